Source: an optimization exercise on an open RTL-to-GDS flow (aim: small area). Production flows keep margins and buffers that such runs may drop.
Where RTL was checked, it was by simulation tests only, not by an equivalence proof against the original.
Order is by start time. A run may have started before the one above it ended, and the first run may already hold edits.
Not every run is shown, and edits may drop behaviour that the tests do not exercise.
No functional check of the RTL was part of runs 1, 2, 5 to 11, 14, 22, 27, 28, 31 and 32.
No driver is modelled on the clock port, so clocking that relies on it looks cheaper here than on a real chip.
Power and IR drop assume default switching activity.

**flow/run.sh**
```bash
#!/bin/bash
# synth_recipe.tcl (not shown) runs the flow's synth.tcl, then flattens the netlist and writes it again
# the make line also repeats each setting of config.mk as NAME=value (left out here)
make -C /OpenROAD-flow-scripts/flow DESIGN_CONFIG=/design/flow/config.mk WORK_HOME=/design/flow/orfs CLKGATE_MAP_FILE= SYNTH_SCRIPT=/design/flow/synth_recipe.tcl finish
```
**flow/config.mk**
```make
export PLATFORM = sky130hd
export DESIGN_NAME = calculator
export DESIGN_NICKNAME = calculator
export VERILOG_FILES = /design/flow/design.v
export SDC_FILE = /design/flow/constraint.sdc
export NUM_CORES = 4
export LEC_CHECK = 0
export CAP_MARGIN = 20
export CORE_MARGIN = 2
export CORE_UTILIZATION = 40
export SLEW_MARGIN = 20
```
**flow/constraint.sdc**
```tcl
create_clock -name core_clock -period 15.0 [get_ports {clk}]
set_input_delay 3.0000 -clock core_clock [delete_from_list [all_inputs] [get_ports {clk}]]
set_output_delay 3.0000 -clock core_clock [all_outputs]
set_load 0.01 [all_outputs]
```
**flow/design.v**
```verilog
module ALU (
    input  wire [7:0] a,
    input  wire [7:0] b,
    input  wire [2:0] op,
    output wire [7:0] result
);
    wire is_mul = (op == 3'd3);
    wire is_dv  = op[2] & (op[0] ^ op[1]);    
    wire is_div = (op == 3'd5);
    wire is_as  = ~is_mul & ~is_dv;           
    wire inv    = is_dv | (op == 3'd4);       
    wire [7:0] bx = b ^ {8{inv}};
    wire [8:0] nz;
    assign nz[8] = 1'b1;
    genvar w, j;
    generate
        for (w = 7; w >= 1; w = w - 1) begin : g_nz
            assign nz[w] = nz[w + 1] & ~b[w];
        end
    endgenerate
    wire [7:0] rr [0:8];
    assign rr[8] = 8'd0;
    wire [7:0] q;
    generate
        for (w = 1; w <= 8; w = w + 1) begin : g_st
            wire [w-1:0] t;
            wire [w-1:0] s;
            wire [w:0]   c;
            wire         sel;
            assign t[0] = a[8 - w] & ~is_mul;
            if (w > 1) begin : g_t
                assign t[w-1:1] = rr[9 - w][w-2:0];
            end
            assign c[0] = inv;
            for (j = 0; j < w; j = j + 1) begin : g_b
                assign s[j]   = t[j] ^ bx[j] ^ c[j];
                assign c[j+1] = (t[j] & bx[j]) | (t[j] & c[j]) | (bx[j] & c[j]);
            end
            assign q[8 - w] = c[w] & nz[w];
            if (w == 8) begin : g_last
                assign sel = is_mul ? a[0] : is_dv ? q[0] : 1'b1;
            end else begin : g_mid
                assign sel = is_mul ? a[8 - w] : (is_dv & q[8 - w]);
            end
            assign rr[8 - w][w-1:0] = sel ? s : t;
            if (w < 8) begin : g_pad
                assign rr[8 - w][7:w] = {(8 - w){1'b0}};
            end
        end
    endgenerate
    assign result = is_div ? q : rr[0];
endmodule
module queue_with_controller (
    input  wire       clk,
    input  wire       rst,
    input  wire       shift,
    input  wire [7:0] back,
    input  wire       inc,
    input  wire       dec,
    input  wire       set_err,
    output wire [7:0] a,
    output wire [7:0] b,
    output wire [7:0] tail,
    output reg  [2:0] n,
    output reg        err
);
    reg [7:0] r0, r1, r2, r3, r4;
    always @(posedge clk) begin
        if (shift) begin
            r0 <= back;
            r1 <= r0;
            r2 <= r1;
            r3 <= r2;
            r4 <= r3;
        end
    end
    always @(posedge clk or posedge rst) begin
        if (rst) begin
            n   <= 3'd0;
            err <= 1'b0;
        end else begin
            if (inc)
                n <= n + 3'd1;
            else if (dec)
                n <= n - 3'd1;
            if (set_err)
                err <= 1'b1;
        end
    end
    reg [7:0] ra, rb;
    always @* begin
        case (n)
            3'd2:    begin ra = r1; rb = r0; end
            3'd3:    begin ra = r2; rb = r1; end
            3'd4:    begin ra = r3; rb = r2; end
            default: begin ra = r4; rb = r3; end
        endcase
    end
    assign a = ra;
    assign b = rb;
    assign tail = r0;
endmodule
module calculator(
    input wire clk,
    input wire rst,
    input wire[7:0] in,
    input wire[2:0] op,
    input wire apply,
    output wire[7:0] tail,
    output wire empty,
    output wire valid
);
    wire [7:0] a, b, result;
    wire [2:0] n;
    wire err;
    wire go     = apply & ~err;
    wire is_push = (op == 3'd0);
    wire is_pop  = (op == 3'd1);
    wire is_arith = (op != 3'd0) & (op != 3'd1) & (op != 3'd7);
    wire by_div  = op[2] & (op[0] ^ op[1]);
    wire full    = (n == 3'd5);
    wire none    = (n == 3'd0);
    wire two     = n[2] | n[1];            
    wire bzero   = (b == 8'd0);
    wire ok_push  = is_push & ~full;
    wire ok_pop   = is_pop & ~none;
    wire ok_arith = is_arith & two & ~(by_div & bzero);
    wire shift   = go & (ok_push | ok_arith);
    wire inc     = go & ok_push;
    wire dec     = go & (ok_pop | ok_arith);
    wire set_err = go & ~(ok_push | ok_pop | ok_arith);
    queue_with_controller queue (
        .clk(clk), .rst(rst),
        .shift(shift), .back(is_push ? in : result),
        .inc(inc), .dec(dec), .set_err(set_err),
        .a(a), .b(b), .tail(tail), .n(n), .err(err)
    );
    ALU alu (.a(a), .b(b), .op(op), .result(result));
    assign empty = none;
    assign valid = ~err;
endmodule
```
==> impl_metrics.csv, run 1 <==
group,metric,value,unit
status,status,"finished with violations",
status,violatedChecks,"negative setup slack",
placed_design,dp_hpwl,9790,um
critical_path,critPathLaunch,"op[1]",
drt,viasPerCell,5.53,
critical_path,critPathKind,"in -> reg",
timing,holdWs,495,ps
synthesis,synth_fp_nets,445,
critical_path,cp.required,15040,ps
placed_design,pre_cts_ws,-3680,ps
floorplan,io_pins,24,
synthesis,synth_edf_count,40,
timing,worst_pin_slew,1040,ps
critical_path,crit_arrival,17780,ps
floorplan,coreArea,9640,sq um
floorplan,dieArea,10600,sq um
timing,final_hold_viol_count,0,
synthesis,yosysUniqueCellTypes,65,
critical_path,worstPathMaxFanout,6,
timing,finalCriticalPeriod,17740,ps
grt,grt_usage,25.4,%
synthesis,async_reset_ff_share,9.09,%
drt,wl_per_cell,18.4,um
synthesis,synth_warnings,2,
floorplan,start_util,40.8,%
synthesis,synth_mux_area_share,9.00,%
critical_path,endpoint_kind,"flip-flop",
layout,utilization,62.6,%
synthesis,yosys.area_share.adder,15.5,%
critical_path,timing.rr.start,"queue.n[2]$_DFFE_PP0P_",
synthesis,ys_ff_latch,44,
synthesis,synth_top_family_by_area,"compound AO/OA/AOI/OAI gates",
synthesis,synthSimpleGateAreaFrac,14.8,%
job,maxCapViolCount,0,
placed_design,place.gp.congestion,0.961,
grt,grt_max_degree,41,
grt,grt_antenna_before_repair,0,
grt,overflow,0,
grt,grt_pass1_vias,3872,
cts,cts_max_path_buffers,2,
synthesis,yosys-top-cells-area,"edfxtp_1 (31%), fa_1 (14%), mux2i_1 (5.1%)",
drt,ant_nets,0,
timing,timing.setup.tns,-21260,ps
synthesis,synth_compound_area_share,20.4,%
critical_path,cp_common_cell,"fa_2",
floorplan,die_y,103,um
layout,nets,614,
synthesis,synth_top_flop_cell,"edfxtp_1",
power,vdd_ir_drop_max,0.0000435,V
layout,fill_cells,812,
critical_path,crit_slowest_cell,"fa_2",
cts,cts_sinks,44,
cts,cts_tree,"built",
timing,setup_viol,8,
power,powerDensity,57.7,nW/um^2
timing,skew,12.4,ps
synthesis,synth_top_area_share,30.5,%
synthesis,synth_xor_area_share,3.12,%
synthesis,yosys.area.top_type,"edfxtp_1",
timing,fmax,56.4,MHz
timing,rsz0062_at_grt,"yes",
timing,slew_headroom,29.7,%
cts,cts_root_buffer,"clkbuf_8",
timing,slew_violations,0,
placed_design,io_buffers,23,
drt,dr.pass1.iters,5,
drt,drc,0,
timing,timing.final.ws_setup,-2740,ps
synthesis,syn_avg_cell_area,9.86,sq um
cts,hold_buffers,0,
synthesis,seq_area_frac_synth,33.1,%
min_path,holdCritPathClass,"reg -> reg",
min_path,hp-start,"queue.r2[6]$_DFFE_PP_",
critical_path,max_stage_delay,410,ps
cts,numCtsBuffers,5,
layout,area_growth,53.4,%
drt,wl,12900,um
cts,clock_latency,310,ps
layout,antenna_cells,0,
critical_path,worst_setup_path_start_kind,"input port",
synthesis,syn_area,3940,sq um
floorplan,dieWidth,103,um
floorplan,rows,36,
cts,clk_pin_slew,100,ps
layout,final_layout_size_suffix_gt1_share,45.5,%
cts,cts_max_level,2,
timing,fin_crit_sh,118,%
grt,grt_pass1_wl,20300,um
synthesis,synthCells,399,
drt,vias,3880,
power,leakagePower,2.35,nW
drt,drtIter0Drc,265,
[sequential cells by signal, summed over array words and instances (netlist names)]
name and count:
queue.err 1, queue.r4 8, queue.r2 8, queue.n 3
queue.r0 8, queue.r1 8, queue.r3 8
[report_power, final]
group	leakage, nW	switching, mW	internal (mW)	total [mW]
Clock	0.0583	0.0453	0.0502	0.0955
Sequential	0.405	0	0.134	0.134
Combinational	1.89	0.0604	0.0590	0.119
[cell type report]
cell class	instances	area (sq um)	area share [%]
multi-input combinational	316	2870	47.6
timing repair buffer	182	1490	24.7
sequential	44	1300	21.5
tap	133	166	2.76
inverter	19	88.8	1.47
clock buffer	5	68.8	1.14
clock inverter	3	47.5	0.787
[cells in the mapped netlist, types with 3 or more instances]
master and instances:
a211oi_1 5, a21oi_1 19, a2bb2oi_1 3, a31oi_1 8, and2_1 6, buf_2 4, clkbuf_1 12, dfrtp_1 4
edfxtp_1 40, fa_1 28, ha_1 4, inv_1 19, mux2_2 8, mux2i_1 20, nand2_1 46, nand2b_1 10
nand3_1 6, nor2_1 33, nor2b_1 4, nor3_1 9, nor3b_1 3, o211a_1 4, o211ai_1 10, o21a_1 3
o21ai_0 21, o21ai_1 3, o21bai_1 3, o22ai_1 3, o31ai_1 3, or3_1 3, xnor2_1 7, xor2_1 7
[cells in the final DEF, fill, tap and decap left out, types with 3 or more instances in the layout]
cell type        Yosys  final
o21ai_0             21     17
o211ai_1            10     10
a21oi_1             19     17
clkdlybuf4s50_1      0     20
nor2_4               0      4
clkbuf_8             0      5
o21a_1               3      3
and2_1               6      5
buf_4                1    148
edfxtp_1            40     40
mux2i_1             20     20
nand2_1             46     43
fa_2                 0     27
nor2b_1              4      4
inv_2                0      4
a2bb2oi_1            3      3
o21ai_1              3      4
dfrtp_1              4      4
xnor2_1              7      5
or3_1                3      3
mux2_4               2      3
buf_6                1     10
nor3_1               9      8
o211a_1              4      4
inv_1               19     13
nand2b_1            10      9
a31oi_1              8      6
nor3b_1              3      3
xor2_1               7      6
nor2_1              33     27
mux2_2               8      7
nand3_1              6      6
[metal layers]
metal | global-route usage, % | vias up | part of all wire, %
li1 | - | 1812 | -
met5 | 0 | - | 0
met1 | 35.3 | 1913 | 44
met4 | 8.20 | 0 | 2.6
met2 | 41.5 | 132 | 49
met3 | 3.16 | 23 | 4.4
[cells by family (layout without fill, tap and decap cells)]
| kind of cell | Yosys count | after routing |
|---|---|---|
| simple gates | 126 | 126 |
| compound gates | 112 | 112 |
| flops | 44 | 44 |
| buf+inv | 39 | 209 |
| fa+ha+maj | 32 | 32 |
| mux | 32 | 32 |
| xor+xnor | 14 | 14 |
[worst max-delay path: cells and delay by family]
kind,cells,cell delay [ps]
compound gates,16,2870
xor+xnor,2,260
buf+inv,7,640
simple gates,8,830
mux,1,190
fa+ha+maj,29,9990
[what timing repair did]
| action | in CTS | in global routing |
|---|---|---|
| pin swaps | 23 | 8 |
| hold endpoints to repair | 0 | 0 |
| setup buffers | 24 | 8 |
| setup endpoints to repair | 8 | 8 |
| gates resized for setup | 49 | 12 |
[metrics by stage]
step                cells  total power, mW  area [sq um]
global placement      663            0.233          5460
CTS                   693            0.343          5890
floorplan             399            0.196          4200
detailed placement    663            0.236          5460
global route          702            0.366          6040
finish                702            0.348          6040
[path summary, 6_finish.rpt]
kind	to	slack, ps	depth (start not counted)
setup reg to reg	queue.r0[1]$_DFFE_PP_	-1150	61
hold reg to reg	queue.r3[6]$_DFFE_PP_	500	0
hold / removal	queue.r3[6]$_DFFE_PP_	500	0
setup / recovery	queue.r0[1]$_DFFE_PP_	-2740	63
min in group asynchronous	queue.n[0]$_DFFE_PP0P_	2870	2
max in group asynchronous	queue.n[1]$_DFFE_PP0P_	11980	2
==> run 2, diff against run 1 <==
--- a/flow/design.v
+++ b/flow/design.v
@@ -1,4 +1,6 @@
-module ALU (
+module ALU #(
+    parameter [8:0] FAST = 9'b000000000    
+) (
     input  wire [7:0] a,
     input  wire [7:0] b,
     input  wire [2:0] op,
@@ -7,7 +9,6 @@
     wire is_mul = (op == 3'd3);
     wire is_dv  = op[2] & (op[0] ^ op[1]);    
     wire is_div = (op == 3'd5);
-    wire is_as  = ~is_mul & ~is_dv;           
     wire inv    = is_dv | (op == 3'd4);       
     wire [7:0] bx = b ^ {8{inv}};
     wire [8:0] nz;
@@ -18,36 +19,59 @@
             assign nz[w] = nz[w + 1] & ~b[w];
         end
     endgenerate
+    wire [7:0] q;
     wire [7:0] rr [0:8];
     assign rr[8] = 8'd0;
-    wire [7:0] q;
+    wire [2:0] r5;    
     generate
         for (w = 1; w <= 8; w = w + 1) begin : g_st
             wire [w-1:0] t;
-            wire [w-1:0] s;
-            wire [w:0]   c;
-            wire         sel;
-            assign t[0] = a[8 - w] & ~is_mul;
-            if (w > 1) begin : g_t
+            wire [w:0]   d;
+            wire [w-1:0] y;
+            wire         cin;
+            if (w == 4) begin : g_t4
+                assign t[3:1] = r5;
+            end else if (w > 1) begin : g_t
                 assign t[w-1:1] = rr[9 - w][w-2:0];
             end
-            assign c[0] = inv;
-            for (j = 0; j < w; j = j + 1) begin : g_b
-                assign s[j]   = t[j] ^ bx[j] ^ c[j];
-                assign c[j+1] = (t[j] & bx[j]) | (t[j] & c[j]) | (bx[j] & c[j]);
+            if (w <= 3) begin : g_ytop
+                assign t[0] = a[8 - w];
+                assign y = ~b[w-1:0];
+                assign cin = 1'b1;
+            end else begin : g_y
+                assign t[0] = a[8 - w] & ~is_mul;
+                assign y = bx[w-1:0];
+                assign cin = inv;
             end
-            assign q[8 - w] = c[w] & nz[w];
-            if (w == 8) begin : g_last
-                assign sel = is_mul ? a[0] : is_dv ? q[0] : 1'b1;
-            end else begin : g_mid
-                assign sel = is_mul ? a[8 - w] : (is_dv & q[8 - w]);
+            if (FAST[w]) begin : g_fast
+                assign d = {1'b0, t} + {1'b0, y} + {{w{1'b0}}, cin};
+            end else begin : g_rip
+                wire [w:0] c;
+                assign c[0] = cin;
+                for (j = 0; j < w; j = j + 1) begin : g_b
+                    assign d[j]   = t[j] ^ y[j] ^ c[j];
+                    assign c[j+1] = (t[j] & y[j]) | (t[j] & c[j]) | (y[j] & c[j]);
+                end
+                assign d[w] = c[w];
             end
-            assign rr[8 - w][w-1:0] = sel ? s : t;
+            wire ge = nz[w] & d[w];
+            assign q[8 - w] = ge;
+            wire sel;
+            if (w <= 3) begin : g_stop
+                assign sel = ge;
+            end else if (w == 8) begin : g_slast
+                assign sel = is_mul ? a[0] : is_dv ? ge : 1'b1;
+            end else begin : g_smid
+                assign sel = is_mul ? a[8 - w] : (is_dv & ge);
+            end
+            assign rr[8 - w][w-1:0] = sel ? d[w-1:0] : t;
             if (w < 8) begin : g_pad
                 assign rr[8 - w][7:w] = {(8 - w){1'b0}};
             end
         end
     endgenerate
+    wire [2:0] m5 = a[7:5] * b[2:0];
+    assign r5 = is_mul ? m5 : is_dv ? rr[5][2:0] : a[7:5];
     assign result = is_div ? q : rr[0];
 endmodule
 module queue_with_controller (
--- a/flow/config.mk
+++ b/flow/config.mk
@@ -5,6 +5,7 @@
 export SDC_FILE = /design/flow/constraint.sdc
 export NUM_CORES = 4
 export LEC_CHECK = 0
+export ABC_AREA = 1
 export CAP_MARGIN = 20
 export CORE_MARGIN = 2
 export CORE_UTILIZATION = 40
==> run 2 against run 1 <==
Compared with the run above:
- the layout still fails its checks (negative setup slack)
- largest power group is now combinational cells
- total power rose by 56%
- sequential cell count unchanged
- critical endpoint unchanged
- largest cell class unchanged
- combinational power rose to 2.7 times the previous value
- highest routed layer unchanged
- final cell count is 10% higher
- fmax increased by 15%
- critical path depth fell by 4
- synthesized cell count up 14%
- design area increased by 2.1%
- count of clock-buffer cells in the layout increased by 1
==> impl_metrics.csv, run 2 <==
group,metric,value,unit
synthesis,yosys-top-cells-area,"edfxtp_1 (30%), fa_1 (12%), nand2_1 (7.6%)",
timing,skew,6.34,ps
cts,clock_latency,290,ps
critical_path,crit_arrival,15530,ps
grt,grt_antenna_before_repair,0,
placed_design,pre_cts_ws,-1150,ps
floorplan,coreArea,9820,sq um
cts,cts_root_buffer,"clkbuf_8",
floorplan,die_y,105,um
synthesis,synth_warnings,2,
cts,cts_tree,"built",
drt,drtIter0Drc,195,
critical_path,cp_common_cell,"fa_2",
layout,utilization,62.8,%
grt,overflow,0,
critical_path,critPathLaunch,"op[1]",
synthesis,synthCells,455,
layout,final_layout_size_suffix_gt1_share,52.0,%
timing,slew_headroom,60.9,%
placed_design,dp_hpwl,8820,um
timing,fin_crit_sh,103,%
critical_path,critPathKind,"in -> reg",
status,violatedChecks,"negative setup slack",
timing,worst_pin_slew,580,ps
timing,finalCriticalPeriod,15480,ps
grt,grt_usage,22.9,%
critical_path,r2r_cells,82,
status,status,"finished with violations",
synthesis,post-synth-top-count-cell,"nand2_1",
layout,fill_cells,827,
drt,ant_nets,0,
floorplan,start_util,41.4,%
layout,nets,691,
timing,final_hold_viol_count,0,
synthesis,synth_top_flop_cell,"edfxtp_1",
min_path,holdPathEnd,"queue.r2[1]$_DFFE_PP_",
grt,grt_pass1_vias,4051,
floorplan,dieArea,11000,sq um
placed_design,place.gp.congestion,0.864,
layout,antenna_cells,0,
layout,final_cell_mix,"buf_4 (157), nand2_1 (73), inv_1 (40), edfxtp_1 (40), inv_2 (25)",
cts,cts_sinks,44,
synthesis,synth_edf_count,40,
critical_path,cp.required,15060,ps
power,powerDensity,88.2,nW/um^2
layout,area_growth,51.7,%
drt,viasPerCell,5.14,
cts,numCtsBuffers,5,
critical_path,worst_setup_path_start_kind,"input port",
layout,layout_commonest_cell,"buf_4",
drt,wl_per_cell,16.3,um
drt,drc,0,
drt,vias,3972,
min_path,holdCritPathClass,"reg -> reg",
synthesis,syn_area,4070,sq um
cts,clk_pin_slew,80,ps
timing,slew_violations,0,
critical_path,timing.rr.start,"queue.n[0]$_DFFE_PP0P_",
synthesis,synth_fp_nets,507,
drt,dr.pass1.iters,5,
min_path,hp-start,"queue.r1[1]$_DFFE_PP_",
power,p_total,0.544,mW
synthesis,yosysUniqueCellTypes,52,
placed_design,io_buffers,23,
synthesis,synth_top_area_share,29.5,%
synthesis,seq_area_frac_synth,32.0,%
floorplan,rows,36,
min_path,min_delay_path_depth,0,
critical_path,endpoint_kind,"flip-flop",
critical_path,worstPathMaxFanout,6,
drt,wl,12600,um
critical_path,max_stage_delay,400,ps
timing,timing.final.ws_setup,-477,ps
synthesis,syn_avg_cell_area,8.94,sq um
timing,setup_viol,8,
critical_path,crit_slowest_cell,"fa_2",
synthesis,ys_ff_latch,44,
power,leakagePower,2.74,nW
grt,grt_max_degree,37,
critical_path,reg2reg_slack,-330,ps
floorplan,io_pins,24,
cts,cts_max_level,2,
floorplan,dieWidth,105,um
synthesis,yosys.area.top_type,"edfxtp_1",
synthesis,synth_common_cells,"nand2_1 (82), inv_1 (56), edfxtp_1 (40), nor2_1 (30), fa_1 (25)",
synthesis,async_reset_ff_share,9.09,%
cts,cts_max_path_buffers,2,
job,maxCapViolCount,0,
critical_path,rr_endpoint,"queue.r0[1]$_DFFE_PP_",
timing,rsz0062_at_grt,"yes",
timing,fmax,64.6,MHz
power,vdd_ir_drop_max,0.0000618,V
grt,grt_pass1_wl,19900,um
-- run 2: cell types whose count changed after synthesis, moves of 15 or more --
cell / before / now
inv_1: 19 / 56
nand2_1: 46 / 82
mux2i_1: 20 / 1
nand3_1: 6 / 23
nand2_2: 0 / 15
-- run 2: through the flow --
step	area, sq um	TNS, ps	cells	hold slack (ps)
after global routing	6170	-7620	773	479
after global placement	5170	-7230	685	437
final	6170	-3290	773	458
after detailed placement	5170	-8760	685	439
after CTS	5700	-3480	742	459
after floorplan	4230	-16.4	455	426
-- run 2: where the power goes --
part	total [mW]	internal (mW)	switching, mW
clock network	0.0898	0.0495	0.0403
logic	0.316	0.154	0.162
registers	0.138	0.137	0.00155
-- run 2: worst max path at each step --
stage	to	slack, ps	cells after the start
global placement	queue.r0[2]$_DFFE_PP_	-960	59
detailed placement	queue.r0[2]$_DFFE_PP_	-1150	61
floorplan	queue.r0[1]$_DFFE_PP_	-20	57
CTS	queue.r0[4]$_DFFE_PP_	-480	59
finish	queue.r0[1]$_DFFE_PP_	-480	59
global route	queue.r0[0]$_DFFE_PP_	-1030	84
-- run 2: what timing repair did --
| action | 4_1_cts | 5_1_grt |
|---|---|---|
| resized for setup | 31 | 56 |
| endpoints found under the hold margin | 0 | 0 |
| endpoints found under the setup margin | 8 | 8 |
| pin swaps | 25 | 39 |
| setup buffers | 49 | 32 |
| hold buffers | 0 | 0 |
-- run 2: area by class of cell --
type	instances	area (sq um)	area share [%]
multi-input cells	334	2830	45.8
clock buffers	6	72.6	1.18
repair buffers	186	1490	24.2
flip-flops and latches	44	1310	21.2
clock inverters	2	35.0	0.568
well taps	133	166	2.70
inverters	68	270	4.38
-- run 2: worst max-delay path, delay by kind of cell --
family / cells / cell delay, ps
AOI/OAI and AO/OA: 13 / 1830
xor gates and xnor gates: 2 / 440
adders and majority gates: 25 / 8430
buffers and inverters: 11 / 860
and+or+nand+nor: 8 / 940
-- run 2: cells by family (layout without fill, tap and decap cells) --
kind of cell    count (synthesis)  in the layout  synth area share [%]
xor+xnor                       18             18                  4.34
simple gates                  196            196                  25.2
mux                             2              2                 0.523
flops                          44             44                  32.0
fa+ha+maj                      38             38                  16.3
buf+inv                        77            262                  8.25
compound gates                 80             80                  13.4
-- run 2: routing by layer --
layer  global-route usage [%]  part of all wire (%)
met3                     5.12                   5.4
met4                     8.38                   3.3
met1                     30.0                    42
met2                     37.0                    49
met5                        0                     0
==> run 3, diff against run 2 <==
--- a/flow/design.v
+++ b/flow/design.v
@@ -1,5 +1,5 @@
 module ALU #(
-    parameter [8:0] FAST = 9'b000000000    
+    parameter [8:0] FAST = 9'b110000000    
 ) (
     input  wire [7:0] a,
     input  wire [7:0] b,
==> run 3 against run 2 <==
Compared with the run above:
- the run now finishes clean
- critical path depth is 3 higher
- via count is 11% lower
- die area up 3.3%
- count of clock-buffer cells in the layout unchanged
- largest cell class unchanged
- area after synthesis grew 3.5%
- clock skew decreased by 1.1 ps
- critical endpoint is now queue.r0[3]$_DFFE_PP_
- first-iteration DRC count up 4.1%
- largest power group unchanged
- sequential share of layout area increased by 5.1 points
- non-clock buffer count fell by 125
- total power down 6.2%
- final cell count down 9.1%
==> impl_metrics.csv, run 3 <==
group,metric,value,unit
critical_path,crit_slowest_cell,"clkdlybuf4s50_1",
timing,slew_violations,0,
layout,layout_commonest_cell,"nand2_1",
floorplan,start_util,40.9,%
timing,setup_viol,0,
drt,viasPerCell,5.03,
layout,final_layout_size_suffix_gt1_share,20.3,%
floorplan,rows,37,
layout,antenna_cells,0,
placed_design,io_buffers,23,
timing,finalCriticalPeriod,14100,ps
power,vdd_ir_drop_max,0.0000732,V
drt,wl,11100,um
cts,clk_pin_slew,80,ps
critical_path,max_stage_delay,510,ps
synthesis,yosysUniqueCellTypes,54,
drt,drtIter0Drc,203,
power,p_int,0.300,mW
drt,dr.pass1.iters,4,
layout,final_cell_mix,"nand2_1 (107), inv_1 (60), edfxtp_1 (40), nor2_1 (38), buf_4 (37)",
timing,timing.final.ws_setup,903,ps
power,leakagePower,2.18,nW
cts,cts_sinks,44,
power,combPwrFrac,57.3,%
grt,grt_pass1_wl,18100,um
grt,grt_usage,20.1,%
grt,grt_max_degree,41,
placed_design,dp_hpwl,8890,um
cts,cts_tree,"built",
synthesis,async_reset_ff_share,9.09,%
min_path,min_delay_path_depth,0,
synthesis,yosys.area_share.adder,14.7,%
cts,numCtsBuffers,5,
floorplan,coreArea,10300,sq um
timing,skew,5.22,ps
synthesis,synth_top_family_by_area,"simple AND/OR/NAND/NOR gates",
placed_design,dpl.cell_count,692,
cts,cts_max_level,2,
power,switching_share,41.1,%
synthesis,seq_area_frac_synth,30.9,%
min_path,holdCritPathClass,"reg -> reg",
grt,overflow,0,
floorplan,dieArea,11400,sq um
drt,ant_nets,0,
timing,final_hold_viol_count,0,
synthesis,synth_compound_area_share,15.3,%
timing,fin_crit_sh,94.0,%
cts,cts_root_buffer,"clkbuf_8",
critical_path,cp_common_cell,"fa_1",
timing,slew_headroom,52.4,%
critical_path,rr_endpoint,"queue.r0[3]$_DFFE_PP_",
drt,drc,0,
grt,grt_antenna_before_repair,0,
critical_path,worstPathMaxFanout,11,
layout,fill_cells,1054,
synthesis,synth_warnings,2,
synthesis,synth_top_flop_cell,"edfxtp_1",
critical_path,endpoint_kind,"flip-flop",
critical_path,timing.rr.start,"queue.n[0]$_DFFE_PP0P_",
grt,grt_pass1_vias,3577,
power,switching_power,0.210,mW
drt,wl_per_cell,15.7,um
synthesis,syn_avg_cell_area,8.32,sq um
synthesis,synth_edf_count,40,
critical_path,critPathKind,"in -> reg",
layout,regArea,1310,sq um
floorplan,io_pins,24,
critical_path,reg2reg_slack,1150,ps
status,status,"no timing/DRC/antenna violations",
floorplan,dieWidth,107,um
placed_design,place.gp.congestion,0.938,
min_path,hp-start,"queue.r2[0]$_DFFE_PP_",
floorplan,die_y,107,um
cts,cts_max_path_buffers,2,
power,powerDensity,103,nW/um^2
layout,area_growth,17.9,%
timing,fmax,70.9,MHz
layout,fin_cells,703,
critical_path,crit_arrival,14120,ps
cts,clock_latency,300,ps
layout,multiInputGateArea,2590,sq um
synthesis,post-synth-top-count-cell,"nand2_1",
layout,nets,620,
power,clockPowerShare,15.4,%
synthesis,syn_area,4210,sq um
synthesis,synth_top_area_share,28.5,%
timing,worst_pin_slew,711,ps
critical_path,worst_setup_path_start_kind,"input port",
job,maxCapViolCount,0,
drt,vias,3535,
synthesis,synth_common_cells,"nand2_1 (108), inv_1 (61), edfxtp_1 (40), nor2_1 (38), nand3_1 (28)",
synthesis,synth_xor_area_share,4.55,%
synthesis,synthCells,506,
min_path,holdPathEnd,"queue.r3[0]$_DFFE_PP_",
synthesis,yosys-top-cells-area,"edfxtp_1 (29%), nand2_1 (9.6%), fa_1 (7.6%)",
synthesis,synth_fp_nets,560,
critical_path,r2r_cells,82,
synthesis,ys_ff_latch,44,
synthesis,synth_mux_area_share,0.506,%
power,seqPwrFrac,27.3,%
critical_path,cp.required,15030,ps
synthesis,synthSimpleGateAreaFrac,25.6,%
synthesis,yosys.area.top_type,"edfxtp_1",
placed_design,pre_cts_ws,502,ps
-- run 3: how the worst max path moves through the flow --
| stage | startpoint | endpoint | cells past startpoint |
|---|---|---|---|
| floorplan | op[1] | queue.r0[0]$_DFFE_PP_ | 58 |
| CTS | queue.n[1]$_DFFE_PP0P_ | queue.r0[0]$_DFFE_PP_ | 79 |
| detailed placement | op[0] | queue.r0[0]$_DFFE_PP_ | 59 |
| finish | op[0] | queue.r0[3]$_DFFE_PP_ | 62 |
| global route | op[0] | queue.r0[3]$_DFFE_PP_ | 62 |
| global placement | op[0] | queue.r0[5]$_DFFE_PP_ | 61 |
-- run 3: power by group through the flow --
stage | clock network, mW | logic, mW | registers, mW
2_1_floorplan | 0 | 0.197 | 0.140
3_3_place_gp | 0 | 0.282 | 0.142
3_5_place_dp | 0 | 0.287 | 0.142
4_1_cts | 0.0798 | 0.290 | 0.139
5_1_grt | 0.0848 | 0.329 | 0.140
6_report | 0.0783 | 0.292 | 0.139
-- run 3: critical path, delay by kind of cell --
family                     cells  cell delay (ps)
AOI/OAI and AO/OA             16             2060
xor gates and xnor gates       1              180
adders and majority gates     14             5380
buffers and inverters         11             1470
and+or+nand+nor               20             1990
-- run 3: logic make-up (layout without fill, tap and decap cells) --
family | after synthesis | in the layout
xor+xnor | 21 | 21
simple gates | 222 | 222
flops | 44 | 44
buf+inv | 81 | 142
compound gates | 96 | 96
fa+ha+maj | 40 | 40
mux | 2 | 2
-- run 3: routing by layer --
| layer | up-vias | wire length (um) | track usage, % | share of wire (%) |
|---|---|---|---|---|
| li1 | 1809 | - | - | - |
| met1 | 1643 | 5200 | 28.9 | 47 |
| met2 | 77 | 5310 | 33.4 | 48 |
| met3 | 6 | 475 | 2.45 | 4.3 |
| met4 | 0 | 87 | 2.69 | 0.79 |
| met5 | - | 0 | 0 | 0 |
-- run 3: stage by stage --
stage          hold slack (ps)  utilization, %  TNS (ps)  power [mW]  cell area [sq um]
2_1_floorplan              426               -         0       0.337               4210
3_3_place_gp               433            46.8         0       0.424               4810
3_5_place_dp               438            46.8         0       0.429               4810
4_1_cts                    459            47.7         0       0.509               4910
5_1_grt                    468            48.3     -11.3       0.554               4960
6_report                   458            48.3         0       0.510               4960
-- run 3: area by class of cell --
cell class / instances / share of cell area (%)
clock buffer: 6 / 1.66
multi-input combinational: 381 / 52.1
tap: 136 / 3.43
sequential: 44 / 26.3
clock inverter: 2 / 0.202
inverter: 73 / 5.62
timing repair buffer: 61 / 10.6
-- run 3: timing repair --
action                     CTS  global route
buffers inserted             0             3
setup endpoints to repair    0             8
resized for setup            0            10
hold buffers                 0             0
==> run 4, diff against run 3 <==
--- a/flow/config.mk
+++ b/flow/config.mk
@@ -8,5 +8,6 @@
 export ABC_AREA = 1
 export CAP_MARGIN = 20
 export CORE_MARGIN = 2
-export CORE_UTILIZATION = 40
+export CORE_UTILIZATION = 70
+export GPL_TIMING_DRIVEN = 0
 export SLEW_MARGIN = 20
==> run 4 against run 3 <==
Compared with the run above:
- still clean on timing, DRC and antenna
- register-to-register slack lost 450 ps
- synthesized cell count is the same
- first-iteration DRC count rose by 140%
- fmax fell by 3.5%
- clock power decreased by 6.6%
- largest power group unchanged
==> impl_metrics.csv, run 4 <==
group,metric,value,unit
placed_design,place.gp.congestion,0.898,
cts,cts_max_path_buffers,2,
drt,wl,11300,um
power,switching_share,42.9,%
drt,wl_per_cell,17.9,um
critical_path,rr_endpoint,"queue.r0[4]$_DFFE_PP_",
timing,slew_violations,0,
power,vdd_ir_drop_max,0.0000969,V
power,leakagePower,2.13,nW
layout,final_layout_size_suffix_gt1_share,20.8,%
cts,cts_max_level,2,
critical_path,crit_arrival,14720,ps
synthesis,seq_area_frac_synth,30.9,%
grt,grt_pass1_vias,3625,
synthesis,synth_top_area_share,28.5,%
critical_path,cp.required,15120,ps
cts,cts_tree,"built",
cts,numCtsBuffers,5,
cts,cts_sinks,44,
synthesis,syn_avg_cell_area,8.32,sq um
synthesis,post-synth-top-count-cell,"nand2_1",
drt,viasPerCell,6.24,
timing,fmax,68.5,MHz
layout,design_area,4920,sq um
cts,clk_pin_slew,80,ps
power,clockPowerShare,14.6,%
min_path,holdCritPathClass,"reg -> reg",
power,switching_power,0.215,mW
grt,grt_usage,33.9,%
timing,fin_crit_sh,97.3,%
layout,final_cell_mix,"nand2_1 (103), inv_1 (59), edfxtp_1 (40), nor2_1 (35), nand3_1 (27)",
synthesis,synth_common_cells,"nand2_1 (108), inv_1 (61), edfxtp_1 (40), nor2_1 (38), nand3_1 (28)",
timing,setup_viol,0,
synthesis,synth_fp_nets,560,
floorplan,dieWidth,81.5,um
synthesis,yosys-top-cells-area,"edfxtp_1 (29%), nand2_1 (9.6%), fa_1 (7.6%)",
synthesis,syn_area,4210,sq um
critical_path,cp_common_cell,"fa_1",
critical_path,timing.rr.start,"queue.n[1]$_DFFE_PP0P_",
critical_path,r2r_cells,82,
timing,finalCriticalPeriod,14600,ps
synthesis,synth_warnings,2,
critical_path,crit_slowest_cell,"clkdlybuf4s50_1",
critical_path,critPathKind,"in -> reg",
critical_path,worstPathMaxFanout,10,
placed_design,io_buffers,23,
floorplan,start_util,71.9,%
layout,antenna_cells,0,
synthesis,synthCells,506,
floorplan,die_y,81.5,um
grt,overflow,0,
min_path,min_delay_path_depth,0,
placed_design,dp_hpwl,8400,um
cts,cts_root_buffer,"clkbuf_8",
critical_path,reg2reg_slack,700,ps
power,seqPwrFrac,27.4,%
timing,slew_headroom,53.6,%
grt,grt_pass1_wl,17100,um
layout,area_growth,16.9,%
critical_path,max_stage_delay,520,ps
drt,dr.pass1.iters,6,
job,maxCapViolCount,0,
synthesis,synth_top_flop_cell,"edfxtp_1",
timing,holdWs,475,ps
power,p_int,0.285,mW
status,status,"no timing/DRC/antenna violations",
grt,grt_antenna_before_repair,0,
floorplan,rows,28,
drt,ant_nets,0,
grt,grt_max_degree,14,
layout,layout_commonest_cell,"nand2_1",
floorplan,io_pins,24,
critical_path,endpoint_kind,"flip-flop",
synthesis,ys_ff_latch,44,
layout,fill_cells,357,
cts,clock_latency,300,ps
timing,final_hold_viol_count,0,
min_path,holdPathEnd,"queue.r3[0]$_DFFE_PP_",
power,combPwrFrac,57.9,%
timing,worst_pin_slew,694,ps
floorplan,dieArea,6650,sq um
power,powerDensity,102,nW/um^2
synthesis,yosys.area.top_type,"edfxtp_1",
drt,drtIter0Drc,495,
timing,skew,11.6,ps
critical_path,worst_setup_path_start_kind,"input port",
synthesis,async_reset_ff_share,9.09,%
placed_design,place_area,4570,sq um
synthesis,synth_edf_count,40,
synthesis,yosysUniqueCellTypes,54,
min_path,hp-start,"queue.r2[0]$_DFFE_PP_",
floorplan,coreArea,5850,sq um
drt,drc,0,
layout,nets,606,
drt,vias,3920,
## run 4: cell counts after synthesis
No cell type changed its count.
## run 4: repair_timing
item	in CTS	in global routing
endpoints found under the setup margin	8	8
gates resized for setup	10	31
hold buffers	0	0
setup buffers	1	11
pin swaps	1	10
## run 4: per-stage QoR
step | setup WS, ps | instances | utilization, % | TNS, ps | power, mW
after floorplan | 1350 | 506 | - | 0 | 0.337
after global placement | -560 | 604 | 77.5 | -3630 | 0.384
after detailed placement | -802 | 608 | 78.1 | -5600 | 0.394
after CTS | 42.4 | 617 | 80.3 | 0 | 0.469
after global routing | -108 | 628 | 84.1 | -127 | 0.534
final | 398 | 628 | 84.1 | 0 | 0.500
## run 4: metal layers
| metal | GRT usage, % | part of all wire (%) |
|---|---|---|
| met4 | 11.7 | 2.4 |
| met1 | 46.3 | 41 |
| met5 | 0 | 0 |
| met2 | 53.9 | 47 |
| met3 | 6.70 | 9.3 |
## run 4: cell families after synthesis
kind of cell	synth area share (%)
mux	0.505
compound gates	15.3
flops	30.9
fa+ha+maj	14.7
buf+inv	8.38
simple gates	25.6
xor+xnor	4.55
## run 4: how the worst max path moves through the flow
| stage | from | to | slack, ps | cells past startpoint |
|---|---|---|---|---|
| 5_1_grt | op[0] | queue.r0[4]$_DFFE_PP_ | -110 | 61 |
| 4_1_cts | op[0] | queue.r0[4]$_DFFE_PP_ | 40 | 59 |
| 2_1_floorplan | op[1] | queue.r0[0]$_DFFE_PP_ | 1350 | 58 |
| 6_report | op[0] | queue.r0[4]$_DFFE_PP_ | 400 | 61 |
| 3_3_place_gp | op[0] | queue.r0[0]$_DFFE_PP_ | -560 | 61 |
| 3_5_place_dp | op[0] | queue.r0[4]$_DFFE_PP_ | -800 | 61 |
## run 4: worst max-delay path, delay by kind of cell
kind / cells / cell delay (ps)
buf+inv: 11 / 1440
xor+xnor: 2 / 370
compound gates: 18 / 2720
fa+ha+maj: 14 / 5300
simple gates: 16 / 1830
## run 4: power by group through the flow
stage / Sequential (mW) / Combinational, mW / Clock (mW)
after floorplan: 0.140 / 0.197 / 0
after global placement: 0.140 / 0.244 / 0
after detailed placement: 0.140 / 0.254 / 0
after CTS: 0.137 / 0.260 / 0.0719
after global routing: 0.137 / 0.320 / 0.0774
final: 0.137 / 0.290 / 0.0731
## run 4: final cells by class
cell class	count	area (sq um)	share of cell area (%)
Multi-Input combinational cell	381	2720	55.3
Sequential cell	44	1300	26.4
Timing Repair Buffer	39	354	7.20
Inverter	73	292	5.92
Tap cell	75	93.8	1.91
Buffer	8	80.1	1.63
Clock buffer	7	76.3	1.55
Clock inverter	1	5.00	0.102
==> run 5, diff against run 4 <==
--- a/flow/design.v
+++ b/flow/design.v
@@ -1,5 +1,6 @@
 module ALU #(
-    parameter [8:0] FAST = 9'b110000000    
+    parameter [8:0] FAST = 9'b000000000,   
+    parameter integer K = 4                
 ) (
     input  wire [7:0] a,
     input  wire [7:0] b,
@@ -22,19 +23,19 @@
     wire [7:0] q;
     wire [7:0] rr [0:8];
     assign rr[8] = 8'd0;
-    wire [2:0] r5;    
+    wire [K-1:0] rk;    
     generate
         for (w = 1; w <= 8; w = w + 1) begin : g_st
             wire [w-1:0] t;
             wire [w:0]   d;
             wire [w-1:0] y;
             wire         cin;
-            if (w == 4) begin : g_t4
-                assign t[3:1] = r5;
+            if (w == K + 1) begin : g_tk
+                assign t[K:1] = rk;
             end else if (w > 1) begin : g_t
                 assign t[w-1:1] = rr[9 - w][w-2:0];
             end
-            if (w <= 3) begin : g_ytop
+            if (w <= K) begin : g_ytop
                 assign t[0] = a[8 - w];
                 assign y = ~b[w-1:0];
                 assign cin = 1'b1;
@@ -57,7 +58,7 @@
             wire ge = nz[w] & d[w];
             assign q[8 - w] = ge;
             wire sel;
-            if (w <= 3) begin : g_stop
+            if (w <= K) begin : g_stop
                 assign sel = ge;
             end else if (w == 8) begin : g_slast
                 assign sel = is_mul ? a[0] : is_dv ? ge : 1'b1;
@@ -70,8 +71,8 @@
             end
         end
     endgenerate
-    wire [2:0] m5 = a[7:5] * b[2:0];
-    assign r5 = is_mul ? m5 : is_dv ? rr[5][2:0] : a[7:5];
+    wire [K-1:0] mk = a[7:8-K] * b[K-1:0];
+    assign rk = is_mul ? mk : is_dv ? rr[8-K][K-1:0] : a[7:8-K];
     assign result = is_div ? q : rr[0];
 endmodule
 module queue_with_controller (
@@ -113,11 +114,11 @@
     end
     reg [7:0] ra, rb;
     always @* begin
-        case (n)
-            3'd2:    begin ra = r1; rb = r0; end
-            3'd3:    begin ra = r2; rb = r1; end
-            3'd4:    begin ra = r3; rb = r2; end
-            default: begin ra = r4; rb = r3; end
+        case ({n[2], n[0]})
+            2'd0: begin ra = r1; rb = r0; end
+            2'd1: begin ra = r2; rb = r1; end
+            2'd2: begin ra = r3; rb = r2; end
+            2'd3: begin ra = r4; rb = r3; end
         endcase
     end
     assign a = ra;
--- a/flow/config.mk
+++ b/flow/config.mk
@@ -8,6 +8,5 @@
 export ABC_AREA = 1
 export CAP_MARGIN = 20
 export CORE_MARGIN = 2
-export CORE_UTILIZATION = 70
-export GPL_TIMING_DRIVEN = 0
+export CORE_UTILIZATION = 40
 export SLEW_MARGIN = 20
==> run 5 against run 4 <==
Compared with the run above:
- highest routed layer unchanged
- first-iteration DRC count down 67%
- setup slack worse by 200 ps
- total power down 10%
- still clean on timing, DRC and antenna
- critical endpoint is now queue.r0[5]$_DFFE_PP_
- largest cell class unchanged
- fmax down 1.3%
- clock skew down 2.8 ps
- register-to-register slack worse by 500 ps
- global-route usage down 12 points
==> impl_metrics.csv, run 5 <==
group,metric,value,unit
status,status,"no timing/DRC/antenna violations",
drt,wl,11500,um
critical_path,worstPathMaxFanout,6,
timing,fmax,67.6,MHz
critical_path,critPathKind,"reg -> reg",
timing,holdWs,464,ps
layout,area_growth,47.6,%
layout,nets,656,
synthesis,async_reset_ff_share,9.09,%
synthesis,synth_fp_nets,507,
grt,grt_pass1_vias,3522,
floorplan,dieWidth,103,um
floorplan,io_pins,24,
drt,dr.pass1.iters,4,
critical_path,max_stage_delay,500,ps
cts,clock_latency,310,ps
layout,fin_cells,733,
power,leakagePower,2.46,nW
power,vdd_ir_drop_max,0.0000524,V
grt,grt_max_degree,41,
cts,cts_tree,"built",
timing,rsz0062_at_grt,"yes",
synthesis,syn_area,3910,sq um
cts,cts_max_level,2,
cts,clk_pin_slew,100,ps
drt,ant_nets,0,
critical_path,critical_path.endpoint,"queue.r0[5]$_DFFE_PP_",
min_path,holdCritPathClass,"reg -> reg",
synthesis,seq_area_frac_synth,33.2,%
job,maxCapViolCount,0,
floorplan,coreArea,9640,sq um
synthesis,synth_top_flop_cell,"edfxtp_1",
layout,antenna_cells,0,
timing,worst_pin_slew,581,ps
timing,slew_headroom,61.1,%
cts,cts_sinks,44,
drt,viasPerCell,4.99,
critical_path,reg2reg_slack,200,ps
synthesis,yosys-top-cells-area,"edfxtp_1 (31%), fa_1 (13%), nand2_1 (9.1%)",
layout,final_layout_size_suffix_gt1_share,43.8,%
synthesis,synth_warnings,2,
critical_path,timing.rr.start,"queue.n[2]$_DFFE_PP0P_",
synthesis,synthCells,450,
layout,layout_commonest_cell,"buf_4",
cts,cts_max_path_buffers,2,
timing,slew_violations,0,
power,p_total,0.449,mW
critical_path,rr_endpoint,"queue.r0[5]$_DFFE_PP_",
grt,grt_antenna_before_repair,0,
timing,fin_crit_sh,98.7,%
synthesis,synth_common_cells,"nand2_1 (95), inv_1 (60), edfxtp_1 (40), nand3_1 (35)",
critical_path,crit_slowest_cell,"dfrtp_2",
drt,drc,0,
grt,grt_usage,21.5,%
placed_design,dpl.cell_count,694,
synthesis,synth_edf_count,40,
synthesis,yosys.area.top_type,"edfxtp_1",
timing,skew,8.80,ps
grt,grt_pass1_wl,17500,um
floorplan,die_y,103,um
synthesis,yosysUniqueCellTypes,46,
drt,vias,3661,
synthesis,syn_avg_cell_area,8.70,sq um
critical_path,critPathLaunch,"queue.n[2]$_DFFE_PP0P_",
timing,finalCriticalPeriod,14800,ps
drt,drtIter0Drc,161,
critical_path,crit_arrival,14840,ps
cts,numCtsBuffers,5,
placed_design,io_buffers,23,
floorplan,dieArea,10600,sq um
critical_path,r2r_cells,78,
synthesis,post-synth-top-count-cell,"nand2_1",
placed_design,place.gp.congestion,0.924,
floorplan,rows,36,
synthesis,ys_ff_latch,44,
synthesis,synth_top_area_share,30.7,%
grt,overflow,0,
critical_path,endpoint_kind,"flip-flop",
cts,cts_root_buffer,"clkbuf_8",
timing,timing.final.ws_setup,202,ps
critical_path,cp.required,15040,ps
placed_design,dp_hpwl,8650,um
floorplan,start_util,40.6,%
timing,final_hold_viol_count,0,
power,powerDensity,77.7,nW/um^2
timing,setup_viol,0,
placed_design,pre_cts_ws,-711,ps
critical_path,worst_setup_path_start_kind,"flip-flop",
critical_path,cp_common_cell,"fa_2",
drt,wl_per_cell,15.7,um
layout,final_cell_mix,"buf_4 (114), nand2_1 (82), inv_1 (46), edfxtp_1 (40), fa_2 (24)",
[run 5: changes by cell type after synthesis, sizes merged, moves of 5 or more]
cell	change
nand2	-24
a21oi	-11
fa	+9
o22ai	-6
o21ai	+5
ha	-6
inv	-7
nor2	-9
[run 5: routing by layer]
metal  global-route usage, %  part of all wire [%]
met2                    37.1                    51
met5                       0                     0
met3                    1.49                   2.4
met1                    29.3                    45
met4                    5.77                   1.8
[run 5: how the worst min path moves through the flow]
stage                                from               endpoint  slack (ps)  cells after the start
floorplan           queue.r2[1]$_DFFE_PP_  queue.r3[1]$_DFFE_PP_         430                      0
global placement    queue.r2[1]$_DFFE_PP_  queue.r3[1]$_DFFE_PP_         440                      0
detailed placement  queue.r2[1]$_DFFE_PP_  queue.r3[1]$_DFFE_PP_         440                      0
CTS                 queue.r2[1]$_DFFE_PP_  queue.r3[1]$_DFFE_PP_         460                      0
global route        queue.r2[1]$_DFFE_PP_  queue.r3[1]$_DFFE_PP_         470                      0
finish              queue.r2[1]$_DFFE_PP_  queue.r3[1]$_DFFE_PP_         460                      0
[run 5: worst max-delay path: cells and delay by family, from the launching register on]
family / cells / cell delay (ps)
compound gates: 15 / 1580
fa+ha+maj: 28 / 9270
buf+inv: 12 / 730
flops: 1 / 500
simple gates: 23 / 2430
[run 5: report_power, final]
part	total, mW	internal [mW]	switching, mW
registers	0.136	0.136	0.000796
logic	0.232	0.112	0.120
clock network	0.0800	0.0343	0.0457
[run 5: what timing repair did]
action,in CTS,in global routing
endpoints found under the setup margin,8,8
gates resized for setup,22,101
hold buffers,0,0
gates cloned,0,2
setup buffers,5,24
pin swaps,7,52
[run 5: stage by stage]
step	TNS [ps]	instance area [sq um]	util (%)
3_3_place_gp	-2640	5010	52.0
2_1_floorplan	0	3950	-
5_1_grt	-2860	5780	59.9
4_1_cts	0	5210	54.0
6_report	0	5780	59.9
3_5_place_dp	-5520	5010	52.0
[run 5: cells by family after synthesis]
logic type / Yosys count / synth area share [%]
flip-flops: 44 / 33.2
buffers and inverters: 71 / 7.35
XOR/XNOR: 19 / 4.44
AO/OA/AOI/OAI: 83 / 12.9
adder cells (fa/ha/maj): 43 / 18.5
AND/OR/NAND/NOR: 188 / 23.0
multiplexers: 2 / 0.512
[run 5: layout make-up]
| cell class | count | area (sq um) |
|---|---|---|
| clock buffers | 5 | 68.8 |
| inverters | 65 | 249 |
| repair buffers | 148 | 1230 |
| multi-input cells | 335 | 2740 |
| clock inverters | 3 | 26.3 |
| fillers | 834 | 3860 |
| flip-flops and latches | 44 | 1300 |
| well taps | 133 | 166 |
==> run 6, diff against run 5 <==
--- a/flow/design.v
+++ b/flow/design.v
@@ -1,5 +1,5 @@
 module ALU #(
-    parameter [8:0] FAST = 9'b000000000,   
+    parameter [8:0] FAST = 9'b100000000,   
     parameter integer K = 4                
 ) (
     input  wire [7:0] a,
==> run 6 against run 5 <==
Compared with the run above:
- still clean on timing, DRC and antenna
- combinational power is 23% higher
- register-to-register slack better by 660 ps
- clock skew is 0.54 ps higher
- count of clock-buffer cells in the layout stayed put
- sequential cell count stayed put
- largest power group unchanged
==> impl_metrics.csv, run 6 <==
group,metric,value,unit
placed_design,dpl.cell_count,648,
power,switching_share,41.9,%
grt,grtUsageMet3,1.44,%
critical_path,worstPathMaxFanout,10,
cts,hold_buffers,0,
synthesis,yosys.area.top_type,"edfxtp_1",
power,seqPwrFrac,27.8,%
synthesis,synth_fp_nets,527,
layout,nets,590,
grt,grt_usage,19.7,%
timing,holdWs,460,ps
job,maxCapViolCount,0,
cts,cts_tree,"built",
timing,skew,9.34,ps
power,combPwrFrac,57.3,%
grt,grt_max_degree,41,
synthesis,synth_top_area_share,29.8,%
grt,grt_busiest_layer,"met2",
synthesis,synth_warnings,2,
critical_path,critPathKind,"reg -> reg",
layout,area_growth,21.5,%
floorplan,io_pins,24,
layout,antenna_cells,0,
synthesis,seq_area_frac_synth,32.3,%
cts,cts_sinks,44,
min_path,holdCritPathClass,"reg -> reg",
drt,drtIter0Drc,210,
layout,final_layout_size_suffix_gt1_share,21.8,%
critical_path,max_stage_delay,510,ps
synthesis,async_reset_ff_share,9.09,%
cts,numCtsBuffers,5,
timing,fin_crit_sh,94.3,%
layout,final_cell_mix,"nand2_1 (101), inv_1 (54), buf_4 (40), edfxtp_1 (40), nand3_1 (39)",
layout,fin_cells,666,
critical_path,crit_arrival,14170,ps
power,p_total,0.498,mW
floorplan,start_util,41.2,%
synthesis,syn_area,4030,sq um
critical_path,rr_endpoint,"queue.r0[4]$_DFFE_PP_",
timing,slew_violations,0,
floorplan,coreArea,9770,sq um
synthesis,synth_top_flop_cell,"edfxtp_1",
grt,grtUsageMet2,35.0,%
critical_path,endpoint_kind,"flip-flop",
power,switching_power,0.209,mW
drt,wl_per_cell,15.8,um
synthesis,yosys-top-cells-area,"edfxtp_1 (30%), fa_1 (10%), nand2_1 (9.5%)",
drt,ant_nets,0,
power,vdd_ir_drop_max,0.0000560,V
cts,cts_root_buffer,"clkbuf_8",
cts,clock_latency,300,ps
floorplan,rows,36,
grt,grt_pass1_vias,3427,
cts,clk_pin_slew,90,ps
synthesis,yosysUniqueCellTypes,43,
placed_design,dp_hpwl,8410,um
synthesis,synthCells,469,
synthesis,post-synth-top-count-cell,"nand2_1",
drt,viasPerCell,5.07,
power,leakagePower,2.08,nW
grt,met1_usage,26.3,%
status,status,"no timing/DRC/antenna violations",
synthesis,synth_edf_count,40,
timing,slew_headroom,44.9,%
timing,worst_pin_slew,823,ps
critical_path,r2r_cells,75,
synthesis,ys_ff_latch,44,
grt,overflow,0,
power,powerDensity,102,nW/um^2
cts,cts_max_level,2,
critical_path,cp.required,15030,ps
critical_path,critical_path.endpoint,"queue.r0[4]$_DFFE_PP_",
drt,wl,10600,um
grt,grt_pass1_wl,17400,um
placed_design,io_buffers,23,
synthesis,synth_common_cells,"nand2_1 (102), inv_1 (55), edfxtp_1 (40), nand3_1 (39), o21ai_0 (29)",
critical_path,worst_setup_path_start_kind,"flip-flop",
power,clockPowerShare,14.9,%
timing,final_hold_viol_count,0,
drt,drc,0,
placed_design,place.gp.congestion,0.963,
layout,layout_commonest_cell,"nand2_1",
floorplan,die_y,104,um
critical_path,critPathLaunch,"queue.n[2]$_DFFE_PP0P_",
cts,cts_max_path_buffers,2,
critical_path,cp_common_cell,"fa_1",
critical_path,reg2reg_slack,860,ps
drt,vias,3378,
synthesis,syn_avg_cell_area,8.58,sq um
timing,timing.setup.tns,0,ps
drt,dr.pass1.iters,4,
timing,setup_viol,0,
critical_path,crit_slowest_cell,"dfrtp_2",
critical_path,timing.rr.start,"queue.n[2]$_DFFE_PP0P_",
power,p_int,0.289,mW
floorplan,dieWidth,104,um
timing,fmax,70.7,MHz
grt,grt_antenna_before_repair,0,
timing,finalCriticalPeriod,14140,ps
floorplan,dieArea,10900,sq um
## run 6: cell count changes in the layout (fill, tap and decap cells not counted), sizes merged, moves of 2 or more
cell / before / now
fa: 25 / 21
o22ai: 4 / 0
nand2: 96 / 105
ha: 18 / 23
buf: 124 / 41
or2: 8 / 4
nor2: 35 / 31
clkinv: 1 / 4
nand3: 37 / 45
a21oi: 16 / 18
o21ai: 41 / 46
inv: 67 / 63
xor2: 12 / 16
## run 6: worst min-delay path by stage
stage	to	start	depth (start not counted)
after CTS	queue.r3[1]$_DFFE_PP_	queue.r2[1]$_DFFE_PP_	0
after global routing	queue.r3[1]$_DFFE_PP_	queue.r2[1]$_DFFE_PP_	0
final	queue.r3[1]$_DFFE_PP_	queue.r2[1]$_DFFE_PP_	0
after floorplan	queue.r3[1]$_DFFE_PP_	queue.r2[1]$_DFFE_PP_	0
after detailed placement	queue.r3[1]$_DFFE_PP_	queue.r2[1]$_DFFE_PP_	0
after global placement	queue.r3[1]$_DFFE_PP_	queue.r2[1]$_DFFE_PP_	0
## run 6: cell families (layout without fill, tap and decap cells)
| group | after synthesis | after routing | synth area share, % |
|---|---|---|---|
| AOI/OAI and AO/OA | 87 | 87 | 13.4 |
| xor gates and xnor gates | 24 | 24 | 5.22 |
| adders and majority gates | 44 | 44 | 17.6 |
| buffers and inverters | 73 | 137 | 7.61 |
| DFF | 44 | 44 | 32.3 |
| muxes | 2 | 2 | 0.808 |
| and+or+nand+nor | 195 | 195 | 23.0 |
## run 6: what timing repair did
item,in CTS,in global routing
endpoints found under the setup margin,8,8
pin swaps,0,5
setup buffers,2,8
gates resized for setup,8,32
## run 6: layout make-up
cell class / instances / area [sq um]
clock buffer: 5 / 68.8
multi-input combinational: 352 / 2540
tap: 133 / 166
sequential: 44 / 1300
timing repair buffer: 65 / 547
inverter: 64 / 249
fill: 954 / 4880
clock inverter: 3 / 18.8
## run 6: per-layer routing
layer	up-vias	part of all wire, %	wire length, um
met2	48	51	5390
met5	-	0	0
li1	1701	-	-
met3	10	2.0	215
met1	1619	46	4810
met4	0	1.4	146
## run 6: critical path, delay by kind of cell (launching register included)
| kind | cells | cell delay, ps |
|---|---|---|
| xor gates and xnor gates | 1 | 160 |
| and+or+nand+nor | 19 | 1910 |
| AOI/OAI and AO/OA | 19 | 2670 |
| adders and majority gates | 22 | 7510 |
| buffers and inverters | 14 | 1060 |
| DFF | 1 | 510 |
## run 6: power by group through the flow
stage / Combinational, mW / Sequential, mW / Clock (mW)
finish: 0.285 / 0.138 / 0.0743
global route: 0.320 / 0.138 / 0.0794
CTS: 0.265 / 0.138 / 0.0746
detailed placement: 0.261 / 0.141 / 0
global placement: 0.255 / 0.141 / 0
floorplan: 0.193 / 0.140 / 0
## run 6: per-stage QoR
step                area [sq um]  utilization (%)  setup WS, ps
floorplan                   4030                -           303
detailed placement          4600             47.1          -309
CTS                         4720             48.3          85.5
finish                      4890             50.0           858
global route                4890             50.0         -23.3
global placement            4600             47.1          -104
==> run 7, diff against run 6 <==
==> flow/flow/run.sh (new file) <==
#!/bin/bash
set -euo pipefail
here=$(cd "$(dirname "$0")" && pwd)
export BUFFER_PORTS_ARGS="-buffer_cell sky130_fd_sc_hd__buf_1"
export POST_CTS_TCL="$here/post_cts.tcl"
bash standard.sh > standard.log 2>&1
==> flow/flow/post_cts.tcl (new file) <==
# Size down cells that do not need their drive strength, keeping setup slack.
estimate_parasitics -placement
report_design_area
log_cmd repair_timing -recover_power 100 -verbose
detailed_placement
estimate_parasitics -placement
report_design_area
report_worst_slack -max
==> flow/standard.sh (new file) <==
#!/bin/bash
# synth_recipe.tcl (not shown) runs the flow's synth.tcl, then flattens the netlist and writes it again
# the make line also repeats each setting of config.mk as NAME=value (left out here)
make -C /OpenROAD-flow-scripts/flow DESIGN_CONFIG=/design/flow/config.mk WORK_HOME=/design/flow/orfs CLKGATE_MAP_FILE= SYNTH_SCRIPT=/design/flow/synth_recipe.tcl "${@:-finish}"
removed: flow/run.sh
==> run 7 against run 6 <==
Compared with the run above:
- sequential share of layout area up 0.46 points
- critical path depth up 3
- synthesized cell count unchanged
- clock skew up 2.8 ps
- largest cell class unchanged
==> impl_metrics.csv, run 7 <==
group,metric,value,unit
status,status,"no timing/DRC/antenna violations",
layout,antenna_cells,0,
critical_path,endpoint_kind,"flip-flop",
critical_path,r2r_cells,78,
min_path,min_delay_path_depth,0,
placed_design,place.gp.congestion,0.958,
timing,setup_viol,0,
layout,fin_cells,672,
floorplan,rows,36,
critical_path,rr_endpoint,"queue.r0[0]$_DFFE_PP_",
placed_design,dpl.cell_count,653,
floorplan,io_pins,24,
layout,fill_cells,954,
min_path,holdPathEnd,"queue.r3[1]$_DFFE_PP_",
layout,final_cell_mix,"nand2_1 (101), inv_1 (55), buf_4 (46), edfxtp_1 (40), nand3_1 (39)",
timing,fmax,70.7,MHz
drt,drc,0,
layout,final_layout_size_suffix_gt1_share,23.2,%
synthesis,ys_ff_latch,44,
min_path,hp-start,"queue.r2[1]$_DFFE_PP_",
critical_path,reg2reg_slack,860,ps
cts,cts_sinks,44,
layout,area_growth,19.4,%
drt,viasPerCell,5.19,
critical_path,crit_arrival,14210,ps
critical_path,critPathKind,"reg -> reg",
timing,final_hold_viol_count,0,
drt,vias,3489,
grt,grt_max_degree,41,
floorplan,dieWidth,104,um
synthesis,synth_fp_nets,527,
synthesis,synth_warnings,2,
critical_path,crit_slowest_cell,"dfrtp_2",
critical_path,max_stage_delay,490,ps
synthesis,yosys-top-cells-area,"edfxtp_1 (30%), fa_1 (10%), nand2_1 (9.5%)",
grt,grt_pass1_vias,3460,
power,powerDensity,107,nW/um^2
floorplan,dieArea,10900,sq um
critical_path,timing.rr.start,"queue.n[2]$_DFFE_PP0P_",
layout,utilization,49.2,%
drt,wl,10500,um
critical_path,worst_setup_path_start_kind,"flip-flop",
synthesis,synth_top_flop_cell,"edfxtp_1",
synthesis,post-synth-top-count-cell,"nand2_1",
critical_path,critical-path-top-delay-family,"adder cells",
synthesis,async_reset_ff_share,9.09,%
critical_path,cp.required,15070,ps
power,leakagePower,2.05,nW
floorplan,die_y,104,um
layout,layout_commonest_cell,"nand2_1",
critical_path,worstPathMaxFanout,7,
floorplan,coreArea,9770,sq um
floorplan,start_util,41.2,%
synthesis,yosysUniqueCellTypes,43,
drt,ant_nets,0,
min_path,holdCritPathClass,"reg -> reg",
synthesis,syn_area,4030,sq um
synthesis,syn_avg_cell_area,8.58,sq um
placed_design,dp_hpwl,8210,um
grt,grt_usage,19.9,%
critical_path,path_buf_inv,14,
synthesis,yosys.area.top_type,"edfxtp_1",
drt,wl_per_cell,15.6,um
timing,finalCriticalPeriod,14140,ps
synthesis,synth_top_area_share,29.8,%
drt,dr.pass1.iters,5,
synthesis,synthCells,469,
job,maxCapViolCount,0,
grt,grt_antenna_before_repair,0,
synthesis,seq_area_frac_synth,32.3,%
power,vdd_ir_drop_max,0.0000838,V
synthesis,synth_edf_count,40,
timing,fin_crit_sh,94.3,%
timing,skew,12.1,ps
layout,nets,596,
timing,slew_headroom,56.2,%
drt,drtIter0Drc,163,
grt,overflow,0,
cts,clock_latency,310,ps
timing,slew_violations,0,
placed_design,io_buffers,23,
cts,cts_tree,"built",
timing,worst_pin_slew,649,ps
cts,clk_pin_slew,90,ps
grt,grt_pass1_wl,17300,um
synthesis,synth_common_cells,"nand2_1 (102), inv_1 (55), edfxtp_1 (40), nand3_1 (39), o21ai_0 (29)",
-- run 7: cell counts after synthesis --
No cell type changed its count.
-- run 7: worst max path at each step --
| stage | start | to | slack (ps) | depth (start not counted) |
|---|---|---|---|---|
| 2_1_floorplan | queue.n[0]$_DFFE_PP0P_ | queue.r0[0]$_DFFE_PP_ | 300 | 77 |
| 5_1_grt | queue.n[2]$_DFFE_PP0P_ | queue.r0[0]$_DFFE_PP_ | -40 | 80 |
| 3_5_place_dp | queue.n[2]$_DFFE_PP0P_ | queue.r0[0]$_DFFE_PP_ | -140 | 76 |
| 3_3_place_gp | queue.n[0]$_DFFE_PP0P_ | queue.r0[0]$_DFFE_PP_ | 120 | 77 |
| 6_report | queue.n[2]$_DFFE_PP0P_ | queue.r0[0]$_DFFE_PP_ | 860 | 78 |
-- run 7: stage by stage --
step	TNS (ps)	cell area, sq um	setup slack [ps]	power [mW]	hold WS [ps]
finish	0	4810	861	0.516	474
floorplan	0	4030	303	0.333	426
global route	-44.9	4810	-44.9	0.561	490
detailed placement	-448	4500	-139	0.404	454
global placement	0	4500	117	0.399	435
-- run 7: final cells by class --
type | count | area [sq um] | share of cell area, %
Multi-Input combinational cell | 352 | 2520 | 52.5
Sequential cell | 44 | 1300 | 27.1
Timing Repair Buffer | 71 | 457 | 9.50
Inverter | 64 | 243 | 5.05
Tap cell | 133 | 166 | 3.46
Clock buffer | 5 | 68.8 | 1.43
Clock inverter | 3 | 46.3 | 0.963
-- run 7: routing by layer --
layer | global-route usage (%) | up-vias | share of wire [%] | routed length (um)
met1 | 26.5 | 1664 | 44 | 4600
met3 | 2.63 | 22 | 4.1 | 427
met4 | 7.14 | 0 | 2.9 | 303
met2 | 33.2 | 88 | 49 | 5160
met5 | 0 | - | 0 | 0
li1 | - | 1715 | - | -
-- run 7: cells by family (layout without fill, tap and decap cells) --
logic type | Yosys count | after routing | synth area share [%]
AND/OR/NAND/NOR | 195 | 195 | 23.0
AO/OA/AOI/OAI | 87 | 87 | 13.4
buffers and inverters | 73 | 143 | 7.61
adder cells (fa/ha/maj) | 44 | 44 | 17.6
flip-flops | 44 | 44 | 32.3
XOR/XNOR | 24 | 24 | 5.22
multiplexers | 2 | 2 | 0.808
-- run 7: where the power goes --
group          total, mW  internal [mW]  switching [mW]  leakage, nW
combinational      0.283          0.120           0.162         1.59
sequential         0.138          0.137         0.00146        0.398
clock             0.0951         0.0502          0.0449       0.0548
total              0.516          0.307           0.209         2.05
-- run 7: worst register-to-register path: cells and delay by family, from the launching register on --
family / cells / cell delay (ps)
compound gates: 15 / 1940
flops: 1 / 490
xor+xnor: 2 / 310
buf+inv: 14 / 1240
fa+ha+maj: 22 / 7550
simple gates: 25 / 2360
==> run 8, diff against run 7 <==
==> flow/flow/run.sh (replaced) <==
#!/bin/bash
set -euo pipefail
export BUFFER_PORTS_ARGS="-buffer_cell sky130_fd_sc_hd__buf_1"
export RECOVER_POWER=100
bash standard.sh > standard.log 2>&1
removed: flow/flow/post_cts.tcl
==> run 8 against run 7 <==
Compared with the run above:
- the layout now fails its checks (max-capacitance violations, max-slew violations)
- clock skew about the same
- non-clock buffer count down 1
- worst hold slack worse by 2.8 ps
- sequential power about the same
- total power about the same
- register-to-register slack about the same
- sequential share of layout area up 0.14 points
- setup slack worse by 1.9 ps
- die area unchanged
- via count down 0.20%
- critical endpoint unchanged
- largest power group unchanged
- highest routed layer unchanged
==> impl_metrics.csv, run 8 <==
group,metric,value,unit
layout,final_cell_mix,"nand2_1 (101), inv_1 (55), buf_4 (45), edfxtp_1 (40), nand3_1 (39)",
grt,overflow,0,
placed_design,io_buffers,23,
drt,vias,3482,
timing,slew_headroom,-47.4,%
layout,antenna_cells,0,
synthesis,synth_fp_nets,527,
floorplan,dieArea,10900,sq um
synthesis,ys_ff_latch,44,
power,leakagePower,2.03,nW
drt,viasPerCell,5.19,
drt,drc,0,
synthesis,yosys.area.top_type,"edfxtp_1",
critical_path,worst_setup_path_start_kind,"flip-flop",
synthesis,synthCells,469,
grt,grt_pass1_wl,17300,um
critical_path,timing.rr.start,"queue.n[2]$_DFFE_PP0P_",
timing,timing.final.ws_setup,859,ps
placed_design,dp_hpwl,8210,um
synthesis,syn_avg_cell_area,8.58,sq um
drt,drtIter0Drc,175,
drt,dr.pass1.iters,4,
cts,clock_latency,310,ps
synthesis,synth_common_cells,"nand2_1 (102), inv_1 (55), edfxtp_1 (40), nand3_1 (39), o21ai_0 (29)",
floorplan,rows,36,
floorplan,io_pins,24,
critical_path,endpoint_kind,"flip-flop",
critical_path,path_buf_inv,14,
floorplan,coreArea,9770,sq um
critical_path,reg2reg_slack,860,ps
job,maxCapViolCount,1,
cts,cts_sinks,44,
timing,worst_pin_slew,2210,ps
cts,cts_max_path_buffers,2,
drt,ant_nets,0,
status,status,"finished with violations",
synthesis,async_reset_ff_share,9.09,%
synthesis,synth_top_flop_cell,"edfxtp_1",
timing,holdWs,471,ps
floorplan,start_util,41.2,%
cts,cts_max_level,2,
grt,grt_max_degree,41,
grt,grt_antenna_before_repair,0,
synthesis,synth_warnings,2,
placed_design,pre_cts_ws,-139,ps
timing,setup_viol,0,
cts,numCtsBuffers,5,
min_path,holdCritPathClass,"reg -> reg",
critical_path,rr_endpoint,"queue.r0[0]$_DFFE_PP_",
drt,wl,10500,um
cts,cts_root_buffer,"clkbuf_8",
synthesis,synth_edf_count,40,
layout,fill_cells,957,
layout,area_growth,18.8,%
critical_path,max_stage_delay,490,ps
grt,grt_usage,19.9,%
critical_path,worstPathMaxFanout,7,
layout,nets,595,
critical_path,r2r_cells,78,
cts,cts_tree,"built",
power,vdd_ir_drop_max,0.0000837,V
cts,clk_pin_slew,90,ps
critical_path,path_depth,78,
critical_path,cp.required,15070,ps
critical_path,critPathKind,"reg -> reg",
critical_path,crit_arrival,14210,ps
status,violatedChecks,"max-capacitance violations, max-slew violations",
layout,final_layout_size_suffix_gt1_share,22.7,%
synthesis,syn_area,4030,sq um
layout,layout_commonest_cell,"nand2_1",
timing,slew_violations,41,
critical_path,crit_slowest_cell,"dfrtp_2",
timing,finalCriticalPeriod,14140,ps
timing,fmax,70.7,MHz
power,powerDensity,108,nW/um^2
min_path,min_delay_path_depth,0,
grt,grt_pass1_vias,3460,
synthesis,post-synth-top-count-cell,"nand2_1",
critical_path,critical-path-top-delay-family,"adder cells",
synthesis,seq_area_frac_synth,32.3,%
critical_path,critPathLaunch,"queue.n[2]$_DFFE_PP0P_",
timing,skew,12.4,ps
floorplan,dieWidth,104,um
synthesis,yosys-top-cells-area,"edfxtp_1 (30%), fa_1 (10%), nand2_1 (9.5%)",
synthesis,yosysUniqueCellTypes,43,
floorplan,die_y,104,um
timing,final_hold_viol_count,0,
critical_path,critical_path.endpoint,"queue.r0[0]$_DFFE_PP_",
placed_design,place.gp.congestion,0.958,
drt,wl_per_cell,15.6,um
timing,fin_crit_sh,94.3,%
synthesis,synth_top_area_share,29.8,%
[run 8: kinds of logic (layout without fill, tap and decap cells)]
logic type,after synthesis,after routing,synth area share [%]
and+or+nand+nor,195,195,23.0
xor gates and xnor gates,24,24,5.22
AOI/OAI and AO/OA,87,87,13.4
DFF,44,44,32.3
buffers and inverters,73,142,7.61
adders and majority gates,44,44,17.6
muxes,2,2,0.808
[run 8: cell type report]
cell class | instances | area, sq um | area share (%)
multi-input combinational | 352 | 2520 | 52.7
inverter | 64 | 243 | 5.08
tap | 133 | 166 | 3.48
sequential | 44 | 1300 | 27.3
clock buffer | 5 | 68.8 | 1.44
clock inverter | 3 | 46.3 | 0.968
timing repair buffer | 70 | 432 | 9.03
[run 8: what timing repair did]
item                                    in CTS  in global routing
buffers inserted                             1                  9
endpoints found under the hold margin        0                  0
gates resized for setup                      5                 30
endpoints found under the setup margin       8                  8
pin swaps                                    1                  6
hold buffers                                 0                  0
cloned                                       0                  0
[run 8: how the worst min path moves through the flow]
stage                                        to             startpoint  slack, ps
after global routing      queue.r3[1]$_DFFE_PP_  queue.r2[1]$_DFFE_PP_        490
final                     queue.r3[1]$_DFFE_PP_  queue.r2[1]$_DFFE_PP_        470
after global placement    queue.r3[1]$_DFFE_PP_  queue.r2[1]$_DFFE_PP_        440
after detailed placement  queue.r2[3]$_DFFE_PP_  queue.r1[3]$_DFFE_PP_        450
after floorplan           queue.r3[1]$_DFFE_PP_  queue.r2[1]$_DFFE_PP_        430
after CTS                 queue.r3[1]$_DFFE_PP_  queue.r2[1]$_DFFE_PP_        480
[run 8: report_power, final]
part           switching, mW  total (mW)  internal [mW]
sequential           0.00146       0.138          0.137
combinational          0.162       0.282          0.120
clock                 0.0448      0.0950         0.0502
total                  0.209       0.516          0.307
[run 8: per-layer routing]
layer / vias up / part of all wire [%] / track usage (%)
li1: 1711 / - / -
met1: 1664 / 45 / 26.5
met2: 85 / 49 / 33.2
met3: 22 / 3.6 / 2.63
met4: 0 / 2.9 / 7.14
met5: - / 0 / 0
[run 8: per-stage QoR]
step / area, sq um / power, mW / util, % / std cells / setup TNS (ps)
2_1_floorplan: 4030 / 0.333 / - / 469 / 0
3_3_place_gp: 4500 / 0.399 / 46.0 / 653 / 0
3_5_place_dp: 4500 / 0.404 / 46.0 / 653 / -448
4_1_cts: 4620 / 0.501 / 47.3 / 662 / 0
5_1_grt: 4780 / 0.561 / 48.9 / 671 / -77.8
6_report: 4780 / 0.516 / 48.9 / 671 / 0
==> run 9, diff against run 8 <==
--- a/flow/design.v
+++ b/flow/design.v
@@ -1,6 +1,5 @@
 module ALU #(
-    parameter [8:0] FAST = 9'b100000000,   
-    parameter integer K = 4                
+    parameter [8:0] FAST = 9'b100000000    
 ) (
     input  wire [7:0] a,
     input  wire [7:0] b,
@@ -23,19 +22,19 @@
     wire [7:0] q;
     wire [7:0] rr [0:8];
     assign rr[8] = 8'd0;
-    wire [K-1:0] rk;    
+    wire [2:0] r5;    
     generate
         for (w = 1; w <= 8; w = w + 1) begin : g_st
             wire [w-1:0] t;
             wire [w:0]   d;
             wire [w-1:0] y;
             wire         cin;
-            if (w == K + 1) begin : g_tk
-                assign t[K:1] = rk;
+            if (w == 4) begin : g_t4
+                assign t[3:1] = r5;
             end else if (w > 1) begin : g_t
                 assign t[w-1:1] = rr[9 - w][w-2:0];
             end
-            if (w <= K) begin : g_ytop
+            if (w <= 3) begin : g_ytop
                 assign t[0] = a[8 - w];
                 assign y = ~b[w-1:0];
                 assign cin = 1'b1;
@@ -58,7 +57,7 @@
             wire ge = nz[w] & d[w];
             assign q[8 - w] = ge;
             wire sel;
-            if (w <= K) begin : g_stop
+            if (w <= 3) begin : g_stop
                 assign sel = ge;
             end else if (w == 8) begin : g_slast
                 assign sel = is_mul ? a[0] : is_dv ? ge : 1'b1;
@@ -71,8 +70,8 @@
             end
         end
     endgenerate
-    wire [K-1:0] mk = a[7:8-K] * b[K-1:0];
-    assign rk = is_mul ? mk : is_dv ? rr[8-K][K-1:0] : a[7:8-K];
+    wire [2:0] m5 = a[7:5] * b[2:0];
+    assign r5 = is_mul ? m5 : is_dv ? rr[5][2:0] : a[7:5];
     assign result = is_div ? q : rr[0];
 endmodule
 module queue_with_controller (
==> run 9 against run 8 <==
Compared with the run above:
- still fails the layout checks on max-capacitance violations, max-slew violations
- setup slack got worse by 390 ps
- sequential power about the same
- critical path depth decreased by 14
- count of clock-buffer cells in the layout unchanged
- non-clock buffer count increased by 75
- final cell count increased by 10%
- area after synthesis decreased by 2.0%
- first-iteration DRC count increased by 2.3%
- register-to-register slack got worse by 170 ps
- highest routed layer unchanged
==> impl_metrics.csv, run 9 <==
group,metric,value,unit
cts,cts_root_buffer,"clkbuf_8",
grt,grt_antenna_before_repair,0,
cts,cts_tree,"built",
min_path,holdPathEnd,"queue.r3[1]$_DFFE_PP_",
timing,fmax,68.8,MHz
cts,clock_latency,300,ps
synthesis,synthSimpleGateAreaFrac,25.8,%
floorplan,dieWidth,103,um
min_path,holdCritPathClass,"reg -> reg",
layout,area_growth,34.9,%
cts,cts_sinks,44,
drt,wl,11100,um
critical_path,crit_arrival,14690,ps
synthesis,yosys-top-cells-area,"edfxtp_1 (30%), fa_1 (11%), nand2_1 (10%)",
power,p_total,0.565,mW
critical_path,timing.rr.start,"queue.n[0]$_DFFE_PP0P_",
placed_design,io_buffers,23,
synthesis,seq_area_frac_synth,33.0,%
cts,cts_max_level,2,
drt,dr.pass1.iters,5,
critical_path,worst_setup_path_start_kind,"input port",
synthesis,yosysUniqueCellTypes,48,
grt,grt_pass1_wl,17500,um
synthesis,syn_area,3950,sq um
drt,vias,3739,
grt,grt_max_degree,41,
status,violatedChecks,"max-capacitance violations, max-slew violations",
timing,worst_pin_slew,2120,ps
layout,final_layout_size_suffix_gt1_share,36.8,%
timing,slew_violations,41,
critical_path,cp.required,15160,ps
synthesis,synth_compound_area_share,12.0,%
critical_path,critPathKind,"in -> reg",
layout,nets,658,
critical_path,rr_endpoint,"queue.r0[6]$_DFFE_PP_",
drt,drtIter0Drc,179,
floorplan,rows,36,
floorplan,io_pins,24,
cts,hold_buffers,0,
job,maxCapViolCount,1,
synthesis,yosys.area_share.adder,16.4,%
critical_path,worstPathMaxFanout,4,
synthesis,yosys.area.top_type,"edfxtp_1",
synthesis,async_reset_ff_share,9.09,%
floorplan,dieArea,10700,sq um
synthesis,synth_top_area_share,30.4,%
floorplan,die_y,103,um
synthesis,synth_mux_area_share,0.792,%
timing,final_hold_viol_count,0,
critical_path,endpoint_kind,"flip-flop",
critical_path,reg2reg_slack,690,ps
cts,cts_max_path_buffers,2,
power,leakagePower,2.38,nW
layout,final_cell_mix,"buf_4 (119), nand2_1 (106), inv_1 (45), edfxtp_1 (40), nand3_1 (30)",
grt,grt_pass1_vias,3694,
drt,dr_wl_met2,5520,um
status,status,"finished with violations",
drt,wl_met3,484,um
layout,antenna_cells,0,
timing,skew,8.04,ps
placed_design,dpl.cell_count,722,
synthesis,synth_fp_nets,511,
grt,grt_usage,21.6,%
power,powerDensity,106,nW/um^2
synthesis,syn_avg_cell_area,8.62,sq um
drt,viasPerCell,5.06,
critical_path,max_stage_delay,430,ps
synthesis,synth_warnings,2,
layout,fin_cells,739,
synthesis,ys_ff_latch,44,
critical_path,cp_common_cell,"fa_2",
min_path,min_delay_path_depth,0,
drt,drc,0,
placed_design,place.gp.congestion,0.922,
layout,layout_commonest_cell,"buf_4",
timing,timing.setup.tns,0,ps
cts,numCtsBuffers,5,
synthesis,synthCells,458,
timing,timing.final.ws_setup,469,ps
drt,topRoutingLayerUsed,"met4",
timing,setup_viol,0,
synthesis,synth_top_flop_cell,"edfxtp_1",
placed_design,dp_hpwl,8770,um
drt,wl_per_cell,15.0,um
drt,wirelength_met1,4910,um
synthesis,synth_edf_count,40,
cts,clk_pin_slew,80,ps
synthesis,synth_xor_area_share,5.04,%
critical_path,r2r_cells,79,
min_path,hp-start,"queue.r2[1]$_DFFE_PP_",
timing,fin_crit_sh,96.9,%
timing,finalCriticalPeriod,14530,ps
synthesis,synth_common_cells,"nand2_1 (110), inv_1 (51), edfxtp_1 (40), nand3_1 (31)",
floorplan,start_util,40.8,%
timing,slew_headroom,-41.6,%
grt,overflow,0,
critical_path,crit_slowest_cell,"fa_2",
power,vdd_ir_drop_max,0.0000580,V
floorplan,coreArea,9680,sq um
synthesis,post-synth-top-count-cell,"nand2_1",
layout,utilization,55.0,%
drt,ant_nets,0,
placed_design,pre_cts_ws,-537,ps
synthesis,synth_top_family_by_area,"simple AND/OR/NAND/NOR gates",
## run 9: cell count changes in the layout (fill, tap and decap cells not counted), moves of 6 or more
cell and change:
fa_2 +6, inv_1 -10, o21ai_0 -9, nand3_1 -9
nand2_2 +6, buf_4 +74, fa_1 -6, o21ai_2 -6
## run 9: cell families (layout without fill, tap and decap cells)
| group | Yosys count | count (layout) |
|---|---|---|
| AOI/OAI and AO/OA | 76 | 76 |
| xor gates and xnor gates | 21 | 21 |
| adders and majority gates | 39 | 39 |
| buffers and inverters | 67 | 215 |
| DFF | 44 | 44 |
| muxes | 3 | 3 |
| and+or+nand+nor | 208 | 208 |
## run 9: worst max path at each step
stage	from	end	slack (ps)	cells after the start
final	op[1]	queue.r0[6]$_DFFE_PP_	470	64
after floorplan	op[1]	queue.r0[5]$_DFFE_PP_	80	64
after detailed placement	op[0]	queue.r0[4]$_DFFE_PP_	-540	60
after global placement	op[0]	queue.r0[4]$_DFFE_PP_	-280	60
after CTS	op[0]	queue.r0[6]$_DFFE_PP_	30	64
after global routing	op[1]	queue.r0[1]$_DFFE_PP_	-110	64
## run 9: per-layer routing
metal / track usage (%) / vias up
li1: - / 1823
met1: 28.9 / 1799
met2: 37.3 / 101
met3: 3.23 / 16
met4: 4.45 / 0
met5: 0 / -
## run 9: what timing repair did
item / in CTS / in global routing
endpoints found under the setup margin: 8 / 8
buffers inserted: 6 / 3
gates resized for setup: 10 / 30
gates cloned: 0 / 0
pin swaps: 10 / 16
## run 9: power by group
group | internal, mW | switching [mW]
logic | 0.173 | 0.181
clock network | 0.0325 | 0.0409
registers | 0.137 | 0.00112
total | 0.342 | 0.223
## run 9: final cells by class
class	count	area, sq um
well taps	133	166
inverters	62	238
fillers	881	4360
flip-flops and latches	44	1300
clock inverters	3	18.8
clock buffers	5	68.8
multi-input cells	347	2530
repair buffers	145	1000
## run 9: per-stage QoR
step | hold slack [ps] | instance area, sq um
finish | 452 | 5330
global route | 471 | 5330
CTS | 456 | 5220
detailed placement | 436 | 5040
global placement | 437 | 5040
floorplan | 426 | 3980
## run 9: critical path: cells and delay by family
family	cells	cell delay, ps
and+or+nand+nor	16	1630
adders and majority gates	19	6730
xor gates and xnor gates	2	380
muxes	1	270
buffers and inverters	11	980
AOI/OAI and AO/OA	15	1690
==> run 10, diff against run 9 <==
--- a/flow/design.v
+++ b/flow/design.v
@@ -1,5 +1,6 @@
 module ALU #(
-    parameter [8:0] FAST = 9'b100000000    
+    parameter [8:0] FAST = 9'b100000000,   
+    parameter integer K = 4                
 ) (
     input  wire [7:0] a,
     input  wire [7:0] b,
@@ -22,19 +23,19 @@
     wire [7:0] q;
     wire [7:0] rr [0:8];
     assign rr[8] = 8'd0;
-    wire [2:0] r5;    
+    wire [K-1:0] rk;    
     generate
         for (w = 1; w <= 8; w = w + 1) begin : g_st
             wire [w-1:0] t;
             wire [w:0]   d;
             wire [w-1:0] y;
             wire         cin;
-            if (w == 4) begin : g_t4
-                assign t[3:1] = r5;
+            if (w == K + 1) begin : g_tk
+                assign t[K:1] = rk;
             end else if (w > 1) begin : g_t
                 assign t[w-1:1] = rr[9 - w][w-2:0];
             end
-            if (w <= 3) begin : g_ytop
+            if (w <= K) begin : g_ytop
                 assign t[0] = a[8 - w];
                 assign y = ~b[w-1:0];
                 assign cin = 1'b1;
@@ -57,7 +58,7 @@
             wire ge = nz[w] & d[w];
             assign q[8 - w] = ge;
             wire sel;
-            if (w <= 3) begin : g_stop
+            if (w <= K) begin : g_stop
                 assign sel = ge;
             end else if (w == 8) begin : g_slast
                 assign sel = is_mul ? a[0] : is_dv ? ge : 1'b1;
@@ -70,8 +71,8 @@
             end
         end
     endgenerate
-    wire [2:0] m5 = a[7:5] * b[2:0];
-    assign r5 = is_mul ? m5 : is_dv ? rr[5][2:0] : a[7:5];
+    wire [K-1:0] mk = a[7:8-K] * b[K-1:0];
+    assign rk = is_mul ? mk : is_dv ? rr[8-K][K-1:0] : a[7:8-K];
     assign result = is_div ? q : rr[0];
 endmodule
 module queue_with_controller (
==> flow/flow/run.sh (replaced) <==
#!/bin/bash
# The standard layout (standard.sh), with one change: the buffers that
# buffer_ports puts on every input and output port use the smallest buffer
# cell, sky130_fd_sc_hd__buf_1, instead of the default pick. ORFS's own logs
# stay under orfs/logs; make's output goes to standard.log here.
set -euo pipefail
export BUFFER_PORTS_ARGS="-buffer_cell sky130_fd_sc_hd__buf_1"
bash standard.sh > standard.log 2>&1
--- a/flow/config.mk
+++ b/flow/config.mk
@@ -9,4 +9,5 @@
 export CAP_MARGIN = 20
 export CORE_MARGIN = 2
 export CORE_UTILIZATION = 40
+export GPL_TIMING_DRIVEN = 0
 export SLEW_MARGIN = 20
==> run 10 against run 9 <==
Compared with the run above:
- now clean on timing, DRC and antenna
- sequential power barely moved
- register-to-register slack got worse by 60 ps
- clock power rose by 23%
- fmax rose by 1.2%
- non-clock buffer count fell by 85
- total power fell by 7.9%
- utilization fell by 5.3 points
- design area fell by 8.7%
- largest power group unchanged
==> impl_metrics.csv, run 10 <==
group,metric,value,unit
placed_design,dp_hpwl,8000,um
layout,fill_cells,961,
grt,grt_pass1_vias,3414,
floorplan,rows,36,
cts,hold_buffers,0,
synthesis,post-synth-top-count-cell,"nand2_1",
critical_path,cp.required,15060,ps
critical_path,rr_endpoint,"queue.r0[0]$_DFFE_PP_",
power,combPwrFrac,56.1,%
power,leakagePower,2.01,nW
cts,cts_max_path_buffers,2,
grt,overflow,0,
synthesis,yosysUniqueCellTypes,43,
floorplan,start_util,41.2,%
cts,clk_pin_slew,80,ps
drt,wirelength_met1,4630,um
critical_path,max_stage_delay,480,ps
grt,grt_antenna_before_repair,0,
timing,final_hold_viol_count,0,
synthesis,syn_area,4030,sq um
timing,finalCriticalPeriod,14370,ps
cts,cts_sinks,44,
synthesis,synthCells,469,
drt,topRoutingLayerUsed,"met4",
power,seqPwrFrac,26.5,%
cts,cts_max_level,2,
cts,cts_root_buffer,"clkbuf_8",
drt,wl,10500,um
drt,dr_wl_met2,5320,um
critical_path,r2r_cells,77,
timing,fin_crit_sh,95.8,%
synthesis,synth_common_cells,"nand2_1 (102), inv_1 (55), edfxtp_1 (40), nand3_1 (39), o21ai_0 (29)",
grt,grt_pass1_wl,17300,um
critical_path,cp_common_cell,"fa_2",
synthesis,synth_warnings,2,
layout,final_layout_size_suffix_gt1_share,26.1,%
critical_path,reg2reg_slack,630,ps
floorplan,dieWidth,104,um
synthesis,ys_ff_latch,44,
power,vdd_ir_drop_max,0.0000467,V
drt,viasPerCell,5.22,
cts,clock_latency,300,ps
drt,wl_per_cell,15.9,um
synthesis,yosys.area.top_type,"edfxtp_1",
drt,wl_met3,336,um
critical_path,crit_slowest_cell,"dfrtp_2",
placed_design,place.gp.congestion,0.893,
layout,area_growth,20.7,%
power,p_int,0.309,mW
timing,slew_headroom,53.5,%
drt,drc,0,
grt,grt_max_degree,15,
drt,dr.pass1.iters,5,
synthesis,async_reset_ff_share,9.09,%
status,status,"no timing/DRC/antenna violations",
power,switching_share,40.7,%
critical_path,worst_setup_path_start_kind,"flip-flop",
cts,cts_tree,"built",
floorplan,io_pins,24,
power,switching_power,0.212,mW
power,clockPowerShare,17.3,%
synthesis,synth_fp_nets,527,
drt,ant_nets,0,
floorplan,dieArea,10900,sq um
placed_design,pre_cts_ws,-2130,ps
placed_design,io_buffers,23,
synthesis,synth_top_area_share,29.8,%
cts,numCtsBuffers,5,
job,maxCapViolCount,0,
synthesis,syn_avg_cell_area,8.58,sq um
synthesis,yosys-top-cells-area,"edfxtp_1 (30%), fa_1 (10%), nand2_1 (9.5%)",
critical_path,critical_path.endpoint,"queue.r0[0]$_DFFE_PP_",
grt,grt_usage,19.7,%
critical_path,critPathKind,"reg -> reg",
drt,drtIter0Drc,196,
critical_path,worstPathMaxFanout,10,
timing,slew_violations,0,
timing,fmax,69.6,MHz
critical_path,timing.rr.start,"queue.n[0]$_DFFE_PP0P_",
timing,setup_viol,0,
timing,timing.setup.tns,0,ps
synthesis,seq_area_frac_synth,32.3,%
layout,final_cell_mix,"nand2_1 (94), inv_1 (52), edfxtp_1 (40), nand3_1 (36), buf_4 (29)",
synthesis,synth_top_flop_cell,"edfxtp_1",
layout,layout_commonest_cell,"nand2_1",
critical_path,endpoint_kind,"flip-flop",
critical_path,critPathLaunch,"queue.n[0]$_DFFE_PP0P_",
min_path,hp-start,"queue.r2[1]$_DFFE_PP_",
floorplan,die_y,104,um
power,powerDensity,107,nW/um^2
layout,antenna_cells,0,
floorplan,coreArea,9770,sq um
timing,skew,4.91,ps
timing,timing.final.ws_setup,635,ps
min_path,holdCritPathClass,"reg -> reg",
timing,worst_pin_slew,689,ps
drt,vias,3451,
layout,nets,585,
synthesis,synth_edf_count,40,
critical_path,crit_arrival,14420,ps
## run 10: cell count changes after synthesis, sizes merged, moves of 3 or more
cell	before	now
o21ai	28	46
nand2	118	105
nand3	39	45
a21oi	23	18
ha	18	23
or2	8	4
xnor2	4	8
a31oi	6	3
inv	59	62
## run 10: worst max-delay path, delay by kind of cell (launching register included)
family | cells | cell delay (ps)
compound gates | 18 | 2570
simple gates | 22 | 2250
xor+xnor | 1 | 170
flops | 1 | 480
fa+ha+maj | 22 | 7550
buf+inv | 14 | 1110
## run 10: timing repair
| action | CTS | global route |
|---|---|---|
| pin swaps | 5 | 22 |
| setup endpoints to repair | 8 | 8 |
| resized for setup | 31 | 45 |
| setup buffers | 11 | 13 |
## run 10: layer usage
| metal | up-vias | GRT usage, % |
|---|---|---|
| li1 | 1691 | - |
| met3 | 19 | 1.63 |
| met2 | 75 | 34.9 |
| met5 | - | 0 |
| met4 | 0 | 4.83 |
| met1 | 1666 | 25.9 |
## run 10: cells by family after synthesis
kind of cell	count (synthesis)	synth area share, %
AND/OR/NAND/NOR	195	23.0
AO/OA/AOI/OAI	87	13.4
buffers and inverters	73	7.61
adder cells (fa/ha/maj)	44	17.6
flip-flops	44	32.3
XOR/XNOR	24	5.22
multiplexers	2	0.808
## run 10: metrics by stage
stage / power [mW] / cells / area (sq um) / util, % / hold WS [ps]
after floorplan: 0.333 / 469 / 4030 / - / 426
after global placement: 0.378 / 625 / 4280 / 43.8 / 436
after detailed placement: 0.385 / 629 / 4310 / 44.1 / 437
after CTS: 0.488 / 648 / 4610 / 47.2 / 458
after global routing: 0.565 / 661 / 4860 / 49.7 / 476
final: 0.521 / 661 / 4860 / 49.7 / 465
## run 10: layout make-up
cell class              count  area [sq um]  share of cell area (%)
clock inverters             3          42.5                   0.875
clock buffers               5          68.8                    1.42
repair buffers             51           297                    6.10
inverters                  64           245                    5.05
flip-flops and latches     44          1300                    26.8
well taps                 133           166                    3.42
plain buffers               9          86.3                    1.78
multi-input cells         352          2650                    54.5
## run 10: power groups by stage
stage                     combinational, mW  clock [mW]  sequential [mW]
after CTS                             0.259      0.0913            0.138
after detailed placement              0.244           0            0.141
after global routing                  0.330      0.0961            0.138
after global placement                0.237           0            0.141
after floorplan                       0.193           0            0.140
final                                 0.292      0.0901            0.138
## run 10: how the worst min path moves through the flow
stage / to / depth (start not counted)
5_1_grt: queue.r3[1]$_DFFE_PP_ / 0
3_5_place_dp: queue.r3[1]$_DFFE_PP_ / 0
6_report: queue.r3[1]$_DFFE_PP_ / 0
3_3_place_gp: queue.r3[1]$_DFFE_PP_ / 0
4_1_cts: queue.r3[1]$_DFFE_PP_ / 0
2_1_floorplan: queue.r3[1]$_DFFE_PP_ / 0
==> run 11, diff against run 10 <==
--- a/flow/design.v
+++ b/flow/design.v
@@ -1,5 +1,5 @@
 module ALU #(
-    parameter [8:0] FAST = 9'b100000000,   
+    parameter [8:0] FAST = 9'b000000000,   
     parameter integer K = 4                
 ) (
     input  wire [7:0] a,
@@ -26,26 +26,29 @@
     wire [K-1:0] rk;    
     generate
         for (w = 1; w <= 8; w = w + 1) begin : g_st
-            wire [w-1:0] t;
-            wire [w:0]   d;
-            wire [w-1:0] y;
-            wire         cin;
+            localparam P = w % 2;              
+            wire [w-1:0] t;                     
+            wire [w:0]   d;                     
+            wire [w-1:0] y;                     
+            wire         cin;                   
             if (w == K + 1) begin : g_tk
                 assign t[K:1] = rk;
             end else if (w > 1) begin : g_t
                 assign t[w-1:1] = rr[9 - w][w-2:0];
             end
             if (w <= K) begin : g_ytop
-                assign t[0] = a[8 - w];
-                assign y = ~b[w-1:0];
-                assign cin = 1'b1;
+                assign t[0] = a[8 - w] ^ P[0];
+                assign y = ~b[w-1:0] ^ {w{P[0]}};
+                assign cin = 1'b1 ^ P[0];
             end else begin : g_y
-                assign t[0] = a[8 - w] & ~is_mul;
-                assign y = bx[w-1:0];
-                assign cin = inv;
+                assign t[0] = (a[8 - w] & ~is_mul) ^ P[0];
+                assign y = bx[w-1:0] ^ {w{P[0]}};
+                assign cin = inv ^ P[0];
             end
             if (FAST[w]) begin : g_fast
-                assign d = {1'b0, t} + {1'b0, y} + {{w{1'b0}}, cin};
+                wire [w-1:0] tt = t ^ {w{P[0]}};
+                wire [w-1:0] yt = y ^ {w{P[0]}};
+                assign d = ({1'b0, tt} + {1'b0, yt} + {{w{1'b0}}, cin ^ P[0]}) ^ {(w+1){P[0]}};
             end else begin : g_rip
                 wire [w:0] c;
                 assign c[0] = cin;
@@ -55,7 +58,7 @@
                 end
                 assign d[w] = c[w];
             end
-            wire ge = nz[w] & d[w];
+            wire ge = nz[w] & (d[w] ^ P[0]);
             assign q[8 - w] = ge;
             wire sel;
             if (w <= K) begin : g_stop
@@ -65,15 +68,16 @@
             end else begin : g_smid
                 assign sel = is_mul ? a[8 - w] : (is_dv & ge);
             end
-            assign rr[8 - w][w-1:0] = sel ? d[w-1:0] : t;
+            assign rr[8 - w][w-1:0] = ~(sel ? d[w-1:0] : t);
             if (w < 8) begin : g_pad
                 assign rr[8 - w][7:w] = {(8 - w){1'b0}};
             end
         end
     endgenerate
+    localparam PK = (K + 1) % 2;
     wire [K-1:0] mk = a[7:8-K] * b[K-1:0];
-    assign rk = is_mul ? mk : is_dv ? rr[8-K][K-1:0] : a[7:8-K];
-    assign result = is_div ? q : rr[0];
+    assign rk = is_mul ? (mk ^ {K{PK[0]}}) : is_dv ? rr[8-K][K-1:0] : (a[7:8-K] ^ {K{PK[0]}});
+    assign result = is_div ? q : ~rr[0];
 endmodule
 module queue_with_controller (
     input  wire       clk,
--- a/flow/config.mk
+++ b/flow/config.mk
@@ -9,5 +9,4 @@
 export CAP_MARGIN = 20
 export CORE_MARGIN = 2
 export CORE_UTILIZATION = 40
-export GPL_TIMING_DRIVEN = 0
 export SLEW_MARGIN = 20
==> run 11 against run 10 <==
Compared with the run above:
- still clean on timing, DRC and antenna
- clock skew increased by 3.0 ps
- register-to-register slack improved by 190 ps
- setup slack improved by 190 ps
- final cell count is 0.61% higher
- count of clock-buffer cells in the layout increased by 2
- synthesized cell count fell by 0.43%
- first-iteration DRC count grew 18%
- worst hold slack worse by 4.0 ps
- die area fell by 0.84%
- sequential power hardly changed
- combinational power shrank about 40%
- critical endpoint is now queue.r0[5]$_DFFE_PP_
- highest routed layer unchanged
==> impl_metrics.csv, run 11 <==
group,metric,value,unit
drt,wl_met3,494,um
drt,drc,0,
synthesis,synthCells,467,
floorplan,dieWidth,104,um
power,seqPwrFrac,33.1,%
critical_path,worst_setup_path_start_kind,"flip-flop",
cts,clock_latency,310,ps
critical_path,critPathKind,"reg -> reg",
drt,wirelength_met1,4760,um
cts,cts_root_buffer,"clkbuf_8",
critical_path,max_stage_delay,440,ps
timing,slew_violations,0,
cts,cts_max_level,2,
critical_path,critical-path-top-delay-family,"adder cells",
drt,wl,10600,um
grt,grt_max_degree,41,
layout,layout_commonest_cell,"nand2_1",
layout,final_layout_size_suffix_gt1_share,22.6,%
synthesis,syn_area,3990,sq um
synthesis,synth_fp_nets,520,
synthesis,synth_common_cells,"nand2_1 (103), inv_1 (60), edfxtp_1 (40), nor2_1 (33), nand3_1 (29)",
power,combPwrFrac,42.7,%
timing,final_hold_viol_count,0,
layout,fill_cells,935,
power,vdd_ir_drop_max,0.0000440,V
floorplan,io_pins,24,
drt,viasPerCell,5.08,
critical_path,path_depth,82,
critical_path,worstPathMaxFanout,11,
synthesis,yosys-top-cells-area,"edfxtp_1 (30%), fa_1 (12%), nand2_1 (9.7%)",
synthesis,post-synth-top-count-cell,"nand2_1",
floorplan,start_util,41.0,%
placed_design,io_buffers,23,
synthesis,ys_ff_latch,44,
synthesis,yosys.area.top_type,"edfxtp_1",
timing,finalCriticalPeriod,14170,ps
layout,final_cell_mix,"nand2_1 (100), inv_1 (58), edfxtp_1 (40), buf_4 (38), nor2_1 (33)",
critical_path,endpoint_kind,"flip-flop",
grt,grt_pass1_wl,17400,um
cts,cts_sinks,44,
synthesis,yosysUniqueCellTypes,46,
drt,wl_per_cell,15.9,um
floorplan,die_y,104,um
critical_path,critical_path.endpoint,"queue.r0[5]$_DFFE_PP_",
drt,dr.pass1.iters,5,
floorplan,dieArea,10800,sq um
power,p_int,0.264,mW
critical_path,path_buf_inv,19,
layout,nets,584,
synthesis,synth_top_flop_cell,"edfxtp_1",
critical_path,cp.required,15180,ps
critical_path,crit_slowest_cell,"dfrtp_1",
layout,utilization,48.5,%
synthesis,synth_top_area_share,30.1,%
grt,grt_pass1_vias,3380,
placed_design,place.gp.congestion,0.922,
drt,dr_wl_met2,5040,um
drt,ant_nets,0,
drt,drtIter0Drc,232,
drt,vias,3381,
critical_path,crit_arrival,14350,ps
synthesis,synth_edf_count,40,
grt,overflow,0,
power,p_total,0.411,mW
layout,area_growth,18.3,%
timing,fmax,70.6,MHz
synthesis,async_reset_ff_share,9.09,%
critical_path,reg2reg_slack,830,ps
layout,regArea,1300,sq um
timing,slew_headroom,47.5,%
timing,setup_viol,0,
cts,cts_tree,"built",
cts,hold_buffers,0,
job,maxCapViolCount,0,
status,status,"no timing/DRC/antenna violations",
drt,topRoutingLayerUsed,"met4",
critical_path,critPathLaunch,"queue.n[0]$_DFFE_PP0P_",
cts,clk_pin_slew,80,ps
cts,numCtsBuffers,5,
power,switching_power,0.148,mW
placed_design,dp_hpwl,8140,um
synthesis,syn_avg_cell_area,8.55,sq um
critical_path,rr_endpoint,"queue.r0[5]$_DFFE_PP_",
floorplan,coreArea,9730,sq um
critical_path,r2r_cells,82,
timing,fin_crit_sh,94.5,%
layout,antenna_cells,0,
layout,multiInputGateArea,2450,sq um
floorplan,rows,36,
grt,grt_antenna_before_repair,0,
power,powerDensity,87.1,nW/um^2
synthesis,synth_warnings,2,
critical_path,cp_common_cell,"fa_1",
min_path,holdCritPathClass,"reg -> reg",
timing,skew,7.92,ps
grt,grt_usage,20.3,%
cts,cts_max_path_buffers,2,
timing,worst_pin_slew,784,ps
power,clockPowerShare,24.2,%
synthesis,seq_area_frac_synth,32.6,%
power,leakagePower,2.02,nW
power,switching_share,35.9,%
critical_path,timing.rr.start,"queue.n[0]$_DFFE_PP0P_",
min_path,hp-start,"queue.r2[1]$_DFFE_PP_",
[run 11: changes by cell type after synthesis, moves of 5 or more]
cell     previous run  this run
nand3_1            39        29
nor2_1             23        33
ha_1               23        16
inv_1              55        60
o21ai_0            29        24
[run 11: layer usage]
metal | vias up | track usage, %
li1 | 1678 | -
met1 | 1589 | 27.7
met2 | 91 | 33.5
met3 | 23 | 2.69
met4 | 0 | 6.95
met5 | - | 0
[run 11: final cells by class]
cell class | count | share of cell area, %
repair buffers | 63 | 8.21
clock inverters | 1 | 0.636
flip-flops and latches | 44 | 27.6
well taps | 133 | 3.52
inverters | 74 | 6.09
multi-input cells | 343 | 51.9
clock buffers | 7 | 2.04
[run 11: worst min-delay path by stage]
stage / endpoint / slack (ps) / depth (start not counted)
2_1_floorplan: queue.r3[1]$_DFFE_PP_ / 430 / 0
3_3_place_gp: queue.r4[0]$_DFFE_PP_ / 430 / 0
3_5_place_dp: queue.r3[1]$_DFFE_PP_ / 440 / 0
4_1_cts: queue.r4[0]$_DFFE_PP_ / 460 / 0
5_1_grt: queue.r4[0]$_DFFE_PP_ / 470 / 0
6_report: queue.r3[1]$_DFFE_PP_ / 460 / 0
[run 11: cell families after synthesis]
kind of cell               share of synthesized area (%)
AOI/OAI and AO/OA                                   12.4
and+or+nand+nor                                     25.3
adders and majority gates                           16.6
buffers and inverters                               8.28
muxes                                              0.251
xor gates and xnor gates                            4.58
DFF                                                 32.6
[run 11: what timing repair did]
| item | in CTS | in global routing |
|---|---|---|
| pin swaps | 0 | 9 |
| buffers inserted | 1 | 19 |
| setup endpoints to repair | 8 | 8 |
| resized for setup | 4 | 33 |
[run 11: through the flow]
stage	std cells	worst slack (ps)	hold slack [ps]	area, sq um	TNS, ps
finish	665	827	461	4720	0
detailed placement	637	-166	444	4350	-441
global placement	637	49.5	433	4350	0
floorplan	467	1080	426	3990	0
global route	665	-65.3	471	4720	-95.3
CTS	646	4.99	456	4500	0
[run 11: power by group through the flow]
stage                     clock, mW  sequential (mW)  combinational, mW
after floorplan                   0            0.139              0.121
after global placement            0            0.139              0.161
after detailed placement          0            0.139              0.163
after CTS                     0.102            0.136              0.165
after global routing          0.106            0.136              0.202
final                        0.0994            0.136              0.176
==> run 12, diff against run 11 <==
--- a/flow/design.v
+++ b/flow/design.v
@@ -1,5 +1,5 @@
 module ALU #(
-    parameter [8:0] FAST = 9'b000000000,   
+    parameter [8:0] FAST = 9'b100000000,   
     parameter integer K = 4                
 ) (
     input  wire [7:0] a,
==> run 12 against run 11 <==
Compared with the run above:
- still clean on timing, DRC and antenna
- clock skew up 2.6 ps
- area after synthesis grew 0.38%
- global-route usage shrank 0.78 points
- largest power group unchanged
- highest routed layer unchanged
==> impl_metrics.csv, run 12 <==
group,metric,value,unit
status,status,"no timing/DRC/antenna violations",
grt,grt_pass1_wl,17000,um
drt,drtIter0Drc,269,
min_path,holdPathEnd,"queue.r4[0]$_DFFE_PP_",
grt,grt_usage,19.6,%
grt,grt_antenna_before_repair,0,
critical_path,timing.rr.start,"queue.n[0]$_DFFE_PP0P_",
placed_design,dp_hpwl,8210,um
layout,fin_cells,656,
cts,cts_max_level,2,
timing,skew,10.5,ps
timing,holdWs,468,ps
layout,final_layout_size_suffix_gt1_share,14.1,%
cts,clk_pin_slew,90,ps
timing,fmax,72.0,MHz
critical_path,r2r_cells,78,
timing,slew_headroom,45.4,%
timing,worst_pin_slew,816,ps
timing,slew_violations,0,
drt,drc,0,
power,leakagePower,1.94,nW
cts,numCtsBuffers,5,
power,vdd_ir_drop_max,0.0000495,V
synthesis,post-synth-top-count-cell,"nand2_1",
layout,layout_commonest_cell,"nand2_1",
floorplan,start_util,41.2,%
timing,rsz0062_at_grt,"no",
floorplan,dieWidth,104,um
cts,cts_tree,"built",
drt,wl_per_cell,15.9,um
synthesis,seq_area_frac_synth,32.5,%
grt,grt_max_degree,41,
cts,cts_root_buffer,"clkbuf_8",
critical_path,endpoint_kind,"flip-flop",
layout,antenna_cells,0,
synthesis,synth_top_flop_cell,"edfxtp_1",
grt,grt_pass1_vias,3300,
timing,setup_viol,0,
min_path,holdCritPathClass,"reg -> reg",
synthesis,synth_fp_nets,541,
timing,fin_crit_sh,92.6,%
critical_path,rr_endpoint,"queue.r0[0]$_DFFE_PP_",
critical_path,worstPathMaxFanout,13,
timing,finalCriticalPeriod,13890,ps
cts,cts_max_path_buffers,2,
cts,cts_sinks,44,
synthesis,syn_area,4010,sq um
placed_design,io_buffers,23,
drt,ant_nets,0,
floorplan,coreArea,9730,sq um
cts,clock_latency,300,ps
synthesis,synth_common_cells,"nand2_1 (100), inv_1 (60), edfxtp_1 (40), nand3_1 (38), nor2_1 (35)",
synthesis,synth_warnings,2,
layout,nets,577,
cts,hold_buffers,0,
critical_path,critPathLaunch,"queue.n[0]$_DFFE_PP0P_",
drt,viasPerCell,5.28,
synthesis,async_reset_ff_share,9.09,%
drt,vias,3465,
min_path,min_delay_path_depth,0,
critical_path,crit_arrival,13950,ps
floorplan,io_pins,24,
power,powerDensity,103,nW/um^2
synthesis,syn_avg_cell_area,8.24,sq um
critical_path,reg2reg_slack,1110,ps
critical_path,cp.required,15060,ps
floorplan,die_y,104,um
synthesis,synthCells,486,
layout,final_cell_mix,"nand2_1 (99), inv_1 (59), edfxtp_1 (40), nand3_1 (37), nor2_1 (34)",
synthesis,yosysUniqueCellTypes,51,
synthesis,yosys-top-cells-area,"edfxtp_1 (30%), nand2_1 (9.4%), fa_1 (8.5%)",
synthesis,synth_edf_count,40,
drt,wl,10400,um
floorplan,rows,36,
power,p_total,0.463,mW
layout,utilization,46.0,%
job,maxCapViolCount,0,
critical_path,critPathKind,"reg -> reg",
timing,timing.setup.tns,0,ps
floorplan,dieArea,10800,sq um
synthesis,synth_top_area_share,30.0,%
critical_path,max_stage_delay,510,ps
critical_path,crit_slowest_cell,"dfrtp_2",
critical_path,cp_common_cell,"fa_1",
drt,dr.pass1.iters,5,
synthesis,ys_ff_latch,44,
synthesis,yosys.area.top_type,"edfxtp_1",
min_path,hp-start,"queue.r3[0]$_DFFE_PP_",
grt,overflow,0,
layout,area_growth,11.6,%
critical_path,worst_setup_path_start_kind,"flip-flop",
timing,final_hold_viol_count,0,
placed_design,dpl.cell_count,641,
placed_design,place.gp.congestion,0.920,
## run 12: cell types whose count changed in the layout (fill, tap and decap cells not counted), moves of 6 or more
cell     delta
buf_4      -26
nand4_1     +6
fa_2        -8
ha_1        +9
nand3_1     +9
o21ai_1     -9
o21ai_0    +14
xor2_1      +6
## run 12: power by group
part,internal (mW),switching (mW)
clock network,0.0317,0.0404
registers,0.137,0.00193
logic,0.0988,0.153
total,0.268,0.195
## run 12: worst max-delay path by stage
stage / slack [ps] / depth (start not counted) / to
after floorplan: 2050 / 73 / queue.r0[1]$_DFFE_PP_
after global placement: 430 / 71 / queue.r0[7]$_DFFE_PP_
after detailed placement: 180 / 73 / queue.r0[1]$_DFFE_PP_
after CTS: 100 / 73 / queue.r0[1]$_DFFE_PP_
after global routing: 3 / 79 / queue.r0[0]$_DFFE_PP_
final: 1110 / 78 / queue.r0[0]$_DFFE_PP_
## run 12: stage by stage
| step | setup WS, ps | instance area, sq um |
|---|---|---|
| 2_1_floorplan | 2050 | 4010 |
| 5_1_grt | 2.91 | 4470 |
| 6_report | 1110 | 4470 |
| 3_5_place_dp | 178 | 4260 |
| 3_3_place_gp | 429 | 4260 |
| 4_1_cts | 99.6 | 4340 |
## run 12: repair_timing
action,CTS,global route
endpoints found under the hold margin,0,0
resized for setup,0,17
endpoints found under the setup margin,0,8
buffers inserted,0,7
## run 12: routing by layer
layer / wire [um] / track usage, %
met1: 4880 / 27.4
met2: 4790 / 32.2
met3: 547 / 2.38
met5: 0 / 0
met4: 189 / 4.83
## run 12: logic make-up (layout without fill, tap and decap cells)
kind of cell    Yosys count  count (layout)  share of synthesized area, %
flops                    44              44                          32.5
buf+inv                  75             112                          7.56
compound gates           91              91                          14.2
simple gates            207             207                          23.5
fa+ha+maj                41              41                          16.0
mux                       2               2                         0.531
xor+xnor                 26              26                          5.68
## run 12: layout make-up
| class | instances | area (sq um) |
|---|---|---|
| fillers | 989 | 5260 |
| clock buffers | 5 | 68.8 |
| inverters | 68 | 255 |
| clock inverters | 3 | 13.8 |
| multi-input cells | 367 | 2470 |
| repair buffers | 36 | 196 |
| flip-flops and latches | 44 | 1300 |
| well taps | 133 | 166 |
## run 12: critical path, delay by kind of cell, from the launching register on
| kind | cells | cell delay, ps |
|---|---|---|
| AND/OR/NAND/NOR | 30 | 3120 |
| flip-flops | 1 | 510 |
| buffers and inverters | 12 | 1220 |
| adder cells (fa/ha/maj) | 17 | 5790 |
| multiplexers | 1 | 150 |
| AO/OA/AOI/OAI | 16 | 2420 |
| XOR/XNOR | 2 | 420 |
==> run 13, diff against run 12 <==
==> flow/flow/run.sh (replaced) <==
#!/bin/bash
# The standard layout (standard.sh) with two changes:
#  1. After the standard synthesis, its combinational logic is mapped again by
#     ABC without the full-adder cells that synthesis extracted (reopt.ys). The
#     registers are untouched: same instances, names and cell types.
#  2. The buffers that buffer_ports puts on the ports use sky130_fd_sc_hd__buf_1.
# Each tool's output goes to a log of its own in this folder.
set -euo pipefail
here=$(cd "$(dirname "$0")" && pwd)
work=$(pwd)
res=$work/orfs/results/$FLOW_PLATFORM/calculator/base
lib=$FLOW_HOME/platforms/$FLOW_PLATFORM/lib/sky130_fd_sc_hd__tt_025C_1v80.lib
yosys=$(command -v yosys || echo "$FLOW_HOME/../tools/install/yosys/bin/yosys")
export BUFFER_PORTS_ARGS="-buffer_cell sky130_fd_sc_hd__buf_1"

# 1. standard synthesis
bash standard.sh synth > synth.log 2>&1
cp "$res/1_2_yosys.v" "$work/standard_synth.v"

# 2. map the combinational logic again
dont_use=$(sed -n '/^export DONT_USE_CELLS/,/^#/p' "$FLOW_HOME/platforms/$FLOW_PLATFORM/config.mk" \
  | grep -o 'sky130_fd_sc_hd__[A-Za-z0-9_]*' | sed 's/^/-dont_use /' | tr '\n' ' ')
script=$(cat "$here/abc.script" | tr -d '\n')
sed -e "s|@LIB@|$lib|g" -e "s|@IN@|$work/standard_synth.v|g" -e "s|@OUT@|$work/reopt.v|g" \
    -e "s|@TOP@|$FLOW_TOP|g" -e "s|@DONT_USE@|$dont_use|g" -e "s|@SCRIPT@|$script|g" "$here/reopt.ys" > "$work/reopt_run.ys"
"$yosys" -l "$work/reopt.log" -s "$work/reopt_run.ys" > /dev/null 2>&1
cp "$work/reopt.v" "$res/1_2_yosys.v"
rm -f "$res/1_synth.odb" "$res/1_synth.sdc"

# 3. the rest of the standard layout, from the new netlist
bash standard.sh > layout.log 2>&1
==> flow/flow/abc.script (new file) <==
strash;dc2;dch,-f;map,-a;topo;dnsize;
==> flow/flow/reopt.ys (new file) <==
# Re-map the combinational cells of a mapped netlist; keep the registers.
read_liberty -ignore_miss_func @LIB@
blackbox sky130_fd_sc_hd__*df* sky130_fd_sc_hd__*dl* sky130_fd_sc_hd__conb_*
read_verilog @IN@
hierarchy -check -top @TOP@
flatten
opt_clean -purge
stat -liberty @LIB@
abc -liberty @LIB@ @DONT_USE@ -script +@SCRIPT@
# the cell types abc used were dropped by hierarchy; reload them as black boxes
read_liberty -lib @LIB@
opt_clean -purge
hilomap -singleton -hicell sky130_fd_sc_hd__conb_1 HI -locell sky130_fd_sc_hd__conb_1 LO
splitnets
opt_clean -purge
stat -liberty @LIB@
check -assert
write_verilog -noattr -nohex -nodec @OUT@
==> run 13 against run 12 <==
Compared with the run above:
- register-to-register slack gained 830 ps
- synthesized cell count increased by 11%
- die area down 8.0%
- clock skew grew 2.7 ps
- utilization is 0.27 points higher
- sequential power shrank 3%
==> impl_metrics.csv, run 13 <==
group,metric,value,unit
timing,setup_viol,0,
floorplan,dieWidth,99.8,um
cts,hold_buffers,0,
cts,cts_max_level,2,
power,switching_share,37.3,%
power,vdd_ir_drop_max,0.0000530,V
floorplan,start_util,41.7,%
status,status,"no timing/DRC/antenna violations",
cts,clock_latency,300,ps
cts,numCtsBuffers,5,
layout,final_cell_mix,"nand2_1 (122), nor2_1 (95), clkinv_1 (84), a21oi_1 (45), edfxtp_1 (40)",
grt,overflow,0,
floorplan,coreArea,8810,sq um
layout,multiInputGateArea,2070,sq um
synthesis,synth_fp_nets,555,
floorplan,io_pins,24,
critical_path,path_depth,90,
grt,grt_pass1_wl,17900,um
synthesis,syn_avg_cell_area,6.79,sq um
layout,utilization,46.2,%
power,combPwrFrac,41.1,%
power,powerDensity,94.0,nW/um^2
cts,cts_sinks,44,
drt,ant_nets,0,
job,maxCapViolCount,0,
floorplan,die_y,99.8,um
timing,final_hold_viol_count,0,
power,p_int,0.240,mW
timing,fin_crit_sh,87.1,%
placed_design,dp_hpwl,8650,um
drt,vias,3757,
critical_path,max_stage_delay,460,ps
critical_path,critPathKind,"reg -> reg",
drt,viasPerCell,5.46,
power,leakagePower,1.56,nW
timing,fmax,76.6,MHz
critical_path,reg2reg_slack,1940,ps
cts,cts_root_buffer,"clkbuf_8",
cts,cts_max_path_buffers,2,
floorplan,dieArea,9960,sq um
placed_design,io_buffers,23,
layout,final_layout_size_suffix_gt1_share,4.14,%
layout,regArea,1300,sq um
cts,cts_tree,"built",
timing,timing.setup.tns,0,ps
synthesis,synthCells,541,
critical_path,cp_common_cell,"nand2_1",
critical_path,path_buf_inv,14,
drt,wl_per_cell,15.8,um
timing,rsz0062_at_grt,"no",
power,seqPwrFrac,35.4,%
grt,grt_antenna_before_repair,0,
timing,slew_headroom,39.9,%
layout,area_growth,10.9,%
cts,ctsResizeCount,0,
layout,nets,593,
critical_path,worstPathMaxFanout,15,
layout,fill_cells,917,
min_path,min_delay_path_depth,0,
drt,drtIter0Drc,239,
cts,clk_pin_slew,90,ps
layout,layout_commonest_cell,"nand2_1",
power,clockPowerShare,23.5,%
timing,worst_pin_slew,891,ps
critical_path,r2r_cells,90,
grt,grt_max_degree,38,
critical_path,critical-path-top-delay-family,"simple AND/OR/NAND/NOR gates",
timing,finalCriticalPeriod,13060,ps
timing,skew,13.3,ps
drt,drc,0,
grt,grt_usage,22.8,%
critical_path,endpoint_kind,"flip-flop",
synthesis,syn_area,3670,sq um
grt,grt_pass1_vias,3594,
synthesis,synth_warnings,2,
timing,slew_violations,0,
drt,dr.pass1.iters,5,
power,switching_power,0.143,mW
critical_path,crit_arrival,13110,ps
drt,wl,10900,um
floorplan,rows,34,
critical_path,cp.required,15050,ps
power,p_total,0.383,mW
placed_design,place.gp.congestion,0.926,
critical_path,worst_setup_path_start_kind,"flip-flop",
min_path,holdCritPathClass,"reg -> reg",
cts,post-cts-setup-buffer-count,0,
critical_path,crit_slowest_cell,"o31ai_1",
layout,antenna_cells,0,
==> run 13: through the flow <==
| step | area (sq um) | std cells | hold WS [ps] | setup WS, ps |
|---|---|---|---|---|
| finish | 4070 | 688 | 477 | 1940 |
| global route | 4070 | 688 | 491 | 140 |
| CTS | 4070 | 688 | 480 | 1740 |
| detailed placement | 3970 | 680 | 447 | 1790 |
| global placement | 3970 | 680 | 453 | 1900 |
| floorplan | 3670 | 541 | 435 | 3900 |
==> run 13: path summary, 6_finish.rpt <==
path                                               end              startpoint
worst min register to register   queue.r4[2]$_DFFE_PP_   queue.r3[2]$_DFFE_PP_
min in group asynchronous       queue.n[1]$_DFFE_PP0P_                     rst
worst max register to register   queue.r0[1]$_DFFE_PP_  queue.n[0]$_DFFE_PP0P_
max in group asynchronous        queue.err$_DFFE_PP0P_                     rst
worst max-delay path             queue.r0[1]$_DFFE_PP_  queue.n[0]$_DFFE_PP0P_
worst min-delay path             queue.r4[2]$_DFFE_PP_   queue.r3[2]$_DFFE_PP_
==> run 13: area by class of cell <==
type	instances	area share, %
multi-input cells	413	50.8
flip-flops and latches	44	32.0
inverters	84	7.74
repair buffers	31	3.60
well taps	108	3.32
clock buffers	7	1.87
clock inverters	1	0.738
==> run 13: power groups by stage <==
stage | combinational, mW | clock, mW | sequential (mW)
detailed placement | 0.155 | 0 | 0.138
floorplan | 0.119 | 0 | 0.138
global route | 0.180 | 0.0956 | 0.135
finish | 0.157 | 0.0901 | 0.135
CTS | 0.156 | 0.0902 | 0.135
global placement | 0.155 | 0 | 0.138
==> run 13: layer usage <==
| metal | up-vias | global-route usage (%) | routed length (um) |
|---|---|---|---|
| li1 | 1874 | - | - |
| met1 | 1715 | 33.2 | 5150 |
| met2 | 147 | 36.0 | 4770 |
| met3 | 21 | 2.99 | 731 |
| met4 | 0 | 6.11 | 221 |
| met5 | - | 0 | 0 |
==> run 14, diff against run 13 <==
--- a/flow/design.v
+++ b/flow/design.v
@@ -1,5 +1,5 @@
 module ALU #(
-    parameter [8:0] FAST = 9'b100000000,   
+    parameter [8:0] FAST = 9'b000000000,   
     parameter integer K = 4                
 ) (
     input  wire [7:0] a,
==> run 14 against run 13 <==
Compared with the run above:
- design area is 2.0% lower
- final cell count is 2.8% lower
- clock power is 19% lower
- sequential share of layout area is 0.66 points higher
- count of clock-buffer cells in the layout stayed put
- setup slack worse by 97 ps
- clock skew hardly changed
- largest power group is now sequential cells
- register-to-register slack worse by 97 ps
- global-route usage is 1.9 points lower
- area after synthesis is 1.2% lower
- via count is 4.5% lower
- die area is 1.1% lower
==> impl_metrics.csv, run 14 <==
group,metric,value,unit
drt,drtIter0Drc,297,
layout,antenna_cells,0,
cts,cts_sinks,44,
cts,cts_root_buffer,"clkbuf_8",
timing,fin_crit_sh,87.7,%
synthesis,synth_warnings,2,
cts,cts_max_path_buffers,2,
grt,overflow,0,
critical_path,crit_slowest_cell,"nor2_1",
critical_path,critPathKind,"reg -> reg",
critical_path,cp.required,15030,ps
status,status,"no timing/DRC/antenna violations",
power,leakagePower,1.52,nW
drt,vias,3589,
cts,cts_max_level,2,
cts,numCtsBuffers,5,
timing,timing.setup.tns,0,ps
timing,slew_headroom,48.7,%
floorplan,die_y,99.2,um
placed_design,io_buffers,23,
synthesis,syn_avg_cell_area,6.92,sq um
floorplan,start_util,41.4,%
timing,final_hold_viol_count,0,
grt,grt_antenna_before_repair,0,
layout,area_growth,9.93,%
grt,grt_pass1_wl,16600,um
critical_path,worst_setup_path_start_kind,"flip-flop",
timing,worst_pin_slew,765,ps
drt,drc,0,
critical_path,max_stage_delay,640,ps
drt,wl_per_cell,14.9,um
critical_path,cp_common_cell,"nand2_1",
cts,hold_buffers,0,
cts,post-cts-setup-buffer-count,0,
placed_design,place.gp.congestion,0.967,
grt,grt_pass1_vias,3356,
cts,clk_pin_slew,90,ps
floorplan,rows,34,
synthesis,synthCells,524,
layout,final_layout_size_suffix_gt1_share,4.63,%
cts,clock_latency,300,ps
drt,wl,10000,um
timing,fmax,76.0,MHz
power,vdd_ir_drop_max,0.0000293,V
timing,slew_violations,0,
floorplan,dieArea,9850,sq um
min_path,holdCritPathClass,"reg -> reg",
timing,rsz0062_at_grt,"no",
timing,skew,13.2,ps
critical_path,worstPathMaxFanout,9,
layout,utilization,45.5,%
synthesis,syn_area,3630,sq um
drt,ant_nets,0,
grt,grt_usage,20.9,%
floorplan,coreArea,8760,sq um
timing,finalCriticalPeriod,13160,ps
grt,grt_max_degree,32,
layout,layout_commonest_cell,"nand2_1",
synthesis,synth_fp_nets,538,
layout,nets,574,
layout,final_cell_mix,"nand2_1 (141), clkinv_1 (74), nor2_1 (61), a21oi_1 (45)",
timing,setup_viol,0,
critical_path,crit_arrival,13190,ps
drt,dr.pass1.iters,5,
critical_path,endpoint_kind,"flip-flop",
power,powerDensity,67.2,nW/um^2
floorplan,io_pins,24,
job,maxCapViolCount,0,
floorplan,dieWidth,99.2,um
cts,cts_tree,"built",
drt,viasPerCell,5.36,
placed_design,dp_hpwl,7930,um
==> run 14: what timing repair did <==
action	CTS	global route
setup endpoints to repair	0	2
gates resized for setup	0	3
hold endpoints to repair	0	0
==> run 14: critical path: cells and delay by family (launching register included) <==
family	cells	cell delay [ps]
and+or+nand+nor	42	5310
AOI/OAI and AO/OA	24	4840
buffers and inverters	10	1950
xor gates and xnor gates	1	180
DFF	1	570
==> run 14: where the power goes <==
group          leakage, nW  switching (mW)  internal [mW]
Sequential           0.405               0          0.133
Clock               0.0422          0.0400         0.0327
Combinational         1.07          0.0395         0.0226
==> run 14: final cells by class <==
type / count / area [sq um]
multi-input cells: 406 / 2060
flip-flops and latches: 44 / 1300
inverters: 74 / 278
clock buffers: 7 / 76.3
well taps: 108 / 135
repair buffers: 29 / 131
fillers: 896 / 4770
clock inverters: 1 / 5.00
==> run 14: layer usage <==
layer / GRT usage (%) / vias to the layer above / routed length (um)
met4: 7.17 / 0 / 233
met5: 0 / - / 0
met2: 34.9 / 105 / 4650
met1: 28.4 / 1625 / 4670
met3: 2.18 / 17 / 449
li1: - / 1842 / -
==> run 14: path summary, 6_finish.rpt <==
| path | startpoint | cells past startpoint | endpoint | slack, ps |
|---|---|---|---|---|
| min reg2reg | queue.r3[5]$_DFFE_PP_ | 0 | queue.r4[5]$_DFFE_PP_ | 480 |
| min in group asynchronous | rst | 2 | queue.err$_DFFE_PP0P_ | 2520 |
| max in group asynchronous | rst | 2 | queue.n[2]$_DFFE_PP0P_ | 12350 |
| max | queue.n[2]$_DFFE_PP0P_ | 77 | queue.r0[0]$_DFFE_PP_ | 1840 |
| min | queue.r3[5]$_DFFE_PP_ | 0 | queue.r4[5]$_DFFE_PP_ | 480 |
| max reg2reg | queue.n[2]$_DFFE_PP0P_ | 77 | queue.r0[0]$_DFFE_PP_ | 1840 |
==> run 14: per-stage QoR <==
step	total power [mW]	std cells	cell area (sq um)	hold slack (ps)	setup WS, ps
global route	0.282	669	3990	494	12.5
CTS	0.268	669	3980	475	1860
finish	0.268	669	3990	476	1840
detailed placement	0.198	661	3900	458	1830
global placement	0.197	661	3900	455	2080
floorplan	0.183	524	3630	435	3620
==> run 15, diff against run 14 <==
--- a/flow/design.v
+++ b/flow/design.v
@@ -1,5 +1,5 @@
 module ALU #(
-    parameter [8:0] FAST = 9'b000000000,   
+    parameter [8:0] FAST = 9'b100000000,   
     parameter integer K = 4                
 ) (
     input  wire [7:0] a,
--- a/flow/flow/run.sh
+++ b/flow/flow/run.sh
@@ -20,7 +20,7 @@
 # 2. map the combinational logic again
 dont_use=$(sed -n '/^export DONT_USE_CELLS/,/^#/p' "$FLOW_HOME/platforms/$FLOW_PLATFORM/config.mk" \
   | grep -o 'sky130_fd_sc_hd__[A-Za-z0-9_]*' | sed 's/^/-dont_use /' | tr '\n' ' ')
-script=$(cat "$here/abc.script" | tr -d '\n')
+script=$(tr -d '\n' < "$here/abc.script" | sed 's/[&|\\]/\\&/g')
 sed -e "s|@LIB@|$lib|g" -e "s|@IN@|$work/standard_synth.v|g" -e "s|@OUT@|$work/reopt.v|g" \
     -e "s|@TOP@|$FLOW_TOP|g" -e "s|@DONT_USE@|$dont_use|g" -e "s|@SCRIPT@|$script|g" "$here/reopt.ys" > "$work/reopt_run.ys"
 "$yosys" -l "$work/reopt.log" -s "$work/reopt_run.ys" > /dev/null 2>&1
==> flow/flow/abc.script (replaced) <==
strash;&get,-n;&deepsyn,-T,30;&dch,-f;&nf,-R,1000,-p;&put;topo;dnsize;
==> run 15 against run 14 <==
Compared with the run above:
- via count down 12%
- first-iteration DRC count down 27%
- routed wire length is 6.1% lower
- register-to-register slack lost 720 ps
- clock power increased by 33%
- combinational power fell by 17%
- worst hold slack improved by 16 ps
- count of clock-buffer cells in the layout fell by 2
- area after synthesis shrank 9.8%
- critical endpoint is now queue.r0[1]$_DFFE_PP_
==> impl_metrics.csv, run 15 <==
group,metric,value,unit
grt,grt_pass1_wl,14800,um
timing,timing.setup.tns,0,ps
cts,clk_pin_slew,90,ps
synthesis,syn_area,3270,sq um
layout,final_layout_size_suffix_gt1_share,11.6,%
timing,fmax,72.1,MHz
synthesis,synthCells,379,
timing,final_hold_viol_count,0,
power,combPwrFrac,18.2,%
cts,hold_buffers,0,
power,leakagePower,1.30,nW
cts,numCtsBuffers,5,
power,switching_power,0.0769,mW
timing,fin_crit_sh,92.5,%
drt,drtIter0Drc,218,
drt,wl_per_cell,17.6,um
timing,setup_viol,0,
layout,layout_commonest_cell,"nand2_1",
critical_path,critPathKind,"reg -> reg",
cts,cts_sinks,44,
drt,vias,3161,
critical_path,endpoint_kind,"flip-flop",
grt,grt_antenna_before_repair,0,
floorplan,rows,32,
drt,viasPerCell,5.93,
timing,skew,7.03,ps
critical_path,cp.required,15050,ps
status,status,"no timing/DRC/antenna violations",
layout,fin_cells,533,
layout,nets,444,
critical_path,max_stage_delay,490,ps
timing,holdWs,492,ps
drt,wl,9390,um
grt,grt_max_degree,41,
placed_design,io_buffers,23,
cts,cts_root_buffer,"clkbuf_8",
placed_design,pre_cts_ws,505,ps
floorplan,coreArea,7850,sq um
floorplan,start_util,41.7,%
layout,area_growth,17.5,%
cts,cts_max_path_buffers,2,
critical_path,critPathLaunch,"queue.n[2]$_DFFE_PP0P_",
floorplan,dieWidth,94.5,um
critical_path,crit_slowest_cell,"dfrtp_2",
placed_design,place.gp.congestion,0.883,
grt,overflow,0,
power,clockPowerShare,34.4,%
timing,timing.final.ws_setup,1120,ps
synthesis,synth_fp_nets,393,
drt,drc,0,
critical_path,cp_common_cell,"nand2_1",
cts,clock_latency,310,ps
layout,antenna_cells,0,
timing,finalCriticalPeriod,13880,ps
synthesis,synth_warnings,2,
placed_design,dp_hpwl,6930,um
timing,slew_headroom,36.1,%
power,powerDensity,73.1,nW/um^2
floorplan,dieArea,8930,sq um
min_path,hp-start,"queue.r0[7]$_DFFE_PP_",
cts,cts_max_level,2,
grt,grt_pass1_vias,2931,
timing,slew_violations,0,
power,p_int,0.204,mW
timing,worst_pin_slew,959,ps
power,seqPwrFrac,47.3,%
critical_path,worst_setup_path_start_kind,"flip-flop",
cts,cts_tree,"built",
power,vdd_ir_drop_max,0.0000322,V
placed_design,dpl.cell_count,519,
layout,design_area,3850,sq um
placed_design,place_area,3600,sq um
grt,grt_usage,21.3,%
critical_path,crit_arrival,13930,ps
drt,dr.pass1.iters,5,
drt,ant_nets,0,
floorplan,io_pins,24,
power,switching_share,27.3,%
floorplan,die_y,94.5,um
job,maxCapViolCount,0,
min_path,holdCritPathClass,"reg -> reg",
critical_path,timing.rr.start,"queue.n[2]$_DFFE_PP0P_",
layout,final_cell_mix,"nand2_1 (55), nor2_1 (43), edfxtp_1 (40), xnor2_1 (27), o22ai_1 (24)",
critical_path,worstPathMaxFanout,10,
synthesis,syn_avg_cell_area,8.64,sq um
[run 15: path summary, 6_finish.rpt]
path / slack (ps) / depth (start not counted) / endpoint
worst min-delay path: 490 / 0 / queue.r1[7]$_DFFE_PP_
worst min register to register: 490 / 0 / queue.r1[7]$_DFFE_PP_
min in group asynchronous: 2510 / 2 / queue.err$_DFFE_PP0P_
worst max register to register: 1120 / 79 / queue.r0[1]$_DFFE_PP_
worst max-delay path: 1120 / 79 / queue.r0[1]$_DFFE_PP_
max in group asynchronous: 12350 / 2 / queue.n[0]$_DFFE_PP0P_
[run 15: worst max-delay path, delay by kind of cell (launching register included)]
kind	cells	cell delay, ps
xor+xnor	6	770
buf+inv	3	510
compound gates	25	4030
flops	1	490
simple gates	38	5710
fa+ha+maj	4	1340
mux	3	770
[run 15: what timing repair did]
action	in CTS	in global routing
resized for setup	0	24
setup endpoints to repair	0	8
setup buffers	0	6
endpoints found under the hold margin	0	0
[run 15: power by group through the flow]
stage	sequential, mW	combinational [mW]	clock [mW]
floorplan	0.136	0.0362	0
global placement	0.136	0.0485	0
detailed placement	0.136	0.0488	0
CTS	0.133	0.0491	0.0970
global route	0.133	0.0569	0.101
finish	0.133	0.0513	0.0969
[run 15: area by class of cell]
cell class                 count  area, sq um
timing repair buffer          44          244
inverter                       6         22.5
fill                         787         4000
multi-input combinational    329         2040
clock inverter                 3         46.3
sequential                    44         1300
clock buffer                   5         68.8
tap                          102          128
[run 15: through the flow]
stage | total power, mW | utilization (%)
5_1_grt | 0.291 | 49.0
3_5_place_dp | 0.185 | 45.9
4_1_cts | 0.279 | 47.4
6_report | 0.281 | 49.0
3_3_place_gp | 0.184 | 45.9
2_1_floorplan | 0.172 | -
[run 15: layer usage]
metal	global-route usage (%)	vias up	routed length, um	part of all wire, %
met5	0	-	0	0
met4	7.37	0	189	2.0
met3	2.39	18	567	6.0
met2	33.3	123	4230	45
met1	30.6	1513	4400	47
li1	-	1507	-	-
==> run 16, diff against run 15 <==
--- a/flow/design.v
+++ b/flow/design.v
@@ -1,6 +1,6 @@
 module ALU #(
-    parameter [8:0] FAST = 9'b100000000,   
-    parameter integer K = 4                
+    parameter [8:0] FAST = 9'b000000000,   
+    parameter integer K = 3                
 ) (
     input  wire [7:0] a,
     input  wire [7:0] b,
==> run 16 against run 15 <==
Compared with the run above:
- first-iteration DRC count rose by 18%
- sequential share of layout area grew 1.3 points
- worst hold slack worse by 41 ps
- sequential power about the same
==> impl_metrics.csv, run 16 <==
group,metric,value,unit
grt,grt_antenna_before_repair,0,
critical_path,crit_arrival,14120,ps
min_path,hp-start,"queue.r3[0]$_DFFE_PP_",
synthesis,syn_area,3200,sq um
power,vdd_ir_drop_max,0.0000326,V
cts,cts_root_buffer,"clkbuf_8",
cts,clk_pin_slew,80,ps
synthesis,synth_warnings,2,
floorplan,dieArea,8740,sq um
layout,nets,437,
critical_path,worstPathMaxFanout,7,
status,status,"no timing/DRC/antenna violations",
layout,antenna_cells,0,
cts,cts_sinks,44,
grt,grt_usage,21.1,%
critical_path,max_stage_delay,370,ps
grt,grt_max_degree,41,
floorplan,io_pins,24,
floorplan,die_y,93.5,um
layout,area_growth,15.6,%
cts,cts_max_level,2,
critical_path,cp.required,15040,ps
timing,slew_headroom,27.3,%
critical_path,worst_setup_path_start_kind,"input port",
critical_path,cp_common_cell,"nand2_1",
grt,grt_pass1_wl,14300,um
placed_design,pre_cts_ws,-19.0,ps
drt,drtIter0Drc,258,
placed_design,dp_hpwl,6950,um
min_path,holdCritPathClass,"reg -> reg",
timing,worst_pin_slew,1090,ps
critical_path,critPathLaunch,"op[1]",
timing,fmax,71.0,MHz
timing,finalCriticalPeriod,14080,ps
timing,final_hold_viol_count,0,
critical_path,rr_endpoint,"queue.r0[4]$_DFFE_PP_",
floorplan,coreArea,7730,sq um
critical_path,r2r_cells,78,
placed_design,place.gp.congestion,0.946,
drt,drc,0,
layout,final_layout_size_suffix_gt1_share,9.69,%
drt,vias,3007,
floorplan,dieWidth,93.5,um
power,leakagePower,1.30,nW
drt,wl,8970,um
power,p_total,0.258,mW
timing,skew,8.77,ps
cts,numCtsBuffers,5,
critical_path,reg2reg_slack,1420,ps
critical_path,critPathKind,"in -> reg",
timing,slew_violations,0,
power,powerDensity,69.7,nW/um^2
grt,overflow,0,
job,maxCapViolCount,0,
layout,fin_cells,525,
grt,grt_pass1_vias,2726,
cts,cts_max_path_buffers,2,
cts,cts_tree,"built",
layout,final_cell_mix,"nor2_1 (58), nand2_1 (58), edfxtp_1 (40), xnor2_1 (29), buf_1 (21)",
layout,utilization,47.9,%
drt,dr.pass1.iters,5,
placed_design,io_buffers,23,
timing,fin_crit_sh,93.9,%
cts,hold_buffers,0,
timing,timing.final.ws_setup,921,ps
critical_path,critical_path.endpoint,"queue.r0[4]$_DFFE_PP_",
drt,viasPerCell,5.73,
synthesis,synthCells,374,
floorplan,start_util,41.4,%
cts,clock_latency,290,ps
critical_path,endpoint_kind,"flip-flop",
floorplan,rows,32,
placed_design,dpl.cell_count,516,
drt,wl_per_cell,17.1,um
critical_path,crit_slowest_cell,"mux2_1",
synthesis,synth_fp_nets,388,
drt,ant_nets,0,
critical_path,timing.rr.start,"queue.n[2]$_DFFE_PP0P_",
synthesis,syn_avg_cell_area,8.56,sq um
timing,setup_viol,0,
run 16: report_power, final:
part | total, mW | internal (mW) | switching [mW]
sequential | 0.133 | 0.133 | 0
clock | 0.0700 | 0.0315 | 0.0384
combinational | 0.0551 | 0.0232 | 0.0319
total | 0.258 | 0.188 | 0.0703
run 16: through the flow:
stage	TNS (ps)	hold slack [ps]	area, sq um
floorplan	0	426	3200
global placement	0	430	3550
detailed placement	-19.0	436	3550
CTS	0	454	3630
global route	-29.2	478	3700
finish	0	451	3700
run 16: what timing repair did:
item                       CTS  global route
buffers inserted             0             2
setup endpoints to repair    0             8
resized for setup            0            22
run 16: metal layers:
| metal | up-vias | global-route usage [%] | routed length, um |
|---|---|---|---|
| li1 | 1485 | - | - |
| met5 | - | 0 | 0 |
| met4 | 0 | 6.86 | 195 |
| met1 | 1401 | 30.0 | 4140 |
| met3 | 14 | 2.50 | 482 |
| met2 | 107 | 33.4 | 4160 |
run 16: critical path: cells and delay by family:
kind / cells / cell delay [ps]
adders and majority gates: 1 / 350
xor gates and xnor gates: 2 / 320
buffers and inverters: 4 / 620
and+or+nand+nor: 40 / 5080
muxes: 2 / 650
AOI/OAI and AO/OA: 23 / 4080
run 16: worst min-delay path by stage:
| stage | endpoint | cells past startpoint |
|---|---|---|
| floorplan | queue.r2[0]$_DFFE_PP_ | 0 |
| global placement | queue.r2[0]$_DFFE_PP_ | 0 |
| detailed placement | queue.r2[0]$_DFFE_PP_ | 0 |
| CTS | queue.r4[0]$_DFFE_PP_ | 0 |
| global route | queue.r2[0]$_DFFE_PP_ | 0 |
| finish | queue.r4[0]$_DFFE_PP_ | 0 |
run 16: area by class of cell:
cell class,instances,area (sq um)
Clock buffer,5,68.8
Clock inverter,2,12.5
Fill cell,758,4030
Inverter,5,18.8
Multi-Input combinational cell,325,1940
Sequential cell,44,1300
Tap cell,102,128
Timing Repair Buffer,42,231
==> run 17, diff against run 16 <==
--- a/flow/config.mk
+++ b/flow/config.mk
@@ -8,5 +8,5 @@
 export ABC_AREA = 1
 export CAP_MARGIN = 20
 export CORE_MARGIN = 2
-export CORE_UTILIZATION = 40
+export CORE_UTILIZATION = 65
 export SLEW_MARGIN = 20
==> run 17 against run 16 <==
Compared with the run above:
- still clean on timing, DRC and antenna
- first-iteration DRC count is 28% higher
- synthesized cell count is the same
- via count grew 6.2%
- die area fell by 37%
- setup slack worse by 140 ps
- total power rose by 1.4%
- non-clock buffer count is the same
- area after synthesis unchanged
- sequential share of layout area rose by 0.24 points
- critical path type unchanged
- critical endpoint unchanged
- largest power group unchanged
==> impl_metrics.csv, run 17 <==
group,metric,value,unit
floorplan,dieArea,5500,sq um
drt,wirelength_met1,3580,um
layout,antenna_cells,0,
critical_path,worstPathMaxFanout,7,
critical_path,endpoint_kind,"flip-flop",
critical_path,crit_slowest_cell,"a2111oi_4",
drt,drc,0,
critical_path,timing.rr.start,"queue.n[0]$_DFFE_PP0P_",
layout,final_layout_size_suffix_gt1_share,9.20,%
critical_path,cp.required,15040,ps
critical_path,max_stage_delay,420,ps
timing,timing.final.ws_setup,784,ps
placed_design,place.gp.congestion,0.967,
job,maxCapViolCount,0,
drt,dr.pass1.iters,6,
timing,slew_violations,0,
power,clockPowerShare,27.5,%
critical_path,critical-path-top-delay-family,"simple AND/OR/NAND/NOR gates",
cts,cts_sinks,44,
synthesis,synthCells,374,
cts,cts_max_level,2,
timing,worst_pin_slew,803,ps
synthesis,synth_fp_nets,388,
power,switching_share,27.9,%
layout,fill_cells,349,
grt,grt_usage,31.6,%
synthesis,synth_warnings,2,
power,leakagePower,1.29,nW
power,p_int,0.189,mW
cts,numCtsBuffers,5,
min_path,holdCritPathClass,"reg -> reg",
cts,hold_buffers,0,
drt,viasPerCell,6.50,
synthesis,syn_avg_cell_area,8.56,sq um
cts,cts_max_path_buffers,2,
critical_path,crit_arrival,14260,ps
floorplan,io_pins,24,
critical_path,cp_common_cell,"nand2_1",
placed_design,pre_cts_ws,-48.4,ps
grt,grt_max_degree,41,
floorplan,dieWidth,74.2,um
drt,wl_met3,909,um
cts,clock_latency,300,ps
status,status,"no timing/DRC/antenna violations",
placed_design,io_buffers,23,
power,vdd_ir_drop_max,0.0000546,V
grt,grt_antenna_before_repair,0,
critical_path,worst_setup_path_start_kind,"input port",
timing,holdWs,460,ps
critical_path,r2r_cells,78,
timing,skew,10.8,ps
timing,slew_headroom,46.1,%
drt,drtIter0Drc,330,
synthesis,syn_area,3200,sq um
timing,final_hold_viol_count,0,
power,powerDensity,71.2,nW/um^2
min_path,min_delay_path_depth,0,
critical_path,path_buf_inv,1,
critical_path,rr_endpoint,"queue.r0[4]$_DFFE_PP_",
floorplan,start_util,67.8,%
timing,timing.setup.tns,0,ps
drt,topRoutingLayerUsed,"met4",
power,switching_power,0.0730,mW
drt,dr_wl_met2,3980,um
timing,fin_crit_sh,94.8,%
grt,overflow,0,
critical_path,reg2reg_slack,1290,ps
drt,ant_nets,0,
timing,fmax,70.3,MHz
floorplan,die_y,74.2,um
power,seqPwrFrac,50.9,%
drt,vias,3192,
grt,grt_pass1_wl,13100,um
min_path,holdPathEnd,"queue.r4[0]$_DFFE_PP_",
layout,regArea,1300,sq um
critical_path,critPathKind,"in -> reg",
layout,utilization,77.9,%
floorplan,rows,25,
grt,grt_pass1_vias,2677,
layout,nets,437,
floorplan,coreArea,4720,sq um
drt,wl,8680,um
layout,multiInputGateArea,1950,sq um
drt,wl_per_cell,17.7,um
min_path,hp-start,"queue.r3[0]$_DFFE_PP_",
cts,cts_tree,"built",
cts,clk_pin_slew,80,ps
layout,final_cell_mix,"nor2_1 (58), nand2_1 (57), edfxtp_1 (40), xnor2_1 (30), buf_1 (22)",
timing,finalCriticalPeriod,14220,ps
layout,area_growth,14.8,%
timing,setup_viol,0,
cts,cts_root_buffer,"clkbuf_8",
power,combPwrFrac,21.6,%
layout,layout_commonest_cell,"nor2_1",
placed_design,dp_hpwl,6520,um
==> run 17: worst reg2reg max path, delay by kind of cell, from the launching register on <==
family / cells / cell delay, ps
flip-flops: 1 / 500
XOR/XNOR: 2 / 430
AND/OR/NAND/NOR: 46 / 6760
multiplexers: 2 / 640
AO/OA/AOI/OAI: 27 / 4770
adder cells (fa/ha/maj): 1 / 350
==> run 17: per-stage QoR <==
stage          cells  instance area, sq um  power (mW)
2_1_floorplan    374                  3200       0.173
3_3_place_gp     480                  3500       0.188
3_5_place_dp     480                  3500       0.188
4_1_cts          488                  3580       0.258
5_1_grt          491                  3680       0.270
6_report         491                  3680       0.262
==> run 17: layer usage <==
layer	GRT usage, %	vias to the layer above
li1	-	1489
met1	45.1	1468
met2	49.5	207
met3	6.37	28
met4	8.08	0
met5	0	-
==> run 17: how the worst max path moves through the flow <==
stage          slack [ps]   from  cells past startpoint                    end
6_report              780  op[1]                     73  queue.r0[4]$_DFFE_PP_
5_1_grt              -150  op[1]                     73  queue.r0[4]$_DFFE_PP_
4_1_cts               170  op[1]                     73  queue.r0[4]$_DFFE_PP_
3_5_place_dp          -50  op[1]                     73  queue.r0[4]$_DFFE_PP_
3_3_place_gp          140  op[1]                     73  queue.r0[4]$_DFFE_PP_
2_1_floorplan         600  op[0]                     71  queue.r0[4]$_DFFE_PP_
==> run 17: what timing repair did <==
action,in CTS,in global routing
buffers inserted,0,2
endpoints found under the setup margin,0,8
gates resized for setup,0,20
==> run 17: power by group through the flow <==
stage	logic [mW]	clock network [mW]	registers, mW
4_1_cts	0.0529	0.0715	0.133
6_report	0.0566	0.0720	0.133
5_1_grt	0.0615	0.0756	0.133
3_5_place_dp	0.0525	0	0.136
3_3_place_gp	0.0520	0	0.136
2_1_floorplan	0.0370	0	0.136
==> run 17: layout make-up <==
cell class	instances	share of cell area (%)
inverters	5	0.510
multi-input cells	325	52.9
repair buffers	42	6.60
clock buffers	6	1.97
flip-flops and latches	44	35.4
well taps	67	2.28
clock inverters	2	0.340
==> run 18, diff against run 17 <==
--- a/flow/config.mk
+++ b/flow/config.mk
@@ -9,4 +9,5 @@
 export CAP_MARGIN = 20
 export CORE_MARGIN = 2
 export CORE_UTILIZATION = 65
+export GPL_TIMING_DRIVEN = 0
 export SLEW_MARGIN = 20
==> run 18 against run 17 <==
Compared with the run above:
- via count is 0.60% lower
- sequential share of layout area rose by 0.097 points
- total power about the same
- combinational power about the same
- sequential cell count is the same
- design area fell by 0.27%
- first-iteration DRC count grew 11%
- largest power group unchanged
==> impl_metrics.csv, run 18 <==
group,metric,value,unit
layout,fill_cells,333,
drt,ant_nets,0,
cts,cts_max_level,2,
critical_path,crit_slowest_cell,"a2111oi_4",
cts,clock_latency,300,ps
layout,antenna_cells,0,
critical_path,cp_common_cell,"nand2_1",
grt,grt_pass1_wl,13100,um
drt,drc,0,
drt,viasPerCell,6.60,
critical_path,crit_arrival,14400,ps
layout,final_layout_size_suffix_gt1_share,9.42,%
placed_design,pre_cts_ws,-1780,ps
timing,worst_pin_slew,920,ps
cts,numCtsBuffers,5,
cts,cts_tree,"built",
critical_path,max_stage_delay,400,ps
power,vdd_ir_drop_max,0.0000508,V
power,leakagePower,1.28,nW
cts,cts_max_path_buffers,2,
layout,nets,427,
critical_path,worst_setup_path_start_kind,"input port",
grt,grt_pass1_vias,2707,
power,p_total,0.262,mW
synthesis,synth_fp_nets,388,
critical_path,critPathKind,"in -> reg",
synthesis,synth_warnings,2,
timing,fmax,69.6,MHz
timing,skew,15.7,ps
cts,clk_pin_slew,90,ps
timing,finalCriticalPeriod,14360,ps
floorplan,rows,25,
status,status,"no timing/DRC/antenna violations",
drt,vias,3173,
timing,fin_crit_sh,95.7,%
grt,grt_max_degree,26,
floorplan,die_y,74.2,um
timing,slew_headroom,38.5,%
min_path,holdCritPathClass,"reg -> reg",
floorplan,coreArea,4720,sq um
critical_path,worstPathMaxFanout,8,
grt,overflow,0,
placed_design,place_area,3420,sq um
cts,hold_buffers,0,
grt,grt_usage,31.8,%
critical_path,cp.required,15040,ps
timing,holdWs,465,ps
cts,cts_root_buffer,"clkbuf_8",
layout,layout_commonest_cell,"nor2_1",
drt,dr.pass1.iters,6,
floorplan,dieWidth,74.2,um
drt,drtIter0Drc,367,
placed_design,io_buffers,23,
timing,slew_violations,0,
drt,wl,8760,um
timing,setup_viol,0,
timing,timing.setup.tns,0,ps
drt,wl_per_cell,18.2,um
layout,final_cell_mix,"nor2_1 (58), nand2_1 (56), edfxtp_1 (40), xnor2_1 (28), buf_1 (20)",
floorplan,dieArea,5500,sq um
floorplan,start_util,67.8,%
layout,design_area,3670,sq um
synthesis,synthCells,374,
grt,grt_antenna_before_repair,0,
synthesis,syn_avg_cell_area,8.56,sq um
power,powerDensity,71.4,nW/um^2
layout,area_growth,14.5,%
critical_path,endpoint_kind,"flip-flop",
timing,timing.final.ws_setup,640,ps
placed_design,place.gp.congestion,0.990,
floorplan,io_pins,24,
job,maxCapViolCount,0,
cts,cts_sinks,44,
synthesis,syn_area,3200,sq um
timing,final_hold_viol_count,0,
placed_design,dp_hpwl,6510,um
[run 18: layout make-up]
type,instances,area [sq um],area share (%)
multi-input cells,325,2000,54.6
flip-flops and latches,44,1300,35.5
clock buffers,6,72.6,1.98
inverters,5,18.8,0.512
clock inverters,2,12.5,0.341
repair buffers,32,178,4.84
well taps,67,83.8,2.29
[run 18: final timing paths]
kind,cells past startpoint,start,end,slack (ps)
setup / recovery,71,op[0],queue.r0[4]$_DFFE_PP_,640
hold / removal,0,queue.r1[0]$_DFFE_PP_,queue.r2[0]$_DFFE_PP_,470
setup reg to reg,76,queue.n[0]$_DFFE_PP0P_,queue.r0[4]$_DFFE_PP_,1270
hold reg to reg,0,queue.r1[0]$_DFFE_PP_,queue.r2[0]$_DFFE_PP_,470
max in group asynchronous,2,rst,queue.n[0]$_DFFE_PP0P_,12350
min in group asynchronous,2,rst,queue.err$_DFFE_PP0P_,2520
[run 18: worst max-delay path, delay by kind of cell]
| kind | cells | cell delay (ps) |
|---|---|---|
| AO/OA/AOI/OAI | 22 | 3960 |
| adder cells (fa/ha/maj) | 1 | 350 |
| buffers and inverters | 1 | 160 |
| XOR/XNOR | 2 | 400 |
| multiplexers | 2 | 660 |
| AND/OR/NAND/NOR | 43 | 5830 |
[run 18: what timing repair did]
item,in CTS,in global routing
pin swaps,1,7
setup buffers,1,6
endpoints found under the setup margin,8,8
gates resized for setup,12,21
[run 18: power by group]
part | switching (mW) | internal (mW) | total, mW
Clock | 0.0399 | 0.0326 | 0.0725
Sequential | 0 | 0.133 | 0.133
Combinational | 0.0343 | 0.0220 | 0.0563
[run 18: per-layer routing]
| metal | GRT usage, % | routed length [um] | up-vias |
|---|---|---|---|
| met5 | 0 | 0 | - |
| met4 | 12.1 | 245 | 0 |
| met3 | 7.05 | 855 | 23 |
| met2 | 50.9 | 4150 | 200 |
| met1 | 42.3 | 3510 | 1478 |
| li1 | - | - | 1472 |
[run 18: metrics by stage]
stage	utilization, %	instances
final	77.6	481
after global placement	71.4	464
after CTS	75.0	475
after global routing	77.6	481
after detailed placement	72.4	466
after floorplan	-	374
==> run 19, diff against run 18 <==
--- a/flow/config.mk
+++ b/flow/config.mk
@@ -6,8 +6,7 @@
 export NUM_CORES = 4
 export LEC_CHECK = 0
 export ABC_AREA = 1
-export CAP_MARGIN = 20
+export CAP_MARGIN = 5
 export CORE_MARGIN = 2
-export CORE_UTILIZATION = 65
-export GPL_TIMING_DRIVEN = 0
-export SLEW_MARGIN = 20
+export CORE_UTILIZATION = 40
+export SLEW_MARGIN = 5
==> run 19 against run 18 <==
Compared with the run above:
- critical endpoint unchanged
- worst hold slack worse by 14 ps
- final cell count up 9.1%
- clock skew down 6.9 ps
- routed wire length up 2.5%
- largest power group unchanged
- total power down 1.4%
- first-iteration DRC count down 30%
- global-route usage down 11 points
- count of clock-buffer cells in the layout down 1
- critical path depth up 1
- largest cell class unchanged
- sequential cell count unchanged
- highest routed layer unchanged
- register-to-register slack better by 150 ps
- setup slack better by 280 ps
==> impl_metrics.csv, run 19 <==
group,metric,value,unit
status,status,"no timing/DRC/antenna violations",
grt,grt_antenna_before_repair,0,
timing,fin_crit_sh,93.9,%
floorplan,io_pins,24,
critical_path,timing.rr.start,"queue.n[2]$_DFFE_PP0P_",
layout,final_cell_mix,"nor2_1 (58), nand2_1 (58), edfxtp_1 (40), xnor2_1 (29), buf_1 (21)",
drt,dr.pass1.iters,5,
drt,viasPerCell,5.73,
placed_design,dp_hpwl,6950,um
drt,vias,3007,
timing,slew_headroom,27.3,%
synthesis,syn_area,3200,sq um
floorplan,die_y,93.5,um
grt,grt_max_degree,41,
floorplan,dieWidth,93.5,um
critical_path,critPathLaunch,"op[1]",
critical_path,worst_setup_path_start_kind,"input port",
cts,numCtsBuffers,5,
drt,drtIter0Drc,258,
grt,grt_pass1_vias,2726,
cts,hold_buffers,0,
placed_design,place_area,3550,sq um
synthesis,synth_warnings,2,
timing,setup_viol,0,
drt,drc,0,
timing,fmax,71.0,MHz
cts,cts_max_level,2,
floorplan,dieArea,8740,sq um
cts,cts_root_buffer,"clkbuf_8",
min_path,holdCritPathClass,"reg -> reg",
timing,final_hold_viol_count,0,
cts,cts_max_path_buffers,2,
floorplan,coreArea,7730,sq um
drt,ant_nets,0,
timing,timing.setup.tns,0,ps
timing,slew_violations,0,
critical_path,max_stage_delay,370,ps
critical_path,critPathKind,"in -> reg",
timing,skew,8.77,ps
floorplan,start_util,41.4,%
grt,met1_usage,30.0,%
power,powerDensity,69.7,nW/um^2
grt,grtUsageMet3,2.50,%
critical_path,path_buf_inv,4,
timing,finalCriticalPeriod,14080,ps
critical_path,cp_common_cell,"nand2_1",
grt,grt_usage,21.1,%
placed_design,io_buffers,23,
drt,wl_per_cell,17.1,um
cts,clock_latency,290,ps
timing,worst_pin_slew,1090,ps
layout,final_layout_size_suffix_gt1_share,9.69,%
placed_design,dpl.cell_count,516,
critical_path,crit_arrival,14120,ps
cts,cts_sinks,44,
drt,wl,8970,um
power,vdd_ir_drop_max,0.0000326,V
min_path,hp-start,"queue.r3[0]$_DFFE_PP_",
synthesis,syn_avg_cell_area,8.56,sq um
cts,clk_pin_slew,80,ps
critical_path,worstPathMaxFanout,7,
floorplan,rows,32,
grt,overflow,0,
layout,design_area,3700,sq um
power,p_total,0.258,mW
placed_design,place.gp.congestion,0.946,
placed_design,pre_cts_ws,-19.0,ps
synthesis,synth_fp_nets,388,
layout,fin_cells,525,
layout,nets,437,
synthesis,synthCells,374,
grt,grtUsageMet2,33.4,%
critical_path,crit_slowest_cell,"mux2_1",
critical_path,endpoint_kind,"flip-flop",
layout,area_growth,15.6,%
grt,grt_busiest_layer,"met2",
power,leakagePower,1.30,nW
critical_path,critical-path-top-delay-family,"simple AND/OR/NAND/NOR gates",
timing,timing.final.ws_setup,921,ps
job,maxCapViolCount,0,
layout,antenna_cells,0,
grt,grt_pass1_wl,14300,um
critical_path,cp.required,15040,ps
cts,cts_tree,"built",
[run 19: worst register-to-register path: cells and delay by family (launching register included)]
family | cells | cell delay (ps)
AND/OR/NAND/NOR | 43 | 6240
AO/OA/AOI/OAI | 27 | 4770
multiplexers | 2 | 650
flip-flops | 1 | 520
buffers and inverters | 3 | 480
adder cells (fa/ha/maj) | 1 | 350
XOR/XNOR | 2 | 320
[run 19: final timing paths]
check	to	slack, ps	depth (start not counted)
min in group asynchronous	queue.n[1]$_DFFE_PP0P_	2540	2
worst min-delay path	queue.r4[0]$_DFFE_PP_	450	0
worst min register to register	queue.r4[0]$_DFFE_PP_	450	0
worst max-delay path	queue.r0[4]$_DFFE_PP_	920	72
worst max register to register	queue.r0[4]$_DFFE_PP_	1420	78
max in group asynchronous	queue.err$_DFFE_PP0P_	12350	2
[run 19: timing repair]
action | 4_1_cts | 5_1_grt
buffers inserted | 0 | 2
endpoints found under the setup margin | 0 | 8
gates resized for setup | 0 | 22
[run 19: routing by layer]
layer / share of wire [%] / vias to the layer above
li1: - / 1485
met1: 46 / 1401
met2: 46 / 107
met3: 5.4 / 14
met4: 2.2 / 0
met5: 0 / -
[run 19: layout make-up]
type	count	area (sq um)
fillers	758	4030
multi-input cells	325	1940
flip-flops and latches	44	1300
repair buffers	42	231
well taps	102	128
clock buffers	5	68.8
inverters	5	18.8
clock inverters	2	12.5
[run 19: where the power goes]
group / internal [mW] / total, mW / switching, mW
clock network: 0.0315 / 0.0700 / 0.0384
logic: 0.0232 / 0.0551 / 0.0319
registers: 0.133 / 0.133 / 0
[run 19: through the flow]
stage	hold slack, ps	utilization, %
floorplan	426	-
global placement	430	46.0
detailed placement	436	46.0
CTS	454	47.0
global route	478	47.9
finish	451	47.9
==> run 20, diff against run 19 <==
--- a/flow/config.mk
+++ b/flow/config.mk
@@ -6,7 +6,7 @@
 export NUM_CORES = 4
 export LEC_CHECK = 0
 export ABC_AREA = 1
-export CAP_MARGIN = 5
+export CAP_MARGIN = 0
 export CORE_MARGIN = 2
 export CORE_UTILIZATION = 40
-export SLEW_MARGIN = 5
+export SLEW_MARGIN = 0
==> run 20 against run 19 <==
Compared with the run above:
- still clean
- worst hold slack is the same
- via count unchanged
- utilization did not move
- area after synthesis unchanged
- first-iteration DRC count did not move
- sequential power is essentially flat
- largest cell class unchanged
- largest power group unchanged
==> impl_metrics.csv, run 20 <==
group,metric,value,unit
drt,vias,3007,
drt,drc,0,
grt,grt_max_degree,41,
cts,cts_sinks,44,
timing,timing.final.ws_setup,921,ps
critical_path,critical-path-top-delay-family,"simple AND/OR/NAND/NOR gates",
critical_path,crit_arrival,14120,ps
power,seqPwrFrac,51.6,%
floorplan,rows,32,
synthesis,synthCells,374,
critical_path,cp_common_cell,"nand2_1",
power,switching_power,0.0703,mW
grt,grt_usage,21.1,%
placed_design,place_area,3550,sq um
synthesis,syn_avg_cell_area,8.56,sq um
grt,grt_pass1_wl,14300,um
cts,cts_max_level,2,
cts,clock_latency,290,ps
placed_design,dpl.cell_count,516,
power,p_total,0.258,mW
timing,worst_pin_slew,1090,ps
layout,antenna_cells,0,
timing,slew_violations,0,
timing,fmax,71.0,MHz
grt,grt_antenna_before_repair,0,
critical_path,critPathKind,"in -> reg",
timing,setup_viol,0,
timing,skew,8.77,ps
grt,grtUsageMet3,2.50,%
layout,final_cell_mix,"nor2_1 (58), nand2_1 (58), edfxtp_1 (40), xnor2_1 (29), buf_1 (21)",
floorplan,dieWidth,93.5,um
power,powerDensity,69.7,nW/um^2
grt,met1_usage,30.0,%
floorplan,coreArea,7730,sq um
power,combPwrFrac,21.3,%
cts,cts_root_buffer,"clkbuf_8",
layout,fin_cells,525,
critical_path,worstPathMaxFanout,7,
grt,overflow,0,
placed_design,place.gp.congestion,0.946,
timing,final_hold_viol_count,0,
drt,dr.pass1.iters,5,
placed_design,dp_hpwl,6950,um
timing,fin_crit_sh,93.9,%
min_path,holdCritPathClass,"reg -> reg",
drt,ant_nets,0,
cts,numCtsBuffers,5,
power,vdd_ir_drop_max,0.0000326,V
synthesis,synth_fp_nets,388,
grt,grt_busiest_layer,"met2",
critical_path,max_stage_delay,370,ps
synthesis,syn_area,3200,sq um
floorplan,dieArea,8740,sq um
cts,clk_pin_slew,80,ps
timing,finalCriticalPeriod,14080,ps
grt,grt_pass1_vias,2726,
placed_design,io_buffers,23,
timing,slew_headroom,27.3,%
drt,wl,8970,um
status,status,"no timing/DRC/antenna violations",
grt,grtUsageMet2,33.4,%
drt,wl_per_cell,17.1,um
placed_design,pre_cts_ws,-19.0,ps
layout,nets,437,
drt,viasPerCell,5.73,
layout,final_layout_size_suffix_gt1_share,9.69,%
cts,cts_tree,"built",
job,maxCapViolCount,0,
synthesis,synth_warnings,2,
power,p_int,0.188,mW
drt,drtIter0Drc,258,
timing,timing.setup.tns,0,ps
power,leakagePower,1.30,nW
critical_path,worst_setup_path_start_kind,"input port",
floorplan,start_util,41.4,%
critical_path,crit_slowest_cell,"mux2_1",
power,switching_share,27.2,%
cts,cts_max_path_buffers,2,
critical_path,reg2reg_slack,1420,ps
critical_path,endpoint_kind,"flip-flop",
timing,holdWs,451,ps
critical_path,path_buf_inv,4,
critical_path,cp.required,15040,ps
floorplan,io_pins,24,
layout,design_area,3700,sq um
layout,area_growth,15.6,%
layout,utilization,47.9,%
power,clockPowerShare,27.1,%
floorplan,die_y,93.5,um
[run 20: timing repair]
action | CTS | global route
hold buffers | 0 | 0
endpoints found under the setup margin | 0 | 8
setup buffers | 0 | 2
gates resized for setup | 0 | 22
[run 20: worst register-to-register path, delay by kind of cell, from the launching register on]
family | cells | cell delay [ps]
simple gates | 43 | 6240
compound gates | 27 | 4770
mux | 2 | 650
flops | 1 | 520
buf+inv | 3 | 480
fa+ha+maj | 1 | 350
xor+xnor | 2 | 320
[run 20: power groups by stage]
stage | Combinational [mW] | Sequential (mW) | Clock (mW)
after floorplan | 0.0370 | 0.136 | 0
after global placement | 0.0513 | 0.136 | 0
after detailed placement | 0.0521 | 0.136 | 0
after CTS | 0.0523 | 0.133 | 0.0704
after global routing | 0.0609 | 0.133 | 0.0753
final | 0.0551 | 0.133 | 0.0700
[run 20: final cells by class]
type	count	area (sq um)
clock inverters	2	12.5
clock buffers	5	68.8
flip-flops and latches	44	1300
fillers	758	4030
well taps	102	128
repair buffers	42	231
multi-input cells	325	1940
inverters	5	18.8
[run 20: final timing paths]
| path | start | to | cells after the start |
|---|---|---|---|
| worst max register to register | queue.n[2]$_DFFE_PP0P_ | queue.r0[4]$_DFFE_PP_ | 78 |
| min in group asynchronous | rst | queue.n[1]$_DFFE_PP0P_ | 2 |
| worst min register to register | queue.r3[0]$_DFFE_PP_ | queue.r4[0]$_DFFE_PP_ | 0 |
| worst max-delay path | op[1] | queue.r0[4]$_DFFE_PP_ | 72 |
| max in group asynchronous | rst | queue.err$_DFFE_PP0P_ | 2 |
| worst min-delay path | queue.r3[0]$_DFFE_PP_ | queue.r4[0]$_DFFE_PP_ | 0 |
[run 20: routing by layer]
metal,routed length [um],vias up
met2,4160,107
met1,4140,1401
li1,-,1485
met5,0,-
met4,195,0
met3,482,14
==> run 21, diff against run 20 <==
==> flow/flow/abc.script (replaced) <==
strash;&get,-n;&deepsyn,-T,30;&dch,-f;&nf,-R,1000,-p;&put;strash;&get,-n;&deepsyn,-T,30;&dch,-f;&nf,-R,1000,-p;&put;topo;dnsize;
--- a/flow/config.mk
+++ b/flow/config.mk
@@ -6,7 +6,7 @@
 export NUM_CORES = 4
 export LEC_CHECK = 0
 export ABC_AREA = 1
-export CAP_MARGIN = 0
+export CAP_MARGIN = 20
 export CORE_MARGIN = 2
 export CORE_UTILIZATION = 40
-export SLEW_MARGIN = 0
+export SLEW_MARGIN = 20
==> run 21 against run 20 <==
Compared with the run above:
- combinational power is 0.7% lower
- utilization is 0.17 points lower
- still clean
- sequential cell count stayed put
- via count is 3.3% higher
- total power is 7.9% higher
- clock skew is 1.6 ps higher
- register-to-register slack better by 60 ps
- largest power group unchanged
- die area is 0.26% higher
- first-iteration DRC count is 38% higher
==> impl_metrics.csv, run 21 <==
group,metric,value,unit
status,status,"no timing/DRC/antenna violations",
cts,numCtsBuffers,5,
synthesis,synth_fp_nets,390,
timing,fmax,72.5,MHz
job,maxCapViolCount,0,
placed_design,pre_cts_ws,440,ps
grt,grt_usage,21.5,%
min_path,holdCritPathClass,"reg -> reg",
drt,vias,3107,
critical_path,critPathKind,"in -> reg",
layout,layout_commonest_cell,"nand2_1",
timing,finalCriticalPeriod,13800,ps
timing,fin_crit_sh,92.0,%
cts,hold_buffers,0,
floorplan,die_y,93.6,um
cts,cts_max_level,2,
grt,grt_pass1_wl,14600,um
placed_design,io_buffers,23,
floorplan,rows,32,
drt,viasPerCell,5.93,
critical_path,crit_arrival,13830,ps
power,vdd_ir_drop_max,0.0000372,V
drt,drtIter0Drc,356,
drt,wl_per_cell,17.7,um
grt,grt_max_degree,41,
floorplan,io_pins,24,
timing,skew,10.3,ps
layout,multiInputGateArea,1940,sq um
critical_path,cp.required,15040,ps
critical_path,worstPathMaxFanout,8,
cts,cts_root_buffer,"clkbuf_8",
synthesis,synth_warnings,2,
grt,grt_antenna_before_repair,0,
critical_path,endpoint_kind,"flip-flop",
layout,fill_cells,794,
timing,timing.final.ws_setup,1200,ps
cts,clk_pin_slew,90,ps
critical_path,cp_common_cell,"nand2_1",
floorplan,dieArea,8760,sq um
critical_path,worst_setup_path_start_kind,"input port",
power,leakagePower,1.29,nW
layout,utilization,47.7,%
timing,final_hold_viol_count,0,
timing,slew_violations,0,
layout,antenna_cells,0,
drt,wl,9270,um
layout,final_layout_size_suffix_gt1_share,7.58,%
cts,clock_latency,300,ps
layout,final_cell_mix,"nand2_1 (68), nor2_1 (48), edfxtp_1 (40), xnor2_1 (22), buf_1 (21)",
floorplan,coreArea,7770,sq um
grt,grt_pass1_vias,2829,
floorplan,start_util,41.3,%
synthesis,syn_avg_cell_area,8.54,sq um
critical_path,max_stage_delay,380,ps
cts,cts_max_path_buffers,2,
timing,worst_pin_slew,785,ps
timing,slew_headroom,47.6,%
grt,overflow,0,
drt,ant_nets,0,
placed_design,place.gp.congestion,0.957,
placed_design,dp_hpwl,7190,um
floorplan,dieWidth,93.6,um
drt,drc,0,
drt,dr.pass1.iters,5,
timing,setup_viol,0,
critical_path,crit_slowest_cell,"maj3_1",
synthesis,synthCells,376,
synthesis,syn_area,3210,sq um
layout,area_growth,15.5,%
power,powerDensity,75.2,nW/um^2
layout,regArea,1300,sq um
cts,cts_sinks,44,
cts,cts_tree,"built",
critical_path,reg2reg_slack,1480,ps
layout,nets,435,
run 21: cell count changes in the layout (fill, tap and decap cells not counted), sizes merged, moves of 6 or more:
cell	before	now
nand2	59	68
nand2b	5	14
nand3	12	18
nor2	59	50
xnor2	31	23
xor2	11	17
run 21: per-layer routing:
layer	up-vias	wire, um	global-route usage [%]
li1	1490	-	-
met1	1488	4480	31.6
met2	115	4160	32.4
met3	14	415	3.06
met4	0	211	7.25
met5	-	0	0
run 21: final cells by class:
cell class              instances  area share, %
clock buffers                   5           1.86
clock inverters                 3           1.15
repair buffers                 38           5.97
flip-flops and latches         44           35.1
multi-input cells             330           52.3
well taps                     102           3.44
inverters                       2          0.202
run 21: worst paths after layout:
| path | from | endpoint | cells after the start |
|---|---|---|---|
| worst max register to register | queue.n[0]$_DFFE_PP0P_ | queue.r0[3]$_DFFE_PP_ | 76 |
| worst min register to register | queue.r1[0]$_DFFE_PP_ | queue.r2[0]$_DFFE_PP_ | 0 |
| worst min-delay path | queue.r1[0]$_DFFE_PP_ | queue.r2[0]$_DFFE_PP_ | 0 |
| max in group asynchronous | rst | queue.n[2]$_DFFE_PP0P_ | 2 |
| min in group asynchronous | rst | queue.err$_DFFE_PP0P_ | 2 |
| worst max-delay path | op[0] | queue.r0[3]$_DFFE_PP_ | 70 |
run 21: metrics by stage:
stage | TNS [ps] | power (mW) | hold slack, ps | std cells | cell area [sq um]
after floorplan | 0 | 0.173 | 426 | 376 | 3210
after global placement | 0 | 0.188 | 447 | 514 | 3530
after detailed placement | 0 | 0.188 | 447 | 514 | 3530
after CTS | 0 | 0.278 | 460 | 522 | 3640
after global routing | -2.66 | 0.290 | 467 | 524 | 3710
final | 0 | 0.279 | 460 | 524 | 3710
run 21: repair_timing:
action | CTS | global route
setup endpoints to repair | 0 | 8
buffers inserted | 0 | 1
gates resized for setup | 0 | 12
run 21: critical path: cells and delay by family:
kind                     cells  cell delay (ps)
AND/OR/NAND/NOR             43             5330
multiplexers                 1              290
AO/OA/AOI/OAI               21             4140
adder cells (fa/ha/maj)      1              380
XOR/XNOR                     2              320
buffers and inverters        2              340
run 21: where the power goes:
part           total, mW  switching (mW)  internal [mW]
Combinational     0.0547          0.0329         0.0217
Sequential         0.133               0          0.133
Clock             0.0910          0.0417         0.0494
Total              0.279          0.0746          0.204
==> run 22, diff against run 21 <==
--- a/flow/design.v
+++ b/flow/design.v
@@ -26,29 +26,26 @@
     wire [K-1:0] rk;    
     generate
         for (w = 1; w <= 8; w = w + 1) begin : g_st
-            localparam P = w % 2;              
-            wire [w-1:0] t;                     
-            wire [w:0]   d;                     
-            wire [w-1:0] y;                     
-            wire         cin;                   
+            wire [w-1:0] t;
+            wire [w:0]   d;
+            wire [w-1:0] y;
+            wire         cin;
             if (w == K + 1) begin : g_tk
                 assign t[K:1] = rk;
             end else if (w > 1) begin : g_t
                 assign t[w-1:1] = rr[9 - w][w-2:0];
             end
             if (w <= K) begin : g_ytop
-                assign t[0] = a[8 - w] ^ P[0];
-                assign y = ~b[w-1:0] ^ {w{P[0]}};
-                assign cin = 1'b1 ^ P[0];
+                assign t[0] = a[8 - w];
+                assign y = ~b[w-1:0];
+                assign cin = 1'b1;
             end else begin : g_y
-                assign t[0] = (a[8 - w] & ~is_mul) ^ P[0];
-                assign y = bx[w-1:0] ^ {w{P[0]}};
-                assign cin = inv ^ P[0];
+                assign t[0] = a[8 - w] & ~is_mul;
+                assign y = bx[w-1:0];
+                assign cin = inv;
             end
             if (FAST[w]) begin : g_fast
-                wire [w-1:0] tt = t ^ {w{P[0]}};
-                wire [w-1:0] yt = y ^ {w{P[0]}};
-                assign d = ({1'b0, tt} + {1'b0, yt} + {{w{1'b0}}, cin ^ P[0]}) ^ {(w+1){P[0]}};
+                assign d = {1'b0, t} + {1'b0, y} + {{w{1'b0}}, cin};
             end else begin : g_rip
                 wire [w:0] c;
                 assign c[0] = cin;
@@ -58,7 +55,7 @@
                 end
                 assign d[w] = c[w];
             end
-            wire ge = nz[w] & (d[w] ^ P[0]);
+            wire ge = nz[w] & d[w];
             assign q[8 - w] = ge;
             wire sel;
             if (w <= K) begin : g_stop
@@ -68,16 +65,15 @@
             end else begin : g_smid
                 assign sel = is_mul ? a[8 - w] : (is_dv & ge);
             end
-            assign rr[8 - w][w-1:0] = ~(sel ? d[w-1:0] : t);
+            assign rr[8 - w][w-1:0] = sel ? d[w-1:0] : t;
             if (w < 8) begin : g_pad
                 assign rr[8 - w][7:w] = {(8 - w){1'b0}};
             end
         end
     endgenerate
-    localparam PK = (K + 1) % 2;
     wire [K-1:0] mk = a[7:8-K] * b[K-1:0];
-    assign rk = is_mul ? (mk ^ {K{PK[0]}}) : is_dv ? rr[8-K][K-1:0] : (a[7:8-K] ^ {K{PK[0]}});
-    assign result = is_div ? q : ~rr[0];
+    assign rk = is_mul ? mk : is_dv ? rr[8-K][K-1:0] : a[7:8-K];
+    assign result = is_div ? q : rr[0];
 endmodule
 module queue_with_controller (
     input  wire       clk,
==> run 22 against run 21 <==
Compared with the run above:
- still clean on timing, DRC and antenna
- routed wire length decreased by 1.3%
- total power rose by 0.98%
- fmax decreased by 1.2%
- critical path depth increased by 5
- synthesized cell count unchanged
- sequential cell count unchanged
- non-clock buffer count is 6 higher
- sequential share of layout area down 1.1 points
- die area fell by 0.75%
- first-iteration DRC count decreased by 15%
- combinational power rose by 6.8%
- clock power is 1% lower
- critical path type unchanged
==> impl_metrics.csv, run 22 <==
group,metric,value,unit
status,status,"no timing/DRC/antenna violations",
grt,grt_usage,21.0,%
critical_path,r2r_cells,83,
layout,design_area,3820,sq um
cts,cts_tree,"built",
synthesis,syn_avg_cell_area,8.47,sq um
synthesis,synth_fp_nets,390,
critical_path,cp.required,15020,ps
min_path,holdCritPathClass,"reg -> reg",
timing,slew_violations,0,
timing,holdWs,454,ps
grt,overflow,0,
layout,final_cell_mix,"nand2_1 (58), edfxtp_1 (40), nor2_1 (37), a21oi_1 (23), buf_1 (23)",
placed_design,place.gp.congestion,0.932,
drt,drc,0,
grt,grt_pass1_wl,14200,um
timing,finalCriticalPeriod,13960,ps
placed_design,dp_hpwl,6930,um
floorplan,die_y,93.2,um
drt,wl,9150,um
power,vdd_ir_drop_max,0.0000386,V
critical_path,timing.rr.start,"queue.n[2]$_DFFE_PP0P_",
timing,timing.final.ws_setup,1040,ps
critical_path,reg2reg_slack,1290,ps
timing,skew,7.42,ps
critical_path,crit_arrival,13990,ps
timing,slew_headroom,42.0,%
grt,grt_antenna_before_repair,0,
power,powerDensity,73.6,nW/um^2
layout,area_growth,20.0,%
timing,setup_viol,0,
cts,numCtsBuffers,5,
critical_path,max_stage_delay,430,ps
drt,dr.pass1.iters,5,
floorplan,rows,32,
drt,drtIter0Drc,301,
drt,wl_per_cell,17.3,um
cts,cts_sinks,44,
critical_path,rr_endpoint,"queue.r0[3]$_DFFE_PP_",
layout,final_layout_size_suffix_gt1_share,13.1,%
timing,timing.setup.tns,0,ps
layout,antenna_cells,0,
critical_path,worst_setup_path_start_kind,"input port",
layout,nets,441,
critical_path,cp_common_cell,"nand2_1",
min_path,holdPathEnd,"queue.r4[4]$_DFFE_PP_",
placed_design,io_buffers,23,
drt,vias,3124,
timing,fin_crit_sh,93.1,%
synthesis,synth_warnings,2,
timing,final_hold_viol_count,0,
cts,clock_latency,300,ps
synthesis,synthCells,376,
timing,rsz0062_at_grt,"no",
min_path,hp-start,"queue.r3[4]$_DFFE_PP_",
drt,viasPerCell,5.89,
floorplan,start_util,41.2,%
timing,worst_pin_slew,863,ps
min_path,min_delay_path_depth,0,
power,leakagePower,1.30,nW
timing,fmax,71.6,MHz
cts,cts_max_path_buffers,2,
critical_path,endpoint_kind,"flip-flop",
drt,ant_nets,0,
synthesis,syn_area,3190,sq um
floorplan,dieWidth,93.2,um
cts,clk_pin_slew,80,ps
layout,layout_commonest_cell,"nand2_1",
floorplan,dieArea,8690,sq um
grt,grt_pass1_vias,2895,
cts,cts_max_level,2,
critical_path,critPathKind,"in -> reg",
layout,utilization,49.5,%
floorplan,io_pins,24,
grt,grt_max_degree,34,
critical_path,worstPathMaxFanout,8,
cts,cts_root_buffer,"clkbuf_8",
critical_path,crit_slowest_cell,"a311oi_1",
placed_design,place_area,3540,sq um
placed_design,pre_cts_ws,95.4,ps
job,maxCapViolCount,0,
floorplan,coreArea,7730,sq um
## run 22: how the worst max path moves through the flow
stage / start / to / slack [ps] / cells past startpoint
after floorplan: op[0] / queue.r0[5]$_DFFE_PP_ / 700 / 73
after global placement: op[0] / queue.r0[1]$_DFFE_PP_ / 500 / 77
after detailed placement: op[0] / queue.r0[1]$_DFFE_PP_ / 100 / 74
after CTS: op[0] / queue.r0[1]$_DFFE_PP_ / 340 / 79
after global routing: op[0] / queue.r0[1]$_DFFE_PP_ / 40 / 76
final: op[2] / queue.r0[3]$_DFFE_PP_ / 1040 / 75
## run 22: layout make-up
type / count / area, sq um
multi-input cells: 325 / 2010
repair buffers: 44 / 244
fillers: 749 / 3900
well taps: 102 / 128
inverters: 7 / 26.3
clock inverters: 3 / 42.5
clock buffers: 5 / 68.8
flip-flops and latches: 44 / 1300
## run 22: what timing repair did
| action | 4_1_cts | 5_1_grt |
|---|---|---|
| setup buffers | 0 | 4 |
| gates resized for setup | 0 | 43 |
| hold buffers | 0 | 0 |
| endpoints found under the setup margin | 0 | 8 |
| hold endpoints to repair | 0 | 0 |
## run 22: worst max-delay path, delay by kind of cell
family          cells  cell delay, ps
fa+ha+maj           2             750
simple gates       37            4490
compound gates     27            4290
xor+xnor            1             250
buf+inv             8            1150
## run 22: power by group
group | switching, mW | internal [mW] | total (mW)
Sequential | 0 | 0.133 | 0.133
Combinational | 0.0351 | 0.0234 | 0.0584
Clock | 0.0406 | 0.0493 | 0.0899
## run 22: per-stage QoR
stage	power [mW]	instances
floorplan	0.172	376
global placement	0.187	518
detailed placement	0.188	518
CTS	0.277	526
global route	0.292	530
finish	0.281	530
## run 22: metal layers
metal | GRT usage (%) | vias up | share of wire [%]
met5 | 0 | - | 0
met4 | 7.35 | 0 | 1.8
met3 | 3.38 | 18 | 6.7
met2 | 33.1 | 131 | 46
met1 | 29.3 | 1461 | 46
li1 | - | 1514 | -
==> run 23, diff against run 22 <==
==> flow/design.v: back to that of run 16 <==
==> flow/flow/abc.script (replaced) <==
strash;&get,-n;&deepsyn,-T,30;&dch,-f;&nf,-R,1000,-p;&put;topo;dnsize;
--- a/flow/config.mk
+++ b/flow/config.mk
@@ -9,4 +9,6 @@
 export CAP_MARGIN = 20
 export CORE_MARGIN = 2
 export CORE_UTILIZATION = 40
+export CTS_BUF_LIST = sky130_fd_sc_hd__clkbuf_4 sky130_fd_sc_hd__clkbuf_8
+export CTS_CLUSTER_SIZE = 12
 export SLEW_MARGIN = 20
==> run 23 against run 22 <==
Compared with the run above:
- fmax fell by 0.82%
- global-route usage rose by 0.099 points
- setup slack got worse by 120 ps
- design area fell by 3.2%
- first-iteration DRC count fell by 14%
- count of clock-buffer cells in the layout did not move
- total power fell by 8.3%
- worst hold slack got worse by 3.1 ps
- sequential share of layout area rose by 1.1 points
- critical path depth fell by 3
- critical endpoint is now queue.r0[4]$_DFFE_PP_
- largest cell class unchanged
==> impl_metrics.csv, run 23 <==
group,metric,value,unit
status,status,"no timing/DRC/antenna violations",
layout,regArea,1300,sq um
floorplan,io_pins,24,
critical_path,max_stage_delay,370,ps
layout,utilization,47.9,%
drt,ant_nets,0,
cts,cts_tree,"built",
layout,design_area,3700,sq um
critical_path,r2r_cells,78,
cts,clock_latency,290,ps
floorplan,dieWidth,93.5,um
synthesis,synth_fp_nets,388,
floorplan,dieArea,8740,sq um
layout,final_layout_size_suffix_gt1_share,9.69,%
drt,wl_per_cell,17.1,um
timing,slew_headroom,27.3,%
critical_path,crit_arrival,14120,ps
layout,nets,437,
timing,skew,8.77,ps
layout,final_cell_mix,"nor2_1 (58), nand2_1 (58), edfxtp_1 (40), xnor2_1 (29), buf_1 (21)",
synthesis,syn_area,3200,sq um
min_path,min_delay_path_depth,0,
grt,grt_pass1_vias,2726,
drt,drtIter0Drc,258,
power,leakagePower,1.30,nW
cts,clk_pin_slew,80,ps
layout,multiInputGateArea,1940,sq um
placed_design,dp_hpwl,6950,um
drt,drc,0,
timing,worst_pin_slew,1090,ps
layout,fill_cells,758,
power,vdd_ir_drop_max,0.0000326,V
synthesis,syn_avg_cell_area,8.56,sq um
timing,fin_crit_sh,93.9,%
critical_path,worstPathMaxFanout,7,
layout,fin_cells,525,
timing,setup_viol,0,
timing,finalCriticalPeriod,14080,ps
critical_path,cp.required,15040,ps
timing,fmax,71.0,MHz
grt,grt_usage,21.1,%
synthesis,synth_warnings,2,
timing,holdWs,451,ps
timing,timing.setup.tns,0,ps
drt,viasPerCell,5.73,
drt,vias,3007,
grt,grt_max_degree,41,
drt,wl,8970,um
critical_path,endpoint_kind,"flip-flop",
critical_path,critPathKind,"in -> reg",
critical_path,worst_setup_path_start_kind,"input port",
drt,dr.pass1.iters,5,
floorplan,start_util,41.4,%
critical_path,crit_slowest_cell,"mux2_1",
floorplan,die_y,93.5,um
cts,cts_max_path_buffers,2,
grt,grt_pass1_wl,14300,um
synthesis,synthCells,374,
grt,overflow,0,
min_path,holdCritPathClass,"reg -> reg",
placed_design,place.gp.congestion,0.946,
placed_design,io_buffers,23,
layout,antenna_cells,0,
placed_design,dpl.cell_count,516,
job,maxCapViolCount,0,
layout,area_growth,15.6,%
power,powerDensity,69.7,nW/um^2
floorplan,rows,32,
timing,final_hold_viol_count,0,
timing,slew_violations,0,
cts,numCtsBuffers,5,
cts,cts_root_buffer,"clkbuf_8",
critical_path,cp_common_cell,"nand2_1",
cts,cts_sinks,44,
placed_design,place_area,3550,sq um
cts,cts_max_level,2,
floorplan,coreArea,7730,sq um
grt,grt_antenna_before_repair,0,
run 23: cell count changes in the layout (fill, tap and decap cells not counted), sizes merged, moves of 4 or more:
| cell | previous run | this run |
|---|---|---|
| nor2 | 41 | 59 |
| a21oi | 30 | 14 |
| xnor2 | 21 | 31 |
| nor3 | 20 | 13 |
| a31oi | 9 | 3 |
| nor3b | 6 | 0 |
| a211oi | 6 | 1 |
| nand2b | 10 | 5 |
| and2 | 5 | 9 |
| and3 | 3 | 7 |
| buf | 44 | 40 |
| xor2 | 15 | 11 |
run 23: report_power, final:
group / switching, mW / internal [mW] / total [mW]
clock network: 0.0384 / 0.0315 / 0.0700
logic: 0.0319 / 0.0232 / 0.0551
registers: 0 / 0.133 / 0.133
total: 0.0703 / 0.188 / 0.258
run 23: area by class of cell:
type	count	share of cell area, %
clock inverters	2	0.338
repair buffers	42	6.25
well taps	102	3.45
multi-input cells	325	52.5
clock buffers	5	1.86
flip-flops and latches	44	35.1
inverters	5	0.507
run 23: final timing paths:
path / startpoint / endpoint / slack, ps
worst max-delay path: op[1] / queue.r0[4]$_DFFE_PP_ / 920
worst min-delay path: queue.r3[0]$_DFFE_PP_ / queue.r4[0]$_DFFE_PP_ / 450
worst max register to register: queue.n[2]$_DFFE_PP0P_ / queue.r0[4]$_DFFE_PP_ / 1420
worst min register to register: queue.r3[0]$_DFFE_PP_ / queue.r4[0]$_DFFE_PP_ / 450
max in group asynchronous: rst / queue.err$_DFFE_PP0P_ / 12350
min in group asynchronous: rst / queue.n[1]$_DFFE_PP0P_ / 2540
run 23: per-layer routing:
layer / vias up / global-route usage, % / share of wire [%]
met5: - / 0 / 0
met4: 0 / 6.86 / 2.2
met3: 14 / 2.50 / 5.4
met2: 107 / 33.4 / 46
met1: 1401 / 30.0 / 46
li1: 1485 / - / -
run 23: critical path: cells and delay by family:
kind	cells	cell delay, ps
AND/OR/NAND/NOR	40	5080
AO/OA/AOI/OAI	23	4080
multiplexers	2	650
buffers and inverters	4	620
adder cells (fa/ha/maj)	1	350
XOR/XNOR	2	320
run 23: repair_timing:
action,in CTS,in global routing
hold buffers,0,0
buffers inserted,0,2
hold endpoints to repair,0,0
setup endpoints to repair,0,8
gates resized for setup,0,22
run 23: metrics by stage:
| step | setup slack, ps | total power, mW |
|---|---|---|
| 5_1_grt | -29.2 | 0.269 |
| 6_report | 921 | 0.258 |
| 3_5_place_dp | -19.0 | 0.188 |
| 2_1_floorplan | 604 | 0.173 |
| 4_1_cts | 229 | 0.256 |
| 3_3_place_gp | 176 | 0.187 |
==> run 24, diff against run 23 <==
--- a/flow/config.mk
+++ b/flow/config.mk
@@ -9,6 +9,6 @@
 export CAP_MARGIN = 20
 export CORE_MARGIN = 2
 export CORE_UTILIZATION = 40
-export CTS_BUF_LIST = sky130_fd_sc_hd__clkbuf_4 sky130_fd_sc_hd__clkbuf_8
-export CTS_CLUSTER_SIZE = 12
+export CTS_CLUSTER_DIAMETER = 200
+export CTS_CLUSTER_SIZE = 25
 export SLEW_MARGIN = 20
==> run 24 against run 23 <==
Compared with the run above:
- design area is the same
- clock skew unchanged
- total power did not move
- count of clock-buffer cells in the layout unchanged
- final cell count is the same
- sequential cell count unchanged
- area after synthesis stayed put
- non-clock buffer count unchanged
- routed wire length unchanged
- combinational power barely moved
- sequential power is essentially flat
- utilization unchanged
- highest routed layer unchanged
==> impl_metrics.csv, run 24 <==
group,metric,value,unit
layout,nets,437,
placed_design,io_buffers,23,
drt,dr.pass1.iters,5,
synthesis,syn_avg_cell_area,8.56,sq um
critical_path,crit_arrival,14120,ps
critical_path,cp_common_cell,"nand2_1",
cts,numCtsBuffers,5,
drt,wl_met3,482,um
synthesis,synth_warnings,2,
synthesis,synth_fp_nets,388,
cts,clock_latency,290,ps
timing,slew_violations,0,
critical_path,max_stage_delay,370,ps
cts,clk_pin_slew,80,ps
drt,topRoutingLayerUsed,"met4",
drt,wirelength_met1,4140,um
power,leakagePower,1.30,nW
drt,dr_wl_met2,4160,um
timing,fmax,71.0,MHz
critical_path,crit_slowest_cell,"mux2_1",
power,powerDensity,69.7,nW/um^2
grt,grt_max_degree,41,
floorplan,die_y,93.5,um
drt,vias,3007,
min_path,holdCritPathClass,"reg -> reg",
cts,cts_max_level,2,
critical_path,critical-path-top-delay-family,"simple AND/OR/NAND/NOR gates",
drt,wl,8970,um
status,status,"no timing/DRC/antenna violations",
timing,final_hold_viol_count,0,
timing,worst_pin_slew,1090,ps
timing,fin_crit_sh,93.9,%
critical_path,worstPathMaxFanout,7,
layout,fin_cells,525,
critical_path,critPathKind,"in -> reg",
layout,regArea,1300,sq um
placed_design,pre_cts_ws,-19.0,ps
critical_path,cp.required,15040,ps
floorplan,coreArea,7730,sq um
critical_path,endpoint_kind,"flip-flop",
floorplan,dieWidth,93.5,um
cts,hold_buffers,0,
layout,final_layout_size_suffix_gt1_share,9.69,%
power,vdd_ir_drop_max,0.0000326,V
placed_design,dpl.cell_count,516,
cts,cts_max_path_buffers,2,
floorplan,rows,32,
cts,cts_tree,"built",
grt,overflow,0,
placed_design,dp_hpwl,6950,um
floorplan,io_pins,24,
critical_path,worst_setup_path_start_kind,"input port",
placed_design,place.gp.congestion,0.946,
synthesis,synthCells,374,
cts,cts_root_buffer,"clkbuf_8",
grt,grt_pass1_vias,2726,
synthesis,syn_area,3200,sq um
timing,finalCriticalPeriod,14080,ps
critical_path,path_buf_inv,4,
drt,ant_nets,0,
drt,viasPerCell,5.73,
timing,timing.final.ws_setup,921,ps
grt,grt_pass1_wl,14300,um
layout,antenna_cells,0,
floorplan,start_util,41.4,%
grt,grt_usage,21.1,%
layout,multiInputGateArea,1940,sq um
drt,drc,0,
timing,setup_viol,0,
job,maxCapViolCount,0,
layout,area_growth,15.6,%
drt,drtIter0Drc,258,
timing,slew_headroom,27.3,%
floorplan,dieArea,8740,sq um
layout,final_cell_mix,"nor2_1 (58), nand2_1 (58), edfxtp_1 (40), xnor2_1 (29), buf_1 (21)",
cts,cts_sinks,44,
timing,skew,8.77,ps
drt,wl_per_cell,17.1,um
grt,grt_antenna_before_repair,0,
layout,fill_cells,758,
run 24: report_power, final:
part	internal (mW)	switching, mW	total, mW
logic	0.0232	0.0319	0.0551
registers	0.133	0	0.133
clock network	0.0315	0.0384	0.0700
run 24: through the flow:
step | power (mW) | hold slack [ps] | TNS (ps) | area, sq um | utilization (%)
after CTS | 0.256 | 454 | 0 | 3630 | 47.0
after global routing | 0.269 | 478 | -29.2 | 3700 | 47.9
final | 0.258 | 451 | 0 | 3700 | 47.9
after detailed placement | 0.188 | 436 | -19.0 | 3550 | 46.0
after global placement | 0.187 | 430 | 0 | 3550 | 46.0
after floorplan | 0.173 | 426 | 0 | 3200 | -
run 24: per-layer routing:
layer	global-route usage, %	vias to the layer above
met2	33.4	107
met4	6.86	0
met1	30.0	1401
li1	-	1485
met3	2.50	14
met5	0	-
run 24: layout make-up:
cell class / instances / area share, %
Sequential cell: 44 / 35.1
Clock inverter: 2 / 0.338
Tap cell: 102 / 3.45
Timing Repair Buffer: 42 / 6.25
Inverter: 5 / 0.507
Multi-Input combinational cell: 325 / 52.5
Clock buffer: 5 / 1.86
run 24: repair_timing:
action | 4_1_cts | 5_1_grt
endpoints found under the setup margin | 0 | 8
gates resized for setup | 0 | 22
buffers inserted | 0 | 2
run 24: final timing paths:
kind | start | cells past startpoint | endpoint | slack (ps)
worst max-delay path | op[1] | 72 | queue.r0[4]$_DFFE_PP_ | 920
worst min-delay path | queue.r3[0]$_DFFE_PP_ | 0 | queue.r4[0]$_DFFE_PP_ | 450
worst max register to register | queue.n[2]$_DFFE_PP0P_ | 78 | queue.r0[4]$_DFFE_PP_ | 1420
worst min register to register | queue.r3[0]$_DFFE_PP_ | 0 | queue.r4[0]$_DFFE_PP_ | 450
max in group asynchronous | rst | 2 | queue.err$_DFFE_PP0P_ | 12350
min in group asynchronous | rst | 2 | queue.n[1]$_DFFE_PP0P_ | 2540
run 24: worst register-to-register path, delay by kind of cell, from the launching register on:
kind / cells / cell delay [ps]
compound gates: 27 / 4770
flops: 1 / 520
fa+ha+maj: 1 / 350
simple gates: 43 / 6240
mux: 2 / 650
buf+inv: 3 / 480
xor+xnor: 2 / 320
==> run 25, diff against run 24 <==
==> flow/flow/abc.script (replaced) <==
strash;&get,-n;&deepsyn,-T,30;&dch,-f;&nf,-R,1000,-p;&put;topo;buffer,-p;upsize,-D,12000;dnsize,-D,12000;
--- a/flow/config.mk
+++ b/flow/config.mk
@@ -9,6 +9,5 @@
 export CAP_MARGIN = 20
 export CORE_MARGIN = 2
 export CORE_UTILIZATION = 40
-export CTS_CLUSTER_DIAMETER = 200
-export CTS_CLUSTER_SIZE = 25
+export GPL_TIMING_DRIVEN = 0
 export SLEW_MARGIN = 20
==> run 25 against run 24 <==
Compared with the run above:
- clock power up 31%
- utilization up 0.85 points
- total power up 9.0%
- register-to-register slack worse by 200 ps
- still clean
- clock skew up 5.6 ps
- design area up 2.3%
- critical path type unchanged
- first-iteration DRC count down 38%
==> impl_metrics.csv, run 25 <==
group,metric,value,unit
grt,grt_pass1_wl,14700,um
floorplan,io_pins,24,
grt,grt_usage,21.3,%
floorplan,coreArea,7770,sq um
power,vdd_ir_drop_max,0.0000412,V
min_path,hp-start,"queue.r1[0]$_DFFE_PP_",
drt,drtIter0Drc,161,
power,powerDensity,74.3,nW/um^2
drt,wl_per_cell,17.6,um
synthesis,synthCells,381,
timing,fin_crit_sh,95.0,%
drt,vias,3085,
layout,final_layout_size_suffix_gt1_share,11.1,%
timing,skew,14.3,ps
timing,slew_headroom,22.7,%
cts,cts_max_path_buffers,2,
drt,viasPerCell,5.87,
critical_path,critical_path.endpoint,"queue.r0[4]$_DFFE_PP_",
cts,cts_root_buffer,"clkbuf_8",
status,status,"no timing/DRC/antenna violations",
placed_design,place.gp.congestion,0.955,
grt,grt_antenna_before_repair,0,
timing,timing.final.ws_setup,750,ps
floorplan,dieArea,8810,sq um
min_path,holdCritPathClass,"reg -> reg",
critical_path,endpoint_kind,"flip-flop",
critical_path,critPathKind,"in -> reg",
synthesis,syn_avg_cell_area,8.47,sq um
synthesis,synth_fp_nets,395,
layout,utilization,48.8,%
cts,clk_pin_slew,90,ps
job,maxCapViolCount,0,
critical_path,timing.rr.start,"queue.n[2]$_DFFE_PP0P_",
timing,holdWs,467,ps
drt,drc,0,
cts,numCtsBuffers,5,
timing,finalCriticalPeriod,14250,ps
critical_path,worstPathMaxFanout,8,
synthesis,syn_area,3230,sq um
layout,final_cell_mix,"nor2_1 (58), nand2_1 (55), edfxtp_1 (40), xnor2_1 (30), buf_1 (20)",
placed_design,pre_cts_ws,-1690,ps
critical_path,critPathLaunch,"op[0]",
critical_path,rr_endpoint,"queue.r0[4]$_DFFE_PP_",
grt,grt_pass1_vias,2842,
cts,cts_max_level,2,
drt,ant_nets,0,
floorplan,start_util,41.6,%
timing,fmax,70.2,MHz
critical_path,crit_slowest_cell,"mux2_2",
power,p_total,0.282,mW
timing,setup_viol,0,
timing,slew_violations,0,
placed_design,dp_hpwl,6930,um
grt,grt_max_degree,22,
timing,worst_pin_slew,1150,ps
cts,cts_tree,"built",
drt,wl,9270,um
critical_path,cp_common_cell,"nor2_1",
cts,clock_latency,300,ps
power,leakagePower,1.34,nW
critical_path,crit_arrival,14310,ps
placed_design,io_buffers,23,
layout,antenna_cells,0,
critical_path,r2r_cells,78,
floorplan,die_y,93.8,um
synthesis,synth_warnings,2,
critical_path,reg2reg_slack,1220,ps
critical_path,cp.required,15060,ps
layout,layout_commonest_cell,"nor2_1",
floorplan,rows,32,
critical_path,worst_setup_path_start_kind,"input port",
cts,cts_sinks,44,
floorplan,dieWidth,93.8,um
drt,dr.pass1.iters,6,
timing,final_hold_viol_count,0,
layout,area_growth,17.3,%
cts,hold_buffers,0,
layout,nets,437,
grt,overflow,0,
critical_path,max_stage_delay,380,ps
run 25: power breakdown:
group | internal, mW | switching [mW] | leakage [nW]
registers | 0.133 | 0 | 0.405
logic | 0.0235 | 0.0334 | 0.883
clock network | 0.0494 | 0.0422 | 0.0558
run 25: how the worst min path moves through the flow:
stage,to,slack (ps),cells past startpoint
3_3_place_gp,queue.r4[0]$_DFFE_PP_,440,0
4_1_cts,queue.r4[0]$_DFFE_PP_,460,0
3_5_place_dp,queue.r4[0]$_DFFE_PP_,440,0
2_1_floorplan,queue.r2[0]$_DFFE_PP_,430,0
5_1_grt,queue.r2[0]$_DFFE_PP_,490,0
6_report,queue.r2[0]$_DFFE_PP_,470,0
run 25: what timing repair did:
action,4_1_cts,5_1_grt
resized for setup,10,19
setup buffers,1,11
cloned,0,0
setup endpoints to repair,8,8
pin swaps,2,8
run 25: worst max-delay path, delay by kind of cell:
family                     cells  cell delay [ps]
xor gates and xnor gates       2              290
buffers and inverters          1              150
and+or+nand+nor               42             5670
AOI/OAI and AO/OA             23             4180
adders and majority gates      1              350
muxes                          2              630
run 25: area by class of cell:
type	count	area, sq um
Buffer	6	22.5
Clock buffer	5	68.8
Clock inverter	3	42.5
Fill cell	765	3980
Inverter	5	18.8
Multi-Input combinational cell	325	2000
Sequential cell	44	1300
Tap cell	102	128
Timing Repair Buffer	36	208
run 25: routing by layer:
metal | wire length [um] | global-route usage, % | up-vias
met2 | 4250 | 33.0 | 84
met1 | 4460 | 30.6 | 1502
met4 | 176 | 7.61 | 0
met3 | 388 | 2.73 | 16
li1 | - | - | 1483
met5 | 0 | 0 | -
run 25: stage by stage:
step,instances,setup TNS [ps],area (sq um)
floorplan,381,0,3230
global placement,506,-7510,3440
detailed placement,507,-10340,3480
CTS,515,0,3630
global route,526,-48.8,3790
finish,526,0,3790
==> run 26, diff against run 25 <==
--- a/flow/config.mk
+++ b/flow/config.mk
@@ -9,5 +9,4 @@
 export CAP_MARGIN = 20
 export CORE_MARGIN = 2
 export CORE_UTILIZATION = 40
-export GPL_TIMING_DRIVEN = 0
 export SLEW_MARGIN = 20
==> run 26 against run 25 <==
Compared with the run above:
- via count down 3.2%
- sequential power barely moved
- worst hold slack got worse by 5.3 ps
- die area unchanged
- combinational power is 3% lower
- still clean
- routed wire length shrank 1.8%
- sequential cell count did not move
==> impl_metrics.csv, run 26 <==
group,metric,value,unit
timing,slew_headroom,34.0,%
cts,numCtsBuffers,5,
placed_design,io_buffers,23,
grt,grt_antenna_before_repair,0,
drt,drtIter0Drc,248,
critical_path,reg2reg_slack,1560,ps
power,vdd_ir_drop_max,0.0000344,V
job,maxCapViolCount,0,
timing,holdWs,462,ps
critical_path,worst_setup_path_start_kind,"input port",
layout,final_cell_mix,"nor2_1 (58), nand2_1 (57), edfxtp_1 (40), xnor2_1 (30), buf_1 (22)",
drt,dr.pass1.iters,4,
cts,cts_tree,"built",
synthesis,syn_avg_cell_area,8.47,sq um
timing,slew_violations,0,
critical_path,timing.rr.start,"queue.n[0]$_DFFE_PP0P_",
placed_design,place.gp.congestion,0.902,
floorplan,rows,32,
floorplan,die_y,93.8,um
cts,cts_max_level,2,
layout,utilization,48.4,%
critical_path,crit_arrival,14000,ps
power,leakagePower,1.36,nW
timing,finalCriticalPeriod,13960,ps
critical_path,max_stage_delay,370,ps
timing,setup_viol,0,
cts,cts_root_buffer,"clkbuf_8",
layout,area_growth,16.5,%
placed_design,dp_hpwl,6920,um
timing,worst_pin_slew,983,ps
critical_path,worstPathMaxFanout,8,
floorplan,start_util,41.6,%
critical_path,critPathKind,"in -> reg",
critical_path,crit_slowest_cell,"mux2_2",
min_path,hp-start,"queue.r1[0]$_DFFE_PP_",
floorplan,dieArea,8810,sq um
layout,nets,439,
critical_path,cp_common_cell,"nor2_1",
drt,vias,2986,
layout,layout_commonest_cell,"nor2_1",
power,powerDensity,74.1,nW/um^2
synthesis,synthCells,381,
floorplan,coreArea,7770,sq um
min_path,min_delay_path_depth,0,
drt,wl,9110,um
timing,skew,4.85,ps
critical_path,rr_endpoint,"queue.r0[4]$_DFFE_PP_",
grt,overflow,0,
grt,grt_pass1_wl,14700,um
cts,cts_max_path_buffers,2,
grt,grt_max_degree,41,
floorplan,io_pins,24,
layout,antenna_cells,0,
timing,fin_crit_sh,93.0,%
layout,design_area,3760,sq um
placed_design,place_area,3540,sq um
synthesis,synth_warnings,2,
drt,viasPerCell,5.66,
layout,final_layout_size_suffix_gt1_share,11.3,%
layout,multiInputGateArea,1950,sq um
cts,hold_buffers,0,
grt,grt_pass1_vias,2865,
synthesis,synth_fp_nets,395,
layout,regArea,1300,sq um
floorplan,dieWidth,93.8,um
cts,cts_sinks,44,
drt,ant_nets,0,
synthesis,syn_area,3230,sq um
critical_path,r2r_cells,79,
cts,clk_pin_slew,90,ps
min_path,holdPathEnd,"queue.r2[0]$_DFFE_PP_",
grt,grt_usage,21.6,%
drt,drc,0,
critical_path,endpoint_kind,"flip-flop",
timing,final_hold_viol_count,0,
min_path,holdCritPathClass,"reg -> reg",
layout,fill_cells,771,
status,status,"no timing/DRC/antenna violations",
timing,fmax,71.7,MHz
cts,clock_latency,290,ps
critical_path,cp.required,15040,ps
drt,wl_per_cell,17.3,um
-- run 26: cell type report --
class	count	share of cell area [%]
timing repair buffer	44	6.86
clock inverter	2	0.932
multi-input combinational	325	51.8
clock buffer	6	1.93
tap	102	3.39
sequential	44	34.6
inverter	5	0.499
-- run 26: worst max path at each step --
stage                     start                    end  slack (ps)
after floorplan           op[0]  queue.r0[4]$_DFFE_PP_         820
after global placement    op[1]  queue.r0[4]$_DFFE_PP_         350
after detailed placement  op[1]  queue.r0[4]$_DFFE_PP_         170
after CTS                 op[1]  queue.r0[4]$_DFFE_PP_         420
after global routing      op[1]  queue.r0[4]$_DFFE_PP_         -60
final                     op[1]  queue.r0[4]$_DFFE_PP_        1040
-- run 26: repair_timing --
item	4_1_cts	5_1_grt
gates resized for setup	0	18
hold endpoints to repair	0	0
setup buffers	0	4
endpoints found under the setup margin	0	8
-- run 26: through the flow --
step	cells	total power [mW]	worst slack, ps	TNS (ps)
5_1_grt	528	0.290	-63.1	-63.1
3_5_place_dp	515	0.189	170	0
3_3_place_gp	515	0.188	351	0
4_1_cts	523	0.276	420	0
2_1_floorplan	381	0.174	822	0
6_report	528	0.279	1040	0
-- run 26: worst max-delay path, delay by kind of cell --
family | cells | cell delay [ps]
multiplexers | 2 | 620
buffers and inverters | 2 | 310
adder cells (fa/ha/maj) | 1 | 350
XOR/XNOR | 2 | 380
AO/OA/AOI/OAI | 23 | 3870
AND/OR/NAND/NOR | 43 | 5420
-- run 26: metal layers --
layer  global-route usage (%)  wire length (um)  vias up
met4                     5.80               144        0
met1                     30.5              4300     1391
li1                         -                 -     1490
met5                        0                 0        -
met2                     34.5              4190       93
met3                     3.13               470       12
-- run 26: power by group --
group          internal, mW  switching (mW)  total, mW
Clock                0.0495          0.0408     0.0903
Sequential            0.133               0      0.133
Combinational        0.0233          0.0321     0.0554
==> run 27, diff against run 26 <==
==> flow/design.v: back to that of run 22 <==
==> flow/flow/abc.script (replaced) <==
strash;&get,-n;&deepsyn,-T,30;&dch,-f;&nf,-R,1000,-p;&put;topo;dnsize;
==> run 27 against run 26 <==
Compared with the run above:
- count of clock-buffer cells in the layout shrank 1
- first-iteration DRC count grew 15%
- non-clock buffer count shrank 5
- still clean
- via count grew 2.1%
- routed wire length grew 0.61%
- sequential cell count is the same
- register-to-register slack lost 390 ps
- utilization shrank 0.064 points
- design area shrank 0.13%
- combinational power grew 79%
- sequential share of layout area is essentially flat
- area after synthesis shrank 0.66%
- critical endpoint is now queue.r0[7]$_DFFE_PP_
==> impl_metrics.csv, run 27 <==
group,metric,value,unit
critical_path,reg2reg_slack,1170,ps
grt,grt_pass1_vias,2717,
layout,final_layout_size_suffix_gt1_share,8.71,%
timing,final_hold_viol_count,0,
critical_path,critPathKind,"in -> reg",
synthesis,synth_warnings,2,
critical_path,cp.required,15050,ps
power,clockPowerShare,34.8,%
synthesis,syn_area,3210,sq um
cts,clock_latency,300,ps
drt,vias,3050,
power,vdd_ir_drop_max,0.0000455,V
power,seqPwrFrac,37.5,%
timing,slew_headroom,39.3,%
placed_design,place.gp.congestion,0.919,
placed_design,io_buffers,23,
power,p_total,0.359,mW
synthesis,syn_avg_cell_area,8.48,sq um
layout,regArea,1300,sq um
grt,grt_usage,21.6,%
critical_path,path_buf_inv,2,
synthesis,synth_fp_nets,392,
critical_path,critPathLaunch,"op[1]",
placed_design,pre_cts_ws,129,ps
timing,setup_viol,0,
grt,overflow,0,
min_path,holdCritPathClass,"reg -> reg",
drt,viasPerCell,5.79,
cts,cts_sinks,44,
placed_design,dp_hpwl,6960,um
floorplan,die_y,93.5,um
synthesis,synthCells,378,
timing,slew_violations,0,
layout,fill_cells,767,
layout,fin_cells,527,
critical_path,crit_slowest_cell,"maj3_1",
placed_design,dpl.cell_count,514,
critical_path,r2r_cells,80,
floorplan,coreArea,7770,sq um
critical_path,worstPathMaxFanout,10,
timing,timing.final.ws_setup,958,ps
drt,wl,9160,um
timing,fin_crit_sh,93.6,%
power,powerDensity,95.6,nW/um^2
critical_path,cp_common_cell,"nor2_1",
critical_path,timing.rr.start,"queue.n[2]$_DFFE_PP0P_",
floorplan,start_util,41.3,%
drt,ant_nets,0,
power,switching_share,28.4,%
critical_path,worst_setup_path_start_kind,"input port",
cts,cts_max_path_buffers,2,
timing,finalCriticalPeriod,14040,ps
layout,antenna_cells,0,
cts,numCtsBuffers,5,
critical_path,rr_endpoint,"queue.r0[7]$_DFFE_PP_",
timing,worst_pin_slew,910,ps
power,switching_power,0.102,mW
layout,nets,438,
critical_path,critical_path.endpoint,"queue.r0[7]$_DFFE_PP_",
layout,utilization,48.3,%
cts,cts_root_buffer,"clkbuf_8",
power,combPwrFrac,27.6,%
cts,cts_tree,"built",
status,status,"no timing/DRC/antenna violations",
timing,fmax,71.2,MHz
grt,grt_max_degree,41,
cts,cts_max_level,2,
critical_path,endpoint_kind,"flip-flop",
timing,holdWs,464,ps
floorplan,rows,32,
layout,layout_commonest_cell,"nand2_1",
drt,dr.pass1.iters,5,
power,p_int,0.257,mW
floorplan,io_pins,24,
cts,clk_pin_slew,90,ps
job,maxCapViolCount,0,
critical_path,max_stage_delay,400,ps
floorplan,dieArea,8750,sq um
layout,final_cell_mix,"nand2_1 (57), nor2_1 (52), edfxtp_1 (40), a21oi_1 (25)",
critical_path,crit_arrival,14100,ps
layout,multiInputGateArea,1950,sq um
grt,grt_pass1_wl,14500,um
drt,drtIter0Drc,285,
timing,skew,6.13,ps
layout,area_growth,17.1,%
critical_path,path_depth,72,
power,leakagePower,1.31,nW
drt,wl_per_cell,17.4,um
floorplan,dieWidth,93.5,um
grt,grt_antenna_before_repair,0,
drt,drc,0,
critical_path,critical-path-top-delay-family,"compound AO/OA/AOI/OAI gates",
-- run 27: power by group through the flow --
stage                     clock network [mW]  registers (mW)  logic, mW
after floorplan                            0           0.137     0.0698
after global placement                     0           0.138     0.0914
after detailed placement                   0           0.138     0.0931
after CTS                              0.126           0.135     0.0937
after global routing                   0.130           0.135      0.109
final                                  0.125           0.135     0.0992
-- run 27: repair_timing --
action                                  in CTS  in global routing
hold buffers                                 0                  0
gates resized for setup                      0                 17
setup buffers                                0                  5
endpoints found under the setup margin       0                  8
-- run 27: how the worst min path moves through the flow --
stage               cells after the start                   from  slack (ps)                    end
CTS                                     0  queue.r3[4]$_DFFE_PP_         470  queue.r4[4]$_DFFE_PP_
global placement                        0  queue.r1[4]$_DFFE_PP_         430  queue.r2[4]$_DFFE_PP_
finish                                  0  queue.r3[4]$_DFFE_PP_         460  queue.r4[4]$_DFFE_PP_
global route                            0  queue.r1[4]$_DFFE_PP_         480  queue.r2[4]$_DFFE_PP_
detailed placement                      0  queue.r1[4]$_DFFE_PP_         440  queue.r2[4]$_DFFE_PP_
floorplan                               0  queue.r1[4]$_DFFE_PP_         430  queue.r2[4]$_DFFE_PP_
-- run 27: area by class of cell --
cell class                      instances  share of cell area [%]
Timing Repair Buffer                   39                    5.56
Multi-Input combinational cell        331                    51.8
Tap cell                              102                    3.40
Clock buffer                            5                    1.83
Clock inverter                          3                    2.40
Inverter                                3                   0.300
Sequential cell                        44                    34.7
-- run 27: metrics by stage --
stage / cell area [sq um] / TNS (ps)
after floorplan: 3210 / 0
after global routing: 3750 / -62.3
after global placement: 3500 / 0
after CTS: 3660 / 0
final: 3750 / 0
after detailed placement: 3500 / 0
-- run 27: per-layer routing --
layer  track usage [%]  vias up  routed length, um
met4              6.40        0                127
met2              34.1      104               4310
met3              2.26       10                386
met1              31.2     1440               4340
li1                  -     1496                  -
met5                 0        -                  0
==> run 28, diff against run 27 <==
--- a/flow/design.v
+++ b/flow/design.v
@@ -1,6 +1,6 @@
 module ALU #(
     parameter [8:0] FAST = 9'b000000000,   
-    parameter integer K = 3                
+    parameter integer K = 2                
 ) (
     input  wire [7:0] a,
     input  wire [7:0] b,
@@ -26,26 +26,29 @@
     wire [K-1:0] rk;    
     generate
         for (w = 1; w <= 8; w = w + 1) begin : g_st
-            wire [w-1:0] t;
-            wire [w:0]   d;
-            wire [w-1:0] y;
-            wire         cin;
+            localparam P = w % 2;              
+            wire [w-1:0] t;                     
+            wire [w:0]   d;                     
+            wire [w-1:0] y;                     
+            wire         cin;                   
             if (w == K + 1) begin : g_tk
                 assign t[K:1] = rk;
             end else if (w > 1) begin : g_t
                 assign t[w-1:1] = rr[9 - w][w-2:0];
             end
             if (w <= K) begin : g_ytop
-                assign t[0] = a[8 - w];
-                assign y = ~b[w-1:0];
-                assign cin = 1'b1;
+                assign t[0] = a[8 - w] ^ P[0];
+                assign y = ~b[w-1:0] ^ {w{P[0]}};
+                assign cin = 1'b1 ^ P[0];
             end else begin : g_y
-                assign t[0] = a[8 - w] & ~is_mul;
-                assign y = bx[w-1:0];
-                assign cin = inv;
+                assign t[0] = (a[8 - w] & ~is_mul) ^ P[0];
+                assign y = bx[w-1:0] ^ {w{P[0]}};
+                assign cin = inv ^ P[0];
             end
             if (FAST[w]) begin : g_fast
-                assign d = {1'b0, t} + {1'b0, y} + {{w{1'b0}}, cin};
+                wire [w-1:0] tt = t ^ {w{P[0]}};
+                wire [w-1:0] yt = y ^ {w{P[0]}};
+                assign d = ({1'b0, tt} + {1'b0, yt} + {{w{1'b0}}, cin ^ P[0]}) ^ {(w+1){P[0]}};
             end else begin : g_rip
                 wire [w:0] c;
                 assign c[0] = cin;
@@ -55,7 +58,7 @@
                 end
                 assign d[w] = c[w];
             end
-            wire ge = nz[w] & d[w];
+            wire ge = nz[w] & (d[w] ^ P[0]);
             assign q[8 - w] = ge;
             wire sel;
             if (w <= K) begin : g_stop
@@ -65,15 +68,16 @@
             end else begin : g_smid
                 assign sel = is_mul ? a[8 - w] : (is_dv & ge);
             end
-            assign rr[8 - w][w-1:0] = sel ? d[w-1:0] : t;
+            assign rr[8 - w][w-1:0] = ~(sel ? d[w-1:0] : t);
             if (w < 8) begin : g_pad
                 assign rr[8 - w][7:w] = {(8 - w){1'b0}};
             end
         end
     endgenerate
+    localparam PK = (K + 1) % 2;
     wire [K-1:0] mk = a[7:8-K] * b[K-1:0];
-    assign rk = is_mul ? mk : is_dv ? rr[8-K][K-1:0] : a[7:8-K];
-    assign result = is_div ? q : rr[0];
+    assign rk = is_mul ? (mk ^ {K{PK[0]}}) : is_dv ? rr[8-K][K-1:0] : (a[7:8-K] ^ {K{PK[0]}});
+    assign result = is_div ? q : ~rr[0];
 endmodule
 module queue_with_controller (
     input  wire       clk,
==> run 28 against run 27 <==
Compared with the run above:
- die area shrank 2.1%
- setup slack lost 99 ps
- total power down 20%
- sequential cell count is the same
- highest routed layer unchanged
==> impl_metrics.csv, run 28 <==
group,metric,value,unit
cts,numCtsBuffers,5,
power,vdd_ir_drop_max,0.0000403,V
critical_path,cp.required,15130,ps
synthesis,syn_avg_cell_area,8.59,sq um
drt,dr.pass1.iters,5,
floorplan,die_y,92.6,um
placed_design,dp_hpwl,6770,um
drt,viasPerCell,5.69,
layout,fill_cells,723,
layout,area_growth,28.9,%
drt,wl,9060,um
drt,drtIter0Drc,184,
layout,final_cell_mix,"nor2_1 (47), buf_4 (47), nand2_1 (46), edfxtp_1 (40), xnor2_1 (28)",
critical_path,worst_setup_path_start_kind,"input port",
critical_path,cp_common_cell,"nor2_1",
drt,vias,3114,
critical_path,crit_arrival,14270,ps
cts,clock_latency,290,ps
drt,drc,0,
min_path,hp-start,"queue.r3[4]$_DFFE_PP_",
cts,cts_max_path_buffers,2,
grt,overflow,0,
cts,cts_tree,"built",
critical_path,critPathLaunch,"op[0]",
timing,final_hold_viol_count,0,
grt,grt_max_degree,41,
cts,cts_sinks,44,
critical_path,endpoint_kind,"flip-flop",
critical_path,critical_path.endpoint,"queue.r0[1]$_DFFE_PP_",
layout,final_layout_size_suffix_gt1_share,22.5,%
power,leakagePower,1.39,nW
floorplan,rows,32,
grt,grt_pass1_vias,2846,
layout,nets,458,
placed_design,place.gp.congestion,0.900,
critical_path,reg2reg_slack,1380,ps
timing,slew_violations,0,
timing,fin_crit_sh,94.3,%
cts,cts_max_level,2,
synthesis,synth_fp_nets,379,
status,status,"no timing/DRC/antenna violations",
timing,timing.setup.tns,0,ps
placed_design,place_area,3700,sq um
critical_path,timing.rr.start,"queue.n[2]$_DFFE_PP0P_",
min_path,holdCritPathClass,"reg -> reg",
cts,clk_pin_slew,80,ps
power,powerDensity,71.4,nW/um^2
drt,wl_per_cell,16.6,um
critical_path,crit_slowest_cell,"a211o_1",
drt,ant_nets,0,
floorplan,io_pins,24,
critical_path,worstPathMaxFanout,7,
synthesis,synthCells,365,
layout,design_area,4040,sq um
timing,slew_headroom,47.3,%
timing,worst_pin_slew,783,ps
timing,skew,4.72,ps
timing,fmax,70.7,MHz
critical_path,critPathKind,"in -> reg",
job,maxCapViolCount,0,
floorplan,dieWidth,92.6,um
layout,multiInputGateArea,2010,sq um
grt,grt_pass1_wl,14500,um
synthesis,syn_area,3140,sq um
layout,regArea,1300,sq um
placed_design,io_buffers,23,
layout,antenna_cells,0,
timing,setup_viol,0,
synthesis,synth_warnings,2,
floorplan,coreArea,7650,sq um
grt,grt_antenna_before_repair,0,
critical_path,r2r_cells,82,
timing,finalCriticalPeriod,14140,ps
grt,grt_usage,21.3,%
critical_path,rr_endpoint,"queue.r0[1]$_DFFE_PP_",
critical_path,max_stage_delay,380,ps
floorplan,dieArea,8570,sq um
floorplan,start_util,41.0,%
cts,cts_root_buffer,"clkbuf_8",
cts,hold_buffers,0,
[run 28: final cells by class]
type                    instances  area share, %
multi-input cells             313           49.6
flip-flops and latches         44           32.2
repair buffers                 72           11.6
well taps                     102           3.16
clock buffers                   6           1.80
clock inverters                 2          0.867
inverters                       8          0.743
[run 28: power by group]
group	switching, mW	internal [mW]
combinational	0.0368	0.0299
clock	0.0396	0.0494
sequential	0	0.133
[run 28: per-stage QoR]
stage	util (%)	hold WS [ps]	total power, mW	setup slack (ps)	instances
after floorplan	-	426	0.174	288	365
final	52.9	459	0.289	858	547
after detailed placement	48.3	438	0.193	-280	535
after global placement	48.3	433	0.192	-67.4	535
after global routing	52.9	477	0.301	-56.7	547
after CTS	49.8	460	0.280	35.5	543
[run 28: worst min-delay path by stage]
stage                       endpoint  cells past startpoint
3_3_place_gp   queue.r2[4]$_DFFE_PP_                      0
3_5_place_dp   queue.r4[4]$_DFFE_PP_                      0
5_1_grt        queue.r4[1]$_DFFE_PP_                      0
4_1_cts        queue.r4[4]$_DFFE_PP_                      0
2_1_floorplan  queue.r2[1]$_DFFE_PP_                      0
6_report       queue.r4[4]$_DFFE_PP_                      0
[run 28: layer usage]
metal  vias up  routed length, um  track usage (%)
li1       1513                  -                -
met1      1476               4220             30.3
met2       111               4180             33.8
met3        14                485             2.60
met4         0                172             7.09
met5         -                  0                0
[run 28: timing repair]
item | CTS | global route
resized for setup | 1 | 58
setup endpoints to repair | 2 | 8
pin swaps | 0 | 15
buffers inserted | 0 | 3
cloned | 0 | 0
[run 28: critical path, delay by kind of cell]
kind	cells	cell delay (ps)
AO/OA/AOI/OAI	27	4440
XOR/XNOR	2	450
adder cells (fa/ha/maj)	2	540
buffers and inverters	5	730
AND/OR/NAND/NOR	43	5130
==> run 29, diff against run 28 <==
--- a/flow/design.v
+++ b/flow/design.v
@@ -1,6 +1,6 @@
 module ALU #(
     parameter [8:0] FAST = 9'b000000000,   
-    parameter integer K = 2                
+    parameter integer K = 3                
 ) (
     input  wire [7:0] a,
     input  wire [7:0] b,
--- a/flow/config.mk
+++ b/flow/config.mk
@@ -9,4 +9,5 @@
 export CAP_MARGIN = 20
 export CORE_MARGIN = 2
 export CORE_UTILIZATION = 40
+export PLACE_DENSITY = 0.8
 export SLEW_MARGIN = 20
==> run 29 against run 28 <==
Compared with the run above:
- still clean on timing, DRC and antenna
- synthesized cell count rose by 2.5%
- sequential share of layout area rose by 2.7 points
- worst hold slack improved by 6.2 ps
- die area rose by 2.0%
- clock power fell by 17%
- global-route usage barely moved
- fmax barely moved
- non-clock buffer count fell by 29
- register-to-register slack got worse by 160 ps
- critical endpoint is now queue.r0[4]$_DFFE_PP_
==> impl_metrics.csv, run 29 <==
group,metric,value,unit
layout,final_layout_size_suffix_gt1_share,9.65,%
floorplan,rows,32,
grt,overflow,0,
layout,fill_cells,762,
cts,cts_max_path_buffers,2,
drt,vias,3221,
drt,drtIter0Drc,351,
status,status,"no timing/DRC/antenna violations",
critical_path,worstPathMaxFanout,5,
min_path,min_delay_path_depth,0,
timing,setup_viol,0,
timing,slew_headroom,28.6,%
job,maxCapViolCount,0,
drt,wl,9370,um
floorplan,start_util,41.4,%
power,switching_power,0.0743,mW
placed_design,dp_hpwl,7010,um
timing,finalCriticalPeriod,14150,ps
synthesis,synth_fp_nets,388,
layout,multiInputGateArea,1960,sq um
timing,fin_crit_sh,94.3,%
floorplan,io_pins,24,
timing,skew,7.57,ps
power,switching_share,28.3,%
drt,viasPerCell,6.11,
cts,cts_root_buffer,"clkbuf_8",
grt,grt_max_degree,41,
critical_path,cp.required,15060,ps
layout,area_growth,16.4,%
grt,grt_antenna_before_repair,0,
critical_path,worst_setup_path_start_kind,"input port",
drt,ant_nets,0,
synthesis,syn_area,3200,sq um
synthesis,synth_warnings,2,
grt,grt_pass1_vias,2882,
layout,regArea,1300,sq um
power,vdd_ir_drop_max,0.0000352,V
placed_design,place.gp.congestion,0.919,
layout,nets,438,
cts,cts_tree,"built",
power,leakagePower,1.30,nW
synthesis,syn_avg_cell_area,8.56,sq um
power,clockPowerShare,28.1,%
floorplan,coreArea,7730,sq um
cts,numCtsBuffers,5,
drt,wl_per_cell,17.8,um
power,combPwrFrac,21.2,%
critical_path,critPathKind,"in -> reg",
floorplan,dieWidth,93.5,um
timing,slew_violations,0,
power,seqPwrFrac,50.6,%
timing,timing.setup.tns,0,ps
layout,final_cell_mix,"nor2_1 (58), nand2_1 (58), edfxtp_1 (40), xnor2_1 (28), buf_1 (23)",
power,powerDensity,70.5,nW/um^2
floorplan,die_y,93.5,um
min_path,holdCritPathClass,"reg -> reg",
layout,antenna_cells,0,
critical_path,crit_slowest_cell,"a2111oi_2",
critical_path,endpoint_kind,"flip-flop",
drt,dr.pass1.iters,6,
timing,fmax,70.7,MHz
timing,worst_pin_slew,1070,ps
grt,grt_pass1_wl,14600,um
critical_path,max_stage_delay,370,ps
cts,clock_latency,310,ps
floorplan,dieArea,8740,sq um
timing,final_hold_viol_count,0,
cts,cts_max_level,2,
cts,cts_sinks,44,
power,p_int,0.189,mW
synthesis,synthCells,374,
timing,holdWs,465,ps
drt,drc,0,
placed_design,io_buffers,23,
critical_path,r2r_cells,80,
critical_path,crit_arrival,14220,ps
grt,grt_usage,21.3,%
cts,clk_pin_slew,90,ps
==> run 29: routing by layer <==
metal / up-vias / GRT usage (%) / part of all wire, %
li1: 1486 / - / -
met5: - / 0 / 0
met3: 31 / 2.42 / 7.2
met1: 1546 / 27.4 / 41
met2: 158 / 36.7 / 48
met4: 0 / 8.21 / 3.7
==> run 29: power groups by stage <==
stage	Combinational [mW]	Clock (mW)	Sequential (mW)
final	0.0558	0.0739	0.133
after global routing	0.0607	0.0781	0.133
after CTS	0.0521	0.0726	0.133
after detailed placement	0.0518	0	0.136
after global placement	0.0502	0	0.136
after floorplan	0.0370	0	0.136
==> run 29: stage by stage <==
stage | total power, mW | area (sq um) | setup slack, ps | utilization, % | instances
finish | 0.263 | 3730 | 848 | 48.2 | 527
global route | 0.272 | 3730 | -38.2 | 48.2 | 527
CTS | 0.258 | 3620 | 119 | 46.9 | 522
detailed placement | 0.188 | 3540 | -281 | 45.8 | 514
global placement | 0.186 | 3540 | 132 | 45.8 | 514
floorplan | 0.173 | 3200 | 604 | - | 374
==> run 29: final timing paths <==
path | start | endpoint | slack (ps)
max in group asynchronous | rst | queue.n[2]$_DFFE_PP0P_ | 12360
worst min-delay path | queue.r3[0]$_DFFE_PP_ | queue.r4[0]$_DFFE_PP_ | 470
worst min register to register | queue.r3[0]$_DFFE_PP_ | queue.r4[0]$_DFFE_PP_ | 470
worst max-delay path | op[0] | queue.r0[4]$_DFFE_PP_ | 850
min in group asynchronous | rst | queue.err$_DFFE_PP0P_ | 2510
worst max register to register | queue.n[0]$_DFFE_PP0P_ | queue.r0[4]$_DFFE_PP_ | 1220
==> run 29: worst max-delay path: cells and delay by family <==
kind / cells / cell delay (ps)
compound gates: 22 / 3930
xor+xnor: 2 / 280
fa+ha+maj: 1 / 350
buf+inv: 4 / 550
mux: 2 / 610
simple gates: 43 / 5450
==> run 29: timing repair <==
item / CTS / global route
hold buffers: 0 / 0
endpoints found under the setup margin: 1 / 8
setup buffers: 0 / 5
pin swaps: 0 / 4
resized for setup: 1 / 22
==> run 29: final cells by class <==
type | instances | area share (%)
timing repair buffer | 43 | 6.35
multi-input combinational | 325 | 52.6
tap | 102 | 3.43
clock inverter | 2 | 0.302
inverter | 5 | 0.504
sequential | 44 | 34.9
clock buffer | 6 | 1.95
==> run 30, diff against run 29 <==
--- a/flow/config.mk
+++ b/flow/config.mk
@@ -9,5 +9,5 @@
 export CAP_MARGIN = 20
 export CORE_MARGIN = 2
 export CORE_UTILIZATION = 40
-export PLACE_DENSITY = 0.8
+export PLACE_DENSITY = 0.45
 export SLEW_MARGIN = 20
==> run 30 against run 29 <==
Compared with the run above:
- clock power fell by 3.9%
- register-to-register slack improved by 270 ps
- critical endpoint unchanged
- design area rose by 2.6%
- total power fell by 0.45%
- area after synthesis did not move
- count of clock-buffer cells in the layout fell by 1
- global-route usage rose by 1.8 points
- worst hold slack got worse by 3.7 ps
==> impl_metrics.csv, run 30 <==
group,metric,value,unit
drt,drtIter0Drc,222,
drt,ant_nets,0,
timing,skew,8.71,ps
drt,wl,9690,um
cts,cts_sinks,44,
cts,cts_max_path_buffers,2,
critical_path,rr_endpoint,"queue.r0[4]$_DFFE_PP_",
critical_path,reg2reg_slack,1490,ps
cts,clk_pin_slew,80,ps
cts,clock_latency,290,ps
power,switching_power,0.0723,mW
timing,timing.final.ws_setup,1160,ps
drt,viasPerCell,5.70,
floorplan,dieWidth,93.5,um
critical_path,worstPathMaxFanout,6,
min_path,holdPathEnd,"queue.r4[0]$_DFFE_PP_",
critical_path,crit_arrival,13890,ps
cts,cts_root_buffer,"clkbuf_8",
timing,final_hold_viol_count,0,
timing,finalCriticalPeriod,13840,ps
layout,antenna_cells,0,
power,powerDensity,68.5,nW/um^2
floorplan,start_util,41.4,%
cts,cts_tree,"built",
power,clockPowerShare,27.1,%
drt,dr.pass1.iters,5,
critical_path,worst_setup_path_start_kind,"input port",
drt,drc,0,
floorplan,die_y,93.5,um
timing,setup_viol,0,
power,combPwrFrac,22.0,%
critical_path,r2r_cells,80,
grt,overflow,0,
power,switching_share,27.6,%
critical_path,critPathKind,"in -> reg",
layout,area_growth,19.3,%
layout,final_cell_mix,"nor2_1 (58), nand2_1 (57), edfxtp_1 (40), buf_4 (33), xnor2_1 (30)",
synthesis,syn_avg_cell_area,8.56,sq um
cts,cts_max_level,2,
synthesis,synth_warnings,2,
timing,slew_violations,0,
timing,rsz0062_at_grt,"no",
floorplan,coreArea,7730,sq um
synthesis,synth_fp_nets,388,
min_path,min_delay_path_depth,0,
placed_design,place.gp.congestion,0.902,
grt,grt_antenna_before_repair,0,
min_path,holdCritPathClass,"reg -> reg",
critical_path,max_stage_delay,430,ps
timing,fmax,72.2,MHz
layout,final_layout_size_suffix_gt1_share,11.9,%
cts,numCtsBuffers,5,
status,status,"no timing/DRC/antenna violations",
timing,timing.setup.tns,0,ps
critical_path,timing.rr.start,"queue.n[2]$_DFFE_PP0P_",
critical_path,crit_slowest_cell,"o21ai_0",
grt,grt_max_degree,41,
placed_design,place_area,3660,sq um
synthesis,synthCells,374,
cts,hold_buffers,0,
placed_design,dp_hpwl,7540,um
layout,design_area,3820,sq um
grt,grt_pass1_wl,15400,um
layout,nets,452,
timing,slew_headroom,45.4,%
timing,fin_crit_sh,92.3,%
synthesis,syn_area,3200,sq um
grt,grt_usage,23.1,%
critical_path,cp.required,15050,ps
power,leakagePower,1.36,nW
timing,holdWs,461,ps
job,maxCapViolCount,0,
placed_design,io_buffers,23,
power,p_int,0.189,mW
timing,worst_pin_slew,817,ps
floorplan,io_pins,24,
floorplan,rows,32,
power,p_total,0.262,mW
drt,vias,3079,
power,seqPwrFrac,50.9,%
min_path,hp-start,"queue.r3[0]$_DFFE_PP_",
layout,layout_commonest_cell,"nor2_1",
grt,grt_pass1_vias,2859,
placed_design,pre_cts_ws,218,ps
floorplan,dieArea,8740,sq um
power,vdd_ir_drop_max,0.0000328,V
drt,wl_per_cell,18.0,um
critical_path,endpoint_kind,"flip-flop",
## run 30: cell types whose count changed in the layout (fill, tap and decap cells not counted), moves of 2 or more
cell | previous run | this run
xnor2_2 | 3 | 1
o21ai_0 | 14 | 16
and2_1 | 2 | 0
xnor2_1 | 28 | 30
buf_4 | 20 | 33
## run 30: layout make-up
| cell class | instances | area [sq um] |
|---|---|---|
| Clock buffer | 5 | 68.8 |
| Clock inverter | 2 | 12.5 |
| Fill cell | 788 | 3910 |
| Inverter | 5 | 18.8 |
| Multi-Input combinational cell | 325 | 1930 |
| Sequential cell | 44 | 1300 |
| Tap cell | 102 | 128 |
| Timing Repair Buffer | 57 | 362 |
## run 30: worst max-delay path, delay by kind of cell
family / cells / cell delay, ps
simple gates: 37 / 4570
compound gates: 23 / 4130
buf+inv: 5 / 720
mux: 2 / 600
xor+xnor: 3 / 470
fa+ha+maj: 1 / 350
## run 30: stage by stage
| stage | instances | utilization, % |
|---|---|---|
| 2_1_floorplan | 374 | - |
| 3_3_place_gp | 530 | 47.3 |
| 6_report | 540 | 49.4 |
| 3_5_place_dp | 530 | 47.3 |
| 5_1_grt | 540 | 49.4 |
| 4_1_cts | 537 | 48.4 |
## run 30: worst max path at each step
stage          startpoint  cells after the start                     to  slack (ps)
6_report            op[1]                     71  queue.r0[4]$_DFFE_PP_        1160
5_1_grt             op[0]                     76  queue.r0[4]$_DFFE_PP_          20
4_1_cts             op[0]                     74  queue.r0[4]$_DFFE_PP_         440
3_5_place_dp        op[0]                     75  queue.r0[4]$_DFFE_PP_         220
3_3_place_gp        op[0]                     75  queue.r0[4]$_DFFE_PP_         300
2_1_floorplan       op[0]                     71  queue.r0[4]$_DFFE_PP_         600
## run 30: timing repair
| action | in CTS | in global routing |
|---|---|---|
| resized for setup | 0 | 17 |
| setup buffers | 0 | 2 |
| setup endpoints to repair | 0 | 8 |
## run 30: power by group through the flow
stage	registers, mW	clock network [mW]	logic [mW]
after floorplan	0.136	0	0.0370
after global routing	0.133	0.0768	0.0639
final	0.133	0.0710	0.0575
after CTS	0.133	0.0727	0.0558
after global placement	0.136	0	0.0550
after detailed placement	0.136	0	0.0555
## run 30: metal layers
layer / routed length, um / global-route usage, % / part of all wire [%]
met3: 354 / 2.98 / 3.7
met1: 4490 / 32.1 / 46
met4: 123 / 6.00 / 1.3
met5: 0 / 0 / 0
met2: 4730 / 38.1 / 49
==> run 31, diff against run 30 <==
--- a/flow/design.v
+++ b/flow/design.v
@@ -82,10 +82,10 @@
 module queue_with_controller (
     input  wire       clk,
     input  wire       rst,
-    input  wire       shift,
+    input  wire       push,      
+    input  wire       pop,       
+    input  wire       arith,     
     input  wire [7:0] back,
-    input  wire       inc,
-    input  wire       dec,
     input  wire       set_err,
     output wire [7:0] a,
     output wire [7:0] b,
@@ -93,41 +93,39 @@
     output reg  [2:0] n,
     output reg        err
 );
-    reg [7:0] r0, r1, r2, r3, r4;
+    reg [7:0] t, q0, q1, q2, q3;
+    wire n1 = (n == 3'd1);
+    wire n2 = (n == 3'd2);
+    wire n3 = (n == 3'd3);
+    wire n4 = (n == 3'd4);
     always @(posedge clk) begin
-        if (shift) begin
-            r0 <= back;
-            r1 <= r0;
-            r2 <= r1;
-            r3 <= r2;
-            r4 <= r3;
-        end
+        if (push | arith)
+            t <= back;
+        if ((push & n1) | pop | arith)
+            q0 <= push ? t : pop ? q1 : (n3 ? t : q2);
+        if ((push & n2) | pop | arith)
+            q1 <= push ? t : pop ? q2 : (n4 ? t : q3);
+        if ((push & n3) | pop | arith)
+            q2 <= (push | arith) ? t : q3;
+        if (push & n4)
+            q3 <= t;
     end
     always @(posedge clk or posedge rst) begin
         if (rst) begin
             n   <= 3'd0;
             err <= 1'b0;
         end else begin
-            if (inc)
+            if (push)
                 n <= n + 3'd1;
-            else if (dec)
+            else if (pop | arith)
                 n <= n - 3'd1;
             if (set_err)
                 err <= 1'b1;
         end
     end
-    reg [7:0] ra, rb;
-    always @* begin
-        case ({n[2], n[0]})
-            2'd0: begin ra = r1; rb = r0; end
-            2'd1: begin ra = r2; rb = r1; end
-            2'd2: begin ra = r3; rb = r2; end
-            2'd3: begin ra = r4; rb = r3; end
-        endcase
-    end
-    assign a = ra;
-    assign b = rb;
-    assign tail = r0;
+    assign a = q0;
+    assign b = n2 ? t : q1;
+    assign tail = t;
 endmodule
 module calculator(
     input wire clk,
@@ -154,14 +152,11 @@
     wire ok_push  = is_push & ~full;
     wire ok_pop   = is_pop & ~none;
     wire ok_arith = is_arith & two & ~(by_div & bzero);
-    wire shift   = go & (ok_push | ok_arith);
-    wire inc     = go & ok_push;
-    wire dec     = go & (ok_pop | ok_arith);
     wire set_err = go & ~(ok_push | ok_pop | ok_arith);
     queue_with_controller queue (
         .clk(clk), .rst(rst),
-        .shift(shift), .back(is_push ? in : result),
-        .inc(inc), .dec(dec), .set_err(set_err),
+        .push(go & ok_push), .pop(go & ok_pop), .arith(go & ok_arith),
+        .back(is_push ? in : result), .set_err(set_err),
         .a(a), .b(b), .tail(tail), .n(n), .err(err)
     );
     ALU alu (.a(a), .b(b), .op(op), .result(result));
--- a/flow/config.mk
+++ b/flow/config.mk
@@ -9,5 +9,4 @@
 export CAP_MARGIN = 20
 export CORE_MARGIN = 2
 export CORE_UTILIZATION = 40
-export PLACE_DENSITY = 0.45
 export SLEW_MARGIN = 20
==> run 31 against run 30 <==
Compared with the run above:
- final cell count grew 4.1%
- combinational power fell by 4.5%
- register-to-register slack is essentially flat
- die area grew 5.0%
- fmax is 0.95% higher
- non-clock buffer count fell by 13
- area after synthesis rose by 5.3%
- setup slack gained 130 ps
- sequential power hardly changed
- via count rose by 1.9%
- largest cell class unchanged
- largest power group unchanged
- highest routed layer unchanged
==> impl_metrics.csv, run 31 <==
group,metric,value,unit
placed_design,place.gp.congestion,0.933,
layout,fill_cells,827,
cts,clk_pin_slew,80,ps
floorplan,rows,33,
power,powerDensity,70.7,nW/um^2
synthesis,syn_avg_cell_area,8.32,sq um
cts,cts_sinks,44,
cts,cts_max_path_buffers,2,
cts,post-cts-setup-buffer-count,0,
timing,finalCriticalPeriod,13710,ps
layout,layout_commonest_cell,"nor2_1",
drt,wl,8950,um
cts,numCtsBuffers,5,
grt,overflow,0,
synthesis,synth_warnings,2,
timing,timing.setup.tns,0,ps
grt,grt_usage,20.5,%
grt,grt_antenna_before_repair,0,
floorplan,start_util,41.2,%
timing,rsz0062_at_grt,"no",
synthesis,synthCells,405,
critical_path,r2r_cells,80,
critical_path,rr_endpoint,"queue.t[4]$_DFFE_PP_",
min_path,hp-start,"queue.err$_DFFE_PP0P_",
critical_path,reg2reg_slack,1500,ps
timing,final_hold_viol_count,0,
critical_path,worstPathMaxFanout,7,
cts,cts_root_buffer,"clkbuf_8",
floorplan,coreArea,8180,sq um
drt,wl_per_cell,15.9,um
drt,vias,3139,
critical_path,crit_slowest_cell,"maj3_1",
min_path,holdCritPathClass,"reg -> reg",
power,vdd_ir_drop_max,0.0000779,V
critical_path,worst_setup_path_start_kind,"input port",
min_path,min_delay_path_depth,2,
critical_path,max_stage_delay,370,ps
timing,slew_headroom,32.9,%
status,status,"no timing/DRC/antenna violations",
timing,skew,5.52,ps
cts,cts_max_level,2,
critical_path,timing.rr.start,"queue.n[1]$_DFFE_PP0P_",
job,maxCapViolCount,0,
timing,setup_viol,0,
floorplan,die_y,95.8,um
timing,fin_crit_sh,91.4,%
grt,grt_pass1_vias,2899,
layout,multiInputGateArea,2080,sq um
layout,final_cell_mix,"nor2_1 (75), nand2_1 (54), edfxtp_1 (40), a21oi_1 (25), xnor2_1 (24)",
drt,drc,0,
critical_path,critPathKind,"in -> reg",
floorplan,dieArea,9180,sq um
layout,final_layout_size_suffix_gt1_share,8.97,%
layout,regArea,1300,sq um
layout,area_growth,15.9,%
cts,clock_latency,290,ps
timing,worst_pin_slew,1010,ps
grt,grt_max_degree,22,
layout,nets,470,
grt,grt_pass1_wl,14400,um
critical_path,crit_arrival,13750,ps
layout,antenna_cells,0,
floorplan,dieWidth,95.8,um
min_path,holdPathEnd,"queue.err$_DFFE_PP0P_",
power,leakagePower,1.38,nW
synthesis,syn_area,3370,sq um
drt,dr.pass1.iters,4,
drt,ant_nets,0,
timing,holdWs,521,ps
critical_path,endpoint_kind,"flip-flop",
drt,drtIter0Drc,129,
timing,slew_violations,0,
placed_design,io_buffers,23,
synthesis,synth_fp_nets,419,
timing,fmax,72.9,MHz
cts,cts_tree,"built",
drt,viasPerCell,5.59,
floorplan,io_pins,24,
critical_path,cp_common_cell,"nor2_1",
placed_design,dp_hpwl,7030,um
critical_path,cp.required,15030,ps
run 31: how the worst max path moves through the flow:
| stage | startpoint | endpoint | slack (ps) | depth (start not counted) |
|---|---|---|---|---|
| finish | op[0] | queue.t[4]$_DFFE_PP_ | 1290 | 76 |
| global route | op[1] | queue.t[4]$_DFFE_PP_ | 40 | 79 |
| detailed placement | op[0] | queue.t[4]$_DFFE_PP_ | 260 | 70 |
| global placement | op[2] | queue.t[4]$_DFFE_PP_ | 680 | 69 |
| CTS | op[0] | queue.t[4]$_DFFE_PP_ | 500 | 70 |
| floorplan | op[1] | queue.t[4]$_DFFE_PP_ | 1880 | 72 |
run 31: final cells by class:
cell class	count	share of cell area, %
Multi-Input combinational cell	351	53.3
Timing Repair Buffer	44	6.28
Tap cell	105	3.36
Clock buffer	5	1.76
Clock inverter	3	1.09
Sequential cell	44	33.3
Inverter	10	0.961
run 31: metal layers:
metal  track usage (%)  vias to the layer above  part of all wire [%]
li1                  -                     1585                     -
met1              25.9                     1463                    46
met2              35.8                       77                    48
met3              2.27                       14                   2.9
met4              7.62                        0                   3.0
met5                 0                        -                     0
run 31: per-stage QoR:
| step | power, mW | instance area (sq um) | instances | utilization, % | worst slack [ps] |
|---|---|---|---|---|---|
| finish | 0.276 | 3910 | 562 | 47.8 | 1290 |
| global route | 0.288 | 3910 | 562 | 47.8 | 41.4 |
| CTS | 0.277 | 3860 | 562 | 47.2 | 502 |
| detailed placement | 0.189 | 3750 | 554 | 45.8 | 255 |
| floorplan | 0.172 | 3370 | 405 | - | 1880 |
| global placement | 0.188 | 3750 | 554 | 45.8 | 680 |
run 31: where the power goes:
part | switching (mW) | internal, mW | total (mW)
Sequential | 0.000286 | 0.133 | 0.133
Combinational | 0.0323 | 0.0226 | 0.0549
Clock | 0.0387 | 0.0492 | 0.0879
run 31: timing repair:
item | in CTS | in global routing
hold buffers | 0 | 0
resized for setup | 0 | 16
setup endpoints to repair | 0 | 8
run 31: critical path, delay by kind of cell:
family,cells,cell delay (ps)
compound gates,24,3510
xor+xnor,3,550
fa+ha+maj,2,740
buf+inv,4,560
simple gates,43,5380
==> run 32, diff against run 31 <==
--- a/flow/design.v
+++ b/flow/design.v
@@ -82,10 +82,10 @@
 module queue_with_controller (
     input  wire       clk,
     input  wire       rst,
-    input  wire       push,      
-    input  wire       pop,       
-    input  wire       arith,     
+    input  wire       shift,
     input  wire [7:0] back,
+    input  wire       inc,
+    input  wire       dec,
     input  wire       set_err,
     output wire [7:0] a,
     output wire [7:0] b,
@@ -93,39 +93,33 @@
     output reg  [2:0] n,
     output reg        err
 );
-    reg [7:0] t, q0, q1, q2, q3;
-    wire n1 = (n == 3'd1);
-    wire n2 = (n == 3'd2);
-    wire n3 = (n == 3'd3);
-    wire n4 = (n == 3'd4);
+    reg [7:0] r0, r1, r2, r3, r4;
     always @(posedge clk) begin
-        if (push | arith)
-            t <= back;
-        if ((push & n1) | pop | arith)
-            q0 <= push ? t : pop ? q1 : (n3 ? t : q2);
-        if ((push & n2) | pop | arith)
-            q1 <= push ? t : pop ? q2 : (n4 ? t : q3);
-        if ((push & n3) | pop | arith)
-            q2 <= (push | arith) ? t : q3;
-        if (push & n4)
-            q3 <= t;
+        if (shift) begin
+            r0 <= back;
+            r1 <= r0;
+            r2 <= r1;
+            r3 <= r2;
+            r4 <= r3;
+        end
     end
+    wire [2:0] n_next = inc ? n + 3'd1 : dec ? n - 3'd1 : n;
     always @(posedge clk or posedge rst) begin
         if (rst) begin
             n   <= 3'd0;
             err <= 1'b0;
         end else begin
-            if (push)
-                n <= n + 3'd1;
-            else if (pop | arith)
-                n <= n - 3'd1;
+            n <= n_next;
             if (set_err)
                 err <= 1'b1;
         end
     end
-    assign a = q0;
-    assign b = n2 ? t : q1;
-    assign tail = t;
+    reg [3:0] sel;
+    always @(posedge clk)
+        sel <= {n_next == 3'd5, n_next == 3'd4, n_next == 3'd3, n_next == 3'd2};
+    assign a = ({8{sel[0]}} & r1) | ({8{sel[1]}} & r2) | ({8{sel[2]}} & r3) | ({8{sel[3]}} & r4);
+    assign b = ({8{sel[0]}} & r0) | ({8{sel[1]}} & r1) | ({8{sel[2]}} & r2) | ({8{sel[3]}} & r3);
+    assign tail = r0;
 endmodule
 module calculator(
     input wire clk,
@@ -152,11 +146,14 @@
     wire ok_push  = is_push & ~full;
     wire ok_pop   = is_pop & ~none;
     wire ok_arith = is_arith & two & ~(by_div & bzero);
+    wire shift   = go & (ok_push | ok_arith);
+    wire inc     = go & ok_push;
+    wire dec     = go & (ok_pop | ok_arith);
     wire set_err = go & ~(ok_push | ok_pop | ok_arith);
     queue_with_controller queue (
         .clk(clk), .rst(rst),
-        .push(go & ok_push), .pop(go & ok_pop), .arith(go & ok_arith),
-        .back(is_push ? in : result), .set_err(set_err),
+        .shift(shift), .back(is_push ? in : result),
+        .inc(inc), .dec(dec), .set_err(set_err),
         .a(a), .b(b), .tail(tail), .n(n), .err(err)
     );
     ALU alu (.a(a), .b(b), .op(op), .result(result));
==> run 32 against run 31 <==
Compared with the run above:
- still clean on timing, DRC and antenna
- combinational power decreased by 19%
- global-route usage rose by 0.28 points
- setup slack improved by 130 ps
- sequential power rose by 8%
- clock power rose by 5.0%
- sequential cell count increased by 4
- clock skew up 5.2 ps
- critical path depth decreased by 2
- area after synthesis fell by 2.7%
- count of clock-buffer cells in the layout increased by 1
- design area shrank 2.4%
- fmax increased by 0.93%
- critical endpoint is now queue.r0[2]$_DFFE_PP_
- largest cell class unchanged
- highest routed layer unchanged
==> impl_metrics.csv, run 32 <==
group,metric,value,unit
status,status,"no timing/DRC/antenna violations",
timing,fmax,73.6,MHz
cts,cts_sinks,48,
cts,cts_tree,"built",
critical_path,critical-path-top-delay-family,"simple AND/OR/NAND/NOR gates",
critical_path,crit_arrival,13760,ps
critical_path,max_stage_delay,380,ps
timing,slew_violations,0,
power,powerDensity,73.6,nW/um^2
timing,setup_viol,0,
layout,area_growth,16.2,%
critical_path,endpoint_kind,"flip-flop",
layout,fill_cells,854,
grt,grt_pass1_vias,2860,
critical_path,reg2reg_slack,1900,ps
layout,utilization,47.1,%
critical_path,crit_slowest_cell,"a2111oi_1",
min_path,min_delay_path_depth,0,
synthesis,synth_fp_nets,401,
layout,fin_cells,543,
floorplan,dieArea,8940,sq um
drt,drc,0,
timing,holdWs,482,ps
min_path,holdCritPathClass,"reg -> reg",
cts,cts_root_buffer,"clkbuf_8",
layout,layout_commonest_cell,"nand2_1",
grt,grt_max_degree,41,
cts,clk_pin_slew,90,ps
cts,ctsResizeCount,0,
drt,viasPerCell,5.78,
layout,regArea,1380,sq um
job,maxCapViolCount,0,
timing,timing.setup.tns,0,ps
min_path,holdPathEnd,"queue.r3[0]$_DFFE_PP_",
timing,fin_crit_sh,90.6,%
cts,cts_max_level,2,
placed_design,place.gp.congestion,0.900,
drt,wl_per_cell,16.6,um
critical_path,rr_endpoint,"queue.r0[2]$_DFFE_PP_",
drt,ant_nets,0,
synthesis,synthCells,387,
grt,grt_usage,20.7,%
floorplan,dieWidth,94.6,um
min_path,hp-start,"queue.r2[0]$_DFFE_PP_",
power,vdd_ir_drop_max,0.0000427,V
synthesis,syn_area,3280,sq um
drt,dr.pass1.iters,6,
timing,finalCriticalPeriod,13590,ps
floorplan,coreArea,8090,sq um
floorplan,start_util,40.5,%
synthesis,synth_warnings,2,
layout,final_layout_size_suffix_gt1_share,9.13,%
placed_design,io_buffers,23,
placed_design,dp_hpwl,6850,um
cts,hold_buffers,0,
critical_path,worstPathMaxFanout,8,
cts,clock_latency,300,ps
layout,final_cell_mix,"nand2_1 (71), nor2_1 (48), edfxtp_1 (40), a21oi_1 (29), xnor2_1 (23)",
floorplan,die_y,94.6,um
layout,multiInputGateArea,1920,sq um
power,leakagePower,1.34,nW
critical_path,cp.required,15170,ps
grt,overflow,0,
timing,final_hold_viol_count,0,
drt,drtIter0Drc,320,
timing,worst_pin_slew,906,ps
critical_path,path_buf_inv,6,
drt,vias,3137,
placed_design,dpl.cell_count,535,
critical_path,timing.rr.start,"queue.sel[3]$_DFF_P_",
floorplan,io_pins,24,
layout,nets,451,
grt,grt_pass1_wl,14400,um
grt,grt_antenna_before_repair,0,
timing,rsz0062_at_grt,"no",
critical_path,worst_setup_path_start_kind,"input port",
cts,cts_max_path_buffers,2,
critical_path,cp_common_cell,"nor2_1",
layout,antenna_cells,0,
critical_path,critPathKind,"in -> reg",
drt,wl,9000,um
timing,slew_headroom,39.6,%
critical_path,r2r_cells,80,
synthesis,syn_avg_cell_area,8.48,sq um
cts,post-cts-setup-buffer-count,0,
cts,numCtsBuffers,5,
floorplan,rows,33,
timing,skew,10.7,ps
==> run 32: report_power, final <==
part / switching [mW] / internal (mW)
combinational: 0.0271 / 0.0174
sequential: 0.000547 / 0.143
clock: 0.0428 / 0.0495
total: 0.0704 / 0.210
==> run 32: worst max path at each step <==
stage | from | cells after the start | endpoint
3_5_place_dp | op[0] | 72 | queue.r0[2]$_DFFE_PP_
4_1_cts | op[2] | 72 | queue.r0[2]$_DFFE_PP_
3_3_place_gp | op[2] | 72 | queue.r0[3]$_DFFE_PP_
2_1_floorplan | op[2] | 65 | queue.r0[2]$_DFFE_PP_
5_1_grt | op[0] | 78 | queue.r0[5]$_DFFE_PP_
6_report | op[0] | 74 | queue.r0[2]$_DFFE_PP_
==> run 32: per-stage QoR <==
step                      power (mW)  cell area (sq um)  setup slack (ps)
final                          0.281               3810              1410
after global routing           0.291               3810              12.3
after CTS                      0.280               3760              1100
after detailed placement       0.190               3650               870
after global placement         0.189               3650              1020
after floorplan                0.174               3280               981
==> run 32: layout make-up <==
type	instances	area share (%)
repair buffers	43	6.33
multi-input cells	330	50.3
well taps	105	3.44
clock buffers	6	1.90
clock inverters	2	0.919
flip-flops and latches	48	36.2
inverters	9	0.886
==> run 32: per-layer routing <==
metal | global-route usage [%] | share of wire, % | wire length, um
met1 | 30.5 | 48 | 4350
met4 | 5.07 | 1.3 | 121
met3 | 2.31 | 5.4 | 489
met5 | 0 | 0 | 0
met2 | 32.6 | 45 | 4040
==> run 33, diff against run 32 <==
--- a/flow/design.v
+++ b/flow/design.v
@@ -103,22 +103,30 @@
             r4 <= r3;
         end
     end
-    wire [2:0] n_next = inc ? n + 3'd1 : dec ? n - 3'd1 : n;
     always @(posedge clk or posedge rst) begin
         if (rst) begin
             n   <= 3'd0;
             err <= 1'b0;
         end else begin
-            n <= n_next;
+            if (inc)
+                n <= n + 3'd1;
+            else if (dec)
+                n <= n - 3'd1;
             if (set_err)
                 err <= 1'b1;
         end
     end
-    reg [3:0] sel;
-    always @(posedge clk)
-        sel <= {n_next == 3'd5, n_next == 3'd4, n_next == 3'd3, n_next == 3'd2};
-    assign a = ({8{sel[0]}} & r1) | ({8{sel[1]}} & r2) | ({8{sel[2]}} & r3) | ({8{sel[3]}} & r4);
-    assign b = ({8{sel[0]}} & r0) | ({8{sel[1]}} & r1) | ({8{sel[2]}} & r2) | ({8{sel[3]}} & r3);
+    reg [7:0] ra, rb;
+    always @* begin
+        case ({n[2], n[0]})
+            2'd0: begin ra = r1; rb = r0; end
+            2'd1: begin ra = r2; rb = r1; end
+            2'd2: begin ra = r3; rb = r2; end
+            2'd3: begin ra = r4; rb = r3; end
+        endcase
+    end
+    assign a = ra;
+    assign b = rb;
     assign tail = r0;
 endmodule
 module calculator(
--- a/flow/flow/run.sh
+++ b/flow/flow/run.sh
@@ -27,5 +27,7 @@
 cp "$work/reopt.v" "$res/1_2_yosys.v"
 rm -f "$res/1_synth.odb" "$res/1_synth.sdc"
 
-# 3. the rest of the standard layout, from the new netlist
+# 3. the rest of the standard layout, from the new netlist; timing and
+#    design repair may buffer with buf_1 and buf_2 only
+export DONT_USE_CELLS="sky130_fd_sc_hd__buf_4 sky130_fd_sc_hd__buf_6 sky130_fd_sc_hd__buf_8 sky130_fd_sc_hd__buf_12 sky130_fd_sc_hd__buf_16"
 bash standard.sh > layout.log 2>&1
==> run 33 against run 32 <==
Compared with the run above:
- sequential share of layout area down 1.1 points
- via count fell by 4.1%
- final cell count decreased by 3.3%
- die area is 2.3% lower
- clock skew fell by 2.0 ps
- clock power is 24% lower
- routed wire length down 0.29%
- critical endpoint is now queue.r0[4]$_DFFE_PP_
- utilization is 0.79 points higher
- register-to-register slack lost 480 ps
- critical path depth fell by 2
==> impl_metrics.csv, run 33 <==
group,metric,value,unit
status,status,"no timing/DRC/antenna violations",
layout,fill_cells,758,
power,p_total,0.258,mW
critical_path,cp_common_cell,"nand2_1",
placed_design,place_area,3550,sq um
cts,cts_max_level,2,
grt,grt_pass1_vias,2726,
min_path,holdCritPathClass,"reg -> reg",
power,leakagePower,1.30,nW
drt,ant_nets,0,
timing,fin_crit_sh,93.9,%
cts,clock_latency,290,ps
critical_path,critical_path.endpoint,"queue.r0[4]$_DFFE_PP_",
timing,finalCriticalPeriod,14080,ps
critical_path,r2r_cells,78,
critical_path,path_depth,72,
placed_design,dp_hpwl,6950,um
synthesis,synth_fp_nets,388,
power,combPwrFrac,21.3,%
cts,cts_root_buffer,"clkbuf_8",
critical_path,worstPathMaxFanout,7,
critical_path,critPathLaunch,"op[1]",
grt,grt_antenna_before_repair,0,
cts,clk_pin_slew,80,ps
layout,area_growth,15.6,%
floorplan,coreArea,7730,sq um
critical_path,reg2reg_slack,1420,ps
cts,numCtsBuffers,5,
critical_path,path_buf_inv,4,
critical_path,rr_endpoint,"queue.r0[4]$_DFFE_PP_",
cts,cts_tree,"built",
drt,dr.pass1.iters,5,
floorplan,rows,32,
critical_path,crit_slowest_cell,"mux2_1",
placed_design,io_buffers,23,
floorplan,io_pins,24,
critical_path,timing.rr.start,"queue.n[2]$_DFFE_PP0P_",
layout,antenna_cells,0,
power,clockPowerShare,27.1,%
grt,grt_usage,21.1,%
drt,viasPerCell,5.73,
cts,hold_buffers,0,
placed_design,dpl.cell_count,516,
timing,timing.final.ws_setup,921,ps
drt,wl_per_cell,17.1,um
timing,timing.setup.tns,0,ps
timing,fmax,71.0,MHz
timing,skew,8.77,ps
critical_path,critical-path-top-delay-family,"simple AND/OR/NAND/NOR gates",
synthesis,synthCells,374,
grt,grt_pass1_wl,14300,um
critical_path,cp.required,15040,ps
timing,slew_violations,0,
timing,setup_viol,0,
power,vdd_ir_drop_max,0.0000326,V
drt,vias,3007,
critical_path,critPathKind,"in -> reg",
cts,cts_sinks,44,
power,p_int,0.188,mW
power,switching_share,27.2,%
layout,design_area,3700,sq um
power,seqPwrFrac,51.6,%
critical_path,endpoint_kind,"flip-flop",
grt,overflow,0,
critical_path,max_stage_delay,370,ps
synthesis,syn_avg_cell_area,8.56,sq um
layout,fin_cells,525,
critical_path,crit_arrival,14120,ps
synthesis,syn_area,3200,sq um
drt,drtIter0Drc,258,
synthesis,synth_warnings,2,
critical_path,worst_setup_path_start_kind,"input port",
drt,drc,0,
job,maxCapViolCount,0,
power,switching_power,0.0703,mW
floorplan,dieWidth,93.5,um
placed_design,place.gp.congestion,0.946,
layout,final_layout_size_suffix_gt1_share,9.69,%
cts,cts_max_path_buffers,2,
placed_design,pre_cts_ws,-19.0,ps
floorplan,dieArea,8740,sq um
layout,final_cell_mix,"nor2_1 (58), nand2_1 (58), edfxtp_1 (40), xnor2_1 (29), buf_1 (21)",
power,powerDensity,69.7,nW/um^2
timing,worst_pin_slew,1090,ps
timing,slew_headroom,27.3,%
drt,wl,8970,um
layout,nets,437,
floorplan,start_util,41.4,%
timing,final_hold_viol_count,0,
grt,grt_max_degree,41,
floorplan,die_y,93.5,um
## run 33: cell types whose count changed in the layout (fill, tap and decap cells not counted), moves of 3 or more
| cell | delta |
|---|---|
| a21oi_1 | -15 |
| a221o_1 | +4 |
| a222oi_1 | -7 |
| a22o_1 | +3 |
| and3_1 | +4 |
| clkinv_1 | -4 |
| dfxtp_1 | -4 |
| nand2_1 | -13 |
| nor2_1 | +10 |
| nor3_1 | -3 |
| nor3b_1 | -6 |
| o21ai_0 | -7 |
| o22ai_1 | +11 |
| xnor2_1 | +6 |
## run 33: per-stage QoR
step / hold slack, ps / util [%]
detailed placement: 436 / 46.0
global placement: 430 / 46.0
floorplan: 426 / -
CTS: 454 / 47.0
global route: 478 / 47.9
finish: 451 / 47.9
## run 33: power groups by stage
stage | logic (mW) | clock network (mW) | registers (mW)
floorplan | 0.0370 | 0 | 0.136
global placement | 0.0513 | 0 | 0.136
detailed placement | 0.0521 | 0 | 0.136
CTS | 0.0523 | 0.0704 | 0.133
global route | 0.0609 | 0.0753 | 0.133
finish | 0.0551 | 0.0700 | 0.133
## run 33: what timing repair did
item                                    CTS  global route
endpoints found under the setup margin    0             8
buffers inserted                          0             2
gates resized for setup                   0            22
## run 33: area by class of cell
cell class	instances	area (sq um)	share of cell area (%)
sequential	44	1300	35.1
timing repair buffer	42	231	6.25
multi-input combinational	325	1940	52.5
clock inverter	2	12.5	0.338
tap	102	128	3.45
clock buffer	5	68.8	1.86
inverter	5	18.8	0.507
## run 33: how the worst min path moves through the flow
stage / end / slack [ps] / depth (start not counted) / from
after detailed placement: queue.r2[0]$_DFFE_PP_ / 440 / 0 / queue.r1[0]$_DFFE_PP_
after CTS: queue.r4[0]$_DFFE_PP_ / 450 / 0 / queue.r3[0]$_DFFE_PP_
after global placement: queue.r2[0]$_DFFE_PP_ / 430 / 0 / queue.r1[0]$_DFFE_PP_
after floorplan: queue.r2[0]$_DFFE_PP_ / 430 / 0 / queue.r1[0]$_DFFE_PP_
final: queue.r4[0]$_DFFE_PP_ / 450 / 0 / queue.r3[0]$_DFFE_PP_
after global routing: queue.r2[0]$_DFFE_PP_ / 480 / 0 / queue.r1[0]$_DFFE_PP_
## run 33: routing by layer
layer	global-route usage [%]	share of wire [%]	routed length, um
met3	2.50	5.4	482
met1	30.0	46	4140
met5	0	0	0
met2	33.4	46	4160
met4	6.86	2.2	195

[port drivers added, routing unchanged]
In the flow no input, the clock included, has a driving cell. The finished layouts below were timed again as built, in two steps. Step 1 sets driving cells, clkbuf_16 on the clock port and buf_2 on the other inputs (assumed; they add their load-dependent delay and slew). Step 2 adds t to the input delays and takes it off the output delays; t is the mean of the earliest and latest rising clock arrival at the registers after step 1. Input paths then give back, and output paths get back, about the clock's delay inside the block. a / b / c = ideal / step 1 / step 2; a / b = the first two.
run | t (ns) | setup slack, ns | worst setup path after step 2 | worst slew at a driven data input, ns
run 1 | 0.339 | -2.738 / -2.761 / -3.100 | input to register | 0.05
run 2 | 0.321 | -0.477 / -0.484 / -0.804 | input to register | 0.04
run 3 | 0.317 | 0.903 / 0.899 / 0.583 | input to register | 0.04
run 4 | 0.316 | 0.398 / 0.398 / 0.083 | input to register | 0.04
run 5 | 0.332 | 0.202 / 0.202 / 0.202 | register to register | 0.04
run 6 | 0.325 | 0.858 / 0.858 / 0.685 | input to register | 0.03
run 7 | 0.331 | 0.861 / 0.861 / 0.861 | register to register | 0.03
run 8 | 0.332 | 0.859 / 0.859 / 0.859 | register to register | 0.03
run 9 | 0.323 | 0.469 / 0.474 / 0.151 | input to register | 0.04
run 10 | 0.320 | 0.635 / 0.635 / 0.635 | register to register | 0.03
run 11 | 0.331 | 0.827 / 0.827 / 0.768 | input to register | 0.03
run 12 | 0.324 | 1.113 / 1.113 / 1.113 | register to register | 0.04
run 13 | 0.318 | 1.939 / 1.939 / 1.856 | input to register | 0.05
run 14 | 0.325 | 1.842 / 1.842 / 1.780 | input to register | 0.03
run 15 | 0.335 | 1.122 / 1.122 / 1.122 | register to register | 0.03
run 16 | 0.315 | 0.921 / 0.929 / 0.615 | input to register | 0.03
run 17 | 0.321 | 0.784 / 0.792 / 0.471 | input to register | 0.03
run 18 | 0.321 | 0.640 / 0.644 / 0.323 | input to register | 0.03
run 19 | 0.315 | 0.921 / 0.929 / 0.615 | input to register | 0.03
run 20 | 0.315 | 0.921 / 0.929 / 0.615 | input to register | 0.03
run 21 | 0.324 | 1.204 / 1.207 / 0.883 | input to register | 0.04
run 22 | 0.321 | 1.036 / 1.038 / 0.717 | input to register | 0.04
run 23 | 0.315 | 0.921 / 0.929 / 0.615 | input to register | 0.03
run 24 | 0.315 | 0.921 / 0.929 / 0.615 | input to register | 0.03
run 25 | 0.328 | 0.750 / 0.761 / 0.433 | input to register | 0.03
run 26 | 0.320 | 1.044 / 1.047 / 0.728 | input to register | 0.03
run 27 | 0.323 | 0.958 / 0.955 / 0.632 | input to register | 0.03
run 28 | 0.321 | 0.858 / 0.864 / 0.543 | input to register | 0.03
run 29 | 0.327 | 0.848 / 0.850 / 0.523 | input to register | 0.03
run 30 | 0.321 | 1.159 / 1.165 / 0.845 | input to register | 0.04
run 31 | 0.314 | 1.289 / 1.295 / 0.981 | input to register | 0.03
run 32 | 0.325 | 1.415 / 1.423 / 1.098 | input to register | 0.03
run 33 | 0.315 | 0.921 / 0.929 / 0.615 | input to register | 0.03
The setup slack of run 1, which loses most, moves by -0.023 ns with the drivers and by -0.362 ns with both steps.
